Source: an optimization exercise on an open RTL-to-GDS flow (aim: a short achievable clock period and few clock cycles). Production flows keep margins and buffers that such runs may drop.
RTL that was checked went through simulation tests only; none was proved equivalent to the original.
The runs stand in the order in which they began. Some may have run side by side, so a run need not build on the results above it, and the first need not be the original design.
Not every run is shown, and edits may drop behaviour that the tests do not exercise.
For run 1, only the layout was checked, not whether the RTL still works.
Power figures rest on the tool's default switching activity, not on a simulated workload.

## run.sh

```bash
#!/bin/bash
# synth_recipe.tcl (not shown) runs the flow's synth.tcl, then flattens the netlist and writes it again
# the make line also repeats each setting of config.mk as NAME=value (left out here)
make -C /OpenROAD-flow-scripts/flow DESIGN_CONFIG=/design/flow/config.mk WORK_HOME=/design/flow/orfs CLKGATE_MAP_FILE= SYNTH_SCRIPT=/design/flow/synth_recipe.tcl finish
```

## config.mk

```make
export PLATFORM = sky130hd
export DESIGN_NAME = Pipeline_CPU
export DESIGN_NICKNAME = Pipeline_CPU
export VERILOG_FILES = /design/flow/design.v
export SDC_FILE = /design/flow/constraint.sdc
export NUM_CORES = 8
export LEC_CHECK = 0
export CAP_MARGIN = 20
export CORE_MARGIN = 2
export CORE_UTILIZATION = 40
export PLACE_DENSITY = 0.6
export SLEW_MARGIN = 20
```

## constraint.sdc

```tcl
create_clock -name core_clock -period 6.0 [get_ports {clk}]
set_input_delay 1.2000 -clock core_clock [delete_from_list [all_inputs] [get_ports {clk}]]
set_output_delay 1.2000 -clock core_clock [all_outputs]
set_load 0.01 [all_outputs]
```

## design.v

```verilog
`timescale 1ns / 1ps
module PC (
    input wire clk,     
    input wire rst,   
    input wire CE,     
    input wire [31:0] D,  
    output reg [31:0] Q  
);
always @(posedge clk  or posedge rst) begin
    if (rst) begin
        Q <= 32'b0;   
    end
    else if (CE) 
        Q <= D;       
end
endmodule
`timescale 1ns / 1ps
module Pipeline_IF(
    input wire clk_IF,
    input wire rst_IF,
    input wire en_IF,
    input wire [31:0] PC_in_IF,
    input wire PCSrc,
    output reg [31:0] PC_out_IF
);
  wire [31:0] Q_0;
  wire [31:0] I0=32'h4+Q_0;
  wire [31:0] o=(PCSrc==1)?PC_in_IF:I0;
  PC PC_0(.clk(clk_IF),.rst(rst_IF),.CE(en_IF),.D(o),.Q(Q_0));
  always @(*)begin
    PC_out_IF=Q_0;
  end
endmodule
module IF_reg_ID(
    input wire clk_IFID,
    input wire rst_IFID,
    input wire en_IFID,
    input wire [31:0]PC_in_IFID,
    input wire [31:0]inst_in_IFID,
    input wire NOP_IFID,
    output reg [31:0]PC_out_IFID,
    output reg [31:0]inst_out_IFID,
    output reg valid_IFID
);
    always @(posedge clk_IFID or posedge rst_IFID) begin
        if (rst_IFID) begin
            PC_out_IFID   <= 32'b0;
            inst_out_IFID <= 32'b0;
            valid_IFID    <= 1'b0;
        end
        else if (!en_IFID) begin
            PC_out_IFID   <= PC_out_IFID;
            inst_out_IFID <= inst_out_IFID;
            valid_IFID    <= valid_IFID;
        end
        else if (NOP_IFID) begin
            PC_out_IFID   <= 32'b0;
            inst_out_IFID <= 32'h00000013;   
            valid_IFID    <= 1'b0;
        end
        else begin
            PC_out_IFID   <= PC_in_IFID;
            inst_out_IFID <= inst_in_IFID;
            valid_IFID    <= 1'b1;
        end
    end
endmodule
`timescale 1ns / 1ps
module Regs(    
        input wire clk,
				input wire rst,
				input wire [4:0] Rs1_addr, 
				input wire [4:0] Rs2_addr, 
				input wire[4:0] Wt_addr, 
				input wire[31:0]Wt_data, 
				input wire RegWrite, 
				output wire[31:0] Rs1_data, 
				output wire[31:0] Rs2_data
    );
    reg [31:0] register [1:31]; 			
    integer i;
        assign Rs1_data = (Rs1_addr == 0)? 0 : ((RegWrite == 1) && (Wt_addr == Rs1_addr))? Wt_data : register[Rs1_addr];
        assign Rs2_data = (Rs2_addr == 0)? 0 : ((RegWrite == 1) && (Wt_addr == Rs2_addr))? Wt_data : register[Rs2_addr];
        always @(posedge clk or posedge rst) 
          begin
            if (rst==1)      begin               
                for (i=1; i<32; i=i+1)
                register[i] <= 0;     
            end 
            else begin
                 if ((Wt_addr != 0) && (RegWrite == 1)) 
                 register[Wt_addr] <= Wt_data;
            end
        end
endmodule
`timescale 1ns / 1ps
module ImmGen (
    input wire [2:0] ImmSel,     
    input wire [31:0] inst_field, 
    output reg [31:0] Imm_out
);
always @(*) begin
    case (ImmSel)
        3'b001: Imm_out = {{20{inst_field[31]}}, inst_field[31:20]};  
        3'b010: Imm_out = {{20{inst_field[31]}}, inst_field[31:25], inst_field[11:7]};  
        3'b011: Imm_out = {{19{inst_field[31]}}, inst_field[31], inst_field[7], inst_field[30:25], inst_field[11:8], 1'b0};  
        3'b100: Imm_out = {{12{inst_field[31]}}, inst_field[19:12], inst_field[20], inst_field[30:21], 1'b0};  
        3'b000: Imm_out = {inst_field[31:12],12'h0};
        default: Imm_out = 32'b0;
    endcase
end
endmodule
`timescale 1ns / 1ps
module SCPU_ctrl(
    input wire[4:0] OPcode,
    input wire[2:0] Fun3,
    input wire Fun7,
    output reg [2:0] ImmSel,
    output reg ALUSrc_B,
    output reg [1:0] MemtoReg,
    output reg [1:0]Jump,
    output reg Branch,
    output reg BranchN,
    output reg RegWrite,
    output reg MemRW,
    output reg [3:0] ALU_Control,
    output reg Rs1_used,
    output reg Rs2_used
);
    wire[3:0] Fun;
    assign Fun={Fun3,Fun7};
    always @* begin
        Rs1_used 	= 1'b1;
		Rs2_used 	= 1'b1;
        case(OPcode)
            5'b00000:  
                begin
                    {ALUSrc_B,MemtoReg,RegWrite,MemRW,Branch,BranchN,Jump, ALU_Control,ImmSel} = {1'b1, 2'b01, 1'b1, 1'b0, 1'b0, 1'b0, 2'b00, 4'b0010, 3'b001};
                end
            5'b01100:  
            begin
                {ALUSrc_B,MemtoReg,RegWrite,MemRW,Branch,BranchN,Jump, ALU_Control,ImmSel} = {1'b0, 2'b00, 1'b1, 1'b0, 1'b0, 1'b0, 2'b00, 4'b0010, 3'b001};
                case(Fun)
                    4'b0000: ALU_Control = 4'b0010;  
                    4'b1100: ALU_Control = 4'b0001;  
                    4'b1110: ALU_Control = 4'b0000;  
                    4'b0001: ALU_Control = 4'b0110;  
                    4'b0010: ALU_Control = 4'b1110;  
                    4'b0100: ALU_Control = 4'b0111;  
                    4'b1000: ALU_Control = 4'b1100;  
                    4'b1010: ALU_Control = 4'b1101;  
                    4'b0110: ALU_Control = 4'b1001;  
                    4'b1011: ALU_Control = 4'b1111;  
                    default: ALU_Control = 4'b0010;
                endcase
            end
            5'b01000: begin {ALUSrc_B,MemtoReg,RegWrite,MemRW,Branch,BranchN,Jump, ALU_Control,ImmSel} ={1'b1, 2'b00, 1'b0, 1'b1, 1'b0, 1'b0, 2'b00, 4'b0010, 3'b010}; end  
            5'b00100:
            begin
                {ALUSrc_B,MemtoReg,RegWrite,MemRW,Branch,BranchN,Jump, ALU_Control,ImmSel} = {1'b1,2'b00,1'b1,1'b0,1'b0,1'b0,2'b00,4'b0010,3'b001};    
                begin
                    case(Fun3)
                    3'b000: ALU_Control=4'b0010;  
                    3'b010: ALU_Control=4'b0111;  
                    3'b011: ALU_Control=4'b1001;  
                    3'b100: ALU_Control=4'b1100;  
                    3'b110: ALU_Control=4'b0001;  
                    3'b111: ALU_Control=4'b0000;  
                    3'b001: ALU_Control=4'b1110;  
                    3'b101:
                        begin
                            case(Fun7)
                            1'b0:ALU_Control=4'b1101; 
                            1'b1:ALU_Control=4'b1111; 
                            endcase
                        end
                    default: ALU_Control=4'b0010;
                    endcase
                end
            end
            5'b11001:   
            begin
                {ALUSrc_B,MemtoReg,RegWrite,MemRW,Branch,BranchN,Jump, ALU_Control,ImmSel}={1'b1,2'b10,1'b1,1'b0,1'b0,1'b0,2'b10,4'b0010,3'b001};    
                Rs1_used = 1'b1;
                Rs2_used = 1'b0;
            end
            5'b11000:   
            begin
                {ALUSrc_B,MemtoReg,RegWrite,MemRW,Branch,BranchN,Jump, ALU_Control,ImmSel}={1'b0,2'b00,1'b0,1'b0,1'b0,1'b0,2'b00,4'b0110,3'b011};
                begin
                    case(Fun3)
                    3'b000:
                    begin
                        Branch=1;
                        BranchN=0;
                    end
                    3'b001:
                    begin
                        BranchN=1;
                        Branch=0;
                    end
                    default:
                    begin
                        Branch=0;
                        BranchN=0;
                    end
                    endcase
                end
            end
            5'b11011:   
            begin
                {ALUSrc_B,MemtoReg,RegWrite,MemRW,Branch,BranchN,Jump, ALU_Control,ImmSel}={1'b1,2'b10,1'b1,1'b0,1'b0,1'b0,2'b01,4'b0010,3'b100};
                Rs1_used = 1'b0;
                Rs2_used = 1'b0;
            end
            5'b00101:    
            begin
                {ALUSrc_B,MemtoReg,RegWrite,MemRW,Branch,BranchN,Jump, ALU_Control,ImmSel}={1'b0,2'b11,1'b1,1'b0,1'b0,1'b0,2'b00,4'b0010,3'b000};
            end
            5'b01101:  
            begin
                {ALUSrc_B,MemtoReg,RegWrite,MemRW,Branch,BranchN,Jump, ALU_Control,ImmSel}={1'b0,2'b11,1'b1,1'b0,1'b0,1'b0,2'b00,4'b0010,3'b000};    
                Rs1_used = 1'b0;
                Rs2_used = 1'b0;
            end
            default: begin {ALUSrc_B,MemtoReg,RegWrite,MemRW,Branch,BranchN,Jump, ALU_Control,ImmSel} = {1'b0, 2'b00, 1'b0,1'b0,1'b0, 1'b0,2'b00, 4'b0010, 3'b000}; end 
        endcase
    end
endmodule
`timescale 1ns / 1ps
module Pipeline_ID( 
  input wire clk_ID,
  input wire rst_ID,
  input wire RegWrite_in_ID,
  input wire [4:0] Rd_addr_ID,
  input wire [31:0] Wt_data_ID,
  input wire [31:0] Inst_in_ID,
  output wire [4:0] Rd_addr_out_ID,
  output wire [31:0] Rs1_out_ID,
  output wire [31:0] Rs2_out_ID,
  output wire [4:0] Rs1_addr_ID,
  output wire [4:0] Rs2_addr_ID,
  output wire Rs1_used,
  output wire Rs2_used, 
  output wire [31:0] Imm_out_ID,
  output wire ALUSrc_B_ID,
  output wire [3:0] ALU_control_ID,
  output wire Branch_ID,
  output wire BranchN_ID,
  output wire MemRW_ID,
  output wire [1:0] Jump_ID,
  output wire [1:0] MemtoReg_ID,
  output wire RegWrite_out_ID,
  output wire [2:0]imm_sel
); 
wire [2:0] ImmSel_0;
assign Rd_addr_out_ID=Inst_in_ID[11:7];
assign imm_sel = ImmSel_0;
assign Rs1_addr_ID=Inst_in_ID[19:15];
assign Rs2_addr_ID = Inst_in_ID[24:20];
wire idle;
Regs Regs_0(
  .clk(clk_ID),
  .rst(rst_ID),
  .Rs1_addr(Inst_in_ID[19:15]),
  .Rs2_addr(Inst_in_ID[24:20]),
  .Rs1_data(Rs1_out_ID),
  .Rs2_data(Rs2_out_ID),
  .RegWrite(RegWrite_in_ID),
  .Wt_addr(Rd_addr_ID),
  .Wt_data(Wt_data_ID)
);
ImmGen ImmGen_0(
  .ImmSel(ImmSel_0),
  .inst_field(Inst_in_ID),
  .Imm_out(Imm_out_ID)
);
SCPU_ctrl SCPU_ctrl_0(
  .OPcode(Inst_in_ID[6:2]),
  .Fun3(Inst_in_ID[14:12]),
  .Fun7(Inst_in_ID[30]),
  .ImmSel(ImmSel_0),
  .ALUSrc_B(ALUSrc_B_ID),
  .MemtoReg(MemtoReg_ID),
  .Jump(Jump_ID),
  .Branch(Branch_ID),
  .BranchN(BranchN_ID),
  .RegWrite(RegWrite_out_ID),
  .MemRW(MemRW_ID),
  .ALU_Control(ALU_control_ID),
  .Rs1_used(Rs1_used),
  .Rs2_used(Rs2_used) 
);
endmodule
`timescale 1ns / 1ps
module ID_reg_Ex( 
    input wire clk_IDEX,
    input wire rst_IDEX,
    input wire en_IDEX,
    input wire NOP_IDEX,
    input wire valid_in_IDEX,
    input wire [31:0] inst_in_IDEX,
    input wire[31:0] PC_in_IDEX,
    input wire[4:0] Rd_addr_IDEX,
    input wire[31:0] Rs1_in_IDEX,
    input wire[31:0] Rs2_in_IDEX,
    input wire[31:0] Imm_in_IDEX,
    input wire ALUSrc_B_in_IDEX,
    input wire[3:0] ALU_control_in_IDEX,
    input wire Branch_in_IDEX,
    input wire BranchN_in_IDEX,
    input wire MemRW_in_IDEX,
    input wire [1:0]Jump_in_IDEX,
    input wire[1:0] MemtoReg_in_IDEX,
    input wire RegWrite_in_IDEX,
    output reg[31:0] PC_out_IDEX,
    output reg[4:0] Rd_addr_out_IDEX,
    output reg[31:0] Rs1_out_IDEX,
    output reg[31:0] Rs2_out_IDEX,
    output reg[31:0] Imm_out_IDEX,
    output reg ALUSrc_B_out_IDEX,
    output reg[3:0] ALU_control_out_IDEX,
    output reg Branch_out_IDEX,
    output reg BranchN_out_IDEX,
    output reg MemRW_out_IDEX,
    output reg [1:0]Jump_out_IDEX,
    output reg [1:0] MemtoReg_out_IDEX,
    output reg RegWrite_out_IDEX,
    output reg[31:0] inst_out_IDEX,
    output reg valid_out_IDEX
); 
always @(posedge clk_IDEX or posedge rst_IDEX) begin
    if(rst_IDEX) begin
      PC_out_IDEX <= 32'b0;
      Rd_addr_out_IDEX <= 5'b0;
      Rs1_out_IDEX <= 32'b0;
      Rs2_out_IDEX <= 32'b0;
      Imm_out_IDEX <= 32'b0;
      ALUSrc_B_out_IDEX <= 1'b0;
      ALU_control_out_IDEX <= 3'b0;
      Branch_out_IDEX <= 1'b0;
      BranchN_out_IDEX <= 1'b0;
      MemRW_out_IDEX <= 1'b0;
      Jump_out_IDEX <= 1'b0;
      MemtoReg_out_IDEX <= 2'b0;
      RegWrite_out_IDEX <= 1'b0;
      inst_out_IDEX <= 32'b0;
      valid_out_IDEX <= 1'b0;
    end 
    else if (en_IDEX)begin
        if (NOP_IDEX)begin
              PC_out_IDEX <= 32'b0;
              Rd_addr_out_IDEX <= 5'b0;
              Rs1_out_IDEX <= 32'b0;
              Rs2_out_IDEX <= 32'b0;
              Imm_out_IDEX <= 32'b0;
              ALUSrc_B_out_IDEX <= 1'b0;
              ALU_control_out_IDEX <= 3'b0;
              Branch_out_IDEX <= 1'b0;
              BranchN_out_IDEX <= 1'b0;
              MemRW_out_IDEX <= 1'b0;
              Jump_out_IDEX <= 1'b0;
              MemtoReg_out_IDEX <= 2'b0;
              RegWrite_out_IDEX <= 1'b0;
              inst_out_IDEX <= 32'h00000013;
              valid_out_IDEX <= 1'b0;
        end
        else begin
          PC_out_IDEX <= PC_in_IDEX;
          Rd_addr_out_IDEX <= Rd_addr_IDEX;
          Rs1_out_IDEX <= Rs1_in_IDEX;
          Rs2_out_IDEX <= Rs2_in_IDEX;
          Imm_out_IDEX <= Imm_in_IDEX;
          ALUSrc_B_out_IDEX <= ALUSrc_B_in_IDEX;
          ALU_control_out_IDEX <= ALU_control_in_IDEX;
          Branch_out_IDEX <= Branch_in_IDEX;
          BranchN_out_IDEX <= BranchN_in_IDEX;
          MemRW_out_IDEX <= MemRW_in_IDEX;
          Jump_out_IDEX <= Jump_in_IDEX;
          MemtoReg_out_IDEX <= MemtoReg_in_IDEX;
          RegWrite_out_IDEX <= RegWrite_in_IDEX;
          inst_out_IDEX <= inst_in_IDEX;
          valid_out_IDEX <= valid_in_IDEX;
        end
    end
  end
endmodule
module stall(
    input wire rst_stall,                 
    input wire RegWrite_out_IDEX,
    input wire [4:0] Rd_addr_out_IDEX,
    input wire RegWrite_out_EXMem,
    input wire [4:0] Rd_addr_out_EXMem,
    input wire [4:0] Rs1_addr_ID,
    input wire [4:0] Rs2_addr_ID,
    input wire Rs1_used,
    input wire Rs2_used,
    input wire Branch_ID,
    input wire BranchN_ID,
    input wire [1:0] Jump_ID,
    input wire Branch_out_IDEX,
    input wire BranchN_out_IDEX,
    input wire [1:0] Jump_out_IDEX,
    input wire Branch_out_EXMem,
    input wire BranchN_out_EXMem,
    input wire [1:0] Jump_out_EXMem,
    input wire PCSrc,
    output reg en_IF,
    output reg en_IFID,
    output reg NOP_IFID,
    output reg NOP_IDEX
);
    reg Data_stall;
    reg Control_stall;
    always @(*) begin
        Data_stall = 0;
        if (RegWrite_out_EXMem && Rs1_used && (Rd_addr_out_EXMem == Rs1_addr_ID) && (Rs1_addr_ID != 0))
            Data_stall = 1;
        else if (RegWrite_out_EXMem && Rs2_used && (Rd_addr_out_EXMem == Rs2_addr_ID) && (Rs2_addr_ID != 0))
            Data_stall = 1;
        else if (RegWrite_out_IDEX && Rs1_used && (Rd_addr_out_IDEX == Rs1_addr_ID) && (Rs1_addr_ID != 0))
            Data_stall = 1;
        else if (RegWrite_out_IDEX && Rs2_used && (Rd_addr_out_IDEX == Rs2_addr_ID) && (Rs2_addr_ID != 0))
            Data_stall = 1;
        Control_stall =
               Branch_ID        | BranchN_ID        | (|Jump_ID)
            |  Branch_out_IDEX  | BranchN_out_IDEX  | (|Jump_out_IDEX)
            |  Branch_out_EXMem | BranchN_out_EXMem | (|Jump_out_EXMem);
        if (rst_stall) begin
            en_IF     = 1;
            en_IFID   = 1;
            NOP_IFID  = 0;
            NOP_IDEX  = 0;
        end
        else if (Data_stall) begin
            en_IF     = 0;
            en_IFID   = 0;
            NOP_IFID  = 0;
            NOP_IDEX  = 1;
        end
        else if (Control_stall) begin
            en_IF     = PCSrc;
            en_IFID   = 1;
            NOP_IFID  = 1;
            NOP_IDEX  = 0;
        end
        else begin
            en_IF     = 1;
            en_IFID   = 1;
            NOP_IFID  = 0;
            NOP_IDEX  = 0;
        end
    end
endmodule
module ALU(input [31:0]A, B, 
 		  input[3:0] ALU_operation, 
		  output reg[31:0]   res, 
		  output zero, overflow
    );
     parameter one = 32'h00000001, zero_0 = 32'h00000000;
always @ (*)
         case (ALU_operation)
                         4'b0000: res=A&B;    
                         4'b0001: res=A|B;    
                         4'b0010: res=A+B;    
                         4'b1100: res=A^B;
                         4'b0110: res=A-B;    
                         4'b1101: res=A>>B[4:0];
                         4'b1111: res=$signed(A)>>>$signed(B[4:0]);
                         4'b1001: res=(A < B) ? one : zero_0;
                         4'b0111: res=($signed(A) < $signed(B)) ? one : zero_0;
                         4'b1110: res=A<<B[4:0];
                         default: res=32'h00000000;
         endcase
 assign zero = (res==0)? 1: 0;
 assign overflow = 1'b0;
endmodule
module Pipeline_Ex(
    input wire[31:0] PC_in_EX,
    input wire[31:0] Rs1_in_EX,
    input wire[31:0] Rs2_in_EX,
    input wire[31:0] Imm_in_EX,
    input wire ALUSrc_B_in_EX,
    input wire [3:0] ALU_control_in_EX,
    input wire [1:0] MemtoReg_in_EX,
    input wire lui_in_EX,
    output wire [31:0] PC_out_EX,
    output wire [31:0] PC4_out_EX,
    output wire zero_out_EX,
    output wire [31:0] ALU_out_EX,
    output wire [31:0] Rs2_out_EX
);
wire [31:0] o_0=(ALUSrc_B_in_EX==1)?Imm_in_EX:Rs2_in_EX;
wire [31:0] ALU_res_EX;
assign PC4_out_EX=32'h4+PC_in_EX;
assign PC_out_EX=PC_in_EX+Imm_in_EX;
assign Rs2_out_EX=Rs2_in_EX;
assign ALU_out_EX=(MemtoReg_in_EX==2'b11)?(lui_in_EX?Imm_in_EX:PC_out_EX):ALU_res_EX;
ALU ALU_0(.A(Rs1_in_EX),.ALU_operation(ALU_control_in_EX),.B(o_0),.res(ALU_res_EX),.zero(zero_out_EX));
endmodule
`timescale 1ns / 1ps
module Ex_reg_Mem( 
    input wire clk_EXMem,
    input wire rst_EXMem,
    input wire en_EXMem,
    input wire [31:0] PC_imm_EXMem,
  	input wire valid_in_EXMem,
	  input wire [31:0] inst_in_EXMem,
    input wire[31:0] PC_in_EXMem,
    input wire[31:0] PC4_in_EXMem,
    input wire [4:0] Rd_addr_EXMem,
    input wire zero_in_EXMem,
    input wire[31:0] ALU_in_EXMem,
    input wire[31:0] Rs2_in_EXMem,
    input wire Branch_in_EXMem,
    input wire BranchN_in_EXMem,
    input wire MemRW_in_EXMem,
    input wire [1:0]Jump_in_EXMem,
    input wire[1:0] MemtoReg_in_EXMem,
    input wire RegWrite_in_EXMem,
    output reg [31:0] PC_imm_out_EXMem,
    output reg valid_out_EXMem,
    output reg [31:0] inst_out_EXMem,
    output reg[31:0] PC_out_EXMem,
    output reg[31:0] PC4_out_EXMem,
    output reg[4:0] Rd_addr_out_EXMem,
    output reg zero_out_EXMem,
    output reg[31:0] ALU_out_EXMem,
    output reg[31:0] Rs2_out_EXMem,
    output reg Branch_out_EXMem,
    output reg BranchN_out_EXMem,
    output reg MemRW_out_EXMem,
    output reg [1:0]Jump_out_EXMem,
    output reg [1:0]MemtoReg_out_EXMem,
    output reg RegWrite_out_EXMem
); 
always @(posedge clk_EXMem or posedge rst_EXMem) begin
    if(rst_EXMem) begin
      PC_out_EXMem <= 32'b0;
      PC4_out_EXMem <= 32'b0;
      Rd_addr_out_EXMem <= 5'b0;
      zero_out_EXMem <= 1'b0;
      ALU_out_EXMem <= 32'b0;
      Rs2_out_EXMem <= 32'b0;
      Branch_out_EXMem <= 1'b0;
      BranchN_out_EXMem <= 1'b0;
      MemRW_out_EXMem <= 1'b0;
      Jump_out_EXMem <= 1'b0;
      MemtoReg_out_EXMem <= 1'b0;
      RegWrite_out_EXMem <= 1'b0;
      PC_imm_out_EXMem <= 32'b0;
      valid_out_EXMem <= 0;
      inst_out_EXMem <= 32'b0;
    end 
    else if(en_EXMem) begin
      PC_out_EXMem <= PC_in_EXMem;
      PC4_out_EXMem <= PC4_in_EXMem;
      Rd_addr_out_EXMem <= Rd_addr_EXMem;
      zero_out_EXMem <= zero_in_EXMem;
      ALU_out_EXMem <= ALU_in_EXMem;
      Rs2_out_EXMem <= Rs2_in_EXMem;
      Branch_out_EXMem <= Branch_in_EXMem;
      BranchN_out_EXMem <= BranchN_in_EXMem;
      MemRW_out_EXMem <= MemRW_in_EXMem;
      Jump_out_EXMem <= Jump_in_EXMem;
      MemtoReg_out_EXMem <= MemtoReg_in_EXMem;
      RegWrite_out_EXMem <= RegWrite_in_EXMem;
      PC_imm_out_EXMem <= PC_imm_EXMem;
      valid_out_EXMem <= valid_in_EXMem;
      inst_out_EXMem <= inst_in_EXMem;
    end    
end
endmodule
`timescale 1ns / 1ps
module Pipeline_Mem(
    input wire zero_in_Mem,
    input wire Branch_in_Mem,
    input wire BranchN_in_Mem,
    input wire [1:0]Jump_in_Mem,
    input wire [31:0] PC_imm_in_Mem,
    input wire [31:0] ALU_in_Mem,
    output wire PCSrc,
    output wire [31:0] PC_target_Mem
);
assign PCSrc=Jump_in_Mem[0]||Jump_in_Mem[1]||(Branch_in_Mem&&zero_in_Mem)||(BranchN_in_Mem&&~zero_in_Mem);
assign PC_target_Mem=(Jump_in_Mem==2'b10)?{ALU_in_Mem[31:1],1'b0}:PC_imm_in_Mem;
endmodule
module Mem_reg_WB( 
    input wire clk_MemWB,
    input wire rst_MemWB,
    input wire en_MemWB,
    input wire [31:0] PC_in_MemWB,
	input wire [31:0] inst_in_MemWB,
	input wire valid_in_MemWB,
    input wire[31:0] PC4_in_MemWB,
    input wire[4:0] Rd_addr_MemWB,
    input wire[31:0] ALU_in_MemWB,
    input wire[31:0] Dmem_data_MemWB,
    input wire[1:0] MemtoReg_in_MemWB,
    input wire RegWrite_in_MemWB,
    output reg[31:0] PC_out_MemWB,
	output reg[31:0] inst_out_MemWB,
	output reg valid_out_MemWB,
    output reg[31:0] PC4_out_MemWB,
    output reg[4:0] Rd_addr_out_MemWB,
    output reg[31:0] ALU_out_MemWB,
    output reg[31:0] DMem_data_out_MemWB,
    output reg[1:0] MemtoReg_out_MemWB,
    output reg RegWrite_out_MemWB
);
  always @(posedge clk_MemWB or posedge rst_MemWB) begin
    if(rst_MemWB) begin
      PC4_out_MemWB <= 32'b0;
      Rd_addr_out_MemWB <= 5'b0;
      ALU_out_MemWB <= 32'b0;
      DMem_data_out_MemWB <= 32'b0;
      MemtoReg_out_MemWB <= 2'b0;
      RegWrite_out_MemWB <= 1'b0;
      PC_out_MemWB <= 32'b0;
      inst_out_MemWB <= 32'b0;
      valid_out_MemWB <= 1'b0;
    end 
    else if(en_MemWB) begin
      PC4_out_MemWB <= PC4_in_MemWB;
      Rd_addr_out_MemWB <= Rd_addr_MemWB;
      ALU_out_MemWB <= ALU_in_MemWB;
      DMem_data_out_MemWB <= Dmem_data_MemWB;
      MemtoReg_out_MemWB <= MemtoReg_in_MemWB;
      RegWrite_out_MemWB <= RegWrite_in_MemWB;
      PC_out_MemWB <= PC_in_MemWB;
      inst_out_MemWB <= inst_in_MemWB;
      valid_out_MemWB <= valid_in_MemWB;
    end    
  end
endmodule
`timescale 1ns / 1ps
module Pipeline_WB(
    input wire[31:0] PC4_in_WB,
    input wire[31:0] ALU_in_WB,
    input wire[31:0] Dmem_data_WB,
    input wire[1:0] MemtoReg_in_WB,
    output  wire[31:0] Data_out_WB
);
assign Data_out_WB=(MemtoReg_in_WB==0||MemtoReg_in_WB==3)?ALU_in_WB:(MemtoReg_in_WB==1?Dmem_data_WB:PC4_in_WB);
endmodule
module Pipeline_CPU(
    input clk,                  
    input rst,                  
    input [31:0] Data_in,       
    input [31:0] inst_IF,       
    output [31:0] PC_out_IF,    
    output MemRW_Mem,           
    output [31:0] Addr_out,     
    output [31:0] Data_out      
);
wire [31:0] PC_out_ID;
wire [31:0] inst_ID;
wire MemRW_Ex;
wire [31:0] Data_out_WB;
wire en_IF;
wire en_IFID;
wire [31:0] PC_out_EXMem;
wire [31:0] PC_imm_out_EXMem;
wire [31:0] PC_target_Mem;
wire PCSrc;
wire RegWrite_out_MemWB;
wire [4:0] Rd_addr_out_MemWB;
wire RegWrite_out_EXMem;
wire [4:0] Rd_addr_out_EXMem;
wire Branch_out_EXMem;
wire BranchN_out_EXMem;
wire [1:0] Jump_out_EXMem;
    Pipeline_IF u_Pipeline_IF (
        .clk_IF(clk),
        .rst_IF(rst),
        .en_IF(en_IF),
        .PC_in_IF(PC_target_Mem),
        .PCSrc(PCSrc),
        .PC_out_IF(PC_out_IF)
    );
wire NOP_IFID;
wire valid_IFID;
    IF_reg_ID u_IF_reg_ID (
        .clk_IFID(clk),
        .rst_IFID(rst),
        .en_IFID(en_IFID),
        .PC_in_IFID(PC_out_IF),
        .NOP_IFID(NOP_IFID),
        .inst_in_IFID(inst_IF),
        .PC_out_IFID(PC_out_ID),
        .inst_out_IFID(inst_ID),
        .valid_IFID(valid_IFID)
    );
wire [4:0] Rd_addr_out_ID;
wire [31:0] Rs1_out_ID;
wire [31:0] Rs2_out_ID;
wire [31:0] Imm_out_ID;
wire ALUSrc_B_ID;
wire [3:0] ALU_control_ID;
wire Branch_ID;
wire BranchN_ID;
wire MemRW_ID;
wire [1:0] Jump_ID;
wire [1:0] MemtoReg_ID;
wire RegWrite_out_ID;
wire Rs1_used;
wire Rs2_used;
wire [4:0] Rs1_addr_ID;
wire [4:0] Rs2_addr_ID;
    Pipeline_ID u_Pipeline_ID (
        .clk_ID(clk),
        .rst_ID(rst),
        .RegWrite_in_ID(RegWrite_out_MemWB),
        .Rd_addr_ID(Rd_addr_out_MemWB),
        .Wt_data_ID(Data_out_WB),
        .Inst_in_ID(inst_ID),
        .Rd_addr_out_ID(Rd_addr_out_ID),
        .Rs1_out_ID(Rs1_out_ID),
        .Rs2_out_ID(Rs2_out_ID),
        .Rs1_addr_ID(Rs1_addr_ID),
        .Rs2_addr_ID(Rs2_addr_ID),
        .Rs1_used(Rs1_used),
        .Rs2_used(Rs2_used),
        .Imm_out_ID(Imm_out_ID),
        .ALUSrc_B_ID(ALUSrc_B_ID),
        .ALU_control_ID(ALU_control_ID),
        .Branch_ID(Branch_ID),
        .BranchN_ID(BranchN_ID),
        .MemRW_ID(MemRW_ID),
        .Jump_ID(Jump_ID),
        .MemtoReg_ID(MemtoReg_ID),
        .RegWrite_out_ID(RegWrite_out_ID),
        .imm_sel()
    );
wire [31:0] PC_out_IDEX;
wire [31:0] inst_out_IDEX;
wire [4:0] Rd_addr_out_IDEX;
wire [31:0] Rs1_out_IDEX;
wire [31:0] Rs2_out_IDEX;
wire [31:0] Imm_out_IDEX;
wire ALUSrc_B_out_IDEX;
wire [3:0] ALU_control_out_IDEX;
wire Branch_out_IDEX;
wire BranchN_out_IDEX;
wire [1:0] Jump_out_IDEX;
wire [1:0] MemtoReg_out_IDEX;
wire RegWrite_out_IDEX;
wire NOP_IDEX;
wire valid_out_IDEX;
    ID_reg_Ex u_ID_reg_Ex (
        .clk_IDEX(clk),
        .rst_IDEX(rst),
        .en_IDEX(1'b1),
        .NOP_IDEX(NOP_IDEX),
        .valid_in_IDEX(valid_IFID),
        .inst_in_IDEX(inst_ID),
        .PC_in_IDEX(PC_out_ID),
        .Rd_addr_IDEX(Rd_addr_out_ID),
        .Rs1_in_IDEX(Rs1_out_ID),
        .Rs2_in_IDEX(Rs2_out_ID),
        .Imm_in_IDEX(Imm_out_ID),
        .ALUSrc_B_in_IDEX(ALUSrc_B_ID),
        .ALU_control_in_IDEX(ALU_control_ID),
        .Branch_in_IDEX(Branch_ID),
        .BranchN_in_IDEX(BranchN_ID),
        .MemRW_in_IDEX(MemRW_ID),
        .Jump_in_IDEX(Jump_ID),
        .MemtoReg_in_IDEX(MemtoReg_ID),
        .RegWrite_in_IDEX(RegWrite_out_ID),
        .PC_out_IDEX(PC_out_IDEX),
        .inst_out_IDEX(inst_out_IDEX),
        .Rd_addr_out_IDEX(Rd_addr_out_IDEX),
        .Rs1_out_IDEX(Rs1_out_IDEX),
        .Rs2_out_IDEX(Rs2_out_IDEX),
        .Imm_out_IDEX(Imm_out_IDEX),
        .ALUSrc_B_out_IDEX(ALUSrc_B_out_IDEX),
        .ALU_control_out_IDEX(ALU_control_out_IDEX),
        .Branch_out_IDEX(Branch_out_IDEX),
        .BranchN_out_IDEX(BranchN_out_IDEX),
        .MemRW_out_IDEX(MemRW_Ex),
        .Jump_out_IDEX(Jump_out_IDEX),
        .MemtoReg_out_IDEX(MemtoReg_out_IDEX),
        .RegWrite_out_IDEX(RegWrite_out_IDEX),
        .valid_out_IDEX(valid_out_IDEX)
    );
    stall u_stall (
        .rst_stall(rst),
        .RegWrite_out_IDEX(RegWrite_out_IDEX),
        .Rd_addr_out_IDEX(Rd_addr_out_IDEX),
        .RegWrite_out_EXMem(RegWrite_out_EXMem),
        .Rd_addr_out_EXMem(Rd_addr_out_EXMem),
        .Rs1_addr_ID(Rs1_addr_ID),
        .Rs2_addr_ID(Rs2_addr_ID),
        .Rs1_used(Rs1_used),
        .Rs2_used(Rs2_used),
        .Branch_ID(Branch_ID),
        .BranchN_ID(BranchN_ID),
        .Jump_ID(Jump_ID),
        .Branch_out_IDEX(Branch_out_IDEX),
        .BranchN_out_IDEX(BranchN_out_IDEX),
        .Jump_out_IDEX(Jump_out_IDEX),
        .Branch_out_EXMem(Branch_out_EXMem),
        .BranchN_out_EXMem(BranchN_out_EXMem),
        .Jump_out_EXMem(Jump_out_EXMem),
        .PCSrc(PCSrc),
        .en_IF(en_IF),
        .en_IFID(en_IFID),
        .NOP_IFID(NOP_IFID),
        .NOP_IDEX(NOP_IDEX)
    );
wire [31:0] PC_out_EX;
wire [31:0] PC4_out_EX;
wire zero_out_EX;
wire [31:0] ALU_out_EX;
wire [31:0] Rs2_out_EX;
    Pipeline_Ex u_Pipeline_Ex (
        .PC_in_EX(PC_out_IDEX),
        .Rs1_in_EX(Rs1_out_IDEX),
        .Rs2_in_EX(Rs2_out_IDEX),
        .Imm_in_EX(Imm_out_IDEX),
        .ALUSrc_B_in_EX(ALUSrc_B_out_IDEX),
        .ALU_control_in_EX(ALU_control_out_IDEX),
        .MemtoReg_in_EX(MemtoReg_out_IDEX),
        .lui_in_EX(inst_out_IDEX[5]),
        .PC_out_EX(PC_out_EX),
        .PC4_out_EX(PC4_out_EX),
        .zero_out_EX(zero_out_EX),
        .ALU_out_EX(ALU_out_EX),
        .Rs2_out_EX(Rs2_out_EX)
    );
wire [31:0] PC4_out_EXMem;
wire zero_out_EXMem;
wire [1:0] MemtoReg_out_EXMem;
wire valid_out_EXMem;
wire [31:0] inst_out_EXMem;
    Ex_reg_Mem u_Ex_reg_Mem (
        .clk_EXMem(clk),
        .rst_EXMem(rst),
        .en_EXMem(1'b1),
        .PC_in_EXMem(PC_out_IDEX),
        .PC4_in_EXMem(PC4_out_EX),
        .PC_imm_EXMem(PC_out_EX),
        .valid_in_EXMem(valid_out_IDEX),
        .inst_in_EXMem(inst_out_IDEX),
        .Rd_addr_EXMem(Rd_addr_out_IDEX),
        .zero_in_EXMem(zero_out_EX),
        .ALU_in_EXMem(ALU_out_EX),
        .Rs2_in_EXMem(Rs2_out_EX),
        .Branch_in_EXMem(Branch_out_IDEX),
        .BranchN_in_EXMem(BranchN_out_IDEX),
        .MemRW_in_EXMem(MemRW_Ex),
        .Jump_in_EXMem(Jump_out_IDEX),
        .MemtoReg_in_EXMem(MemtoReg_out_IDEX),
        .RegWrite_in_EXMem(RegWrite_out_IDEX),
        .PC_out_EXMem(PC_out_EXMem),
        .PC4_out_EXMem(PC4_out_EXMem),
        .PC_imm_out_EXMem(PC_imm_out_EXMem),
        .valid_out_EXMem(valid_out_EXMem),
        .inst_out_EXMem(inst_out_EXMem),
        .Rd_addr_out_EXMem(Rd_addr_out_EXMem),
        .zero_out_EXMem(zero_out_EXMem),
        .ALU_out_EXMem(Addr_out),
        .Rs2_out_EXMem(Data_out),
        .Branch_out_EXMem(Branch_out_EXMem),
        .BranchN_out_EXMem(BranchN_out_EXMem),
        .MemRW_out_EXMem(MemRW_Mem),
        .Jump_out_EXMem(Jump_out_EXMem),
        .MemtoReg_out_EXMem(MemtoReg_out_EXMem),
        .RegWrite_out_EXMem(RegWrite_out_EXMem)
    );
    Pipeline_Mem u_Pipeline_Mem (
        .zero_in_Mem(zero_out_EXMem),
        .Branch_in_Mem(Branch_out_EXMem),
        .BranchN_in_Mem(BranchN_out_EXMem),
        .Jump_in_Mem(Jump_out_EXMem),
        .PC_imm_in_Mem(PC_imm_out_EXMem),
        .ALU_in_Mem(Addr_out),
        .PCSrc(PCSrc),
        .PC_target_Mem(PC_target_Mem)
    );
wire [31:0] PC4_out_MemWB;
wire [31:0] ALU_out_MemWB;
wire [31:0] DMem_data_out_MemWB;
wire [1:0] MemtoReg_out_MemWB;
    Mem_reg_WB u_Mem_reg_WB (
        .clk_MemWB(clk),
        .rst_MemWB(rst),
        .en_MemWB(1'b1),
        .PC4_in_MemWB(PC4_out_EXMem),
        .PC_in_MemWB(PC_out_EXMem),
        .inst_in_MemWB(inst_out_EXMem),
        .valid_in_MemWB(valid_out_EXMem),
        .Rd_addr_MemWB(Rd_addr_out_EXMem),
        .ALU_in_MemWB(Addr_out),
        .Dmem_data_MemWB(Data_in),
        .MemtoReg_in_MemWB(MemtoReg_out_EXMem),
        .RegWrite_in_MemWB(RegWrite_out_EXMem),
        .PC4_out_MemWB(PC4_out_MemWB),
        .inst_out_MemWB(),
        .valid_out_MemWB(),
        .PC_out_MemWB(),
        .Rd_addr_out_MemWB(Rd_addr_out_MemWB),
        .ALU_out_MemWB(ALU_out_MemWB),
        .DMem_data_out_MemWB(DMem_data_out_MemWB),
        .MemtoReg_out_MemWB(MemtoReg_out_MemWB),
        .RegWrite_out_MemWB(RegWrite_out_MemWB)
    );
    Pipeline_WB u_Pipeline_WB (
        .PC4_in_WB(PC4_out_MemWB),
        .ALU_in_WB(ALU_out_MemWB),
        .Dmem_data_WB(DMem_data_out_MemWB),
        .MemtoReg_in_WB(MemtoReg_out_MemWB),
        .Data_out_WB(Data_out_WB)
    );
endmodule
```

==> qor.txt, run 1 <==
HPWL Detailed: 244,000 um
# rows: 159
Rel. slew slack: 0.121
Clock power share: 0.247
Cell-internal power: 24.1 mW
Hold crit path type: register to register
Total CTS buffers: 158
Slowest stage delay, CP: 600 ps
Hold Crit Depth: 0
Critical Path AT: 6080 ps
Seq/Total Area, Yosys: 0.488
CTS Sinks: 1,479
Final instance area: 87,000 sq um
Combinational share of power: 0.351
Number of post-CTS setup repair buffers: 0
Mapped Avg Cell Area: 9.41 sq um
Global-route wire length before repair: 538,000 um
Cell Pwr Density: 481 nW/um^2
Synth Instances: 8,048
Worst Tran Pin Value: 1320 ps
Avg WL per Cell: 36.7 um
Largest Register: u_Pipeline_ID.Regs_0.register
Die Span X: 439 um
Gr ovfl total: 0
FFs w/ async S/R, synth: 1.00
Number of global-route vias before repair: 68,020
Die outline height: 439 um
CTS tree: built
Number of synthesized flops with an enable pin: 0
Post-CTS Hold Buffers: 0
DRT Pass-1 Iters: 10
#FFs+latches synth: 1,479
Outcome: timing/DRC/antenna clean
Leak pwr: 37.4 nW
Synthesis-to-layout area growth: 14.9%
Total Routing Usage GR: 0.393
Cell Chain, Critical Path: mux2i_4 > inv_4 > ha_1 > inv_1 > fa_1 > or3b_2 > a21o_1 > a31oi_1 > buf_4 > o2111ai_1 > a21oi_1 > o21ai_0 > a31oi_1 > and4_1 > and4b_1 > nand4b_1 > nor2_1
Crit path kind: register to register
Vias per cell: 6.94
Share of layout cells above drive strength 1: 0.103
Antenna violations before repair: 24
Tcrit/Tclk final: 0.885
Longest Clk Path Bufs: 3
Synth Warn #: 12
Fin nets: 8,149
Unrepaired setup endpoints after global routing: no
Hold Crit Start: u_Ex_reg_Mem.PC4_out_EXMem[5]$_DFF_PP0_
DRT Wirelength: 388,000 um
Sequential power share: 0.401
Reg2Reg Setup Slack: 690 ps
H-tree depth: 4
Starting density of the core: 0.403
Reg-to-Reg Start: u_ID_reg_Ex.ALUSrc_B_out_IDEX$_DFF_PP0_
Sw Share: 0.424
Slowest cell on the critical path: dfrtp_2
Psw: 17.8 mW
Gpl congestion: 1.01
DP Area: 81,300 sq um
Reg2reg end: u_Ex_reg_Mem.zero_out_EXMem$_DFF_PP0_
Largest register FFs: 992
Initial drt markers: 13,707
Port Buffers: 160
Critical Path Fanout Max: 16
Netlist cell types: 84
Cell area after synthesis: 75,800 sq um
Startpoint types: register
F_max: 188 MHz
Peak supply drop: 0.000355 V
Slew Viols, Final: 0
Routed vias: 73,342
Die area: 193,000 sq um
Setup Skew: 61.9 ps
Final TNS setup: 0 ps
Final core occ: 0.463
CP required: 6770 ps
Clock Root Buffer: clkbuf_16
Element type at the critical path end: register
Post-CTS resize count: 0
Hold EP: u_Mem_reg_WB.PC4_out_MemWB[5]$_DFF_PP0_
Max-cap violations: 0
Synth Flop Type: dfrtp_1
Largest net degree at the start of global routing: 163
Post-DRT Antenna Nets: 0
Crit-path most repeated cell: a31oi_1
Reg clk slew, reported paths: 60 ps
Io pins: 163
Post-layout minimum cycle time: 5310 ps
Core area: 188,000 sq um
Worst skew pair latency: 850 ps
# setup viols final: 0
Worst R2R Path Depth: 17
Fin. Hold Viols: 0
DR DRC count: 0
## cell families after synthesis
kind of cell	count (synthesis)	synth area share
compound gates	2746	0.243
fa+ha+maj	149	0.0249
xor+xnor	108	0.0125
mux	311	0.0522
buf+inv	845	0.0426
flops	1479	0.488
simple gates	2410	0.137
## cells in the mapped netlist (33+ instances only)
master | count | area [sq um]
a22oi_1 | 42 | 315
nand3_1 | 105 | 526
nor4_1 | 36 | 225
nand2_1 | 1463 | 5490
a22o_1 | 380 | 3330
nand4_1 | 147 | 920
nor2_1 | 390 | 1460
o21ai_0 | 1141 | 5710
mux2i_1 | 185 | 1850
a211oi_1 | 35 | 263
a221oi_1 | 458 | 4010
a21oi_1 | 265 | 1330
xor2_1 | 40 | 350
clkbuf_1 | 642 | 2410
mux4_2 | 51 | 1150
o22ai_1 | 83 | 519
dfrtp_1 | 1479 | 37000
ha_1 | 146 | 1830
a31oi_1 | 33 | 206
buf_1 | 46 | 173
nor3_1 | 47 | 235
xnor2_1 | 68 | 596
inv_1 | 128 | 480
mux2_2 | 67 | 754
a222oi_1 | 66 | 661
and2_1 | 63 | 394
## critical path: cells and delay by family (launching register included)
family                     cells  cell delay, ps
AOI/OAI and AO/OA              6            1590
DFF                            1             600
buffers and inverters          3             560
adders and majority gates      2             770
muxes                          1             340
and+or+nand+nor                5            1360
## layout by cell type, fill, tap and decap left out, types with 28 or more instances in the layout
cell             netlist  final
a221oi_1             458    458
mux2_2                67     67
inv_1                128    127
o221ai_1              29     28
nor2_1               390    333
o22ai_1               83     83
nor2b_1               31     30
clkdlybuf4s50_1        0    160
and2_1                63     61
xor2_1                40     40
mux4_2                51     51
a211oi_1              35     35
buf_4                  3    228
mux2i_1              185    182
clkbuf_1             642     28
clkbuf_8               0     37
nor4_1                36     30
o21ai_0             1141   1141
dfrtp_1             1479   1478
xnor2_1               68     68
buf_12                 0     39
o211ai_1              30     30
a22oi_1               42     42
a222oi_1              66     66
nand4_1              147    147
clkbuf_16              0    160
ha_1                 146    145
nor2_4                 0     57
a21oi_1              265    233
and3_1                32     30
nand2_1             1463   1439
a31oi_1               33     33
nand3_1              105     97
a22o_1               380    380
nor3_1                47     44
## worst max path at each step
stage / start / end / slack, ps / cells past startpoint
3_5_place_dp: u_ID_reg_Ex.ALUSrc_B_out_IDEX$_DFF_PP0_ / u_Ex_reg_Mem.zero_out_EXMem$_DFF_PP0_ / 890 / 17
6_report: u_ID_reg_Ex.ALUSrc_B_out_IDEX$_DFF_PP0_ / u_Ex_reg_Mem.zero_out_EXMem$_DFF_PP0_ / 690 / 17
2_1_floorplan: rst / u_Pipeline_IF.PC_0.Q[12]$_DFFE_PP0P_ / -19240 / 7
3_3_place_gp: u_ID_reg_Ex.ALUSrc_B_out_IDEX$_DFF_PP0_ / u_Ex_reg_Mem.zero_out_EXMem$_DFF_PP0_ / 790 / 17
5_1_grt: u_ID_reg_Ex.ALUSrc_B_out_IDEX$_DFF_PP0_ / u_Ex_reg_Mem.ALU_out_EXMem[31]$_DFF_PP0_ / 500 / 15
4_1_cts: u_ID_reg_Ex.ALUSrc_B_out_IDEX$_DFF_PP0_ / u_Ex_reg_Mem.zero_out_EXMem$_DFF_PP0_ / 890 / 17
## final cells by class
class / instances / area (sq um)
inverters: 134 / 509
repair buffers: 437 / 4290
clock buffers: 225 / 4620
clock inverters: 64 / 823
flip-flops and latches: 1479 / 37000
multi-input cells: 5724 / 36600
well taps: 2495 / 3120
diodes: 12 / 30.0
fillers: 17692 / 101000
## through the flow
| step | hold slack (ps) | total power, mW | cells | setup WS, ps |
|---|---|---|---|---|
| 2_1_floorplan | 331 | 24.2 | 8048 | -19240 |
| 5_1_grt | 354 | 43.5 | 10559 | 500 |
| 4_1_cts | 347 | 41.2 | 10548 | 889 |
| 3_5_place_dp | 335 | 30.9 | 10259 | 892 |
| 3_3_place_gp | 331 | 30.7 | 10258 | 793 |
| 6_report | 347 | 41.9 | 10570 | 692 |
## power groups by stage
stage | combinational (mW) | clock, mW | sequential (mW)
2_1_floorplan | 8.80 | 0 | 15.4
3_3_place_gp | 14.0 | 0 | 16.7
3_5_place_dp | 14.1 | 0 | 16.8
4_1_cts | 14.2 | 10.4 | 16.6
5_1_grt | 15.6 | 10.8 | 17.0
6_report | 14.7 | 10.4 | 16.8
## routing by layer
metal  vias to the layer above  routed length (um)  GRT usage
met5                         -                 378     0.0186
met4                        29               29400      0.229
met3                      1866               56800      0.157
met2                      6295              153000      0.533
met1                     35791              149000      0.524
li1                      29361                   -          -
==> inputs of run 2 (changes only) <==
==> design.v (replaced) <==
module Pipeline_CPU(
    input clk,                  
    input rst,                  
    input [31:0] Data_in,       
    input [31:0] inst_IF,       
    output [31:0] PC_out_IF,    
    output MemRW_Mem,           
    output [31:0] Addr_out,     
    output [31:0] Data_out      
);
    reg  [31:0] pc;
    reg         ex_valid;
    reg         ex_wr;           
    reg  [4:0]  ex_rd;
    reg         ex_ld, ex_st, ex_br, ex_bne, ex_jalr, ex_pred;
    reg  [31:0] ex_alt;          
    reg  [31:0] ex_a, ex_b, ex_sd, ex_pre;
    reg         ex_s_add, ex_s_sub, ex_s_sll, ex_s_srl, ex_s_sra;
    reg         ex_s_slt, ex_s_sltu, ex_s_xor, ex_s_or, ex_s_and, ex_s_pre;
    reg  [4:0]  ex_bidx;         
    reg         m_wr, m_ld, m_st;
    reg  [4:0]  m_rd;
    reg  [31:0] m_res, m_sd;
    reg  [31:0] rf [1:31];
    reg  [1:0]  bp_cnt [0:31];
    reg  [31:0] bp_seen;
    wire [31:0] ins = inst_IF;
    wire [4:0]  opc = ins[6:2];
    wire [4:0]  rd  = ins[11:7];
    wire [4:0]  rs1 = ins[19:15];
    wire [4:0]  rs2 = ins[24:20];
    wire [2:0]  f3  = ins[14:12];
    wire        f7b = ins[30];
    wire d_lui   = (opc == 5'b01101);
    wire d_auipc = (opc == 5'b00101);
    wire d_jal   = (opc == 5'b11011);
    wire d_jalr  = (opc == 5'b11001);
    wire d_br    = (opc == 5'b11000);
    wire d_ld    = (opc == 5'b00000);
    wire d_st    = (opc == 5'b01000);
    wire d_opi   = (opc == 5'b00100);
    wire d_op    = (opc == 5'b01100);
    wire use1 = ~(d_lui | d_auipc | d_jal);
    wire use2 = d_op | d_st | d_br;
    wire d_wr = (rd != 5'd0) & ~(d_br | d_st);
    wire [31:0] immI = {{20{ins[31]}}, ins[31:20]};
    wire [31:0] immS = {{20{ins[31]}}, ins[31:25], ins[11:7]};
    wire [31:0] immB = {{19{ins[31]}}, ins[31], ins[7], ins[30:25], ins[11:8], 1'b0};
    wire [31:0] immJ = {{11{ins[31]}}, ins[31], ins[19:12], ins[20], ins[30:21], 1'b0};
    wire [31:0] immU = {ins[31:12], 12'h0};
    wire alu_op = d_op | d_opi;
    wire s_add  = (alu_op & f3 == 3'b000 & ~(d_op & f7b)) | d_ld | d_st;
    wire s_sub  = d_op & f3 == 3'b000 & f7b;
    wire s_sll  = alu_op & f3 == 3'b001;
    wire s_slt  = alu_op & f3 == 3'b010;
    wire s_sltu = alu_op & f3 == 3'b011;
    wire s_xor  = alu_op & f3 == 3'b100;
    wire s_srl  = alu_op & f3 == 3'b101 & ~f7b;
    wire s_sra  = alu_op & f3 == 3'b101 & f7b;
    wire s_or   = alu_op & f3 == 3'b110;
    wire s_and  = alu_op & f3 == 3'b111;
    wire s_pre  = d_lui | d_auipc | d_jal | d_jalr;
    wire [31:0] pc4    = pc + 32'd4;
    wire [31:0] br_tgt = pc + (d_jal ? immJ : immB);
    wire [4:0]  bidx   = pc[6:2];
    wire        pred   = bp_seen[bidx] ? bp_cnt[bidx][1] : ins[31];
    wire        take   = d_jal | (d_br & pred);
    wire [31:0] fd_next = take ? br_tgt : pc4;
    wire [31:0] pre    = d_lui ? immU : d_auipc ? (pc + immU) : pc4;
    wire [31:0] ex_res;
    wire [31:0] wb;
    wire [31:0] rf1 = (rs1 == 5'd0) ? 32'd0 : rf[rs1];
    wire [31:0] rf2 = (rs2 == 5'd0) ? 32'd0 : rf[rs2];
    wire e1 = ex_wr & (ex_rd == rs1);
    wire e2 = ex_wr & (ex_rd == rs2);
    wire m1 = m_wr & (m_rd == rs1);
    wire m2 = m_wr & (m_rd == rs2);
    wire [31:0] v1 = e1 ? ex_res : m1 ? wb : rf1;
    wire [31:0] v2 = e2 ? ex_res : m2 ? wb : rf2;
    wire stall = ex_ld & ((use1 & e1) | (use2 & e2));
    wire [31:0] sum  = ex_a + ex_b;
    wire [31:0] diff = ex_a - ex_b;
    wire        lts  = $signed(ex_a) < $signed(ex_b);
    wire        ltu  = ex_a < ex_b;
    wire [31:0] shl  = ex_a << ex_b[4:0];
    wire [31:0] shr  = ex_a >> ex_b[4:0];
    wire [31:0] sha  = $signed(ex_a) >>> ex_b[4:0];
    assign ex_res = ({32{ex_s_add}}  & sum)
                  | ({32{ex_s_sub}}  & diff)
                  | ({32{ex_s_sll}}  & shl)
                  | ({32{ex_s_srl}}  & shr)
                  | ({32{ex_s_sra}}  & sha)
                  | ({32{ex_s_xor}}  & (ex_a ^ ex_b))
                  | ({32{ex_s_or}}   & (ex_a | ex_b))
                  | ({32{ex_s_and}}  & (ex_a & ex_b))
                  | ({32{ex_s_pre}}  & ex_pre)
                  | {31'd0, (ex_s_slt & lts) | (ex_s_sltu & ltu)};
    wire eq       = (ex_a == ex_b);
    wire taken    = ex_bne ? ~eq : eq;
    wire mispred  = ex_valid & ex_br & (taken != ex_pred);
    wire jredir   = ex_valid & ex_jalr;
    wire redirect = mispred | jredir;
    wire [31:0] redir_pc = ex_jalr ? {sum[31:1], 1'b0} : ex_alt;
    assign Addr_out  = m_res;
    assign Data_out  = m_sd;
    assign MemRW_Mem = m_st;
    assign wb = m_ld ? Data_in : m_res;
    assign PC_out_IF = pc;
    always @(posedge clk or posedge rst) begin
        if (rst) begin
            pc       <= 32'd0;
            ex_valid <= 1'b0;
            ex_wr    <= 1'b0;
            ex_ld    <= 1'b0;
            ex_st    <= 1'b0;
            ex_br    <= 1'b0;
            ex_jalr  <= 1'b0;
            m_wr     <= 1'b0;
            m_ld     <= 1'b0;
            m_st     <= 1'b0;
        end else begin
            if (redirect)    pc <= redir_pc;
            else if (!stall) pc <= fd_next;
            begin : fd_to_ex
                reg go;
                go = ~redirect & ~stall;
                ex_valid <= go;
                ex_wr    <= go & d_wr;
                ex_ld    <= go & d_ld;
                ex_st    <= go & d_st;
                ex_br    <= go & d_br;
                ex_jalr  <= go & d_jalr;
            end
            m_wr <= ex_wr;
            m_ld <= ex_ld;
            m_st <= ex_st;
        end
    end
    always @(posedge clk) begin
        ex_rd     <= rd;
        ex_bne    <= f3[0];
        ex_pred   <= pred;
        ex_alt    <= pred ? pc4 : br_tgt;
        ex_bidx   <= bidx;
        ex_a      <= v1;
        ex_b      <= (d_op | d_br) ? v2 : d_st ? immS : immI;
        ex_sd     <= v2;
        ex_pre    <= pre;
        ex_s_add  <= s_add;
        ex_s_sub  <= s_sub;
        ex_s_sll  <= s_sll;
        ex_s_srl  <= s_srl;
        ex_s_sra  <= s_sra;
        ex_s_slt  <= s_slt;
        ex_s_sltu <= s_sltu;
        ex_s_xor  <= s_xor;
        ex_s_or   <= s_or;
        ex_s_and  <= s_and;
        ex_s_pre  <= s_pre;
        m_rd  <= ex_rd;
        m_res <= ex_res;
        m_sd  <= ex_sd;
    end
    integer i;
    always @(posedge clk or posedge rst) begin
        if (rst) begin
            for (i = 1; i < 32; i = i + 1) rf[i] <= 32'd0;
        end else if (m_wr) begin
            rf[m_rd] <= wb;
        end
    end
    always @(posedge clk or posedge rst) begin
        if (rst) begin
            bp_seen <= 32'd0;
            for (i = 0; i < 32; i = i + 1) bp_cnt[i] <= 2'b00;
        end else if (ex_valid & ex_br) begin
            bp_seen[ex_bidx] <= 1'b1;
            if (!bp_seen[ex_bidx])
                bp_cnt[ex_bidx] <= taken ? 2'b10 : 2'b01;
            else if (taken & (bp_cnt[ex_bidx] != 2'b11))
                bp_cnt[ex_bidx] <= bp_cnt[ex_bidx] + 2'b01;
            else if (!taken & (bp_cnt[ex_bidx] != 2'b00))
                bp_cnt[ex_bidx] <= bp_cnt[ex_bidx] - 2'b01;
        end
    end
endmodule
==> qor.txt, run 2 <==
Outcome: timing/DRC/antenna clean
Reg2Reg Setup Slack: 960 ps
Sequential power share: 0.407
FFs w/ async S/R, synth: 0.818
#FFs+latches synth: 1,381
Post-synth top area share: 0.379
DR DRC count: 0
Synth Instances: 8,381
Hold slack final: 325 ps
Netlist cell types: 109
Busiest grt layer: met2
Worst skew pair latency: 880 ps
Sw Share: 0.406
Fin nets: 8,619
Max-cap violations: 0
Synth Warn #: 3
Post-CTS resize count: 0
Element type at the critical path end: register
Power, Total: 38.8 mW
Clock Root Buffer: clkbuf_16
Core area: 185,000 sq um
Antenna violations before repair: 18
Initial drt markers: 13,114
Number of synthesized flops with an enable pin: 0
Port Buffers: 160
Leak pwr: 36.0 nW
Fin. Hold Viols: 0
Total Routing Usage GR: 0.395
F_max: 198 MHz
HPWL Detailed: 249,000 um
Io pins: 163
Worst setup margin: 956 ps
Combinational share of power: 0.322
Cell area after synthesis: 74,500 sq um
Die area: 190,000 sq um
Placed cell count: 10,690
# setup viols final: 0
DP Area: 81,100 sq um
Routing usage on met2: 0.571
Most frequent cells in the layout: 1,128 x dfrtp_1, 940 x nor2_1, 935 x a21oi_1
Worst slack at placement: 563 ps
CTS tree: built
Startpoint types: register
Die Span X: 435 um
Synth area leaders: dfrtp_1 38%, dfxtp_1 6.8%, a21oi_1 6.3%
Final non-filler cell total: 11,012
Starting density of the core: 0.402
Die outline height: 435 um
Total CTS buffers: 156
Fillers: 17,703
Crit path kind: register to register
Synth Flop Type: dfrtp_1
Routed vias: 75,215
Largest net degree at the start of global routing: 167
Gpl congestion: 1.00
Top flop regs: rf (992), bp_cnt (64)
Unrepaired setup endpoints after global routing: no
Worst Tran Pin Value: 1380 ps
Cell-internal power: 23.0 mW
DRT Wirelength: 386,000 um
Avg WL per Cell: 35.1 um
Critical Path Fanout Max: 38
CTS Sinks: 1,381
Met1 Resource Use GR: 0.484
Clock power share: 0.271
Post-DRT Antenna Nets: 0
Area leader, netlist: dfrtp_1
Share of layout cells above drive strength 1: 0.123
Met3 usage: 0.152
Slew Viols, Final: 0
DRT Pass-1 Iters: 11
Peak supply drop: 0.000288 V
Synthesis-to-layout area growth: 17.0%
Psw: 15.7 mW
Setup Skew: 60.2 ps
Final core occ: 0.470
Number of post-CTS setup repair buffers: 0
Vias per cell: 6.83
Final instance area: 87,100 sq um
Tcrit/Tclk final: 0.841
Commonest non-fill, non-tap cell in the layout: dfrtp_1
Global-route wire length before repair: 540,000 um
Final TNS setup: 0 ps
Rel. slew slack: 0.0806
Cell Pwr Density: 445 nW/um^2
Gr ovfl total: 0
Post-CTS Hold Buffers: 0
CP required: 6760 ps
Longest Clk Path Bufs: 3
Mapped Avg Cell Area: 8.88 sq um
Top-count cell post-synth: dfrtp_1
Reg clk slew, reported paths: 80 ps
Largest Register: rf
# rows: 158
Post-layout minimum cycle time: 5040 ps
Hold crit path type: register to register
Critical Path AT: 5810 ps
Largest register FFs: 992
H-tree depth: 4
Number of global-route vias before repair: 70,746
Seq/Total Area, Yosys: 0.447
Top cells by count, synth: 1,129 x dfrtp_1, 1,014 x nor2_1, 936 x a21oi_1, 765 x nand2_1, 641 x o21ai_0
-- run 2: cell count changes after synthesis, sizes merged, moves of 61 or more --
cell    before   now
dfxtp        0   252
a22o       380   130
nor3        47   131
mux2i      187   126
a22oi       42   616
o21ai     1145   644
nand2     1463   769
nor2       390  1017
a21oi      265   936
dfrtp     1479  1129
a221oi     458   152
-- run 2: per-layer routing --
| layer | vias up | wire length (um) | part of all wire |
|---|---|---|---|
| li1 | 30820 | - | - |
| met5 | - | 267 | 0.00069 |
| met1 | 36535 | 139000 | 0.36 |
| met2 | 6129 | 161000 | 0.42 |
| met3 | 1711 | 53200 | 0.14 |
| met4 | 20 | 32700 | 0.085 |
-- run 2: logic make-up after synthesis --
kind of cell / count (synthesis) / share of synthesized area
buf+inv: 899 / 0.0474
mux: 287 / 0.0513
simple gates: 2438 / 0.143
fa+ha+maj: 171 / 0.0291
flops: 1381 / 0.447
compound gates: 3081 / 0.267
xor+xnor: 124 / 0.0148
-- run 2: final cells by class --
cell class | count | area (sq um) | share of cell area
Multi-Input combinational cell | 6101 | 38800 | 0.445
Inverter | 171 | 646 | 0.00741
Sequential cell | 1381 | 33300 | 0.382
Clock inverter | 91 | 1320 | 0.0151
Clock buffer | 200 | 4300 | 0.0493
Tap cell | 2480 | 3100 | 0.0356
Antenna cell | 17 | 42.5 | 0.000488
Timing Repair Buffer | 571 | 5660 | 0.0650
-- run 2: power by group through the flow --
stage               clock network [mW]  logic (mW)  registers, mW
CTS                               10.5        12.1           15.5
finish                            10.5        12.5           15.8
floorplan                            0        7.95           14.4
global route                      10.9        13.5           15.9
detailed placement                   0        12.1           15.7
global placement                     0        11.9           15.6
-- run 2: worst max-delay path, cell delays in order, from the launching register on --
cell and delay (ps):
dfxtp_4 350, buf_4 510, buf_4 580, mux2i_1 550
mux2i_1 370, nor2b_1 240, o21a_1 230, o22ai_1 540
o2111ai_1 210, a21oi_1 600, o21ai_0 460, a21o_1 280
-- run 2: final timing paths --
| path | cells after the start | startpoint | endpoint |
|---|---|---|---|
| min reg2reg | 0 | ex_sd[14]$_DFF_P_ | m_sd[14]$_DFF_P_ |
| max in group asynchronous | 3 | rst | rf[27][28]$_DFFE_PP0P_ |
| max reg2reg | 11 | ex_b[0]$_DFF_P_ | ex_b[11]$_DFF_P_ |
| max | 11 | ex_b[0]$_DFF_P_ | ex_b[11]$_DFF_P_ |
| min | 0 | ex_sd[14]$_DFF_P_ | m_sd[14]$_DFF_P_ |
| min in group asynchronous | 2 | rst | rf[23][12]$_DFFE_PP0P_ |
Testbench counts for the RTL of run 2, summed over its fixed seeds: cycles 52,037.
==> inputs of run 3 (changes only) <==
--- a/config.mk
+++ b/config.mk
@@ -9,4 +9,5 @@
 export CORE_MARGIN = 2
 export CORE_UTILIZATION = 40
 export PLACE_DENSITY = 0.6
+export SETUP_SLACK_MARGIN = 3.0
 export SLEW_MARGIN = 20
==> qor.txt, run 3 <==
Synth Warn #: 3
Top flop regs: rf (992), bp_cnt (64)
Hold Crit Depth: 0
CTS Sinks: 1,381
Crit-path most repeated cell: buf_4
Routed vias: 81,296
Gr ovfl total: 0
Critical Path Fanout Max: 3
Fin nets: 9,265
Cell Chain, Critical Path: inv_4 > ha_4 > inv_2 > fa_2 > nor2b_4 > o211ai_1 > buf_4 > a311oi_4 > buf_6 > a21oi_4 > nor3_4 > o21ai_2 > a21o_1 > a311o_1 > a2111oi_4 > buf_4 > a31oi_4
Longest Clk Path Bufs: 3
Unrepaired setup endpoints after global routing: yes
Mapped Avg Cell Area: 8.88 sq um
Number of synthesized flops with an enable pin: 0
Synth area leaders: dfrtp_1 38%, dfxtp_1 6.8%, a21oi_1 6.3%
Die outline height: 435 um
Multi-input logic area: 43,600 sq um
Startpoint types: register
Most frequent cells in the layout: 1,105 x dfrtp_1, 907 x nor2_1, 864 x a21oi_1
Core area: 185,000 sq um
Post-DRT Antenna Nets: 0
Setup Skew: 51.0 ps
Rel. slew slack: 0.122
Placed cell count: 10,713
Die area: 190,000 sq um
Post-layout minimum cycle time: 3660 ps
Synth Flop Type: dfrtp_1
HPWL Detailed: 250,000 um
Commonest non-fill, non-tap cell in the layout: dfrtp_1
Final TNS setup: 0 ps
Worst R2R Path Depth: 17
Met3 usage: 0.176
Number of global-route vias before repair: 74,851
Netlist cell types: 109
Final core occ: 0.534
Avg WL per Cell: 35.5 um
Reg clk slew, reported paths: 60 ps
Initial drt markers: 15,947
Cell Pwr Density: 433 nW/um^2
Worst slack at placement: 496 ps
DP Area: 81,300 sq um
Power, Total: 42.8 mW
Busiest grt layer: met2
DR DRC count: 0
Top cells by count, synth: 1,129 x dfrtp_1, 1,014 x nor2_1, 936 x a21oi_1, 765 x nand2_1, 641 x o21ai_0
Io pins: 163
Largest register FFs: 992
Total Routing Usage GR: 0.415
FFs w/ async S/R, synth: 0.818
Top-count cell post-synth: dfrtp_1
Final instance area: 98,800 sq um
Met1 Resource Use GR: 0.495
Vias per cell: 6.97
Max-cap violations: 0
Total CTS buffers: 151
Worst Tran Pin Value: 1320 ps
Worst skew pair latency: 860 ps
Worst setup margin: 2340 ps
Leak pwr: 41.0 nW
CTS tree: built
Slowest cell on the critical path: dfxtp_4
Peak supply drop: 0.000277 V
# rows: 158
F_max: 274 MHz
Area leader, netlist: dfrtp_1
Hold slack final: 323 ps
Final non-filler cell total: 11,663
Hold crit path type: register to register
Synthesis-to-layout area growth: 32.7%
Post-synth top area share: 0.379
Slew Viols, Final: 0
Antenna violations before repair: 29
Outcome: timing/DRC/antenna clean
# setup viols final: 0
Sequential cell area: 33,500 sq um
H-tree depth: 4
Post-CTS Hold Buffers: 0
Largest net degree at the start of global routing: 131
Share of layout cells above drive strength 1: 0.262
#FFs+latches synth: 1,381
Seq/Total Area, Yosys: 0.447
Clock Root Buffer: clkbuf_16
CP required: 6660 ps
Port Buffers: 160
Fin. Hold Viols: 0
Routing usage on met2: 0.577
Slowest stage delay, CP: 420 ps
Largest Register: rf
Die Span X: 435 um
DRT Wirelength: 414,000 um
Gpl congestion: 1.06
Element type at the critical path end: register
Crit path kind: register to register
Global-route wire length before repair: 568,000 um
Critical Path AT: 4310 ps
Starting density of the core: 0.402
Fillers: 16,401
Synth Instances: 8,381
DRT Pass-1 Iters: 14
Tcrit/Tclk final: 0.609
Cell area after synthesis: 74,500 sq um
run 3: cell counts after synthesis:
Identical to the previous run, type by type.
run 3: logic make-up (layout without fill, tap and decap cells):
family                     Yosys count  count (layout)  synth area share
DFF                               1381            1381             0.447
and+or+nand+nor                   2438            2442             0.143
muxes                              287             289            0.0513
buffers and inverters              899            1666            0.0474
other                                0              28                 0
xor gates and xnor gates           124             124            0.0148
adders and majority gates          171             171            0.0291
AOI/OAI and AO/OA                 3081            3082             0.267
run 3: metal layers:
| layer | wire (um) | vias up |
|---|---|---|
| met4 | 45100 | 28 |
| li1 | - | 32143 |
| met2 | 164000 | 7686 |
| met3 | 63200 | 2530 |
| met5 | 520 | - |
| met1 | 141000 | 38909 |
run 3: worst max-delay path: cells and delay by family (launching register included):
kind,cells,cell delay (ps)
AOI/OAI and AO/OA,8,1660
adders and majority gates,2,360
buffers and inverters,5,630
DFF,1,420
and+or+nand+nor,2,410
run 3: cell type report:
cell class,instances,share of cell area
flip-flops and latches,1381,0.338
diodes,28,0.000709
well taps,2480,0.0314
multi-input cells,6108,0.441
inverters,171,0.00743
clock inverters,59,0.00743
repair buffers,1214,0.127
clock buffers,221,0.0464
repair inverters,1,0.000203
run 3: repair_timing:
action / CTS / global route
gates cloned: 24 / 7
setup endpoints to repair: 434 / 565
resized for setup: 1151 / 452
pin swaps: 296 / 225
buffers inserted: 446 / 162
run 3: path summary, 6_finish.rpt:
| path | endpoint | from | slack (ps) |
|---|---|---|---|
| min reg2reg | m_sd[6]$_DFF_P_ | ex_sd[6]$_DFF_P_ | 320 |
| max in group asynchronous | pc[6]$_DFFE_PP0P_ | rst | 3600 |
| max reg2reg | ex_sd[28]$_DFF_P_ | ex_a[0]$_DFF_P_ | 2340 |
| max | ex_sd[28]$_DFF_P_ | ex_a[0]$_DFF_P_ | 2340 |
| min in group asynchronous | rf[20][8]$_DFFE_PP0P_ | rst | 860 |
| min | m_sd[6]$_DFF_P_ | ex_sd[6]$_DFF_P_ | 320 |
run 3: power by group:
group          internal [mW]  switching (mW)  total [mW]
sequential              12.4            3.21        15.6
combinational           7.14            9.99        17.1
clock                   5.78            4.27        10.0
==> inputs of run 4 (changes only) <==
==> design.v (replaced) <==
module Pipeline_CPU(
    input clk,                  
    input rst,                  
    input [31:0] Data_in,       
    input [31:0] inst_IF,       
    output [31:0] PC_out_IF,    
    output MemRW_Mem,           
    output [31:0] Addr_out,     
    output [31:0] Data_out      
);
    integer i;
    genvar gi;
    reg  [31:2] pc;
    reg  [31:0] pc_oh;           
    reg  [31:0] ic_v;
    reg  [11:7] ic_tag [0:31];
    reg  [31:0] ic_w   [0:31];
    reg  [31:0] w1_q;
    reg         w1_okq;
    reg  [31:0] btb_v;
    reg  [31:0] btb_tw  [0:31];
    reg  [31:0] btb_twv;
    reg  [8:7]  btb_tag [0:31];
    reg  [11:2] btb_tgt [0:31];
    reg  [11:2] btb_tg4 [0:31];
    reg  [1:0]  btb_cnt [0:31];
    reg         x0_chk, x1_chk;            
    reg         x0_wr,  x1_wr;             
    reg  [4:0]  x0_rd,  x1_rd;
    reg         x0_br,  x1_br, x0_jal, x1_jal, x0_jalr;
    reg         x0_bne, x1_bne;
    reg  [31:2] x0_bt, x1_bt, x0_jt, x1_jt, x0_pc4, x1_pc4;
    reg  [31:0] x0_a, x0_b, x1_a, x1_b, x0_sd, x1_sd, x0_pre, x1_pre;
    reg         x0_add, x0_sub, x0_sll, x0_srl, x0_sra, x0_slt, x0_sltu, x0_xor, x0_or, x0_and;
    reg         x1_add, x1_sub, x1_sll, x1_srl, x1_sra, x1_slt, x1_sltu, x1_xor, x1_or, x1_and;
    reg         x0_hit, x1_hit, x0_ptk, x1_ptk, x0_pg, x1_pg;
    reg  [1:0]  x0_cnt, x1_cnt;
    reg  [4:0]  x0_bidx, x1_bidx;
    reg  [8:7]  x0_btag, x1_btag;
    reg  [11:2] x0_ptgt, x1_ptgt, x0_lo, x1_lo;
    reg         x_ld, x_st, x_ms;          
    reg  [4:0]  x_ldrd;                    
    reg         x_ldw;
    reg         m0_wr, m1_wr, m_ld, m_st, m_ms, m_jalr;
    reg  [4:0]  m0_rd, m1_rd;
    reg  [31:1] m0_we, m1_we;
    reg  [31:0] m0_res, m1_res, m_addr, m_sd;
    reg  [31:2] m_jt;
    reg  [31:0] rf [1:31];
    wire [31:0] wb0 = (m_ld & ~m_ms) ? Data_in : m0_res;
    wire [31:0] wb1 = (m_ld &  m_ms) ? Data_in : m1_res;
    assign Addr_out  = m_addr;
    assign Data_out  = m_sd;
    assign MemRW_Mem = m_st;
    assign PC_out_IF = {pc, 2'b00};
    wire jr_m = m_jalr;
    wire [31:0] w0 = inst_IF;
    wire [31:0] w1 = w1_q;
    wire        w1_ok = w1_okq;
    wire        d0_lui, d0_auipc, d0_jal, d0_jalr, d0_br, d0_ld, d0_st, d0_op, d0_u1, d0_u2, d0_wr;
    wire        d1_lui, d1_auipc, d1_jal, d1_jalr, d1_br, d1_ld, d1_st, d1_op, d1_u1, d1_u2, d1_wr;
    wire [9:0]  d0_s, d1_s;    
    wire [31:0] d0_immb, d1_immb;              
    idec u_d0 (.w(w0), .lui(d0_lui), .auipc(d0_auipc), .jal(d0_jal), .jalr(d0_jalr),
               .br(d0_br), .ld(d0_ld), .st(d0_st), .op(d0_op), .use1(d0_u1), .use2(d0_u2),
               .wr(d0_wr), .s(d0_s), .immb(d0_immb));
    idec u_d1 (.w(w1), .lui(d1_lui), .auipc(d1_auipc), .jal(d1_jal), .jalr(d1_jalr),
               .br(d1_br), .ld(d1_ld), .st(d1_st), .op(d1_op), .use1(d1_u1), .use2(d1_u2),
               .wr(d1_wr), .s(d1_s), .immb(d1_immb));
    wire [4:0] r0d = w0[11:7], r01 = w0[19:15], r02 = w0[24:20];
    wire [4:0] r1d = w1[11:7], r11 = w1[19:15], r12 = w1[24:20];
    wire [31:2] pc4, pc8, pc12;
    inc30 u_i4 (.a(pc), .k(2'd1), .y(pc4));
    inc30 u_i8 (.a(pc), .k(2'd2), .y(pc8));
    inc30 u_ic (.a(pc), .k(2'd3), .y(pc12));
    wire [31:0] oh1 = {pc_oh[30:0], pc_oh[31]};
    wire [31:0] oh2 = {pc_oh[29:0], pc_oh[31:30]};
    wire [31:0] oh3 = {pc_oh[28:0], pc_oh[31:29]};
    wire [31:2] bt0, jt0, bt1, jt1;
    wire [10:0] lob0, loj0, lob1, loj1;
    wire        pgb0, pgj0, pgb1, pgj1;
    tgt u_t0 (.pc(pc), .ci(1'b0), .lpc(pc[11:2]), .w(w0), .bt(bt0), .jt(jt0), .lob(lob0), .loj(loj0), .pgb(pgb0), .pgj(pgj0));
    tgt u_t1 (.pc(pc), .ci(1'b1), .lpc(pc4[11:2]), .w(w1), .bt(bt1), .jt(jt1), .lob(lob1), .loj(loj1), .pgb(pgb1), .pgj(pgj1));
    wire [31:0] pre0 = d0_lui ? {w0[31:12], 12'h0} : d0_auipc ? ({pc, 2'b00} + {w0[31:12], 12'h0})
                     : (d0_jal | d0_jalr) ? {pc4, 2'b00} : 32'd0;
    wire [31:0] pre1 = d1_lui ? {w1[31:12], 12'h0} : d1_auipc ? ({pc, 2'b00} + {w1[31:12], 12'h004})
                     : (d1_jal | d1_jalr) ? {pc8, 2'b00} : 32'd0;
    wire [63:0]  tags_f;
    wire [319:0] tgts_f, tg4s_f;
    wire [63:0]  cnts_f;
    wire [1023:0] tws_f;
    generate for (gi = 0; gi < 32; gi = gi + 1) begin : btbf
        assign tws_f[32*gi +: 32]  = btb_tw[gi];
        assign tags_f[2*gi +: 2]   = btb_tag[gi];
        assign tgts_f[10*gi +: 10] = btb_tgt[gi];
        assign tg4s_f[10*gi +: 10] = btb_tg4[gi];
        assign cnts_f[2*gi +: 2]   = btb_cnt[gi];
    end endgenerate
    wire        b0_hit, b0_tk, b1_hit, b1_tk;
    wire [1:0]  b0_cnt, b1_cnt;
    wire [11:2] b0_tgt, b0_tg4, b1_tgt, b1_tg4;
    wire [31:0] b0_tw, b1_tw;
    wire        b0_twv, b1_twv;
    btb_look u_b0 (.oh(pc_oh), .tag(pc[8:7]), .v(btb_v), .tags(tags_f), .tgts(tgts_f),
                   .tg4s(tg4s_f), .cnts(cnts_f),
                   .tws(tws_f), .twv(btb_twv),
                   .hit(b0_hit), .tk(b0_tk), .cnt(b0_cnt), .tgt(b0_tgt), .tg4(b0_tg4),
                   .tw(b0_tw), .twok(b0_twv));
    btb_look u_b1 (.oh(oh1), .tag(pc4[8:7]), .v(btb_v), .tags(tags_f), .tgts(tgts_f),
                   .tg4s(tg4s_f), .cnts(cnts_f),
                   .tws(tws_f), .twv(btb_twv),
                   .hit(b1_hit), .tk(b1_tk), .cnt(b1_cnt), .tgt(b1_tgt), .tg4(b1_tg4),
                   .tw(b1_tw), .twok(b1_twv));
    wire [31:0] rf01 = (r01 == 5'd0) ? 32'd0 : rf[r01];
    wire [31:0] rf02 = (r02 == 5'd0) ? 32'd0 : rf[r02];
    wire [31:0] rf11 = (r11 == 5'd0) ? 32'd0 : rf[r11];
    wire [31:0] rf12 = (r12 == 5'd0) ? 32'd0 : rf[r12];
    wire [31:0] o01 = (m1_wr & m1_rd == r01) ? wb1 : (m0_wr & m0_rd == r01) ? wb0 : rf01;
    wire [31:0] o02 = (m1_wr & m1_rd == r02) ? wb1 : (m0_wr & m0_rd == r02) ? wb0 : rf02;
    wire [31:0] o11 = (m1_wr & m1_rd == r11) ? wb1 : (m0_wr & m0_rd == r11) ? wb0 : rf11;
    wire [31:0] o12 = (m1_wr & m1_rd == r12) ? wb1 : (m0_wr & m0_rd == r12) ? wb0 : rf12;
    wire e01_1 = x1_wr & (x1_rd == r01), e01_0 = ~e01_1 & x0_wr & (x0_rd == r01);
    wire e02_1 = x1_wr & (x1_rd == r02), e02_0 = ~e02_1 & x0_wr & (x0_rd == r02);
    wire e11_1 = x1_wr & (x1_rd == r11), e11_0 = ~e11_1 & x0_wr & (x0_rd == r11);
    wire e12_1 = x1_wr & (x1_rd == r12), e12_0 = ~e12_1 & x0_wr & (x0_rd == r12);
    wire lu0 = x_ldw & ((d0_u1 & r01 == x_ldrd) | (d0_u2 & r02 == x_ldrd));
    wire lu1 = x_ldw & ((d1_u1 & r11 == x_ldrd) | (d1_u2 & r12 == x_ldrd));
    wire raw  = d0_wr & ((d1_u1 & r11 == r0d) | (d1_u2 & r12 == r0d));
    wire pair = w1_ok & ~b0_tk & ~d0_jal & ~d0_jalr & ~d1_jalr & ~raw & ~lu1
              & ~((d0_ld | d0_st) & (d1_ld | d1_st));
    wire [31:0] sum0, diff0, reso0, res0, sum1, diff1, reso1, res1;
    alu u_a0 (.a(x0_a), .b(x0_b), .pre(x0_pre),
              .s({x0_add, x0_sub, x0_sll, x0_srl, x0_sra, x0_slt, x0_sltu, x0_xor, x0_or, x0_and}),
              .sum(sum0), .diff(diff0), .reso(reso0), .res(res0));
    alu u_a1 (.a(x1_a), .b(x1_b), .pre(x1_pre),
              .s({x1_add, x1_sub, x1_sll, x1_srl, x1_sra, x1_slt, x1_sltu, x1_xor, x1_or, x1_and}),
              .sum(sum1), .diff(diff1), .reso(reso1), .res(res1));
    wire tok0, tok1;
    eq10 u_k0 (.a(x0_lo), .b(x0_ptgt), .y(tok0));
    eq10 u_k1 (.a(x1_lo), .b(x1_ptgt), .y(tok1));
    wire tkn0, act0, mis0r, tkn1, act1, mis1r;
    br_res u_r0 (.a(x0_a), .b(x0_b), .bne(x0_bne), .br(x0_br), .jal(x0_jal),
                 .live(x0_chk & ~jr_m), .ptk(x0_ptk), .tok(x0_pg & tok0),
                 .taken(tkn0), .act(act0), .mis(mis0r));
    br_res u_r1 (.a(x1_a), .b(x1_b), .bne(x1_bne), .br(x1_br), .jal(x1_jal),
                 .live(x1_chk & ~jr_m), .ptk(x1_ptk), .tok(x1_pg & tok1),
                 .taken(tkn1), .act(act1), .mis(mis1r));
    wire mis0 = mis0r;
    wire mis1 = mis1r & ~mis0;
    wire mis  = mis0 | mis1;
    wire [31:2] rd0 = act0 ? (x0_jal ? x0_jt : x0_bt) : x0_pc4;
    wire [31:2] rd1 = act1 ? (x1_jal ? x1_jt : x1_bt) : x1_pc4;
    wire a0s = x0_add, a0d = x0_sub, a1s = x1_add, a1d = x1_sub;
    wire [31:0] n0a, n0b, n0sd, n1a, n1b, n1sd;
    wire [31:0] b0o = d0_op | d0_br ? o02 : d0_immb;
    wire [31:0] b1o = d1_op | d1_br ? o12 : d1_immb;
    wire b0e1 = (d0_op | d0_br) & e02_1, b0e0 = (d0_op | d0_br) & e02_0;
    wire b1e1 = (d1_op | d1_br) & e12_1, b1e0 = (d1_op | d1_br) & e12_0;
    sel7 u_n0a (.s0(e01_1 & a1s), .s1(e01_1 & a1d), .s2(e01_1), .s3(e01_0 & a0s), .s4(e01_0 & a0d),
                .s5(e01_0), .s6(~e01_1 & ~e01_0),
                .d0(sum1), .d1(diff1), .d2(reso1), .d3(sum0), .d4(diff0), .d5(reso0), .d6(o01), .y(n0a));
    sel7 u_n0b (.s0(b0e1 & a1s), .s1(b0e1 & a1d), .s2(b0e1), .s3(b0e0 & a0s), .s4(b0e0 & a0d),
                .s5(b0e0), .s6(~b0e1 & ~b0e0),
                .d0(sum1), .d1(diff1), .d2(reso1), .d3(sum0), .d4(diff0), .d5(reso0), .d6(b0o), .y(n0b));
    sel7 u_n0s (.s0(e02_1 & a1s), .s1(e02_1 & a1d), .s2(e02_1), .s3(e02_0 & a0s), .s4(e02_0 & a0d),
                .s5(e02_0), .s6(~e02_1 & ~e02_0),
                .d0(sum1), .d1(diff1), .d2(reso1), .d3(sum0), .d4(diff0), .d5(reso0), .d6(o02), .y(n0sd));
    sel7 u_n1a (.s0(e11_1 & a1s), .s1(e11_1 & a1d), .s2(e11_1), .s3(e11_0 & a0s), .s4(e11_0 & a0d),
                .s5(e11_0), .s6(~e11_1 & ~e11_0),
                .d0(sum1), .d1(diff1), .d2(reso1), .d3(sum0), .d4(diff0), .d5(reso0), .d6(o11), .y(n1a));
    sel7 u_n1b (.s0(b1e1 & a1s), .s1(b1e1 & a1d), .s2(b1e1), .s3(b1e0 & a0s), .s4(b1e0 & a0d),
                .s5(b1e0), .s6(~b1e1 & ~b1e0),
                .d0(sum1), .d1(diff1), .d2(reso1), .d3(sum0), .d4(diff0), .d5(reso0), .d6(b1o), .y(n1b));
    sel7 u_n1s (.s0(e12_1 & a1s), .s1(e12_1 & a1d), .s2(e12_1), .s3(e12_0 & a0s), .s4(e12_0 & a0d),
                .s5(e12_0), .s6(~e12_1 & ~e12_0),
                .d0(sum1), .d1(diff1), .d2(reso1), .d3(sum0), .d4(diff0), .d5(reso0), .d6(o12), .y(n1sd));
    wire stall = lu0;
    wire hold  = ~jr_m & ~mis & stall;
    wire go0   = ~jr_m & ~mis & ~stall;
    wire go1   = go0 & pair;
    wire s_t0  = go0 & b0_tk;
    wire s_t1  = go1 & b1_tk;
    wire s_p8  = go1 & ~b1_tk;
    wire s_p4  = go0 & ~pair & ~b0_tk;
    wire [31:2] pc_nx = ({30{s_t0}} & {pc[31:12], b0_tgt}) | ({30{s_t1}} & {pc4[31:12], b1_tgt})
                      | ({30{s_p8}} & pc8) | ({30{s_p4}} & pc4) | ({30{hold}} & pc)
                      | ({30{jr_m}} & m_jt) | ({30{mis0}} & rd0) | ({30{mis1}} & rd1);
    wire [31:0] oh_bt0, oh_bt1, oh_mjt, oh_rd0, oh_rd1;
    dec5 u_o1 (.a(b0_tgt[6:2]), .y(oh_bt0));
    dec5 u_o2 (.a(b1_tgt[6:2]), .y(oh_bt1));
    dec5 u_o3 (.a(m_jt[6:2]),   .y(oh_mjt));
    dec5 u_o4 (.a(rd0[6:2]),    .y(oh_rd0));
    dec5 u_o5 (.a(rd1[6:2]),    .y(oh_rd1));
    wire [31:0] oh_nx = ({32{s_t0}} & oh_bt0) | ({32{s_t1}} & oh_bt1) | ({32{s_p8}} & oh2)
                      | ({32{s_p4}} & oh1) | ({32{hold}} & pc_oh) | ({32{jr_m}} & oh_mjt)
                      | ({32{mis0}} & oh_rd0) | ({32{mis1}} & oh_rd1);
    wire [1023:0] icw_f;
    wire [159:0]  ict_f;
    generate for (gi = 0; gi < 32; gi = gi + 1) begin : icf
        assign icw_f[32*gi +: 32] = ic_w[gi];
        assign ict_f[5*gi +: 5]   = ic_tag[gi];
    end endgenerate
    wire [31:0] r8_w, r12_w;
    wire        r8_ok, r12_ok;
    ic_look u_c8  (.oh(oh2), .tag(pc8[11:7]),  .v(ic_v), .tags(ict_f), .ws(icw_f), .ok(r8_ok),  .w(r8_w));
    ic_look u_c12 (.oh(oh3), .tag(pc12[11:7]), .v(ic_v), .tags(ict_f), .ws(icw_f), .ok(r12_ok), .w(r12_w));
    wire [31:0] w1_nx = ({32{hold}} & w1_q) | ({32{s_p4}} & r8_w) | ({32{s_p8}} & r12_w)
                      | ({32{s_t0}} & b0_tw) | ({32{s_t1}} & b1_tw);
    wire        ok_nx = (hold & w1_okq) | (s_p4 & r8_ok) | (s_p8 & r12_ok)
                      | (s_t0 & b0_twv) | (s_t1 & b1_twv);
    wire k1 = ~jr_m & ~mis0;         
    always @(posedge clk or posedge rst) begin
        if (rst) begin
            pc     <= 30'd0;
            pc_oh  <= 32'd1;
            w1_okq <= 1'b0;
            x0_chk <= 1'b0; x1_chk <= 1'b0;
            x0_wr  <= 1'b0; x1_wr  <= 1'b0;
            x0_br  <= 1'b0; x1_br  <= 1'b0;
            x0_jal <= 1'b0; x1_jal <= 1'b0; x0_jalr <= 1'b0;
            x_ld   <= 1'b0; x_st   <= 1'b0; x_ldw <= 1'b0;
            m0_wr  <= 1'b0; m1_wr  <= 1'b0;
            m0_we  <= 31'd0; m1_we <= 31'd0;
            m_ld   <= 1'b0; m_st   <= 1'b0; m_jalr <= 1'b0;
        end else begin
            pc     <= pc_nx;
            pc_oh  <= oh_nx;
            w1_okq <= ok_nx;
            x0_chk <= go0 & ~d0_jalr;
            x1_chk <= go1;
            x0_wr  <= go0 & d0_wr;
            x1_wr  <= go1 & d1_wr;
            x0_br  <= go0 & d0_br;
            x1_br  <= go1 & d1_br;
            x0_jal <= go0 & d0_jal;
            x1_jal <= go1 & d1_jal;
            x0_jalr <= go0 & d0_jalr;
            x_ld   <= (go0 & d0_ld) | (go1 & d1_ld);
            x_st   <= (go0 & d0_st) | (go1 & d1_st);
            x_ldw  <= (go0 & d0_ld & d0_wr) | (go1 & d1_ld & d1_wr);
            m0_wr  <= ~jr_m & x0_wr;
            m1_wr  <= k1 & x1_wr;
            m0_we  <= {31{~jr_m & x0_wr}} & (32'd1 << x0_rd) >> 1;
            m1_we  <= {31{k1 & x1_wr}} & (32'd1 << x1_rd) >> 1;
            m_ld   <= x_ld & (x_ms ? k1 : ~jr_m);
            m_st   <= x_st & (x_ms ? k1 : ~jr_m);
            m_jalr <= ~jr_m & x0_jalr;
        end
    end
    always @(posedge clk) begin
        w1_q <= w1_nx;
        x0_rd <= r0d;  x1_rd <= r1d;
        x0_bne <= w0[12]; x1_bne <= w1[12];
        x0_bt <= bt0; x0_jt <= jt0; x0_pc4 <= pc4;
        x1_bt <= bt1; x1_jt <= jt1; x1_pc4 <= pc8;
        x0_a <= n0a; x0_b <= n0b; x0_sd <= n0sd; x0_pre <= pre0;
        x1_a <= n1a; x1_b <= n1b; x1_sd <= n1sd; x1_pre <= pre1;
        {x0_add, x0_sub, x0_sll, x0_srl, x0_sra, x0_slt, x0_sltu, x0_xor, x0_or, x0_and} <= d0_s;
        {x1_add, x1_sub, x1_sll, x1_srl, x1_sra, x1_slt, x1_sltu, x1_xor, x1_or, x1_and} <= d1_s;
        x0_hit <= b0_hit; x0_cnt <= b0_cnt; x0_bidx <= pc[6:2]; x0_btag <= pc[8:7];
        x1_hit <= b1_hit; x1_cnt <= b1_cnt; x1_bidx <= pc4[6:2]; x1_btag <= pc4[8:7];
        x0_ptk <= b0_tk; x0_ptgt <= b0_tgt;
        x1_ptk <= b1_tk; x1_ptgt <= b1_tgt;
        x0_lo <= d0_jal ? loj0[9:0] : lob0[9:0];
        x0_pg <= d0_jal ? pgj0 : pgb0;
        x1_lo <= d1_jal ? loj1[9:0] : lob1[9:0];
        x1_pg <= d1_jal ? pgj1 : pgb1;
        x_ms   <= go1 & (d1_ld | d1_st);
        x_ldrd <= (go1 & d1_ld) ? r1d : r0d;
        m0_rd <= x0_rd; m1_rd <= x1_rd;
        m0_res <= res0; m1_res <= res1;
        m_ms   <= x_ms;
        m_addr <= x_ms ? sum1 : sum0;
        m_sd   <= x_ms ? x1_sd : x0_sd;
        m_jt   <= sum0[31:2];
    end
    always @(posedge clk or posedge rst) begin
        if (rst) ic_v <= 32'd0;
        else     ic_v <= ic_v | pc_oh;
    end
    always @(posedge clk) begin
        for (i = 0; i < 32; i = i + 1)
            if (pc_oh[i]) begin
                ic_w[i]   <= inst_IF;
                ic_tag[i] <= pc[11:7];
            end
    end
    always @(posedge clk or posedge rst) begin
        if (rst) begin
            for (i = 1; i < 32; i = i + 1) rf[i] <= 32'd0;
        end else begin
            for (i = 1; i < 32; i = i + 1)
                if (m1_we[i])      rf[i] <= wb1;
                else if (m0_we[i]) rf[i] <= wb0;
        end
    end
    reg         u0_ins, u0_dec, u0_clr, u1_ins, u1_dec, u1_clr;
    reg  [31:0] u0_oh, u1_oh;
    reg  [8:7]  u0_tag, u1_tag;
    reg  [11:2] u0_tgt, u1_tgt;
    reg  [1:0]  u0_cnt, u1_cnt;
    wire l0 = x0_chk & ~jr_m, l1 = x1_chk & k1;
    always @(posedge clk or posedge rst) begin
        if (rst) begin
            u0_ins <= 1'b0; u0_dec <= 1'b0; u0_clr <= 1'b0;
            u1_ins <= 1'b0; u1_dec <= 1'b0; u1_clr <= 1'b0;
        end else begin
            u0_ins <= l0 & act0;
            u0_dec <= l0 & x0_br & ~tkn0 & x0_hit;
            u0_clr <= l0 & ~x0_br & ~x0_jal & x0_hit;
            u1_ins <= l1 & act1;
            u1_dec <= l1 & x1_br & ~tkn1 & x1_hit;
            u1_clr <= l1 & ~x1_br & ~x1_jal & x1_hit;
        end
    end
    always @(posedge clk) begin
        u0_oh  <= 32'd1 << x0_bidx;
        u0_tag <= x0_btag;
        u0_tgt <= x0_jal ? x0_jt[11:2] : x0_bt[11:2];
        u0_cnt <= ~x0_hit ? (x0_jal ? 2'b11 : 2'b10)
                : act0    ? ((x0_cnt == 2'b11) ? 2'b11 : x0_cnt + 2'b01)
                :           ((x0_cnt == 2'b00) ? 2'b00 : x0_cnt - 2'b01);
        u1_oh  <= 32'd1 << x1_bidx;
        u1_tag <= x1_btag;
        u1_tgt <= x1_jal ? x1_jt[11:2] : x1_bt[11:2];
        u1_cnt <= ~x1_hit ? (x1_jal ? 2'b11 : 2'b10)
                : act1    ? ((x1_cnt == 2'b11) ? 2'b11 : x1_cnt + 2'b01)
                :           ((x1_cnt == 2'b00) ? 2'b00 : x1_cnt - 2'b01);
    end
    reg  [11:2] u1_t4, u0_t4;
    reg  [31:0] u1_t4oh, u0_t4oh;
    wire [11:2] x1_t4 = (x1_jal ? x1_jt[11:2] : x1_bt[11:2]) + 10'd1;
    wire [11:2] x0_t4 = (x0_jal ? x0_jt[11:2] : x0_bt[11:2]) + 10'd1;
    always @(posedge clk) begin
        u1_t4 <= x1_t4; u1_t4oh <= 32'd1 << x1_t4[6:2];
        u0_t4 <= x0_t4; u0_t4oh <= 32'd1 << x0_t4[6:2];
    end
    wire [31:0] u1_tw, u0_tw;
    wire        u1_twok, u0_twok;
    ic_look u_cu1 (.oh(u1_t4oh), .tag(u1_t4[11:7]), .v(ic_v), .tags(ict_f), .ws(icw_f), .ok(u1_twok), .w(u1_tw));
    ic_look u_cu0 (.oh(u0_t4oh), .tag(u0_t4[11:7]), .v(ic_v), .tags(ict_f), .ws(icw_f), .ok(u0_twok), .w(u0_tw));
    always @(posedge clk or posedge rst) begin
        if (rst) begin
            btb_twv <= 32'd0;
        end else begin
            for (i = 0; i < 32; i = i + 1)
                if (u1_oh[i] & u1_ins)      btb_twv[i] <= u1_twok;
                else if (u0_oh[i] & u0_ins) btb_twv[i] <= u0_twok;
        end
    end
    always @(posedge clk or posedge rst) begin
        if (rst) begin
            btb_v <= 32'd0;
        end else begin
            for (i = 0; i < 32; i = i + 1)
                if (u1_oh[i] & (u1_ins | u1_clr))      btb_v[i] <= u1_ins;
                else if (u0_oh[i] & (u0_ins | u0_clr)) btb_v[i] <= u0_ins;
        end
    end
    always @(posedge clk) begin
        for (i = 0; i < 32; i = i + 1) begin
            if (u1_oh[i] & u1_ins) begin
                btb_tag[i] <= u1_tag;
                btb_tgt[i] <= u1_tgt;
                btb_tg4[i] <= u1_t4;
                btb_tw[i]  <= u1_tw;
            end else if (u0_oh[i] & u0_ins) begin
                btb_tag[i] <= u0_tag;
                btb_tgt[i] <= u0_tgt;
                btb_tg4[i] <= u0_t4;
                btb_tw[i]  <= u0_tw;
            end
            if (u1_oh[i] & (u1_ins | u1_dec))      btb_cnt[i] <= u1_cnt;
            else if (u0_oh[i] & (u0_ins | u0_dec)) btb_cnt[i] <= u0_cnt;
        end
    end
endmodule
module idec(input [31:0] w,
            output lui, output auipc, output jal, output jalr, output br,
            output ld, output st, output op, output use1, output use2, output wr,
            output [9:0] s, output [31:0] immb);
    wire [4:0] opc = w[6:2];
    wire [2:0] f3  = w[14:12];
    wire       f7b = w[30];
    assign lui   = (opc == 5'b01101);
    assign auipc = (opc == 5'b00101);
    assign jal   = (opc == 5'b11011);
    assign jalr  = (opc == 5'b11001);
    assign br    = (opc == 5'b11000);
    assign ld    = (opc == 5'b00000);
    assign st    = (opc == 5'b01000);
    assign op    = (opc == 5'b01100);
    wire   opi   = (opc == 5'b00100);
    assign use1  = ~(lui | auipc | jal);
    assign use2  = op | st | br;
    assign wr    = (w[11:7] != 5'd0) & ~(br | st);
    wire alu = op | opi;
    assign s[9] = (alu & f3 == 3'b000 & ~(op & f7b)) | ld | st;    
    assign s[8] = op & f3 == 3'b000 & f7b;                         
    assign s[7] = alu & f3 == 3'b001;                              
    assign s[6] = alu & f3 == 3'b101 & ~f7b;                       
    assign s[5] = alu & f3 == 3'b101 & f7b;                        
    assign s[4] = alu & f3 == 3'b010;                              
    assign s[3] = alu & f3 == 3'b011;                              
    assign s[2] = alu & f3 == 3'b100;                              
    assign s[1] = alu & f3 == 3'b110;                              
    assign s[0] = alu & f3 == 3'b111;                              
    assign immb = st ? {{20{w[31]}}, w[31:25], w[11:7]} : {{20{w[31]}}, w[31:20]};
endmodule
module tgt(input [31:2] pc, input ci, input [11:2] lpc, input [31:0] w,
           output [31:2] bt, output [31:2] jt,
           output [10:0] lob, output [10:0] loj, output pgb, output pgj);
    wire [31:0] immB = {{19{w[31]}}, w[31], w[7], w[30:25], w[11:8], 1'b0};
    wire [31:0] immJ = {{11{w[31]}}, w[31], w[19:12], w[20], w[30:21], 1'b0};
    wire [30:0] sb = {pc, ci} + {immB[31:2], ci};
    wire [30:0] sj = {pc, ci} + {immJ[31:2], ci};
    assign bt  = sb[30:1];
    assign jt  = sj[30:1];
    assign lob = {1'b0, lpc} + {1'b0, immB[11:2]};
    assign loj = {1'b0, lpc} + {1'b0, immJ[11:2]};
    assign pgb = (lob[10] == w[31]);
    assign pgj = w[31] ? (loj[10] & (w[19:12] == 8'hFF)) : (~loj[10] & (w[19:12] == 8'h00));
endmodule
module alu(input [31:0] a, input [31:0] b, input [31:0] pre, input [9:0] s,
           output [31:0] sum, output [31:0] diff, output [31:0] reso, output [31:0] res);
    add32 u_add (.a(a), .b(b), .y(sum));
    sub32 u_sub (.a(a), .b(b), .y(diff));
    wire        lts = $signed(a) < $signed(b);
    wire        ltu = a < b;
    wire [31:0] shl = a << b[4:0];
    wire [31:0] shr = a >> b[4:0];
    wire [31:0] sha = $signed(a) >>> b[4:0];
    assign reso = ({32{s[7]}} & shl) | ({32{s[6]}} & shr) | ({32{s[5]}} & sha)
                | ({32{s[2]}} & (a ^ b)) | ({32{s[1]}} & (a | b)) | ({32{s[0]}} & (a & b))
                | pre | {31'd0, (s[4] & lts) | (s[3] & ltu)};
    sel4 u_res (.s0(s[9]), .d0(sum), .s1(s[8]), .d1(diff), .s2(1'b1), .d2(reso),
                .s3(1'b0), .d3(32'd0), .y(res));
endmodule
module add32(input [31:0] a, input [31:0] b, output [31:0] y);
    assign y = a + b;
endmodule
module sub32(input [31:0] a, input [31:0] b, output [31:0] y);
    assign y = a - b;
endmodule
module inc30(input [31:2] a, input [1:0] k, output [31:2] y);
    assign y = a + {28'd0, k};
endmodule
module eq10(input [9:0] a, input [9:0] b, output y);
    assign y = (a == b);
endmodule
module dec5(input [4:0] a, output [31:0] y);
    assign y = 32'd1 << a;
endmodule
module sel4(input s0, input [31:0] d0, input s1, input [31:0] d1,
            input s2, input [31:0] d2, input s3, input [31:0] d3,
            output [31:0] y);
    assign y = ({32{s0}} & d0) | ({32{s1}} & d1) | ({32{s2}} & d2) | ({32{s3}} & d3);
endmodule
module sel7(input s0, input s1, input s2, input s3, input s4, input s5, input s6,
            input [31:0] d0, input [31:0] d1, input [31:0] d2, input [31:0] d3,
            input [31:0] d4, input [31:0] d5, input [31:0] d6,
            output [31:0] y);
    assign y = ({32{s0}} & d0) | ({32{s1}} & d1) | ({32{s2}} & d2) | ({32{s3}} & d3)
             | ({32{s4}} & d4) | ({32{s5}} & d5) | ({32{s6}} & d6);
endmodule
module btb_look(input [31:0] oh, input [8:7] tag, input [31:0] v,
                input [63:0] tags, input [319:0] tgts, input [319:0] tg4s, input [63:0] cnts,
                input [1023:0] tws, input [31:0] twv,
                output hit, output tk, output [1:0] cnt, output [11:2] tgt, output [11:2] tg4,
                output [31:0] tw, output twok);
    reg        rv, rtv;
    reg [31:0] rtw;
    reg [1:0]  rtag, rcnt;
    reg [9:0]  rtgt, rtg4;
    integer k;
    always @(*) begin
        rv = 1'b0; rtag = 2'd0; rcnt = 2'd0; rtgt = 10'd0; rtg4 = 10'd0;
        rtv = 1'b0; rtw = 32'd0;
        for (k = 0; k < 32; k = k + 1) begin
            rtv  = rtv  | (oh[k] & twv[k]);
            rtw  = rtw  | ({32{oh[k]}} & tws[32*k +: 32]);
            rv   = rv   | (oh[k] & v[k]);
            rtag = rtag | ({2{oh[k]}} & tags[2*k +: 2]);
            rcnt = rcnt | ({2{oh[k]}} & cnts[2*k +: 2]);
            rtgt = rtgt | ({10{oh[k]}} & tgts[10*k +: 10]);
            rtg4 = rtg4 | ({10{oh[k]}} & tg4s[10*k +: 10]);
        end
    end
    assign hit = rv;
    assign cnt = rcnt;
    assign tk  = rv & rcnt[1];
    assign tgt = rtgt;
    assign tg4 = rtg4;
    assign tw  = rtw;
    assign twok = rtv;
endmodule
module ic_look(input [31:0] oh, input [11:7] tag, input [31:0] v,
               input [159:0] tags, input [1023:0] ws, output ok, output [31:0] w);
    reg        rv;
    reg [4:0]  rtag;
    reg [31:0] rw;
    integer k;
    always @(*) begin
        rv = 1'b0; rtag = 5'd0; rw = 32'd0;
        for (k = 0; k < 32; k = k + 1) begin
            rv   = rv   | (oh[k] & v[k]);
            rtag = rtag | ({5{oh[k]}} & tags[5*k +: 5]);
            rw   = rw   | ({32{oh[k]}} & ws[32*k +: 32]);
        end
    end
    assign ok = rv & (rtag == tag);
    assign w  = rw;
endmodule
module br_res(input [31:0] a, input [31:0] b, input bne, input br, input jal,
              input live, input ptk, input tok,
              output taken, output act, output mis);
    wire eq = (a == b);
    assign taken = eq ^ bne;
    assign act   = jal | (br & taken);
    assign mis   = live & (ptk ? ~(act & tok) : act);
endmodule
--- a/config.mk
+++ b/config.mk
@@ -7,7 +7,8 @@
 export LEC_CHECK = 0
 export CAP_MARGIN = 20
 export CORE_MARGIN = 2
-export CORE_UTILIZATION = 40
-export PLACE_DENSITY = 0.6
-export SETUP_SLACK_MARGIN = 3.0
+export CORE_UTILIZATION = 55
+export PLACE_DENSITY = 0.75
+export SETUP_SLACK_MARGIN = 3.2
 export SLEW_MARGIN = 20
+export SYNTH_HIERARCHICAL = 1
==> qor.txt, run 4 <==
Clock Root Buffer: clkbuf_16
Synth Instances: 28,616
Outcome: stopped before the end
Err: [ERROR GRT-0232] Routing congestion too high. Check the congestion heatmap in the GUI.
Worst slack at placement: 149 ps
Port Buffers: 158
Mapped Avg Cell Area: 9.83 sq um
Total CTS buffers: 480
DP Area: 293,000 sq um
Gpl congestion: 1.17
# rows: 262
Exit stage: global routing (5_1_grt)
Gr ovfl total: 4
Die Span X: 719 um
Starting density of the core: 0.552
Longest Clk Path Bufs: 4
Cell area after synthesis: 281,000 sq um
HPWL Detailed: 1,160,000 um
Io pins: 163
Largest net degree at the start of global routing: 160
Die outline height: 719 um
H-tree depth: 5
Post-CTS Hold Buffers: 0
Placed cell count: 33,938
Synth Warn #: 49
Total Routing Usage GR: 0.764
[run 4: timing repair]
| action | 4_1_cts |
|---|---|
| endpoints found under the setup margin | 2600 |
| buffers inserted | 1391 |
| gates resized for setup | 3722 |
| pin swaps | 1209 |
| gates cloned | 99 |
[run 4: worst max path at each step]
| stage | from | endpoint | slack (ps) |
|---|---|---|---|
| 2_1_floorplan | rst | btb_twv[0]$_DFFE_PP0P_ | -12280 |
| 3_3_place_gp | inst_IF[17] | x0_a[10]$_DFF_P_ | -110 |
| 3_5_place_dp | inst_IF[21] | x0_b[29]$_DFF_P_ | 150 |
| 4_1_cts | w1_q[16]$_DFF_P_ | x1_a[4]$_DFF_P_ | 2180 |
[run 4: layer usage]
layer | GRT overflow | global-route usage
met1 | 0 | 0.774
met2 | 0 | 0.893
met3 | 4 | 0.642
met4 | 0 | 0.748
met5 | 0 | 0.385
[run 4: through the flow]
stage | power (mW) | hold slack, ps
CTS | 221 | 446
global placement | 168 | 418
detailed placement | 170 | 440
floorplan | 116 | 329
[run 4: power by group through the flow]
stage               registers, mW  clock network [mW]  logic [mW]
floorplan                    52.4                   0        63.6
global placement             59.6                   0         108
detailed placement           59.5                   0         111
CTS                          58.2                32.3         130
Testbench counts for the RTL of run 4, summed over its fixed seeds: cycles 41,367.
==> inputs of run 5 (changes only) <==
--- a/design.v
+++ b/design.v
@@ -17,6 +17,7 @@
     reg  [31:0] ic_w   [0:31];
     reg  [31:0] w1_q;
     reg         w1_okq;
+    reg  [31:0] w1_o1, w1_o2;      
     reg  [31:0] btb_v;
     reg  [31:0] btb_tw  [0:31];
     reg  [31:0] btb_twv;
@@ -113,8 +114,14 @@
                    .tw(b1_tw), .twok(b1_twv));
     wire [31:0] rf01 = (r01 == 5'd0) ? 32'd0 : rf[r01];
     wire [31:0] rf02 = (r02 == 5'd0) ? 32'd0 : rf[r02];
-    wire [31:0] rf11 = (r11 == 5'd0) ? 32'd0 : rf[r11];
-    wire [31:0] rf12 = (r12 == 5'd0) ? 32'd0 : rf[r12];
+    wire [31:0] rf11, rf12;
+    wire [1023:0] rf_f;
+    assign rf_f[31:0] = 32'd0;
+    generate for (gi = 1; gi < 32; gi = gi + 1) begin : rff
+        assign rf_f[32*gi +: 32] = rf[gi];
+    end endgenerate
+    rf_oh u_rf11 (.oh(w1_o1), .r(rf_f), .y(rf11));
+    rf_oh u_rf12 (.oh(w1_o2), .r(rf_f), .y(rf12));
     wire [31:0] o01 = (m1_wr & m1_rd == r01) ? wb1 : (m0_wr & m0_rd == r01) ? wb0 : rf01;
     wire [31:0] o02 = (m1_wr & m1_rd == r02) ? wb1 : (m0_wr & m0_rd == r02) ? wb0 : rf02;
     wire [31:0] o11 = (m1_wr & m1_rd == r11) ? wb1 : (m0_wr & m0_rd == r11) ? wb0 : rf11;
@@ -175,25 +182,32 @@
                 .s5(e12_0), .s6(~e12_1 & ~e12_0),
                 .d0(sum1), .d1(diff1), .d2(reso1), .d3(sum0), .d4(diff0), .d5(reso0), .d6(o12), .y(n1sd));
     wire stall = lu0;
-    wire hold  = ~jr_m & ~mis & stall;
-    wire go0   = ~jr_m & ~mis & ~stall;
+    wire fgo   = ~jr_m & ~stall;
+    wire hold  = ~jr_m & stall;
+    wire go0   = fgo & ~mis;
     wire go1   = go0 & pair;
-    wire s_t0  = go0 & b0_tk;
-    wire s_t1  = go1 & b1_tk;
-    wire s_p8  = go1 & ~b1_tk;
-    wire s_p4  = go0 & ~pair & ~b0_tk;
-    wire [31:2] pc_nx = ({30{s_t0}} & {pc[31:12], b0_tgt}) | ({30{s_t1}} & {pc4[31:12], b1_tgt})
+    wire s_t0  = fgo & b0_tk;
+    wire s_t1  = fgo & pair & b1_tk;
+    wire s_p8  = fgo & pair & ~b1_tk;
+    wire s_p4  = fgo & ~pair & ~b0_tk;
+    wire [31:2] pc_fd = ({30{s_t0}} & {pc[31:12], b0_tgt}) | ({30{s_t1}} & {pc4[31:12], b1_tgt})
                       | ({30{s_p8}} & pc8) | ({30{s_p4}} & pc4) | ({30{hold}} & pc)
-                      | ({30{jr_m}} & m_jt) | ({30{mis0}} & rd0) | ({30{mis1}} & rd1);
+                      | ({30{jr_m}} & m_jt);
+    wire [31:2] pc_nx = mis0 ? rd0 : mis1r ? rd1 : pc_fd;
     wire [31:0] oh_bt0, oh_bt1, oh_mjt, oh_rd0, oh_rd1;
     dec5 u_o1 (.a(b0_tgt[6:2]), .y(oh_bt0));
     dec5 u_o2 (.a(b1_tgt[6:2]), .y(oh_bt1));
     dec5 u_o3 (.a(m_jt[6:2]),   .y(oh_mjt));
-    dec5 u_o4 (.a(rd0[6:2]),    .y(oh_rd0));
-    dec5 u_o5 (.a(rd1[6:2]),    .y(oh_rd1));
-    wire [31:0] oh_nx = ({32{s_t0}} & oh_bt0) | ({32{s_t1}} & oh_bt1) | ({32{s_p8}} & oh2)
-                      | ({32{s_p4}} & oh1) | ({32{hold}} & pc_oh) | ({32{jr_m}} & oh_mjt)
-                      | ({32{mis0}} & oh_rd0) | ({32{mis1}} & oh_rd1);
+    wire [31:0] oh_t0, oh_n0, oh_t1, oh_n1;
+    dec5 u_o4 (.a(x0_jal ? x0_jt[6:2] : x0_bt[6:2]), .y(oh_t0));
+    dec5 u_o5 (.a(x0_pc4[6:2]), .y(oh_n0));
+    dec5 u_o6 (.a(x1_jal ? x1_jt[6:2] : x1_bt[6:2]), .y(oh_t1));
+    dec5 u_o7 (.a(x1_pc4[6:2]), .y(oh_n1));
+    assign oh_rd0 = act0 ? oh_t0 : oh_n0;
+    assign oh_rd1 = act1 ? oh_t1 : oh_n1;
+    wire [31:0] oh_fd = ({32{s_t0}} & oh_bt0) | ({32{s_t1}} & oh_bt1) | ({32{s_p8}} & oh2)
+                      | ({32{s_p4}} & oh1) | ({32{hold}} & pc_oh) | ({32{jr_m}} & oh_mjt);
+    wire [31:0] oh_nx = mis0 ? oh_rd0 : mis1r ? oh_rd1 : oh_fd;
     wire [1023:0] icw_f;
     wire [159:0]  ict_f;
     generate for (gi = 0; gi < 32; gi = gi + 1) begin : icf
@@ -206,8 +220,21 @@
     ic_look u_c12 (.oh(oh3), .tag(pc12[11:7]), .v(ic_v), .tags(ict_f), .ws(icw_f), .ok(r12_ok), .w(r12_w));
     wire [31:0] w1_nx = ({32{hold}} & w1_q) | ({32{s_p4}} & r8_w) | ({32{s_p8}} & r12_w)
                       | ({32{s_t0}} & b0_tw) | ({32{s_t1}} & b1_tw);
-    wire        ok_nx = (hold & w1_okq) | (s_p4 & r8_ok) | (s_p8 & r12_ok)
-                      | (s_t0 & b0_twv) | (s_t1 & b1_twv);
+    wire [31:0] o8_1, o8_2, o12_1, o12_2, ot0_1, ot0_2, ot1_1, ot1_2;
+    dec5 u_p1 (.a(r8_w[19:15]),  .y(o8_1));
+    dec5 u_p2 (.a(r8_w[24:20]),  .y(o8_2));
+    dec5 u_p3 (.a(r12_w[19:15]), .y(o12_1));
+    dec5 u_p4 (.a(r12_w[24:20]), .y(o12_2));
+    dec5 u_p5 (.a(b0_tw[19:15]), .y(ot0_1));
+    dec5 u_p6 (.a(b0_tw[24:20]), .y(ot0_2));
+    dec5 u_p7 (.a(b1_tw[19:15]), .y(ot1_1));
+    dec5 u_p8 (.a(b1_tw[24:20]), .y(ot1_2));
+    wire [31:0] o1_nx = ({32{hold}} & w1_o1) | ({32{s_p4}} & o8_1) | ({32{s_p8}} & o12_1)
+                      | ({32{s_t0}} & ot0_1) | ({32{s_t1}} & ot1_1);
+    wire [31:0] o2_nx = ({32{hold}} & w1_o2) | ({32{s_p4}} & o8_2) | ({32{s_p8}} & o12_2)
+                      | ({32{s_t0}} & ot0_2) | ({32{s_t1}} & ot1_2);
+    wire        ok_nx = ~mis & ((hold & w1_okq) | (s_p4 & r8_ok) | (s_p8 & r12_ok)
+                      | (s_t0 & b0_twv) | (s_t1 & b1_twv));
     wire k1 = ~jr_m & ~mis0;         
     always @(posedge clk or posedge rst) begin
         if (rst) begin
@@ -248,7 +275,9 @@
         end
     end
     always @(posedge clk) begin
-        w1_q <= w1_nx;
+        w1_q  <= w1_nx;
+        w1_o1 <= o1_nx;
+        w1_o2 <= o2_nx;
         x0_rd <= r0d;  x1_rd <= r1d;
         x0_bne <= w0[12]; x1_bne <= w1[12];
         x0_bt <= bt0; x0_jt <= jt0; x0_pc4 <= pc4;
@@ -519,3 +548,13 @@
     assign act   = jal | (br & taken);
     assign mis   = live & (ptk ? ~(act & tok) : act);
 endmodule
+module rf_oh(input [31:0] oh, input [1023:0] r, output [31:0] y);
+    reg [31:0] acc;
+    integer k;
+    always @(*) begin
+        acc = 32'd0;
+        for (k = 1; k < 32; k = k + 1)
+            acc = acc | ({32{oh[k]}} & r[32*k +: 32]);
+    end
+    assign y = acc;
+endmodule
--- a/config.mk
+++ b/config.mk
@@ -7,8 +7,8 @@
 export LEC_CHECK = 0
 export CAP_MARGIN = 20
 export CORE_MARGIN = 2
-export CORE_UTILIZATION = 55
-export PLACE_DENSITY = 0.75
+export CORE_UTILIZATION = 40
+export PLACE_DENSITY = 0.6
 export SETUP_SLACK_MARGIN = 3.2
 export SLEW_MARGIN = 20
 export SYNTH_HIERARCHICAL = 1
==> qor.txt, run 5 <==
Outcome: finished with violations
SO Faults: capacitance limit, slew limit
Worst Setup SP: w1_o1[17]$_DFF_P_
Slowest stage delay, CP: 970 ps
CTS tree: built
Mapped Avg Cell Area: 9.76 sq um
Crit path kind: register to register
Io pins: 163
Post-CTS Hold Buffers: 0
Power, Total: 280 mW
Gpl congestion: 1.11
Reg2Reg Setup Slack: 1920 ps
Post-layout minimum cycle time: 4080 ps
Crit-path most repeated cell: nand3_1
Reg clk slew, reported paths: 70 ps
# setup viols final: 0
Worst Tran Pin Value: 1640 ps
Largest register FFs: 992
Cell Chain, Critical Path: buf_4 > a22oi_1 > nand3_1 > or4_1 > o21ai_0 > o21ai_1 > a222oi_1 > nand3_1
Leak pwr: 132 nW
Hold slack final: 454 ps
Largest Register: rf
Worst setup path end: x1_a[26]$_DFF_P_
Peak supply drop: 0.000942 V
Most frequent cells in the layout: 4,711 x a22oi_1, 3,021 x nand2_1, 2,464 x edfxtp_1
Reg-to-Reg Start: w1_o1[17]$_DFF_P_
Share of layout cells above drive strength 1: 0.299
Cell Pwr Density: 761 nW/um^2
Synth Warn #: 50
Die outline height: 852 um
Routed vias: 335,209
Vias per cell: 8.15
Worst R2R Path Depth: 8
Hold crit path type: register to register
Setup Skew: 95.6 ps
Global-route wire length before repair: 2,750,000 um
Commonest non-fill, non-tap cell in the layout: a22oi_1
DRT Wirelength: 2,160,000 um
Post-DRT Antenna Nets: 0
Avg WL per Cell: 52.4 um
Multi-input logic area: 165,000 sq um
Startpoint types: register
Largest net degree at the start of global routing: 137
Initial drt markers: 79,872
DR DRC count: 0
Tcrit/Tclk final: 0.680
H-tree depth: 6
Worst setup margin: 1920 ps
Final core occ: 0.512
F_max: 245 MHz
Port Buffers: 158
Final TNS setup: 0 ps
Total CTS buffers: 556
# rows: 311
Fillers: 63,248
Starting density of the core: 0.401
Max-cap violations: 1
Unrepaired setup endpoints after global routing: yes
Die area: 726,000 sq um
Antenna violations before repair: 344
Top flop regs: rf (992), btb_tw (960), ic_w (960)
Sequential cell area: 125,000 sq um
Critical Path Fanout Max: 10
HPWL Detailed: 1,250,000 um
CTS Sinks: 4,648
Critical Path AT: 5230 ps
Clock Root Buffer: clkbuf_16
Slew Viols, Final: 5
Fin nets: 31,159
Total Routing Usage GR: 0.556
Gr ovfl total: 0
Rel. slew slack: -0.0958
Worst slack at placement: 235 ps
DRT Pass-1 Iters: 28
Core area: 717,000 sq um
Synthesis-to-layout area growth: 27.7%
Element type at the critical path end: register
Worst skew pair latency: 1280 ps
Die Span X: 852 um
Longest Clk Path Bufs: 4
Number of global-route vias before repair: 290,680
Cell area after synthesis: 288,000 sq um
Reg2reg end: x1_a[26]$_DFF_P_
Synth Instances: 29,483
Slowest cell on the critical path: dfxtp_2
Fin. Hold Viols: 0
CP required: 7150 ps
run 5: worst min-delay path by stage:
stage,from,end,slack [ps],depth (start not counted)
detailed placement,x0_hit$_DFF_P_,u0_cnt[1]$_SDFF_PN1_,430,1
global route,x0_hit$_DFF_P_,u0_cnt[1]$_SDFF_PN1_,470,1
finish,x0_hit$_DFF_P_,u0_cnt[1]$_SDFF_PN1_,450,1
floorplan,x0_rd[0]$_DFF_P_,m0_rd[0]$_DFF_P_,330,0
CTS,x0_hit$_DFF_P_,u0_cnt[1]$_SDFF_PN1_,450,1
global placement,x0_hit$_DFF_P_,u0_cnt[1]$_SDFF_PN1_,430,1
run 5: metrics by stage:
step	instance area (sq um)	instances
floorplan	288000	29584
global placement	302000	37469
detailed placement	302000	37475
CTS	352000	39958
global route	367000	40791
finish	368000	41143
run 5: timing repair:
item,in CTS,in global routing
pin swaps,919,915
gates resized for setup,4140,1503
endpoints found under the setup margin,3227,2012
cloned,152,75
buffers inserted,1321,557
run 5: worst max-delay path: cells and delay by family (launching register included):
kind                   cells  cell delay [ps]
AND/OR/NAND/NOR            3             1120
flip-flops                 1              970
buffers and inverters      1              530
AO/OA/AOI/OAI              4             1350
run 5: metal layers:
layer	GRT usage	wire length (um)
met1	0.620	680000
met2	0.716	792000
met3	0.341	393000
met4	0.515	283000
met5	0.0500	7800
run 5: area by class of cell:
type                    instances  share of cell area
diodes                        551             0.00375
clock buffers                 747              0.0420
clock inverters               263             0.00724
inverters                     339             0.00362
multi-input cells           21413               0.448
flip-flops and latches       4648               0.341
well taps                    9546              0.0325
repair buffers               3636               0.122
run 5: where the power goes:
group,internal (mW),total [mW],switching (mW)
registers,47.9,63.9,16.0
logic,66.7,180,114
clock network,19.6,35.3,15.8
Testbench counts for the RTL of run 5, summed over its fixed seeds: cycles 41,367.
==> inputs of run 6 (changes only) <==
--- a/design.v
+++ b/design.v
@@ -79,9 +79,10 @@
     wire [31:0] oh3 = {pc_oh[28:0], pc_oh[31:29]};
     wire [31:2] bt0, jt0, bt1, jt1;
     wire [10:0] lob0, loj0, lob1, loj1;
+    wire [9:0]  l4b0, l4j0, l4b1, l4j1;
     wire        pgb0, pgj0, pgb1, pgj1;
-    tgt u_t0 (.pc(pc), .ci(1'b0), .lpc(pc[11:2]), .w(w0), .bt(bt0), .jt(jt0), .lob(lob0), .loj(loj0), .pgb(pgb0), .pgj(pgj0));
-    tgt u_t1 (.pc(pc), .ci(1'b1), .lpc(pc4[11:2]), .w(w1), .bt(bt1), .jt(jt1), .lob(lob1), .loj(loj1), .pgb(pgb1), .pgj(pgj1));
+    tgt u_t0 (.pc(pc), .ci(1'b0), .lpc(pc[11:2]), .w(w0), .bt(bt0), .jt(jt0), .lob(lob0), .loj(loj0), .l4b(l4b0), .l4j(l4j0), .pgb(pgb0), .pgj(pgj0));
+    tgt u_t1 (.pc(pc), .ci(1'b1), .lpc(pc4[11:2]), .w(w1), .bt(bt1), .jt(jt1), .lob(lob1), .loj(loj1), .l4b(l4b1), .l4j(l4j1), .pgb(pgb1), .pgj(pgj1));
     wire [31:0] pre0 = d0_lui ? {w0[31:12], 12'h0} : d0_auipc ? ({pc, 2'b00} + {w0[31:12], 12'h0})
                      : (d0_jal | d0_jalr) ? {pc4, 2'b00} : 32'd0;
     wire [31:0] pre1 = d1_lui ? {w1[31:12], 12'h0} : d1_auipc ? ({pc, 2'b00} + {w1[31:12], 12'h004})
@@ -218,7 +219,36 @@
     wire        r8_ok, r12_ok;
     ic_look u_c8  (.oh(oh2), .tag(pc8[11:7]),  .v(ic_v), .tags(ict_f), .ws(icw_f), .ok(r8_ok),  .w(r8_w));
     ic_look u_c12 (.oh(oh3), .tag(pc12[11:7]), .v(ic_v), .tags(ict_f), .ws(icw_f), .ok(r12_ok), .w(r12_w));
-    wire [31:0] w1_nx = ({32{hold}} & w1_q) | ({32{s_p4}} & r8_w) | ({32{s_p8}} & r12_w)
+    reg  [11:2] x0_t4, x1_t4, xn0, xn1;
+    reg  [31:0] ohx_t0, ohx_n0, ohx_t1, ohx_n1;
+    wire [9:0]  f0_t4 = d0_jal ? l4j0 : l4b0;
+    wire [9:0]  f1_t4 = d1_jal ? l4j1 : l4b1;
+    always @(posedge clk) begin
+        x0_t4 <= f0_t4;  ohx_t0 <= 32'd1 << f0_t4[4:0];
+        x1_t4 <= f1_t4;  ohx_t1 <= 32'd1 << f1_t4[4:0];
+        xn0   <= pc8[11:2];  ohx_n0 <= oh2;
+        xn1   <= pc12[11:2]; ohx_n1 <= oh3;
+    end
+    wire [31:0] wx_t0, wx_n0, wx_t1, wx_n1;
+    wire        kx_t0, kx_n0, kx_t1, kx_n1;
+    ic_look u_cx1 (.oh(ohx_t0), .tag(x0_t4[11:7]), .v(ic_v), .tags(ict_f), .ws(icw_f), .ok(kx_t0), .w(wx_t0));
+    ic_look u_cx2 (.oh(ohx_n0), .tag(xn0[11:7]),   .v(ic_v), .tags(ict_f), .ws(icw_f), .ok(kx_n0), .w(wx_n0));
+    ic_look u_cx3 (.oh(ohx_t1), .tag(x1_t4[11:7]), .v(ic_v), .tags(ict_f), .ws(icw_f), .ok(kx_t1), .w(wx_t1));
+    ic_look u_cx4 (.oh(ohx_n1), .tag(xn1[11:7]),   .v(ic_v), .tags(ict_f), .ws(icw_f), .ok(kx_n1), .w(wx_n1));
+    wire [31:0] ox_t0_1, ox_t0_2, ox_n0_1, ox_n0_2, ox_t1_1, ox_t1_2, ox_n1_1, ox_n1_2;
+    dec5 u_rx1 (.a(wx_t0[19:15]), .y(ox_t0_1));
+    dec5 u_rx2 (.a(wx_t0[24:20]), .y(ox_t0_2));
+    dec5 u_rx3 (.a(wx_n0[19:15]), .y(ox_n0_1));
+    dec5 u_rx4 (.a(wx_n0[24:20]), .y(ox_n0_2));
+    dec5 u_rx5 (.a(wx_t1[19:15]), .y(ox_t1_1));
+    dec5 u_rx6 (.a(wx_t1[24:20]), .y(ox_t1_2));
+    dec5 u_rx7 (.a(wx_n1[19:15]), .y(ox_n1_1));
+    dec5 u_rx8 (.a(wx_n1[24:20]), .y(ox_n1_2));
+    wire [31:0] wr0  = act0 ? wx_t0 : wx_n0,     wr1  = act1 ? wx_t1 : wx_n1;
+    wire        kr0  = act0 ? kx_t0 : kx_n0,     kr1  = act1 ? kx_t1 : kx_n1;
+    wire [31:0] or0_1 = act0 ? ox_t0_1 : ox_n0_1, or1_1 = act1 ? ox_t1_1 : ox_n1_1;
+    wire [31:0] or0_2 = act0 ? ox_t0_2 : ox_n0_2, or1_2 = act1 ? ox_t1_2 : ox_n1_2;
+    wire [31:0] w1_fd = ({32{hold}} & w1_q) | ({32{s_p4}} & r8_w) | ({32{s_p8}} & r12_w)
                       | ({32{s_t0}} & b0_tw) | ({32{s_t1}} & b1_tw);
     wire [31:0] o8_1, o8_2, o12_1, o12_2, ot0_1, ot0_2, ot1_1, ot1_2;
     dec5 u_p1 (.a(r8_w[19:15]),  .y(o8_1));
@@ -229,12 +259,16 @@
     dec5 u_p6 (.a(b0_tw[24:20]), .y(ot0_2));
     dec5 u_p7 (.a(b1_tw[19:15]), .y(ot1_1));
     dec5 u_p8 (.a(b1_tw[24:20]), .y(ot1_2));
-    wire [31:0] o1_nx = ({32{hold}} & w1_o1) | ({32{s_p4}} & o8_1) | ({32{s_p8}} & o12_1)
+    wire [31:0] w1_nx = mis0 ? wr0 : mis1r ? wr1 : w1_fd;
+    wire [31:0] o1_fd = ({32{hold}} & w1_o1) | ({32{s_p4}} & o8_1) | ({32{s_p8}} & o12_1)
                       | ({32{s_t0}} & ot0_1) | ({32{s_t1}} & ot1_1);
-    wire [31:0] o2_nx = ({32{hold}} & w1_o2) | ({32{s_p4}} & o8_2) | ({32{s_p8}} & o12_2)
+    wire [31:0] o1_nx = mis0 ? or0_1 : mis1r ? or1_1 : o1_fd;
+    wire [31:0] o2_fd = ({32{hold}} & w1_o2) | ({32{s_p4}} & o8_2) | ({32{s_p8}} & o12_2)
                       | ({32{s_t0}} & ot0_2) | ({32{s_t1}} & ot1_2);
-    wire        ok_nx = ~mis & ((hold & w1_okq) | (s_p4 & r8_ok) | (s_p8 & r12_ok)
-                      | (s_t0 & b0_twv) | (s_t1 & b1_twv));
+    wire [31:0] o2_nx = mis0 ? or0_2 : mis1r ? or1_2 : o2_fd;
+    wire        ok_fd = (hold & w1_okq) | (s_p4 & r8_ok) | (s_p8 & r12_ok)
+                      | (s_t0 & b0_twv) | (s_t1 & b1_twv);
+    wire        ok_nx = mis0 ? kr0 : mis1r ? kr1 : ok_fd;
     wire k1 = ~jr_m & ~mis0;         
     always @(posedge clk or posedge rst) begin
         if (rst) begin
@@ -358,16 +392,16 @@
     end
     reg  [11:2] u1_t4, u0_t4;
     reg  [31:0] u1_t4oh, u0_t4oh;
-    wire [11:2] x1_t4 = (x1_jal ? x1_jt[11:2] : x1_bt[11:2]) + 10'd1;
-    wire [11:2] x0_t4 = (x0_jal ? x0_jt[11:2] : x0_bt[11:2]) + 10'd1;
     always @(posedge clk) begin
-        u1_t4 <= x1_t4; u1_t4oh <= 32'd1 << x1_t4[6:2];
-        u0_t4 <= x0_t4; u0_t4oh <= 32'd1 << x0_t4[6:2];
+        u1_t4 <= x1_t4; u1_t4oh <= ohx_t1;
+        u0_t4 <= x0_t4; u0_t4oh <= ohx_t0;
+    end
+    reg  [31:0] u1_tw, u0_tw;
+    reg         u1_twok, u0_twok;
+    always @(posedge clk) begin
+        u1_tw <= wx_t1; u1_twok <= kx_t1;
+        u0_tw <= wx_t0; u0_twok <= kx_t0;
     end
-    wire [31:0] u1_tw, u0_tw;
-    wire        u1_twok, u0_twok;
-    ic_look u_cu1 (.oh(u1_t4oh), .tag(u1_t4[11:7]), .v(ic_v), .tags(ict_f), .ws(icw_f), .ok(u1_twok), .w(u1_tw));
-    ic_look u_cu0 (.oh(u0_t4oh), .tag(u0_t4[11:7]), .v(ic_v), .tags(ict_f), .ws(icw_f), .ok(u0_twok), .w(u0_tw));
     always @(posedge clk or posedge rst) begin
         if (rst) begin
             btb_twv <= 32'd0;
@@ -438,7 +472,8 @@
 endmodule
 module tgt(input [31:2] pc, input ci, input [11:2] lpc, input [31:0] w,
            output [31:2] bt, output [31:2] jt,
-           output [10:0] lob, output [10:0] loj, output pgb, output pgj);
+           output [10:0] lob, output [10:0] loj, output [9:0] l4b, output [9:0] l4j,
+           output pgb, output pgj);
     wire [31:0] immB = {{19{w[31]}}, w[31], w[7], w[30:25], w[11:8], 1'b0};
     wire [31:0] immJ = {{11{w[31]}}, w[31], w[19:12], w[20], w[30:21], 1'b0};
     wire [30:0] sb = {pc, ci} + {immB[31:2], ci};
@@ -447,6 +482,10 @@
     assign jt  = sj[30:1];
     assign lob = {1'b0, lpc} + {1'b0, immB[11:2]};
     assign loj = {1'b0, lpc} + {1'b0, immJ[11:2]};
+    wire [10:0] s4b = {lpc, 1'b1} + {immB[11:2], 1'b1};
+    wire [10:0] s4j = {lpc, 1'b1} + {immJ[11:2], 1'b1};
+    assign l4b = s4b[10:1];       
+    assign l4j = s4j[10:1];
     assign pgb = (lob[10] == w[31]);
     assign pgj = w[31] ? (loj[10] & (w[19:12] == 8'hFF)) : (~loj[10] & (w[19:12] == 8'h00));
 endmodule
--- a/config.mk
+++ b/config.mk
@@ -5,10 +5,10 @@
 export SDC_FILE = /design/flow/constraint.sdc
 export NUM_CORES = 8
 export LEC_CHECK = 0
-export CAP_MARGIN = 20
+export CAP_MARGIN = 40
 export CORE_MARGIN = 2
 export CORE_UTILIZATION = 40
 export PLACE_DENSITY = 0.6
 export SETUP_SLACK_MARGIN = 3.2
-export SLEW_MARGIN = 20
+export SLEW_MARGIN = 40
 export SYNTH_HIERARCHICAL = 1
==> qor.txt, run 6 <==
Outcome: finished with violations
SO Faults: antenna rules
Largest register FFs: 992
CP bufs+invs: 2
Family with the most delay on the worst path: simple AND/OR/NAND/NOR gates
Startpoint types: register
CTS tree: built
Io pins: 163
Leak pwr: 133 nW
Critical Path AT: 5440 ps
Rel. slew slack: 0.204
Most frequent cells in the layout: 5,702 x a22oi_1, 3,138 x nand2_1, 2,464 x edfxtp_1
HPWL Detailed: 1,400,000 um
Synth Instances: 32,072
Reg2Reg Setup Slack: 1790 ps
H-tree depth: 6
Die Span X: 880 um
Total CTS buffers: 575
Antenna violations before repair: 337
Commonest non-fill, non-tap cell in the layout: a22oi_1
Post-layout minimum cycle time: 4210 ps
Unrepaired setup endpoints after global routing: yes
Gr ovfl total: 0
Vias per cell: 8.34
Top flop regs: rf (992), btb_tw (960), ic_w (960)
Hold crit path type: input port to register
Die outline height: 880 um
Longest Clk Path Bufs: 4
Synthesis-to-layout area growth: 23.7%
Reg clk slew, reported paths: 60 ps
Total Routing Usage GR: 0.571
Post-DRT Antenna Nets: 1
Fin. Hold Viols: 0
Gpl congestion: 1.12
Die area: 775,000 sq um
DR DRC count: 0
Initial drt markers: 85,845
Hold slack final: 275 ps
CP required: 7230 ps
Slowest stage delay, CP: 610 ps
Worst setup margin: 1790 ps
Mapped Avg Cell Area: 9.57 sq um
Worst Tran Pin Value: 1190 ps
Share of layout cells above drive strength 1: 0.271
Worst slack at placement: 206 ps
Synth Warn #: 50
DRT Wirelength: 2,360,000 um
CTS Sinks: 4,747
# setup viols final: 0
Crit path kind: register to register
Tcrit/Tclk final: 0.702
Element type at the critical path end: register
Fin nets: 33,063
F_max: 238 MHz
Cell Pwr Density: 707 nW/um^2
Clock Root Buffer: clkbuf_16
Peak supply drop: 0.000934 V
Routed vias: 364,692
Setup Skew: 126 ps
Largest net degree at the start of global routing: 110
Placed cell count: 40,448
Largest Register: rf
Power, Total: 269 mW
Critical Path Fanout Max: 60
Worst skew pair latency: 1330 ps
Starting density of the core: 0.402
Port Buffers: 158
Slowest cell on the critical path: nor4_4
Fillers: 68,748
Global-route wire length before repair: 3,020,000 um
Post-CTS Hold Buffers: 0
Max-cap violations: 0
Final non-filler cell total: 43,747
Cell area after synthesis: 307,000 sq um
Number of global-route vias before repair: 317,915
DRT Pass-1 Iters: 23
Slew Viols, Final: 0
Avg WL per Cell: 53.8 um
Core area: 765,000 sq um
Cell Chain, Critical Path: buf_12 > buf_12 > a22oi_2 > nand4_1 > nor4_4 > xor2_1 > nand4_1 > nor3_2 > a221o_1 > a21oi_1 > o22ai_1
# rows: 321
[run 6: power breakdown]
part	total, mW	switching, mW	internal [mW]
Combinational	169	115	54.3
Clock	37.6	16.4	21.2
Sequential	62.0	18.1	43.9
Total	269	149	119
[run 6: timing repair]
item	CTS	global route
pin swaps	994	936
endpoints found under the setup margin	1658	878
gates resized for setup	3489	1142
setup buffers	1083	398
gates cloned	103	47
[run 6: path summary, 6_finish.rpt]
path                                      from                     end  cells after the start
setup / recovery           pc_oh[26]$_DFF_PP0_        w1_okq$_DFF_PP0_                     11
hold / removal                     inst_IF[24]  ic_w[24][24]$_DFFE_PP_                      1
setup reg to reg           pc_oh[26]$_DFF_PP0_        w1_okq$_DFF_PP0_                     11
hold reg to reg                 x0_hit$_DFF_P_    u0_cnt[1]$_SDFF_PN1_                      1
max in group asynchronous                  rst  rf[21][16]$_DFFE_PP0P_                      5
min in group asynchronous                  rst        pc[28]$_DFF_PP0_                      3
[run 6: metal layers]
metal	vias to the layer above	track usage	routed length (um)
li1	127926	-	-
met1	175212	0.634	751000
met2	45008	0.732	865000
met3	16351	0.345	418000
met4	195	0.545	316000
met5	-	0.0696	5710
[run 6: area by class of cell]
cell class | instances | area, sq um | area share
Sequential cell | 4747 | 127000 | 0.335
Multi-Input combinational cell | 23556 | 179000 | 0.472
Inverter | 351 | 1400 | 0.00367
Clock buffer | 768 | 16000 | 0.0422
Clock inverter | 292 | 3330 | 0.00876
Antenna cell | 590 | 1480 | 0.00389
Timing Repair inverter | 2 | 40.0 | 0.000105
Tap cell | 10174 | 12700 | 0.0335
Timing Repair Buffer | 3267 | 38300 | 0.101
[run 6: stage by stage]
stage	instance area, sq um	TNS (ps)	utilization
2_1_floorplan	307000	-	-
3_3_place_gp	321000	-40.0	0.420
3_5_place_dp	323000	0	0.423
4_1_cts	368000	0	0.481
5_1_grt	379000	0	0.495
6_report	380000	0	0.497
Testbench counts for the RTL of run 6, summed over its fixed seeds: cycles 39,818.
==> inputs of run 7 (changes only) <==
==> design.v (replaced) <==
module Pipeline_CPU(
    input clk,                  
    input rst,                  
    input [31:0] Data_in,       
    input [31:0] inst_IF,       
    output [31:0] PC_out_IF,    
    output MemRW_Mem,           
    output [31:0] Addr_out,     
    output [31:0] Data_out      
);
    reg  [31:2] pc;
    reg  [31:0] pc_oh;           
    reg         ex_chk;          
    reg         ex_wr;           
    reg  [4:0]  ex_rd;
    reg         ex_ld, ex_st, ex_br, ex_jal, ex_jalr;    
    reg         ex_bne;
    reg  [31:2] ex_bt, ex_jt, ex_pc4;
    reg  [31:0] ex_a, ex_b, ex_sd, ex_pre;
    reg         ex_s_add, ex_s_sub, ex_s_sll, ex_s_srl, ex_s_sra;
    reg         ex_s_slt, ex_s_sltu, ex_s_xor, ex_s_or, ex_s_and;
    reg         ex_hit;          
    reg  [1:0]  ex_cnt;
    reg  [4:0]  ex_bidx;
    reg  [8:7]  ex_btag;
    reg         ex_ptk;          
    reg  [11:2] ex_ptgt;         
    reg  [11:2] ex_lo;           
    reg         ex_pg;           
    reg         m_wr, m_ld, m_st, m_jalr;
    reg  [4:0]  m_rd;
    reg  [31:1] m_we;            
    reg  [31:0] m_res, m_sd;
    reg  [31:2] m_jt;            
    reg  [31:0] rf [1:31];
    reg  [31:0] btb_v;
    reg  [8:7]  btb_tag [0:31];
    reg  [11:2] btb_tgt [0:31];
    reg  [1:0]  btb_cnt [0:31];
    wire [31:0] ins = inst_IF;
    wire [4:0]  opc = ins[6:2];
    wire [4:0]  rd  = ins[11:7];
    wire [4:0]  rs1 = ins[19:15];
    wire [4:0]  rs2 = ins[24:20];
    wire [2:0]  f3  = ins[14:12];
    wire        f7b = ins[30];
    wire d_lui   = (opc == 5'b01101);
    wire d_auipc = (opc == 5'b00101);
    wire d_jal   = (opc == 5'b11011);
    wire d_jalr  = (opc == 5'b11001);
    wire d_br    = (opc == 5'b11000);
    wire d_ld    = (opc == 5'b00000);
    wire d_st    = (opc == 5'b01000);
    wire d_opi   = (opc == 5'b00100);
    wire d_op    = (opc == 5'b01100);
    wire use1 = ~(d_lui | d_auipc | d_jal);
    wire use2 = d_op | d_st | d_br;
    wire d_wr = (rd != 5'd0) & ~(d_br | d_st);
    wire [31:0] immI = {{20{ins[31]}}, ins[31:20]};
    wire [31:0] immS = {{20{ins[31]}}, ins[31:25], ins[11:7]};
    wire [31:0] immB = {{19{ins[31]}}, ins[31], ins[7], ins[30:25], ins[11:8], 1'b0};
    wire [31:0] immJ = {{11{ins[31]}}, ins[31], ins[19:12], ins[20], ins[30:21], 1'b0};
    wire [31:0] immU = {ins[31:12], 12'h0};
    wire alu_op = d_op | d_opi;
    wire s_add  = (alu_op & f3 == 3'b000 & ~(d_op & f7b)) | d_ld | d_st;
    wire s_sub  = d_op & f3 == 3'b000 & f7b;
    wire s_sll  = alu_op & f3 == 3'b001;
    wire s_slt  = alu_op & f3 == 3'b010;
    wire s_sltu = alu_op & f3 == 3'b011;
    wire s_xor  = alu_op & f3 == 3'b100;
    wire s_srl  = alu_op & f3 == 3'b101 & ~f7b;
    wire s_sra  = alu_op & f3 == 3'b101 & f7b;
    wire s_or   = alu_op & f3 == 3'b110;
    wire s_and  = alu_op & f3 == 3'b111;
    wire [31:2] pc4;
    inc30 u_inc (.a(pc), .y(pc4));
    wire [31:2] br_tgt = pc + immB[31:2];
    wire [31:2] jl_tgt = pc + immJ[31:2];
    wire [31:0] pre    = d_lui ? immU : d_auipc ? ({pc, 2'b00} + immU) : {pc4, 2'b00};
    wire [4:0]  bidx  = pc[6:2];
    wire        b_hit, b_tk;
    wire [1:0]  b_cnt;
    wire [11:2] b_tgt;
    wire [63:0]  tags_f;
    wire [319:0] tgts_f;
    wire [63:0]  cnts_f;
    genvar gi;
    generate for (gi = 0; gi < 32; gi = gi + 1) begin : btbf
        assign tags_f[2*gi +: 2]  = btb_tag[gi];
        assign tgts_f[10*gi +: 10] = btb_tgt[gi];
        assign cnts_f[2*gi +: 2]  = btb_cnt[gi];
    end endgenerate
    btb_look u_btb (.oh(pc_oh), .tag(pc[8:7]), .v(btb_v), .tags(tags_f),
                    .tgts(tgts_f), .cnts(cnts_f),
                    .hit(b_hit), .tk(b_tk), .cnt(b_cnt), .tgt(b_tgt));
    wire [10:0] lo_b  = {1'b0, pc[11:2]} + {1'b0, immB[11:2]};
    wire [10:0] lo_j  = {1'b0, pc[11:2]} + {1'b0, immJ[11:2]};
    wire        pg_b  = (lo_b[10] == ins[31]);
    wire        pg_j  = ins[31] ? (lo_j[10] & (ins[19:12] == 8'hFF))
                                : (~lo_j[10] & (ins[19:12] == 8'h00));
    wire        tok;
    eq10 u_tok (.a(ex_lo), .b(ex_ptgt), .y(tok));
    wire [31:0] wb;
    wire [31:0] rf1 = (rs1 == 5'd0) ? 32'd0 : rf[rs1];
    wire [31:0] rf2 = (rs2 == 5'd0) ? 32'd0 : rf[rs2];
    wire e1 = ex_wr & (ex_rd == rs1);
    wire e2 = ex_wr & (ex_rd == rs2);
    wire m1 = m_wr & (m_rd == rs1);
    wire m2 = m_wr & (m_rd == rs2);
    wire [31:0] o1 = m1 ? wb : rf1;           
    wire [31:0] o2 = m2 ? wb : rf2;
    wire stall = ex_ld & ((use1 & e1) | (use2 & e2));
    wire [31:0] sum, diff;
    add32 u_add (.a(ex_a), .b(ex_b), .y(sum));
    sub32 u_sub (.a(ex_a), .b(ex_b), .y(diff));
    wire        lts  = $signed(ex_a) < $signed(ex_b);
    wire        ltu  = ex_a < ex_b;
    wire [31:0] shl  = ex_a << ex_b[4:0];
    wire [31:0] shr  = ex_a >> ex_b[4:0];
    wire [31:0] sha  = $signed(ex_a) >>> ex_b[4:0];
    wire [31:0] res_o = ({32{ex_s_sll}}  & shl)
                      | ({32{ex_s_srl}}  & shr)
                      | ({32{ex_s_sra}}  & sha)
                      | ({32{ex_s_xor}}  & (ex_a ^ ex_b))
                      | ({32{ex_s_or}}   & (ex_a | ex_b))
                      | ({32{ex_s_and}}  & (ex_a & ex_b))
                      | ex_pre
                      | {31'd0, (ex_s_slt & lts) | (ex_s_sltu & ltu)};
    wire [31:0] ex_res;
    sel4 u_res (.s0(ex_s_add), .d0(sum), .s1(ex_s_sub), .d1(diff),
                .s2(1'b1), .d2(res_o), .s3(1'b0), .d3(32'd0), .y(ex_res));
    wire jr_m  = m_jalr;
    wire taken, act, mis;
    br_res u_br (.a(ex_a), .b(ex_b), .bne(ex_bne), .br(ex_br), .jal(ex_jal),
                 .live(ex_chk & ~jr_m), .ptk(ex_ptk), .tok(ex_pg & tok),
                 .taken(taken), .act(act), .mis(mis));
    wire [31:2] redir = act ? (ex_jal ? ex_jt : ex_bt) : ex_pc4;
    wire use_b2 = d_op | d_br;
    wire a_ea = e1 & ex_s_add, a_es = e1 & ex_s_sub;
    wire b_e  = use_b2 & e2;
    wire b_ea = b_e & ex_s_add, b_es = b_e & ex_s_sub;
    wire [31:0] imm_b = d_st ? immS : immI;
    wire [31:0] b_oth = use_b2 ? o2 : imm_b;
    wire [31:0] a_nx, b_nx, sd_nx;
    sel4 u_a  (.s0(a_ea), .d0(sum), .s1(a_es), .d1(diff),
               .s2(e1), .d2(res_o), .s3(~e1), .d3(o1), .y(a_nx));
    sel4 u_b  (.s0(b_ea), .d0(sum), .s1(b_es), .d1(diff),
               .s2(b_e), .d2(res_o), .s3(~b_e), .d3(b_oth), .y(b_nx));
    sel4 u_sd (.s0(e2 & ex_s_add), .d0(sum), .s1(e2 & ex_s_sub), .d1(diff),
               .s2(e2), .d2(res_o), .s3(~e2), .d3(o2), .y(sd_nx));
    wire hold  = ~jr_m & stall;
    wire fgo   = ~jr_m & ~stall;
    wire [31:2] pc_nx;
    next_pc u_npc (.pc(pc), .pc4(pc4), .b_tgt(b_tgt), .b_tk(b_tk),
                   .m_jt(m_jt), .redir(redir), .fgo(fgo), .hold(hold),
                   .jr_m(jr_m), .mis(mis), .y(pc_nx));
    wire [31:0] oh_nx;
    wire [31:0] oh_btgt, oh_mjt, oh_t, oh_n;
    wire [6:2]  ttgt = ex_jal ? ex_jt[6:2] : ex_bt[6:2];
    dec5 u_d1 (.a(b_tgt[6:2]), .y(oh_btgt));
    dec5 u_d2 (.a(m_jt[6:2]), .y(oh_mjt));
    dec5 u_d3 (.a(ttgt), .y(oh_t));
    dec5 u_d4 (.a(ex_pc4[6:2]), .y(oh_n));
    next_oh u_noh (.oh(pc_oh), .oh_btgt(oh_btgt), .b_tk(b_tk), .oh_mjt(oh_mjt),
                   .oh_t(oh_t), .oh_n(oh_n), .act(act),
                   .fgo(fgo), .hold(hold), .jr_m(jr_m),
                   .mis(mis), .y(oh_nx));
    wire go = fgo & ~mis;
    assign Addr_out  = m_res;
    assign Data_out  = m_sd;
    assign MemRW_Mem = m_st;
    assign wb = m_ld ? Data_in : m_res;
    assign PC_out_IF = {pc, 2'b00};
    always @(posedge clk or posedge rst) begin
        if (rst) begin
            pc       <= 30'd0;
            pc_oh    <= 32'd1;
            ex_chk   <= 1'b0;
            ex_wr    <= 1'b0;
            ex_ld    <= 1'b0;
            ex_st    <= 1'b0;
            ex_br    <= 1'b0;
            ex_jal   <= 1'b0;
            ex_jalr  <= 1'b0;
            m_wr     <= 1'b0;
            m_we     <= 31'd0;
            m_ld     <= 1'b0;
            m_st     <= 1'b0;
            m_jalr   <= 1'b0;
        end else begin
            pc       <= pc_nx;
            pc_oh    <= oh_nx;
            ex_chk   <= go & ~d_jalr;
            ex_wr    <= go & d_wr;
            ex_ld    <= go & d_ld;
            ex_st    <= go & d_st;
            ex_br    <= go & d_br;
            ex_jal   <= go & d_jal;
            ex_jalr  <= go & d_jalr;
            m_wr     <= ~jr_m & ex_wr;
            m_we     <= {31{~jr_m & ex_wr}} & (32'd1 << ex_rd) >> 1;
            m_ld     <= ~jr_m & ex_ld;
            m_st     <= ~jr_m & ex_st;
            m_jalr   <= ~jr_m & ex_jalr;
        end
    end
    always @(posedge clk) begin
        ex_rd     <= rd;
        ex_bne    <= f3[0];
        ex_bt     <= br_tgt;
        ex_jt     <= jl_tgt;
        ex_pc4    <= pc4;
        ex_hit    <= b_hit;
        ex_cnt    <= b_cnt;
        ex_bidx   <= bidx;
        ex_btag   <= pc[8:7];
        ex_ptk    <= b_tk;
        ex_ptgt   <= b_tgt;
        ex_lo     <= d_jal ? lo_j[9:0] : lo_b[9:0];
        ex_pg     <= d_jal ? pg_j : pg_b;
        ex_a      <= a_nx;
        ex_b      <= b_nx;
        ex_sd     <= sd_nx;
        ex_pre    <= (d_lui | d_auipc | d_jal | d_jalr) ? pre : 32'd0;
        ex_s_add  <= s_add;
        ex_s_sub  <= s_sub;
        ex_s_sll  <= s_sll;
        ex_s_srl  <= s_srl;
        ex_s_sra  <= s_sra;
        ex_s_slt  <= s_slt;
        ex_s_sltu <= s_sltu;
        ex_s_xor  <= s_xor;
        ex_s_or   <= s_or;
        ex_s_and  <= s_and;
        m_rd  <= ex_rd;
        m_res <= ex_res;
        m_sd  <= ex_sd;
        m_jt  <= sum[31:2];
    end
    integer i;
    always @(posedge clk or posedge rst) begin
        if (rst) begin
            for (i = 1; i < 32; i = i + 1) rf[i] <= 32'd0;
        end else begin
            for (i = 1; i < 32; i = i + 1)
                if (m_we[i]) rf[i] <= wb;
        end
    end
    reg         u_ins, u_dec, u_clr;
    reg  [31:0] u_oh;
    reg  [8:7]  u_tag;
    reg  [11:2] u_tgt;
    reg  [1:0]  u_cnt;
    always @(posedge clk or posedge rst) begin
        if (rst) begin
            u_ins <= 1'b0;
            u_dec <= 1'b0;
            u_clr <= 1'b0;
        end else begin
            u_ins <= ex_chk & ~jr_m & act;
            u_dec <= ex_chk & ~jr_m & ex_br & ~taken & ex_hit;
            u_clr <= ex_chk & ~jr_m & ~ex_br & ~ex_jal & ex_hit;
        end
    end
    always @(posedge clk) begin
        u_oh  <= 32'd1 << ex_bidx;
        u_tag <= ex_btag;
        u_tgt <= ex_jal ? ex_jt[11:2] : ex_bt[11:2];
        u_cnt <= ~ex_hit ? (ex_jal ? 2'b11 : 2'b10)
               : act     ? ((ex_cnt == 2'b11) ? 2'b11 : ex_cnt + 2'b01)
               :           ((ex_cnt == 2'b00) ? 2'b00 : ex_cnt - 2'b01);
    end
    always @(posedge clk or posedge rst) begin
        if (rst) begin
            btb_v <= 32'd0;
        end else begin
            for (i = 0; i < 32; i = i + 1)
                if (u_oh[i] & (u_ins | u_clr)) btb_v[i] <= u_ins;
        end
    end
    always @(posedge clk) begin
        for (i = 0; i < 32; i = i + 1) begin
            if (u_oh[i] & u_ins) begin
                btb_tag[i] <= u_tag;
                btb_tgt[i] <= u_tgt;
            end
            if (u_oh[i] & (u_ins | u_dec)) btb_cnt[i] <= u_cnt;
        end
    end
endmodule
module add32(input [31:0] a, input [31:0] b, output [31:0] y);
    assign y = a + b;
endmodule
module sub32(input [31:0] a, input [31:0] b, output [31:0] y);
    assign y = a - b;
endmodule
module sel4(input s0, input [31:0] d0, input s1, input [31:0] d1,
            input s2, input [31:0] d2, input s3, input [31:0] d3,
            output [31:0] y);
    assign y = ({32{s0}} & d0) | ({32{s1}} & d1) | ({32{s2}} & d2) | ({32{s3}} & d3);
endmodule
module inc30(input [31:2] a, output [31:2] y);
    assign y = a + 30'd1;
endmodule
module eq10(input [9:0] a, input [9:0] b, output y);
    assign y = (a == b);
endmodule
module btb_look(input [31:0] oh, input [8:7] tag, input [31:0] v,
                input [63:0] tags, input [319:0] tgts, input [63:0] cnts,
                output hit, output tk, output [1:0] cnt, output [11:2] tgt);
    reg        rv;
    reg [1:0]  rtag, rcnt;
    reg [9:0]  rtgt;
    integer k;
    always @(*) begin
        rv = 1'b0; rtag = 2'd0; rcnt = 2'd0; rtgt = 10'd0;
        for (k = 0; k < 32; k = k + 1) begin
            rv   = rv   | (oh[k] & v[k]);
            rtag = rtag | ({2{oh[k]}} & tags[2*k +: 2]);
            rcnt = rcnt | ({2{oh[k]}} & cnts[2*k +: 2]);
            rtgt = rtgt | ({10{oh[k]}} & tgts[10*k +: 10]);
        end
    end
    assign hit = rv & (rtag == tag);
    assign cnt = rcnt;
    assign tk  = hit & rcnt[1];
    assign tgt = rtgt;
endmodule
module dec5(input [4:0] a, output [31:0] y);
    assign y = 32'd1 << a;
endmodule
module next_oh(input [31:0] oh, input [31:0] oh_btgt, input b_tk,
               input [31:0] oh_mjt, input [31:0] oh_t, input [31:0] oh_n,
               input act, input fgo, input hold, input jr_m, input mis,
               output [31:0] y);
    wire [31:0] onext = b_tk ? oh_btgt : {oh[30:0], oh[31]};
    wire [31:0] o_fd  = ({32{fgo}} & onext) | ({32{hold}} & oh) | ({32{jr_m}} & oh_mjt);
    assign y = mis ? (act ? oh_t : oh_n) : o_fd;
endmodule
module br_res(input [31:0] a, input [31:0] b, input bne, input br, input jal,
              input live, input ptk, input tok,
              output taken, output act, output mis);
    wire eq = (a == b);
    assign taken = eq ^ bne;
    assign act   = jal | (br & taken);
    assign mis   = live & (ptk ? ~(act & tok) : act);
endmodule
module next_pc(input [31:2] pc, input [31:2] pc4, input [11:2] b_tgt,
               input b_tk, input [31:2] m_jt, input [31:2] redir,
               input fgo, input hold, input jr_m, input mis,
               output [31:2] y);
    wire [31:2] pnext = b_tk ? {pc[31:12], b_tgt} : pc4;
    wire [31:2] pc_fd = ({30{fgo}} & pnext) | ({30{hold}} & pc) | ({30{jr_m}} & m_jt);
    assign y = mis ? redir : pc_fd;
endmodule
--- a/config.mk
+++ b/config.mk
@@ -7,8 +7,8 @@
 export LEC_CHECK = 0
 export CAP_MARGIN = 40
 export CORE_MARGIN = 2
-export CORE_UTILIZATION = 40
-export PLACE_DENSITY = 0.6
+export CORE_UTILIZATION = 45
+export PLACE_DENSITY = 0.65
 export SETUP_SLACK_MARGIN = 3.2
 export SLEW_MARGIN = 40
 export SYNTH_HIERARCHICAL = 1
==> qor.txt, run 7 <==
Antenna violations before repair: 48
Gr ovfl total: 0
Netlist cell types: 112
Reg2Reg Setup Slack: 2580 ps
Cell area after synthesis: 98,800 sq um
Post-layout minimum cycle time: 3420 ps
Avg WL per Cell: 36.4 um
Clock power share: 0.238
Routing usage on met2: 0.600
Fin nets: 10,945
DR DRC count: 0
Rel. slew slack: 0.339
Reg-to-Reg Start: ex_b[0]$_DFF_P_
Longest Clk Path Bufs: 3
Worst setup path end: m_res[14]$_DFF_P_
CTS tree: built
Total Routing Usage GR: 0.430
Top cells by count, synth: 1,526 x nor2_1, 1,458 x a21oi_1, 1,293 x a22oi_1, 1,130 x dfrtp_1, 554 x nand2_1
Worst R2R Path Depth: 18
Synthesis-to-layout area growth: 25.6%
Synth Warn #: 44
Most frequent cells in the layout: 1,451 x nor2_1, 1,387 x a21oi_1, 1,152 x a22oi_1
H-tree depth: 4
Post-DRT Antenna Nets: 0
Post-synthesis mux area share: 0.0407
Largest net degree at the start of global routing: 153
Cell-internal power: 35.1 mW
Slew Viols, Final: 0
CTS Sinks: 1,988
Busiest grt layer: met2
Die Span X: 472 um
Clock Root Buffer: clkbuf_16
Number of global-route vias before repair: 90,128
Port Buffers: 158
Post-CTS Hold Buffers: 0
Top-count cell post-synth: nor2_1
Post-synth top area share: 0.286
Cell Pwr Density: 471 nW/um^2
Critical Path AT: 4180 ps
DRT Wirelength: 500,000 um
Io pins: 163
Synth Instances: 10,117
Global-route wire length before repair: 683,000 um
Seq/Total Area, Yosys: 0.506
Worst skew pair latency: 950 ps
Sequential power share: 0.383
Reg clk slew, reported paths: 60 ps
Startpoint types: register
Die area: 223,000 sq um
Gpl congestion: 0.982
Fin. Hold Viols: 0
Element type at the critical path end: register
Psw: 23.3 mW
Routed vias: 97,176
# setup viols final: 0
Synth Flop Type: dfrtp_1
Starting density of the core: 0.454
Peak supply drop: 0.000367 V
Synth Area in Simple Gates: 0.127
Critical Path Fanout Max: 4
Mapped Avg Cell Area: 9.76 sq um
Combinational share of power: 0.379
Met1 Resource Use GR: 0.523
Hold crit path type: register to register
Die outline height: 472 um
Worst Tran Pin Value: 985 ps
Crit path kind: register to register
Met3 usage: 0.181
Hold slack final: 325 ps
Unrepaired setup endpoints after global routing: yes
Worst Setup SP: ex_b[0]$_DFF_P_
Area leader, netlist: dfrtp_1
Sw Share: 0.399
Largest Register: rf
Vias per cell: 7.08
Core area: 218,000 sq um
Largest register FFs: 992
Max-cap violations: 0
Synth Area in XOR/XNOR: 0.0197
Main combinational cell family by area after synthesis: compound AO/OA/AOI/OAI gates
F_max: 292 MHz
Synth area leaders: dfrtp_1 29%, edfxtp_1 14%, a22oi_1 9.8%
CP required: 6760 ps
Initial drt markers: 19,878
# rows: 171
Worst slack at placement: 322 ps
Leak pwr: 49.1 nW
DRT Pass-1 Iters: 11
HPWL Detailed: 301,000 um
Outcome: timing/DRC/antenna clean
Commonest non-fill, non-tap cell in the layout: nor2_1
Total CTS buffers: 206
Share of layout cells above drive strength 1: 0.230
Reg2reg end: m_res[14]$_DFF_P_
Top flop regs: rf (992), btb_tgt (320)
Setup Skew: 112 ps
Adder-Cell Fraction of Synth Area: 0.0280
#FFs+latches synth: 1,988
Worst setup margin: 2580 ps
Number of synthesized flops with an enable pin: 448
Compound-Gate Fraction of Synth Area: 0.234
FFs w/ async S/R, synth: 0.569
Tcrit/Tclk final: 0.571
## run 7: through the flow
| step | cell area (sq um) | cells | utilization | setup TNS [ps] | power (mW) |
|---|---|---|---|---|---|
| after global placement | 105000 | 12737 | 0.483 | -66.8 | 39.0 |
| after global routing | 124000 | 13692 | 0.570 | 0 | 60.1 |
| after CTS | 122000 | 13608 | 0.560 | 0 | 56.1 |
| after detailed placement | 106000 | 12788 | 0.488 | 0 | 39.6 |
| after floorplan | 99100 | 10159 | - | - | 32.2 |
| final | 124000 | 13730 | 0.570 | 0 | 58.4 |
## run 7: layout make-up
class | instances | area (sq um)
Inverter | 202 | 788
Timing Repair Buffer | 1110 | 12600
Clock buffer | 295 | 6050
Fill cell | 18196 | 93600
Multi-Input combinational cell | 7154 | 49300
Sequential cell | 1988 | 50300
Tap cell | 2854 | 3570
Antenna cell | 42 | 105
Clock inverter | 85 | 1340
## run 7: timing repair
action	in CTS	in global routing
gates resized for setup	1230	247
endpoints found under the setup margin	391	254
gates cloned	27	8
pin swaps	360	197
setup buffers	413	70
## run 7: worst min path at each step
stage,start,endpoint,cells after the start
finish,ex_sd[26]$_DFF_P_,m_sd[26]$_DFF_P_,0
global route,ex_sd[27]$_DFF_P_,m_sd[27]$_DFF_P_,0
CTS,ex_sd[26]$_DFF_P_,m_sd[26]$_DFF_P_,0
detailed placement,ex_sd[31]$_DFF_P_,m_sd[31]$_DFF_P_,0
global placement,ex_sd[27]$_DFF_P_,m_sd[27]$_DFF_P_,0
floorplan,ex_sd[0]$_DFF_P_,m_sd[0]$_DFF_P_,0
## run 7: cells by family (layout without fill, tap and decap cells)
family / count (synthesis) / after routing
fa+ha+maj: 218 / 218
simple gates: 2854 / 2857
other cells: 2 / 86
flops: 1988 / 1988
buf+inv: 1020 / 1692
compound gates: 3525 / 3525
xor+xnor: 222 / 222
mux: 288 / 288
## run 7: per-module statistics from Yosys, one instance, submodules excluded
module | flip-flops and latches | copies in the design | area, sq um
add32 | 0 | 1 | 1500
sub32 | 0 | 1 | 1820
sel4 | 0 | 4 | 679
btb_look | 0 | 1 | 2530
inc30 | 0 | 1 | 566
eq10 | 0 | 1 | 113
next_pc | 0 | 1 | 1530
br_res | 0 | 1 | 425
dec5 | 0 | 4 | 214
next_oh | 0 | 1 | 1720
Pipeline_CPU | 1988 | 1 | 85000
## run 7: per-layer routing
| metal | wire, um | share of wire |
|---|---|---|
| met1 | 171000 | 0.34 |
| met4 | 50100 | 0.10 |
| met2 | 201000 | 0.40 |
| met5 | 580 | 0.0012 |
| met3 | 76900 | 0.15 |
## run 7: power groups by stage
stage	clock network (mW)	registers, mW	logic, mW
after floorplan	0	20.8	11.4
after global placement	0	22.4	16.5
after detailed placement	0	22.5	17.0
after CTS	13.9	22.0	20.2
after global routing	14.4	22.6	23.1
final	13.9	22.4	22.1
## run 7: critical path, cell delays in order (launching register included)
cell and delay, ps:
dfxtp_4 360, buf_6 120, buf_6 110, buf_12 140
buf_12 140, buf_8 120, buf_16 130, buf_6 110
buf_6 100, mux4_2 470, nor2_4 120, nor2_4 50
nor2_4 140, a21oi_2 60, o21ai_1 200, a22o_2 240
o2111ai_4 250, a22oi_2 270, nand2_2 160
Testbench counts for the RTL of run 7, summed over its fixed seeds: cycles 52,246.
==> inputs of run 8 (changes only) <==
--- a/design.v
+++ b/design.v
@@ -16,7 +16,8 @@
     reg         ex_ld, ex_st, ex_br, ex_jal, ex_jalr;    
     reg         ex_bne;
     reg  [31:2] ex_bt, ex_jt, ex_pc4;
-    reg  [31:0] ex_a, ex_b, ex_sd, ex_pre;
+    reg  [31:0] ex_a, ex_b, ex_sd, ex_pre;      
+    reg  [31:0] ex_ao, ex_bo, ex_ac, ex_bc;
     reg         ex_s_add, ex_s_sub, ex_s_sll, ex_s_srl, ex_s_sra;
     reg         ex_s_slt, ex_s_sltu, ex_s_xor, ex_s_or, ex_s_and;
     reg         ex_hit;          
@@ -113,17 +114,17 @@
     wire [31:0] sum, diff;
     add32 u_add (.a(ex_a), .b(ex_b), .y(sum));
     sub32 u_sub (.a(ex_a), .b(ex_b), .y(diff));
-    wire        lts  = $signed(ex_a) < $signed(ex_b);
-    wire        ltu  = ex_a < ex_b;
-    wire [31:0] shl  = ex_a << ex_b[4:0];
-    wire [31:0] shr  = ex_a >> ex_b[4:0];
-    wire [31:0] sha  = $signed(ex_a) >>> ex_b[4:0];
+    wire        lts  = $signed(ex_ac) < $signed(ex_bc);
+    wire        ltu  = ex_ac < ex_bc;
+    wire [31:0] shl  = ex_ao << ex_bo[4:0];
+    wire [31:0] shr  = ex_ao >> ex_bo[4:0];
+    wire [31:0] sha  = $signed(ex_ao) >>> ex_bo[4:0];
     wire [31:0] res_o = ({32{ex_s_sll}}  & shl)
                       | ({32{ex_s_srl}}  & shr)
                       | ({32{ex_s_sra}}  & sha)
-                      | ({32{ex_s_xor}}  & (ex_a ^ ex_b))
-                      | ({32{ex_s_or}}   & (ex_a | ex_b))
-                      | ({32{ex_s_and}}  & (ex_a & ex_b))
+                      | ({32{ex_s_xor}}  & (ex_ao ^ ex_bo))
+                      | ({32{ex_s_or}}   & (ex_ao | ex_bo))
+                      | ({32{ex_s_and}}  & (ex_ao & ex_bo))
                       | ex_pre
                       | {31'd0, (ex_s_slt & lts) | (ex_s_sltu & ltu)};
     wire [31:0] ex_res;
@@ -131,7 +132,7 @@
                 .s2(1'b1), .d2(res_o), .s3(1'b0), .d3(32'd0), .y(ex_res));
     wire jr_m  = m_jalr;
     wire taken, act, mis;
-    br_res u_br (.a(ex_a), .b(ex_b), .bne(ex_bne), .br(ex_br), .jal(ex_jal),
+    br_res u_br (.a(ex_ac), .b(ex_bc), .bne(ex_bne), .br(ex_br), .jal(ex_jal),
                  .live(ex_chk & ~jr_m), .ptk(ex_ptk), .tok(ex_pg & tok),
                  .taken(taken), .act(act), .mis(mis));
     wire [31:2] redir = act ? (ex_jal ? ex_jt : ex_bt) : ex_pc4;
@@ -148,6 +149,17 @@
                .s2(b_e), .d2(res_o), .s3(~b_e), .d3(b_oth), .y(b_nx));
     sel4 u_sd (.s0(e2 & ex_s_add), .d0(sum), .s1(e2 & ex_s_sub), .d1(diff),
                .s2(e2), .d2(res_o), .s3(~e2), .d3(o2), .y(sd_nx));
+    wire g_o = s_sll | s_srl | s_sra | s_xor | s_or | s_and;
+    wire g_c = s_slt | s_sltu | d_br;
+    wire [31:0] ao_nx, bo_nx, ac_nx, bc_nx;
+    sel4 u_ao (.s0(g_o & a_ea), .d0(sum), .s1(g_o & a_es), .d1(diff),
+               .s2(g_o & e1), .d2(res_o), .s3(g_o & ~e1), .d3(o1), .y(ao_nx));
+    sel4 u_bo (.s0(g_o & b_ea), .d0(sum), .s1(g_o & b_es), .d1(diff),
+               .s2(g_o & b_e), .d2(res_o), .s3(g_o & ~b_e), .d3(b_oth), .y(bo_nx));
+    sel4 u_ac (.s0(g_c & a_ea), .d0(sum), .s1(g_c & a_es), .d1(diff),
+               .s2(g_c & e1), .d2(res_o), .s3(g_c & ~e1), .d3(o1), .y(ac_nx));
+    sel4 u_bc (.s0(g_c & b_ea), .d0(sum), .s1(g_c & b_es), .d1(diff),
+               .s2(g_c & b_e), .d2(res_o), .s3(g_c & ~b_e), .d3(b_oth), .y(bc_nx));
     wire hold  = ~jr_m & stall;
     wire fgo   = ~jr_m & ~stall;
     wire [31:2] pc_nx;
@@ -220,6 +232,10 @@
         ex_pg     <= d_jal ? pg_j : pg_b;
         ex_a      <= a_nx;
         ex_b      <= b_nx;
+        ex_ao     <= ao_nx;
+        ex_bo     <= bo_nx;
+        ex_ac     <= ac_nx;
+        ex_bc     <= bc_nx;
         ex_sd     <= sd_nx;
         ex_pre    <= (d_lui | d_auipc | d_jal | d_jalr) ? pre : 32'd0;
         ex_s_add  <= s_add;
==> qor.txt, run 8 <==
Outcome: timing/DRC/antenna clean
Hold Crit Start: ex_sd[31]$_DFF_P_
Synth area leaders: dfrtp_1 27%, edfxtp_1 13%, dfxtp_1 10%
Cell area after synthesis: 104,000 sq um
Most frequent cells in the layout: 1,439 x nor2_1, 1,302 x a21oi_1, 1,052 x dfrtp_1
DR DRC count: 0
Synth Instances: 10,615
Placed cell count: 13,488
Synth Flop Type: dfrtp_1
DRT Pass-1 Iters: 22
Slew Viols, Final: 0
DRT Wirelength: 523,000 um
CTS Sinks: 2,116
Post-layout minimum cycle time: 3560 ps
Vias per cell: 7.14
Mapped Avg Cell Area: 9.79 sq um
# rows: 176
Cell Pwr Density: 451 nW/um^2
Starting density of the core: 0.452
Startpoint types: input port
Final non-filler cell total: 14,685
Unrepaired setup endpoints after global routing: yes
Top flop regs: rf (992), btb_tgt (320)
Rel. slew slack: 0.342
Fin. Hold Viols: 0
H-tree depth: 4
Top cells by count, synth: 1,546 x nor2_1, 1,401 x a21oi_1, 1,144 x a22oi_1, 1,130 x dfrtp_1, 577 x clkbuf_1
Global-route wire length before repair: 721,000 um
Synth Warn #: 44
Largest Register: rf
Post-DRT Antenna Nets: 0
Largest register FFs: 992
Reg-to-Reg Start: ex_b[0]$_DFF_P_
Final TNS setup: 0 ps
Cell Chain, Critical Path: buf_12 > buf_12 > or2_4 > buf_8 > nor3_4 > buf_4 > a22o_1 > a221oi_1 > nand4_1 > nor3_1 > buf_4 > nor2_2 > a21oi_1 > a21oi_2 > a22oi_1 > nand2_1
Slowest cell on the critical path: buf_4
Element type at the critical path end: register
Sequential power share: 0.382
Hold crit path type: register to register
Worst slack at placement: 507 ps
Antenna violations before repair: 46
Hold slack final: 325 ps
Worst Tran Pin Value: 987 ps
Gr ovfl total: 0
Share of layout cells above drive strength 1: 0.277
Top-count cell post-synth: nor2_1
Sequential cell area: 52,900 sq um
Number of global-route vias before repair: 97,461
Clock Root Buffer: clkbuf_16
# setup viols final: 0
Worst skew pair latency: 990 ps
Worst Setup SP: inst_IF[22]
Commonest non-fill, non-tap cell in the layout: nor2_1
Total Routing Usage GR: 0.426
Longest Clk Path Bufs: 3
Leak pwr: 53.6 nW
HPWL Detailed: 315,000 um
Reg clk slew, reported paths: 60 ps
Io pins: 163
Peak supply drop: 0.000383 V
Post-synth top area share: 0.272
Routed vias: 104,813
Seq/Total Area, Yosys: 0.505
Initial drt markers: 21,732
Setup Skew: 114 ps
Area leader, netlist: dfrtp_1
Die outline height: 484 um
Power, Total: 61.2 mW
Total CTS buffers: 219
Max-cap violations: 0
Multi-input logic area: 54,300 sq um
#FFs+latches synth: 2,116
Netlist cell types: 110
Slowest stage delay, CP: 410 ps
Crit path kind: input port to register
Psw: 24.3 mW
Port Buffers: 158
Die Span X: 484 um
Fillers: 18,396
Core area: 230,000 sq um
Largest net degree at the start of global routing: 147
Die area: 235,000 sq um
Cell-internal power: 36.9 mW
Avg WL per Cell: 35.6 um
Fin nets: 11,706
Critical Path AT: 4390 ps
CP required: 6830 ps
Synthesis-to-layout area growth: 30.6%
Gpl congestion: 1.03
CTS tree: built
Critical Path Fanout Max: 12
Clock power share: 0.243
Sw Share: 0.397
Worst setup margin: 2440 ps
Combinational share of power: 0.375
Tcrit/Tclk final: 0.593
FFs w/ async S/R, synth: 0.534
F_max: 281 MHz
Number of synthesized flops with an enable pin: 448
## run 8: changes by cell type after synthesis, moves of 57 or more
cell / previous run / this run
a221oi_1: 29 / 229
a22oi_1: 1293 / 1144
dfxtp_1: 409 / 537
a22o_1: 43 / 233
a21oi_1: 1458 / 1401
## run 8: path summary, 6_finish.rpt
path | cells after the start | end | slack (ps)
worst max register to register | 13 | ex_sd[30]$_DFF_P_ | 2490
worst min register to register | 0 | m_sd[31]$_DFF_P_ | 320
min in group asynchronous | 3 | rf[31][22]$_DFFE_PP0P_ | 680
max in group asynchronous | 6 | rf[12][19]$_DFFE_PP0P_ | 3930
worst min-delay path | 0 | m_sd[31]$_DFF_P_ | 320
worst max-delay path | 16 | ex_bo[30]$_DFF_P_ | 2440
## run 8: area by class of cell
type,count,area share
multi-input cells,7458,0.401
flip-flops and latches,2116,0.390
clock buffers,306,0.0462
clock inverters,108,0.0120
diodes,42,0.000775
well taps,3026,0.0279
inverters,218,0.00621
repair buffers,1411,0.117
## run 8: Yosys stat by module, one instance, submodules excluded, a selection
module | area (sq um) | flip-flops and latches | times used | cells inside
Pipeline_CPU | 87400 | 2116 | 1 | 8244
btb_look | 2530 | 0 | 1 | 350
sub32 | 1820 | 0 | 1 | 265
next_oh | 1720 | 0 | 1 | 184
next_pc | 1530 | 0 | 1 | 169
add32 | 1500 | 0 | 1 | 202
sel4 | 679 | 0 | 8 | 108
inc30 | 566 | 0 | 1 | 81
br_res | 425 | 0 | 1 | 55
eq10 | 113 | 0 | 1 | 13
## run 8: critical path: cells and delay by family
family | cells | cell delay, ps
AOI/OAI and AO/OA | 5 | 880
buffers and inverters | 5 | 1030
and+or+nand+nor | 6 | 1250
## run 8: power groups by stage
stage	registers (mW)	clock network (mW)	logic, mW
global route	23.5	15.4	23.9
detailed placement	23.3	0	16.6
floorplan	21.6	0	11.1
finish	23.4	14.9	23.0
CTS	22.9	14.8	20.7
global placement	23.2	0	15.9
## run 8: per-stage QoR
stage          cell area, sq um  utilization
2_1_floorplan            104000            -
3_3_place_gp             111000        0.483
3_5_place_dp             113000        0.490
4_1_cts                  131000        0.572
5_1_grt                  136000        0.590
6_report                 136000        0.591
## run 8: routing by layer
metal  up-vias  track usage  routed length (um)
met5         -       0.0329                2060
met4        64        0.311               50800
met3      3265        0.195               85300
met2     10093        0.586              208000
met1     50311        0.517              177000
li1      41080            -                   -
## run 8: logic make-up (layout without fill, tap and decap cells)
group	Yosys count	count (layout)	synth area share
compound gates	3780	3780	0.247
simple gates	2917	2924	0.125
flops	2116	2116	0.505
buf+inv	1092	2043	0.0457
mux	266	267	0.0320
xor+xnor	225	226	0.0190
fa+ha+maj	217	217	0.0265
other cells	2	86	0.0000723
## run 8: repair_timing
action | in CTS | in global routing
endpoints found under the setup margin | 501 | 403
setup buffers | 529 | 161
hold buffers | 0 | 0
gates resized for setup | 1605 | 560
cloned | 41 | 4
pin swaps | 636 | 484
Testbench counts for the RTL of run 8, summed over its fixed seeds: cycles 52,246.
==> inputs of run 9 (changes only) <==
==> design.v (replaced) <==
module Pipeline_CPU(
    input clk,                  
    input rst,                  
    input [31:0] Data_in,       
    input [31:0] inst_IF,       
    output [31:0] PC_out_IF,    
    output MemRW_Mem,           
    output [31:0] Addr_out,     
    output [31:0] Data_out      
);
    integer i;
    genvar gi;
    reg  [31:2] pc;
    reg  [31:0] pc_oh;           
    reg  [31:0] ic_v;
    reg  [11:7] ic_tag [0:31];
    reg  [31:0] ic_w   [0:31];
    reg  [31:0] w1_q;
    reg         w1_okq;
    reg  [31:0] w1_o1, w1_o2;      
    reg  [31:0] btb_v;
    reg  [31:0] btb_tkv;         
    reg  [31:0] btb_tw  [0:31];
    reg  [31:0] btb_twv;
    reg  [8:7]  btb_tag [0:31];
    reg  [11:2] btb_tgt [0:31];
    reg  [11:2] btb_tg4 [0:31];
    reg  [1:0]  btb_cnt [0:31];
    reg         x0_chk, x1_chk;            
    reg         x0_wr,  x1_wr;             
    reg  [4:0]  x0_rd,  x1_rd;
    reg         x0_br,  x1_br, x0_jal, x1_jal, x0_jalr;
    reg         x0_bne, x1_bne;
    reg  [31:2] x0_bt, x1_bt, x0_jt, x1_jt, x0_pc4, x1_pc4;
    reg  [31:0] x0_a, x0_b, x1_a, x1_b, x0_sd, x1_sd, x0_pre, x1_pre;
    reg         x0_add, x0_sub, x0_sll, x0_srl, x0_sra, x0_slt, x0_sltu, x0_xor, x0_or, x0_and;
    reg         x1_add, x1_sub, x1_sll, x1_srl, x1_sra, x1_slt, x1_sltu, x1_xor, x1_or, x1_and;
    reg         x0_hit, x1_hit, x0_ptk, x1_ptk, x0_pg, x1_pg;
    reg  [1:0]  x0_cnt, x1_cnt;
    reg  [4:0]  x0_bidx, x1_bidx;
    reg  [8:7]  x0_btag, x1_btag;
    reg  [11:2] x0_ptgt, x1_ptgt, x0_lo, x1_lo;
    reg         x_ld, x_st, x_ms;          
    reg  [4:0]  x_ldrd;                    
    reg         x_ldw;
    reg         m0_wr, m1_wr, m_ld, m_st, m_ms, m_jalr;
    reg  [4:0]  m0_rd, m1_rd;
    reg  [31:1] m0_we, m1_we;
    reg  [31:0] m0_res, m1_res, m_addr, m_sd;
    reg  [31:2] m_jt;
    reg  [31:0] rf [1:31];
    wire [31:0] wb0 = (m_ld & ~m_ms) ? Data_in : m0_res;
    wire [31:0] wb1 = (m_ld &  m_ms) ? Data_in : m1_res;
    assign Addr_out  = m_addr;
    assign Data_out  = m_sd;
    assign MemRW_Mem = m_st;
    assign PC_out_IF = {pc, 2'b00};
    wire jr_m = m_jalr;
    wire [31:0] w0 = inst_IF;
    wire [31:0] w1 = w1_q;
    wire        w1_ok = w1_okq;
    wire        d0_lui, d0_auipc, d0_jal, d0_jalr, d0_br, d0_ld, d0_st, d0_op, d0_u1, d0_u2, d0_wr;
    wire        d1_lui, d1_auipc, d1_jal, d1_jalr, d1_br, d1_ld, d1_st, d1_op, d1_u1, d1_u2, d1_wr;
    wire [9:0]  d0_s, d1_s;    
    wire [31:0] d0_immb, d1_immb;              
    idec u_d0 (.w(w0), .lui(d0_lui), .auipc(d0_auipc), .jal(d0_jal), .jalr(d0_jalr),
               .br(d0_br), .ld(d0_ld), .st(d0_st), .op(d0_op), .use1(d0_u1), .use2(d0_u2),
               .wr(d0_wr), .s(d0_s), .immb(d0_immb));
    idec u_d1 (.w(w1), .lui(d1_lui), .auipc(d1_auipc), .jal(d1_jal), .jalr(d1_jalr),
               .br(d1_br), .ld(d1_ld), .st(d1_st), .op(d1_op), .use1(d1_u1), .use2(d1_u2),
               .wr(d1_wr), .s(d1_s), .immb(d1_immb));
    wire [4:0] r0d = w0[11:7], r01 = w0[19:15], r02 = w0[24:20];
    wire [4:0] r1d = w1[11:7], r11 = w1[19:15], r12 = w1[24:20];
    wire [31:2] pc4, pc8, pc12;
    inc30 u_i4 (.a(pc), .k(2'd1), .y(pc4));
    inc30 u_i8 (.a(pc), .k(2'd2), .y(pc8));
    inc30 u_ic (.a(pc), .k(2'd3), .y(pc12));
    wire [31:0] oh1 = {pc_oh[30:0], pc_oh[31]};
    wire [31:0] oh2 = {pc_oh[29:0], pc_oh[31:30]};
    wire [31:0] oh3 = {pc_oh[28:0], pc_oh[31:29]};
    wire [31:2] bt0, jt0, bt1, jt1;
    wire [10:0] lob0, loj0, lob1, loj1;
    wire [9:0]  l4b0, l4j0, l4b1, l4j1;
    wire        pgb0, pgj0, pgb1, pgj1;
    tgt u_t0 (.pc(pc), .ci(1'b0), .lpc(pc[11:2]), .w(w0), .bt(bt0), .jt(jt0), .lob(lob0), .loj(loj0), .l4b(l4b0), .l4j(l4j0), .pgb(pgb0), .pgj(pgj0));
    tgt u_t1 (.pc(pc), .ci(1'b1), .lpc(pc4[11:2]), .w(w1), .bt(bt1), .jt(jt1), .lob(lob1), .loj(loj1), .l4b(l4b1), .l4j(l4j1), .pgb(pgb1), .pgj(pgj1));
    wire [31:0] pre0 = d0_lui ? {w0[31:12], 12'h0} : d0_auipc ? ({pc, 2'b00} + {w0[31:12], 12'h0})
                     : (d0_jal | d0_jalr) ? {pc4, 2'b00} : 32'd0;
    wire [31:0] pre1 = d1_lui ? {w1[31:12], 12'h0} : d1_auipc ? ({pc, 2'b00} + {w1[31:12], 12'h004})
                     : (d1_jal | d1_jalr) ? {pc8, 2'b00} : 32'd0;
    wire [63:0]  tags_f;
    wire [319:0] tgts_f, tg4s_f;
    wire [63:0]  cnts_f;
    wire [1023:0] tws_f;
    generate for (gi = 0; gi < 32; gi = gi + 1) begin : btbf
        assign tws_f[32*gi +: 32]  = btb_tw[gi];
        assign tags_f[2*gi +: 2]   = btb_tag[gi];
        assign tgts_f[10*gi +: 10] = btb_tgt[gi];
        assign tg4s_f[10*gi +: 10] = btb_tg4[gi];
        assign cnts_f[2*gi +: 2]   = btb_cnt[gi];
    end endgenerate
    wire        b0_hit, b0_tk, b1_hit, b1_tk;
    wire [1:0]  b0_cnt, b1_cnt;
    wire [11:2] b0_tgt, b0_tg4, b1_tgt, b1_tg4;
    wire [31:0] b0_tw, b1_tw;
    wire        b0_twv, b1_twv;
    btb_look u_b0 (.oh(pc_oh), .tag(pc[8:7]), .v(btb_v), .tkv(btb_tkv), .tags(tags_f), .tgts(tgts_f),
                   .tg4s(tg4s_f), .cnts(cnts_f),
                   .tws(tws_f), .twv(btb_twv),
                   .hit(b0_hit), .tk(b0_tk), .cnt(b0_cnt), .tgt(b0_tgt), .tg4(b0_tg4),
                   .tw(b0_tw), .twok(b0_twv));
    btb_look u_b1 (.oh(oh1), .tag(pc4[8:7]), .v(btb_v), .tkv(btb_tkv), .tags(tags_f), .tgts(tgts_f),
                   .tg4s(tg4s_f), .cnts(cnts_f),
                   .tws(tws_f), .twv(btb_twv),
                   .hit(b1_hit), .tk(b1_tk), .cnt(b1_cnt), .tgt(b1_tgt), .tg4(b1_tg4),
                   .tw(b1_tw), .twok(b1_twv));
    wire [31:0] rf01 = (r01 == 5'd0) ? 32'd0 : rf[r01];
    wire [31:0] rf02 = (r02 == 5'd0) ? 32'd0 : rf[r02];
    wire [31:0] rf11, rf12;
    wire [1023:0] rf_f;
    assign rf_f[31:0] = 32'd0;
    generate for (gi = 1; gi < 32; gi = gi + 1) begin : rff
        assign rf_f[32*gi +: 32] = rf[gi];
    end endgenerate
    rf_oh u_rf11 (.oh(w1_o1), .r(rf_f), .y(rf11));
    rf_oh u_rf12 (.oh(w1_o2), .r(rf_f), .y(rf12));
    wire [31:0] o01 = (m1_wr & m1_rd == r01) ? wb1 : (m0_wr & m0_rd == r01) ? wb0 : rf01;
    wire [31:0] o02 = (m1_wr & m1_rd == r02) ? wb1 : (m0_wr & m0_rd == r02) ? wb0 : rf02;
    wire [31:0] o11 = (m1_wr & m1_rd == r11) ? wb1 : (m0_wr & m0_rd == r11) ? wb0 : rf11;
    wire [31:0] o12 = (m1_wr & m1_rd == r12) ? wb1 : (m0_wr & m0_rd == r12) ? wb0 : rf12;
    wire e01_1 = x1_wr & (x1_rd == r01), e01_0 = ~e01_1 & x0_wr & (x0_rd == r01);
    wire e02_1 = x1_wr & (x1_rd == r02), e02_0 = ~e02_1 & x0_wr & (x0_rd == r02);
    wire e11_1 = x1_wr & (x1_rd == r11), e11_0 = ~e11_1 & x0_wr & (x0_rd == r11);
    wire e12_1 = x1_wr & (x1_rd == r12), e12_0 = ~e12_1 & x0_wr & (x0_rd == r12);
    wire lu0 = x_ldw & ((d0_u1 & r01 == x_ldrd) | (d0_u2 & r02 == x_ldrd));
    wire lu1 = x_ldw & ((d1_u1 & r11 == x_ldrd) | (d1_u2 & r12 == x_ldrd));
    wire raw  = d0_wr & ((d1_u1 & r11 == r0d) | (d1_u2 & r12 == r0d));
    wire pair = w1_ok & ~b0_tk & ~d0_jal & ~d0_jalr & ~d1_jalr & ~raw & ~lu1
              & ~((d0_ld | d0_st) & (d1_ld | d1_st));
    wire [31:0] sum0, diff0, reso0, res0, sum1, diff1, reso1, res1;
    alu u_a0 (.a(x0_a), .b(x0_b), .pre(x0_pre),
              .s({x0_add, x0_sub, x0_sll, x0_srl, x0_sra, x0_slt, x0_sltu, x0_xor, x0_or, x0_and}),
              .sum(sum0), .diff(diff0), .reso(reso0), .res(res0));
    alu u_a1 (.a(x1_a), .b(x1_b), .pre(x1_pre),
              .s({x1_add, x1_sub, x1_sll, x1_srl, x1_sra, x1_slt, x1_sltu, x1_xor, x1_or, x1_and}),
              .sum(sum1), .diff(diff1), .reso(reso1), .res(res1));
    wire tok0, tok1;
    eq10 u_k0 (.a(x0_lo), .b(x0_ptgt), .y(tok0));
    eq10 u_k1 (.a(x1_lo), .b(x1_ptgt), .y(tok1));
    wire tkn0, act0, mis0r, tkn1, act1, mis1r;
    br_res u_r0 (.a(x0_a), .b(x0_b), .bne(x0_bne), .br(x0_br), .jal(x0_jal),
                 .live(x0_chk & ~jr_m), .ptk(x0_ptk), .tok(x0_pg & tok0),
                 .taken(tkn0), .act(act0), .mis(mis0r));
    br_res u_r1 (.a(x1_a), .b(x1_b), .bne(x1_bne), .br(x1_br), .jal(x1_jal),
                 .live(x1_chk & ~jr_m), .ptk(x1_ptk), .tok(x1_pg & tok1),
                 .taken(tkn1), .act(act1), .mis(mis1r));
    wire mis0 = mis0r;
    wire mis1 = mis1r & ~mis0;
    wire mis  = mis0 | mis1;
    wire [31:2] rd0 = act0 ? (x0_jal ? x0_jt : x0_bt) : x0_pc4;
    wire [31:2] rd1 = act1 ? (x1_jal ? x1_jt : x1_bt) : x1_pc4;
    wire a0s = x0_add, a0d = x0_sub, a1s = x1_add, a1d = x1_sub;
    wire [31:0] n0a, n0b, n0sd, n1a, n1b, n1sd;
    wire [31:0] b0o = d0_op | d0_br ? o02 : d0_immb;
    wire [31:0] b1o = d1_op | d1_br ? o12 : d1_immb;
    wire b0e1 = (d0_op | d0_br) & e02_1, b0e0 = (d0_op | d0_br) & e02_0;
    wire b1e1 = (d1_op | d1_br) & e12_1, b1e0 = (d1_op | d1_br) & e12_0;
    sel7 u_n0a (.s0(e01_1 & a1s), .s1(e01_1 & a1d), .s2(e01_1), .s3(e01_0 & a0s), .s4(e01_0 & a0d),
                .s5(e01_0), .s6(~e01_1 & ~e01_0),
                .d0(sum1), .d1(diff1), .d2(reso1), .d3(sum0), .d4(diff0), .d5(reso0), .d6(o01), .y(n0a));
    sel7 u_n0b (.s0(b0e1 & a1s), .s1(b0e1 & a1d), .s2(b0e1), .s3(b0e0 & a0s), .s4(b0e0 & a0d),
                .s5(b0e0), .s6(~b0e1 & ~b0e0),
                .d0(sum1), .d1(diff1), .d2(reso1), .d3(sum0), .d4(diff0), .d5(reso0), .d6(b0o), .y(n0b));
    sel7 u_n0s (.s0(e02_1 & a1s), .s1(e02_1 & a1d), .s2(e02_1), .s3(e02_0 & a0s), .s4(e02_0 & a0d),
                .s5(e02_0), .s6(~e02_1 & ~e02_0),
                .d0(sum1), .d1(diff1), .d2(reso1), .d3(sum0), .d4(diff0), .d5(reso0), .d6(o02), .y(n0sd));
    sel7 u_n1a (.s0(e11_1 & a1s), .s1(e11_1 & a1d), .s2(e11_1), .s3(e11_0 & a0s), .s4(e11_0 & a0d),
                .s5(e11_0), .s6(~e11_1 & ~e11_0),
                .d0(sum1), .d1(diff1), .d2(reso1), .d3(sum0), .d4(diff0), .d5(reso0), .d6(o11), .y(n1a));
    sel7 u_n1b (.s0(b1e1 & a1s), .s1(b1e1 & a1d), .s2(b1e1), .s3(b1e0 & a0s), .s4(b1e0 & a0d),
                .s5(b1e0), .s6(~b1e1 & ~b1e0),
                .d0(sum1), .d1(diff1), .d2(reso1), .d3(sum0), .d4(diff0), .d5(reso0), .d6(b1o), .y(n1b));
    sel7 u_n1s (.s0(e12_1 & a1s), .s1(e12_1 & a1d), .s2(e12_1), .s3(e12_0 & a0s), .s4(e12_0 & a0d),
                .s5(e12_0), .s6(~e12_1 & ~e12_0),
                .d0(sum1), .d1(diff1), .d2(reso1), .d3(sum0), .d4(diff0), .d5(reso0), .d6(o12), .y(n1sd));
    wire stall = lu0;
    wire fgo   = ~jr_m & ~stall;
    wire hold  = ~jr_m & stall;
    wire go0   = fgo & ~mis;
    wire go1   = go0 & pair;
    wire s_t0  = fgo & b0_tk;
    wire s_t1  = fgo & pair & b1_tk;
    wire s_p8  = fgo & pair & ~b1_tk;
    wire s_p4  = fgo & ~pair & ~b0_tk;
    wire [31:2] pc_fd = ({30{s_t0}} & {pc[31:12], b0_tgt}) | ({30{s_t1}} & {pc4[31:12], b1_tgt})
                      | ({30{s_p8}} & pc8) | ({30{s_p4}} & pc4) | ({30{hold}} & pc)
                      | ({30{jr_m}} & m_jt);
    wire [31:2] pc_nx = mis0 ? rd0 : mis1r ? rd1 : pc_fd;
    wire [31:0] oh_bt0, oh_bt1, oh_mjt, oh_rd0, oh_rd1;
    dec5 u_o1 (.a(b0_tgt[6:2]), .y(oh_bt0));
    dec5 u_o2 (.a(b1_tgt[6:2]), .y(oh_bt1));
    dec5 u_o3 (.a(m_jt[6:2]),   .y(oh_mjt));
    wire [31:0] oh_t0, oh_n0, oh_t1, oh_n1;
    dec5 u_o4 (.a(x0_jal ? x0_jt[6:2] : x0_bt[6:2]), .y(oh_t0));
    dec5 u_o5 (.a(x0_pc4[6:2]), .y(oh_n0));
    dec5 u_o6 (.a(x1_jal ? x1_jt[6:2] : x1_bt[6:2]), .y(oh_t1));
    dec5 u_o7 (.a(x1_pc4[6:2]), .y(oh_n1));
    assign oh_rd0 = act0 ? oh_t0 : oh_n0;
    assign oh_rd1 = act1 ? oh_t1 : oh_n1;
    wire [31:0] oh_fd = ({32{s_t0}} & oh_bt0) | ({32{s_t1}} & oh_bt1) | ({32{s_p8}} & oh2)
                      | ({32{s_p4}} & oh1) | ({32{hold}} & pc_oh) | ({32{jr_m}} & oh_mjt);
    wire [31:0] oh_nx = mis0 ? oh_rd0 : mis1r ? oh_rd1 : oh_fd;
    wire [1023:0] icw_f;
    wire [159:0]  ict_f;
    generate for (gi = 0; gi < 32; gi = gi + 1) begin : icf
        assign icw_f[32*gi +: 32] = ic_w[gi];
        assign ict_f[5*gi +: 5]   = ic_tag[gi];
    end endgenerate
    wire [31:0] r8_w, r12_w;
    wire        r8_ok, r12_ok;
    ic_look u_c8  (.oh(oh2), .tag(pc8[11:7]),  .v(ic_v), .tags(ict_f), .ws(icw_f), .ok(r8_ok),  .w(r8_w));
    ic_look u_c12 (.oh(oh3), .tag(pc12[11:7]), .v(ic_v), .tags(ict_f), .ws(icw_f), .ok(r12_ok), .w(r12_w));
    reg  [11:2] x0_t4, x1_t4, xn0, xn1;
    reg  [31:0] ohx_t0, ohx_n0, ohx_t1, ohx_n1;
    wire [9:0]  f0_t4 = d0_jal ? l4j0 : l4b0;
    wire [9:0]  f1_t4 = d1_jal ? l4j1 : l4b1;
    always @(posedge clk) begin
        x0_t4 <= f0_t4;  ohx_t0 <= 32'd1 << f0_t4[4:0];
        x1_t4 <= f1_t4;  ohx_t1 <= 32'd1 << f1_t4[4:0];
        xn0   <= pc8[11:2];  ohx_n0 <= oh2;
        xn1   <= pc12[11:2]; ohx_n1 <= oh3;
    end
    wire [31:0] wx_t0, wx_n0, wx_t1, wx_n1;
    wire        kx_t0, kx_n0, kx_t1, kx_n1;
    ic_look u_cx1 (.oh(ohx_t0), .tag(x0_t4[11:7]), .v(ic_v), .tags(ict_f), .ws(icw_f), .ok(kx_t0), .w(wx_t0));
    ic_look u_cx2 (.oh(ohx_n0), .tag(xn0[11:7]),   .v(ic_v), .tags(ict_f), .ws(icw_f), .ok(kx_n0), .w(wx_n0));
    ic_look u_cx3 (.oh(ohx_t1), .tag(x1_t4[11:7]), .v(ic_v), .tags(ict_f), .ws(icw_f), .ok(kx_t1), .w(wx_t1));
    ic_look u_cx4 (.oh(ohx_n1), .tag(xn1[11:7]),   .v(ic_v), .tags(ict_f), .ws(icw_f), .ok(kx_n1), .w(wx_n1));
    wire [31:0] ox_t0_1, ox_t0_2, ox_n0_1, ox_n0_2, ox_t1_1, ox_t1_2, ox_n1_1, ox_n1_2;
    dec5 u_rx1 (.a(wx_t0[19:15]), .y(ox_t0_1));
    dec5 u_rx2 (.a(wx_t0[24:20]), .y(ox_t0_2));
    dec5 u_rx3 (.a(wx_n0[19:15]), .y(ox_n0_1));
    dec5 u_rx4 (.a(wx_n0[24:20]), .y(ox_n0_2));
    dec5 u_rx5 (.a(wx_t1[19:15]), .y(ox_t1_1));
    dec5 u_rx6 (.a(wx_t1[24:20]), .y(ox_t1_2));
    dec5 u_rx7 (.a(wx_n1[19:15]), .y(ox_n1_1));
    dec5 u_rx8 (.a(wx_n1[24:20]), .y(ox_n1_2));
    wire [31:0] wr0  = act0 ? wx_t0 : wx_n0,     wr1  = act1 ? wx_t1 : wx_n1;
    wire        kr0  = act0 ? kx_t0 : kx_n0,     kr1  = act1 ? kx_t1 : kx_n1;
    wire [31:0] or0_1 = act0 ? ox_t0_1 : ox_n0_1, or1_1 = act1 ? ox_t1_1 : ox_n1_1;
    wire [31:0] or0_2 = act0 ? ox_t0_2 : ox_n0_2, or1_2 = act1 ? ox_t1_2 : ox_n1_2;
    wire [31:0] w1_fd = ({32{hold}} & w1_q) | ({32{s_p4}} & r8_w) | ({32{s_p8}} & r12_w)
                      | ({32{s_t0}} & b0_tw) | ({32{s_t1}} & b1_tw);
    wire [31:0] o8_1, o8_2, o12_1, o12_2, ot0_1, ot0_2, ot1_1, ot1_2;
    dec5 u_p1 (.a(r8_w[19:15]),  .y(o8_1));
    dec5 u_p2 (.a(r8_w[24:20]),  .y(o8_2));
    dec5 u_p3 (.a(r12_w[19:15]), .y(o12_1));
    dec5 u_p4 (.a(r12_w[24:20]), .y(o12_2));
    dec5 u_p5 (.a(b0_tw[19:15]), .y(ot0_1));
    dec5 u_p6 (.a(b0_tw[24:20]), .y(ot0_2));
    dec5 u_p7 (.a(b1_tw[19:15]), .y(ot1_1));
    dec5 u_p8 (.a(b1_tw[24:20]), .y(ot1_2));
    wire [31:0] w1_nx = mis0 ? wr0 : mis1r ? wr1 : w1_fd;
    wire [31:0] o1_fd = ({32{hold}} & w1_o1) | ({32{s_p4}} & o8_1) | ({32{s_p8}} & o12_1)
                      | ({32{s_t0}} & ot0_1) | ({32{s_t1}} & ot1_1);
    wire [31:0] o1_nx = mis0 ? or0_1 : mis1r ? or1_1 : o1_fd;
    wire [31:0] o2_fd = ({32{hold}} & w1_o2) | ({32{s_p4}} & o8_2) | ({32{s_p8}} & o12_2)
                      | ({32{s_t0}} & ot0_2) | ({32{s_t1}} & ot1_2);
    wire [31:0] o2_nx = mis0 ? or0_2 : mis1r ? or1_2 : o2_fd;
    wire        ok_fd = (hold & w1_okq) | (s_p4 & r8_ok) | (s_p8 & r12_ok)
                      | (s_t0 & b0_twv) | (s_t1 & b1_twv);
    wire        ok_nx = mis0 ? kr0 : mis1r ? kr1 : ok_fd;
    wire k1 = ~jr_m & ~mis0;         
    always @(posedge clk or posedge rst) begin
        if (rst) begin
            pc     <= 30'd0;
            pc_oh  <= 32'd1;
            w1_okq <= 1'b0;
            x0_chk <= 1'b0; x1_chk <= 1'b0;
            x0_wr  <= 1'b0; x1_wr  <= 1'b0;
            x0_br  <= 1'b0; x1_br  <= 1'b0;
            x0_jal <= 1'b0; x1_jal <= 1'b0; x0_jalr <= 1'b0;
            x_ld   <= 1'b0; x_st   <= 1'b0; x_ldw <= 1'b0;
            m0_wr  <= 1'b0; m1_wr  <= 1'b0;
            m0_we  <= 31'd0; m1_we <= 31'd0;
            m_ld   <= 1'b0; m_st   <= 1'b0; m_jalr <= 1'b0;
        end else begin
            pc     <= pc_nx;
            pc_oh  <= oh_nx;
            w1_okq <= ok_nx;
            x0_chk <= go0 & ~d0_jalr;
            x1_chk <= go1;
            x0_wr  <= go0 & d0_wr;
            x1_wr  <= go1 & d1_wr;
            x0_br  <= go0 & d0_br;
            x1_br  <= go1 & d1_br;
            x0_jal <= go0 & d0_jal;
            x1_jal <= go1 & d1_jal;
            x0_jalr <= go0 & d0_jalr;
            x_ld   <= (go0 & d0_ld) | (go1 & d1_ld);
            x_st   <= (go0 & d0_st) | (go1 & d1_st);
            x_ldw  <= (go0 & d0_ld & d0_wr) | (go1 & d1_ld & d1_wr);
            m0_wr  <= ~jr_m & x0_wr;
            m1_wr  <= k1 & x1_wr;
            m0_we  <= {31{~jr_m & x0_wr}} & (32'd1 << x0_rd) >> 1;
            m1_we  <= {31{k1 & x1_wr}} & (32'd1 << x1_rd) >> 1;
            m_ld   <= x_ld & (x_ms ? k1 : ~jr_m);
            m_st   <= x_st & (x_ms ? k1 : ~jr_m);
            m_jalr <= ~jr_m & x0_jalr;
        end
    end
    always @(posedge clk) begin
        w1_q  <= w1_nx;
        w1_o1 <= o1_nx;
        w1_o2 <= o2_nx;
        x0_rd <= r0d;  x1_rd <= r1d;
        x0_bne <= w0[12]; x1_bne <= w1[12];
        x0_bt <= bt0; x0_jt <= jt0; x0_pc4 <= pc4;
        x1_bt <= bt1; x1_jt <= jt1; x1_pc4 <= pc8;
        x0_a <= n0a; x0_b <= n0b; x0_sd <= n0sd; x0_pre <= pre0;
        x1_a <= n1a; x1_b <= n1b; x1_sd <= n1sd; x1_pre <= pre1;
        {x0_add, x0_sub, x0_sll, x0_srl, x0_sra, x0_slt, x0_sltu, x0_xor, x0_or, x0_and} <= d0_s;
        {x1_add, x1_sub, x1_sll, x1_srl, x1_sra, x1_slt, x1_sltu, x1_xor, x1_or, x1_and} <= d1_s;
        x0_hit <= b0_hit; x0_cnt <= b0_cnt; x0_bidx <= pc[6:2]; x0_btag <= pc[8:7];
        x1_hit <= b1_hit; x1_cnt <= b1_cnt; x1_bidx <= pc4[6:2]; x1_btag <= pc4[8:7];
        x0_ptk <= b0_tk; x0_ptgt <= b0_tgt;
        x1_ptk <= b1_tk; x1_ptgt <= b1_tgt;
        x0_lo <= d0_jal ? loj0[9:0] : lob0[9:0];
        x0_pg <= d0_jal ? pgj0 : pgb0;
        x1_lo <= d1_jal ? loj1[9:0] : lob1[9:0];
        x1_pg <= d1_jal ? pgj1 : pgb1;
        x_ms   <= go1 & (d1_ld | d1_st);
        x_ldrd <= (go1 & d1_ld) ? r1d : r0d;
        m0_rd <= x0_rd; m1_rd <= x1_rd;
        m0_res <= res0; m1_res <= res1;
        m_ms   <= x_ms;
        m_addr <= x_ms ? sum1 : sum0;
        m_sd   <= x_ms ? x1_sd : x0_sd;
        m_jt   <= sum0[31:2];
    end
    always @(posedge clk or posedge rst) begin
        if (rst) ic_v <= 32'd0;
        else     ic_v <= ic_v | pc_oh;
    end
    always @(posedge clk) begin
        for (i = 0; i < 32; i = i + 1)
            if (pc_oh[i]) begin
                ic_w[i]   <= inst_IF;
                ic_tag[i] <= pc[11:7];
            end
    end
    always @(posedge clk or posedge rst) begin
        if (rst) begin
            for (i = 1; i < 32; i = i + 1) rf[i] <= 32'd0;
        end else begin
            for (i = 1; i < 32; i = i + 1)
                if (m1_we[i])      rf[i] <= wb1;
                else if (m0_we[i]) rf[i] <= wb0;
        end
    end
    reg         u0_ins, u0_dec, u0_clr, u1_ins, u1_dec, u1_clr;
    reg  [31:0] u0_oh, u1_oh;
    reg  [8:7]  u0_tag, u1_tag;
    reg  [11:2] u0_tgt, u1_tgt;
    reg  [1:0]  u0_cnt, u1_cnt;
    wire l0 = x0_chk & ~jr_m, l1 = x1_chk & k1;
    always @(posedge clk or posedge rst) begin
        if (rst) begin
            u0_ins <= 1'b0; u0_dec <= 1'b0; u0_clr <= 1'b0;
            u1_ins <= 1'b0; u1_dec <= 1'b0; u1_clr <= 1'b0;
        end else begin
            u0_ins <= l0 & act0;
            u0_dec <= l0 & x0_br & ~tkn0 & x0_hit;
            u0_clr <= l0 & ~x0_br & ~x0_jal & x0_hit;
            u1_ins <= l1 & act1;
            u1_dec <= l1 & x1_br & ~tkn1 & x1_hit;
            u1_clr <= l1 & ~x1_br & ~x1_jal & x1_hit;
        end
    end
    always @(posedge clk) begin
        u0_oh  <= 32'd1 << x0_bidx;
        u0_tag <= x0_btag;
        u0_tgt <= x0_jal ? x0_jt[11:2] : x0_bt[11:2];
        u0_cnt <= ~x0_hit ? (x0_jal ? 2'b11 : 2'b10)
                : act0    ? ((x0_cnt == 2'b11) ? 2'b11 : x0_cnt + 2'b01)
                :           ((x0_cnt == 2'b00) ? 2'b00 : x0_cnt - 2'b01);
        u1_oh  <= 32'd1 << x1_bidx;
        u1_tag <= x1_btag;
        u1_tgt <= x1_jal ? x1_jt[11:2] : x1_bt[11:2];
        u1_cnt <= ~x1_hit ? (x1_jal ? 2'b11 : 2'b10)
                : act1    ? ((x1_cnt == 2'b11) ? 2'b11 : x1_cnt + 2'b01)
                :           ((x1_cnt == 2'b00) ? 2'b00 : x1_cnt - 2'b01);
    end
    reg  [11:2] u1_t4, u0_t4;
    reg  [31:0] u1_t4oh, u0_t4oh;
    always @(posedge clk) begin
        u1_t4 <= x1_t4; u1_t4oh <= ohx_t1;
        u0_t4 <= x0_t4; u0_t4oh <= ohx_t0;
    end
    reg  [31:0] u1_tw, u0_tw;
    reg         u1_twok, u0_twok;
    always @(posedge clk) begin
        u1_tw <= wx_t1; u1_twok <= kx_t1;
        u0_tw <= wx_t0; u0_twok <= kx_t0;
    end
    always @(posedge clk or posedge rst) begin
        if (rst) begin
            btb_twv <= 32'd0;
        end else begin
            for (i = 0; i < 32; i = i + 1)
                if (u1_oh[i] & u1_ins)      btb_twv[i] <= u1_twok;
                else if (u0_oh[i] & u0_ins) btb_twv[i] <= u0_twok;
        end
    end
    always @(posedge clk or posedge rst) begin
        if (rst) begin
            btb_tkv <= 32'd0;
        end else begin
            for (i = 0; i < 32; i = i + 1)
                if (u1_oh[i] & (u1_ins | u1_dec | u1_clr))      btb_tkv[i] <= ~u1_clr & u1_cnt[1];
                else if (u0_oh[i] & (u0_ins | u0_dec | u0_clr)) btb_tkv[i] <= ~u0_clr & u0_cnt[1];
        end
    end
    always @(posedge clk or posedge rst) begin
        if (rst) begin
            btb_v <= 32'd0;
        end else begin
            for (i = 0; i < 32; i = i + 1)
                if (u1_oh[i] & (u1_ins | u1_clr))      btb_v[i] <= u1_ins;
                else if (u0_oh[i] & (u0_ins | u0_clr)) btb_v[i] <= u0_ins;
        end
    end
    always @(posedge clk) begin
        for (i = 0; i < 32; i = i + 1) begin
            if (u1_oh[i] & u1_ins) begin
                btb_tag[i] <= u1_tag;
                btb_tgt[i] <= u1_tgt;
                btb_tg4[i] <= u1_t4;
                btb_tw[i]  <= u1_tw;
            end else if (u0_oh[i] & u0_ins) begin
                btb_tag[i] <= u0_tag;
                btb_tgt[i] <= u0_tgt;
                btb_tg4[i] <= u0_t4;
                btb_tw[i]  <= u0_tw;
            end
            if (u1_oh[i] & (u1_ins | u1_dec))      btb_cnt[i] <= u1_cnt;
            else if (u0_oh[i] & (u0_ins | u0_dec)) btb_cnt[i] <= u0_cnt;
        end
    end
endmodule
module idec(input [31:0] w,
            output lui, output auipc, output jal, output jalr, output br,
            output ld, output st, output op, output use1, output use2, output wr,
            output [9:0] s, output [31:0] immb);
    wire [4:0] opc = w[6:2];
    wire [2:0] f3  = w[14:12];
    wire       f7b = w[30];
    assign lui   = (opc == 5'b01101);
    assign auipc = (opc == 5'b00101);
    assign jal   = (opc == 5'b11011);
    assign jalr  = (opc == 5'b11001);
    assign br    = (opc == 5'b11000);
    assign ld    = (opc == 5'b00000);
    assign st    = (opc == 5'b01000);
    assign op    = (opc == 5'b01100);
    wire   opi   = (opc == 5'b00100);
    assign use1  = ~(lui | auipc | jal);
    assign use2  = op | st | br;
    assign wr    = (w[11:7] != 5'd0) & ~(br | st);
    wire alu = op | opi;
    assign s[9] = (alu & f3 == 3'b000 & ~(op & f7b)) | ld | st;    
    assign s[8] = op & f3 == 3'b000 & f7b;                         
    assign s[7] = alu & f3 == 3'b001;                              
    assign s[6] = alu & f3 == 3'b101 & ~f7b;                       
    assign s[5] = alu & f3 == 3'b101 & f7b;                        
    assign s[4] = alu & f3 == 3'b010;                              
    assign s[3] = alu & f3 == 3'b011;                              
    assign s[2] = alu & f3 == 3'b100;                              
    assign s[1] = alu & f3 == 3'b110;                              
    assign s[0] = alu & f3 == 3'b111;                              
    assign immb = st ? {{20{w[31]}}, w[31:25], w[11:7]} : {{20{w[31]}}, w[31:20]};
endmodule
module tgt(input [31:2] pc, input ci, input [11:2] lpc, input [31:0] w,
           output [31:2] bt, output [31:2] jt,
           output [10:0] lob, output [10:0] loj, output [9:0] l4b, output [9:0] l4j,
           output pgb, output pgj);
    wire [31:0] immB = {{19{w[31]}}, w[31], w[7], w[30:25], w[11:8], 1'b0};
    wire [31:0] immJ = {{11{w[31]}}, w[31], w[19:12], w[20], w[30:21], 1'b0};
    wire [30:0] sb = {pc, ci} + {immB[31:2], ci};
    wire [30:0] sj = {pc, ci} + {immJ[31:2], ci};
    assign bt  = sb[30:1];
    assign jt  = sj[30:1];
    assign lob = {1'b0, lpc} + {1'b0, immB[11:2]};
    assign loj = {1'b0, lpc} + {1'b0, immJ[11:2]};
    wire [10:0] s4b = {lpc, 1'b1} + {immB[11:2], 1'b1};
    wire [10:0] s4j = {lpc, 1'b1} + {immJ[11:2], 1'b1};
    assign l4b = s4b[10:1];       
    assign l4j = s4j[10:1];
    assign pgb = (lob[10] == w[31]);
    assign pgj = w[31] ? (loj[10] & (w[19:12] == 8'hFF)) : (~loj[10] & (w[19:12] == 8'h00));
endmodule
module alu(input [31:0] a, input [31:0] b, input [31:0] pre, input [9:0] s,
           output [31:0] sum, output [31:0] diff, output [31:0] reso, output [31:0] res);
    add32 u_add (.a(a), .b(b), .y(sum));
    sub32 u_sub (.a(a), .b(b), .y(diff));
    wire        lts = $signed(a) < $signed(b);
    wire        ltu = a < b;
    wire [31:0] shl = a << b[4:0];
    wire [31:0] shr = a >> b[4:0];
    wire [31:0] sha = $signed(a) >>> b[4:0];
    assign reso = ({32{s[7]}} & shl) | ({32{s[6]}} & shr) | ({32{s[5]}} & sha)
                | ({32{s[2]}} & (a ^ b)) | ({32{s[1]}} & (a | b)) | ({32{s[0]}} & (a & b))
                | pre | {31'd0, (s[4] & lts) | (s[3] & ltu)};
    sel4 u_res (.s0(s[9]), .d0(sum), .s1(s[8]), .d1(diff), .s2(1'b1), .d2(reso),
                .s3(1'b0), .d3(32'd0), .y(res));
endmodule
module add32(input [31:0] a, input [31:0] b, output [31:0] y);
    assign y = a + b;
endmodule
module sub32(input [31:0] a, input [31:0] b, output [31:0] y);
    assign y = a - b;
endmodule
module inc30(input [31:2] a, input [1:0] k, output [31:2] y);
    assign y = a + {28'd0, k};
endmodule
module eq10(input [9:0] a, input [9:0] b, output y);
    assign y = (a == b);
endmodule
module dec5(input [4:0] a, output [31:0] y);
    assign y = 32'd1 << a;
endmodule
module sel4(input s0, input [31:0] d0, input s1, input [31:0] d1,
            input s2, input [31:0] d2, input s3, input [31:0] d3,
            output [31:0] y);
    assign y = ({32{s0}} & d0) | ({32{s1}} & d1) | ({32{s2}} & d2) | ({32{s3}} & d3);
endmodule
module sel7(input s0, input s1, input s2, input s3, input s4, input s5, input s6,
            input [31:0] d0, input [31:0] d1, input [31:0] d2, input [31:0] d3,
            input [31:0] d4, input [31:0] d5, input [31:0] d6,
            output [31:0] y);
    assign y = ({32{s0}} & d0) | ({32{s1}} & d1) | ({32{s2}} & d2) | ({32{s3}} & d3)
             | ({32{s4}} & d4) | ({32{s5}} & d5) | ({32{s6}} & d6);
endmodule
module btb_look(input [31:0] oh, input [8:7] tag, input [31:0] v, input [31:0] tkv,
                input [63:0] tags, input [319:0] tgts, input [319:0] tg4s, input [63:0] cnts,
                input [1023:0] tws, input [31:0] twv,
                output hit, output tk, output [1:0] cnt, output [11:2] tgt, output [11:2] tg4,
                output [31:0] tw, output twok);
    reg        rv, rtv;
    reg [31:0] rtw;
    reg [1:0]  rtag, rcnt;
    reg [9:0]  rtgt, rtg4;
    integer k;
    always @(*) begin
        rv = 1'b0; rtag = 2'd0; rcnt = 2'd0; rtgt = 10'd0; rtg4 = 10'd0;
        rtv = 1'b0; rtw = 32'd0;
        for (k = 0; k < 32; k = k + 1) begin
            rtv  = rtv  | (oh[k] & twv[k]);
            rtw  = rtw  | ({32{oh[k]}} & tws[32*k +: 32]);
            rv   = rv   | (oh[k] & v[k]);
            rtag = rtag | ({2{oh[k]}} & tags[2*k +: 2]);
            rcnt = rcnt | ({2{oh[k]}} & cnts[2*k +: 2]);
            rtgt = rtgt | ({10{oh[k]}} & tgts[10*k +: 10]);
            rtg4 = rtg4 | ({10{oh[k]}} & tg4s[10*k +: 10]);
        end
    end
    assign hit = rv;
    assign cnt = rcnt;
    assign tk  = |(oh & tkv);
    assign tgt = rtgt;
    assign tg4 = rtg4;
    assign tw  = rtw;
    assign twok = rtv;
endmodule
module ic_look(input [31:0] oh, input [11:7] tag, input [31:0] v,
               input [159:0] tags, input [1023:0] ws, output ok, output [31:0] w);
    reg        rv;
    reg [4:0]  rtag;
    reg [31:0] rw;
    integer k;
    always @(*) begin
        rv = 1'b0; rtag = 5'd0; rw = 32'd0;
        for (k = 0; k < 32; k = k + 1) begin
            rv   = rv   | (oh[k] & v[k]);
            rtag = rtag | ({5{oh[k]}} & tags[5*k +: 5]);
            rw   = rw   | ({32{oh[k]}} & ws[32*k +: 32]);
        end
    end
    assign ok = rv & (rtag == tag);
    assign w  = rw;
endmodule
module br_res(input [31:0] a, input [31:0] b, input bne, input br, input jal,
              input live, input ptk, input tok,
              output taken, output act, output mis);
    wire eq = (a == b);
    assign taken = eq ^ bne;
    assign act   = jal | (br & taken);
    assign mis   = live & (ptk ? ~(act & tok) : act);
endmodule
module rf_oh(input [31:0] oh, input [1023:0] r, output [31:0] y);
    reg [31:0] acc;
    integer k;
    always @(*) begin
        acc = 32'd0;
        for (k = 1; k < 32; k = k + 1)
            acc = acc | ({32{oh[k]}} & r[32*k +: 32]);
    end
    assign y = acc;
endmodule
--- a/config.mk
+++ b/config.mk
@@ -7,8 +7,8 @@
 export LEC_CHECK = 0
 export CAP_MARGIN = 40
 export CORE_MARGIN = 2
-export CORE_UTILIZATION = 45
-export PLACE_DENSITY = 0.65
+export CORE_UTILIZATION = 40
+export PLACE_DENSITY = 0.6
 export SETUP_SLACK_MARGIN = 3.2
 export SLEW_MARGIN = 40
 export SYNTH_HIERARCHICAL = 1
==> qor.txt, run 9 <==
Share of layout cells above drive strength 1: 0.274
Outcome: timing/DRC/antenna clean
Crit path kind: register to register
CTS Sinks: 4,779
Final TNS setup: 0 ps
Longest Clk Path Bufs: 4
Reg clk slew, reported paths: 70 ps
Top flop regs: rf (992), btb_tw (960), ic_w (960)
Io pins: 163
Met3 usage: 0.343
Synthesis-to-layout area growth: 24.1%
CP required: 7130 ps
DRT Pass-1 Iters: 22
Core area: 770,000 sq um
H-tree depth: 6
Port Buffers: 158
Largest net degree at the start of global routing: 124
Fin. Hold Viols: 0
Die area: 780,000 sq um
Commonest non-fill, non-tap cell in the layout: a22oi_1
Critical Path Fanout Max: 53
Initial drt markers: 84,207
DRT Wirelength: 2,350,000 um
Rel. slew slack: 0.248
Cell Pwr Density: 691 nW/um^2
DP Area: 326,000 sq um
Number of global-route vias before repair: 321,320
Post-layout minimum cycle time: 4070 ps
Synth Instances: 32,264
Tcrit/Tclk final: 0.679
Hold crit path type: input port to register
Clock Root Buffer: clkbuf_16
Worst Tran Pin Value: 1130 ps
F_max: 246 MHz
Avg WL per Cell: 53.3 um
Gpl congestion: 1.10
Setup Skew: 105 ps
Element type at the critical path end: register
Routing usage on met2: 0.732
Worst skew pair latency: 1260 ps
# setup viols final: 0
Leak pwr: 134 nW
Starting density of the core: 0.402
Die outline height: 883 um
Antenna violations before repair: 358
Most frequent cells in the layout: 6,040 x a22oi_1, 3,074 x nand2_1, 2,464 x edfxtp_1
Fin nets: 33,450
Unrepaired setup endpoints after global routing: yes
Routed vias: 364,345
Busiest grt layer: met2
Peak supply drop: 0.000894 V
Total Routing Usage GR: 0.571
Die Span X: 883 um
Synth Warn #: 50
Slew Viols, Final: 0
# rows: 322
Max-cap violations: 0
Total CTS buffers: 578
Largest Register: rf
DR DRC count: 0
Global-route wire length before repair: 3,040,000 um
Met1 Resource Use GR: 0.633
Startpoint types: register
Largest register FFs: 992
HPWL Detailed: 1,440,000 um
Critical Path AT: 5200 ps
Gr ovfl total: 0
CTS tree: built
Post-DRT Antenna Nets: 0
Final instance area: 384,000 sq um
Cell area after synthesis: 309,000 sq um
Vias per cell: 8.26
Mapped Avg Cell Area: 9.58 sq um
-- run 9: layer usage --
| metal | vias to the layer above | part of all wire |
|---|---|---|
| li1 | 129018 | - |
| met1 | 175737 | 0.32 |
| met2 | 43666 | 0.37 |
| met3 | 15719 | 0.18 |
| met4 | 205 | 0.13 |
| met5 | - | 0.0023 |
-- run 9: final timing paths --
path | start | end | slack [ps] | depth (start not counted)
worst max-delay path | pc_oh[20]$_DFF_PP0_ | w1_okq$_DFF_PP0_ | 1930 | 12
worst min-delay path | inst_IF[16] | ic_w[23][16]$_DFFE_PP_ | 440 | 2
worst max register to register | pc_oh[20]$_DFF_PP0_ | w1_okq$_DFF_PP0_ | 1930 | 12
worst min register to register | x_st$_DFF_PP0_ | m_st$_DFF_PP0_ | 460 | 1
max in group asynchronous | rst | rf[18][20]$_DFFE_PP0P_ | 4170 | 7
min in group asynchronous | rst | rf[11][22]$_DFFE_PP0P_ | 650 | 4
-- run 9: per-stage QoR --
step                instances  worst slack, ps  hold WS, ps   util  total power [mW]
global placement        40765              310          442  0.422               183
global route            43757             2000          464  0.497               260
detailed placement      40818              430          439  0.424               184
CTS                     43144             2220          434  0.484               239
floorplan               32369           -12730          329      -               115
finish                  44112             1930          436  0.498               265
-- run 9: report_power, final --
group	internal, mW	switching [mW]	leakage [nW]
Sequential	44.0	18.1	46.2
Combinational	52.1	113	78.5
Clock	21.6	16.5	9.61
Total	118	148	134
-- run 9: worst max-delay path: stages (launching register included) --
cell and delay [ps]:
dfrtp_4 570, buf_4 170, buf_12 150, buf_12 190, a22oi_2 320, nand4_1 130
nor4_2 610, xor2_1 190, nand4_1 430, nor3_2 450, a221oi_2 100, a221o_1 320
o21ai_1 80
-- run 9: layout make-up --
type,count,area [sq um]
fill,69658,386000
clock buffer,800,16500
tap,10206,12800
timing repair buffer,3470,40000
antenna,529,1320
timing repair inverter,5,75.1
multi-input combinational,23685,180000
clock inverter,270,3230
inverter,368,1490
sequential,4779,128000
-- run 9: timing repair --
item	in CTS	in global routing
gates cloned	89	26
setup endpoints to repair	1840	934
gates resized for setup	3610	1231
setup buffers	1167	391
hold buffers	0	0
pin swaps	1018	900
Testbench counts for the RTL of run 9, summed over its fixed seeds: cycles 39,818.
==> inputs of run 10 (changes only) <==
==> design.v: back to that of run 7 <==
--- a/config.mk
+++ b/config.mk
@@ -7,8 +7,8 @@
 export LEC_CHECK = 0
 export CAP_MARGIN = 40
 export CORE_MARGIN = 2
-export CORE_UTILIZATION = 40
-export PLACE_DENSITY = 0.6
-export SETUP_SLACK_MARGIN = 3.2
+export CORE_UTILIZATION = 50
+export PLACE_DENSITY = 0.7
+export SETUP_SLACK_MARGIN = 3.4
 export SLEW_MARGIN = 40
 export SYNTH_HIERARCHICAL = 1
==> qor.txt, run 10 <==
CP required: 6740 ps
Synthesis-to-layout area growth: 29.4%
#FFs+latches synth: 1,988
Tcrit/Tclk final: 0.575
Avg WL per Cell: 37.5 um
Reg2Reg Setup Slack: 2550 ps
Mapped Avg Cell Area: 9.76 sq um
Starting density of the core: 0.502
Io pins: 163
Post-layout minimum cycle time: 3450 ps
Hold slack final: 329 ps
Outcome: timing/DRC/antenna clean
# setup viols final: 0
Netlist cell types: 112
Top cells by count, synth: 1,526 x nor2_1, 1,458 x a21oi_1, 1,293 x a22oi_1, 1,130 x dfrtp_1, 554 x nand2_1
Post-synth top area share: 0.286
Cell Pwr Density: 476 nW/um^2
Die Span X: 448 um
FFs w/ async S/R, synth: 0.569
Initial drt markers: 23,114
Final TNS setup: 0 ps
Synth Flop Type: dfrtp_1
Vias per cell: 7.46
Clock Root Buffer: clkbuf_16
Post-DRT Antenna Nets: 0
HPWL Detailed: 292,000 um
Synth Warn #: 44
F_max: 290 MHz
Worst Tran Pin Value: 1050 ps
Routed vias: 102,533
Antenna violations before repair: 54
Peak supply drop: 0.000325 V
Total CTS buffers: 203
Cell area after synthesis: 98,800 sq um
Post-CTS Hold Buffers: 0
DRT Pass-1 Iters: 17
Power, Total: 60.9 mW
Crit path kind: register to register
Hold crit path type: register to register
Setup Skew: 81.4 ps
Critical Path Fanout Max: 5
Die area: 201,000 sq um
Placed cell count: 12,555
Gpl congestion: 1.03
DR DRC count: 0
Reg clk slew, reported paths: 80 ps
Top flop regs: rf (992), btb_tgt (320)
Area leader, netlist: dfrtp_1
CTS tree: built
Unrepaired setup endpoints after global routing: yes
Top-count cell post-synth: nor2_1
Die outline height: 448 um
Synth area leaders: dfrtp_1 29%, edfxtp_1 14%, a22oi_1 9.8%
Worst skew pair latency: 930 ps
Element type at the critical path end: register
Gr ovfl total: 0
Number of global-route vias before repair: 95,295
Max-cap violations: 0
Largest Register: rf
Fin. Hold Viols: 0
Seq/Total Area, Yosys: 0.506
Synth Instances: 10,117
Startpoint types: register
Commonest non-fill, non-tap cell in the layout: nor2_1
CTS Sinks: 1,988
DRT Wirelength: 516,000 um
# rows: 163
Leak pwr: 50.8 nW
Most frequent cells in the layout: 1,440 x nor2_1, 1,356 x a21oi_1, 1,135 x a22oi_1
Critical Path AT: 4190 ps
Core area: 197,000 sq um
Port Buffers: 158
Largest net degree at the start of global routing: 162
H-tree depth: 4
Rel. slew slack: 0.300
Share of layout cells above drive strength 1: 0.271
Number of synthesized flops with an enable pin: 448
Global-route wire length before repair: 705,000 um
Final non-filler cell total: 13,752
Slew Viols, Final: 0
Fin nets: 11,165
Longest Clk Path Bufs: 3
Largest register FFs: 992
Total Routing Usage GR: 0.495
==> run 10: cell count changes in the layout (fill, tap and decap cells not counted), moves of 954 or more <==
| cell | delta |
|---|---|
| nand2_1 | -2567 |
| edfxtp_1 | -2016 |
| nand4_1 | -1036 |
| mux2_2 | -1555 |
| a21oi_1 | +954 |
| a22oi_1 | -4905 |
| o21ai_0 | -2214 |
| buf_4 | -1294 |
==> run 10: routing by layer <==
metal / track usage / up-vias / wire length [um]
met5: 0.0519 / - / 1610
met2: 0.658 / 11161 / 198000
li1: - / 38805 / -
met1: 0.565 / 48356 / 161000
met3: 0.271 / 4147 / 93100
met4: 0.433 / 64 / 62700
==> run 10: cell type report <==
type / instances / area, sq um
repair buffers: 1333 / 15400
clock buffers: 271 / 5790
flip-flops and latches: 1988 / 50400
multi-input cells: 7154 / 50600
well taps: 2640 / 3300
diodes: 53 / 133
inverters: 202 / 790
clock inverters: 111 / 1390
fillers: 14757 / 69000
==> run 10: metrics by stage <==
step                worst slack, ps   util  cell area, sq um
CTS                            2640  0.635            125000
floorplan                    -10810      -             99100
global route                   2570  0.649            128000
global placement                676  0.532            105000
finish                         2550  0.649            128000
detailed placement              679  0.538            106000
==> run 10: where the power goes <==
part           internal (mW)  total (mW)  leakage [nW]  switching, mW
Combinational           10.5        24.9          27.6           14.3
Sequential              18.0        22.4          19.7           4.31
Clock                   7.61        13.6          3.49           6.03
==> run 10: worst max-delay path: stages, from the launching register on <==
cell	delay [ps]
dfxtp_4	360
ha_2	330
a211o_1	330
a211oi_2	290
a21oi_4	90
a311o_1	410
a211o_4	350
a21o_4	230
a311oi_4	320
xnor2_2	170
a22oi_1	200
nand2_1	180
==> run 10: kinds of logic (layout without fill, tap and decap cells) <==
family                   count (synthesis)  in the layout  share of synthesized area
adder cells (fa/ha/maj)                218            218                     0.0280
AND/OR/NAND/NOR                       2854           2857                      0.127
AO/OA/AOI/OAI                         3525           3525                      0.234
other                                    2             97                  0.0000760
XOR/XNOR                               222            222                     0.0197
buffers and inverters                 1020           1917                     0.0446
multiplexers                           288            288                     0.0407
flip-flops                            1988           1988                      0.506
==> run 10: final timing paths <==
kind                            cells past startpoint                      to             start
worst max-delay path                               11       m_res[30]$_DFF_P_   ex_a[7]$_DFF_P_
min in group asynchronous                           3       ex_jalr$_DFF_PP0_               rst
worst max register to register                     11       m_res[30]$_DFF_P_   ex_a[7]$_DFF_P_
worst min-delay path                                0         m_sd[8]$_DFF_P_  ex_sd[8]$_DFF_P_
worst min register to register                      0         m_sd[8]$_DFF_P_  ex_sd[8]$_DFF_P_
max in group asynchronous                           6  rf[18][14]$_DFFE_PP0P_               rst
==> run 10: per-module statistics from Yosys, one instance, submodules excluded, excerpt <==
module	times used	flip-flops and latches	cells inside	area, sq um
Pipeline_CPU	1	1988	8178	85000
eq10	1	0	13	113
sub32	1	0	265	1820
next_oh	1	0	184	1720
sel4	4	0	108	679
dec5	4	0	47	214
next_pc	1	0	169	1530
add32	1	0	202	1500
==> run 10: repair_timing <==
item                                    in CTS  in global routing
buffers inserted                           598                110
cloned                                      48                  5
pin swaps                                  554                339
resized for setup                         1863                376
endpoints found under the setup margin     405                329
Testbench counts for the RTL of run 10, summed over its fixed seeds: cycles 52,246.

-- afterwards: timing with drivers on the ports --
How much do the figures lean on ideal ports? The routed layouts below were timed once more, with nothing changed but the port constraints. Step 1: set_driving_cell puts a clkbuf_16 on clk and a buf_2 on each other input, an assumption about the parent block. Step 2, shift: input delay + t, output delay - t, t = (earliest + latest rising clock arrival at the registers) / 2. This alone moves slack from input paths to output paths. a / b / c = no drivers / after step 1 / after step 2; a / b = the first two.
| run | t (ns) | setup WS [ns] | hold WS [ns] | worst setup path after step 2 | worst slew at a driven data input, ns |
|---|---|---|---|---|---|
| run 1 | 0.910 | 0.692 / 0.692 / 0.692 | 0.347 / 0.347 / 0.347 | register to register | 0.10 |
| run 2 | 0.944 | 0.956 / 0.956 / 0.228 | 0.325 / 0.325 / 0.325 | input to register | 0.09 |
| run 3 | 0.924 | 2.345 / 2.345 / 1.517 | 0.323 / 0.323 / 0.323 | input to register | 0.20 |
| run 5 | 1.396 | 1.919 / 1.919 / 0.559 | 0.454 / 0.315 / 0.454 | input to register | 0.87 |
| run 6 | 1.421 | 1.790 / 1.790 / 0.476 | 0.275 / 0.303 / 0.423 | input to register | 0.69 |
| run 7 | 0.983 | 2.575 / 2.575 / 1.604 | 0.325 / 0.325 / 0.325 | input to register | 0.25 |
| run 8 | 1.038 | 2.443 / 2.442 / 1.405 | 0.325 / 0.325 / 0.325 | input to register | 0.40 |
| run 9 | 1.366 | 1.929 / 1.708 / 0.342 | 0.436 / 0.336 / 0.456 | input to register | 1.04 |
| run 10 | 0.986 | 2.549 / 2.549 / 1.710 | 0.329 / 0.329 / 0.329 | input to register | 0.25 |
For run 9, which loses most, drivers alone change the setup slack by -0.221 ns; drivers and shift together by -1.587 ns.
